This is an optimization exercise on Yosys and OpenROAD, whose aim is small area, not a production implementation. At most, simulation tests tie the RTL to the original design; equivalence was not proved. Runs are listed by start time; runs that overlapped did not see each other's results, and the first one shown may already differ from the original design. The series may have gaps, and a smaller design here may also do less where the tests do not look. The RTL of runs 2, 3 and 5 to 7 was laid out without a check of its function. The flow treats the clock pin as an ideal source, which a real chip does not have. Power and IR drop assume default switching activity.

==> flow/design.v <==
package state_enc_one_hot_pkg;
    localparam logic [5:0] PRE_FIRST_IDLE = 6'b000001;
    localparam logic [5:0] IDLE           = 6'b000010;
    localparam logic [5:0] START          = 6'b000100;
    localparam logic [5:0] DATA           = 6'b001000;
    localparam logic [5:0] PARITY         = 6'b010000;
    localparam logic [5:0] STOP           = 6'b100000;
endpackage
import state_enc_one_hot_pkg::*;
module Rx # (
    parameter int W_DATA = 'd8,
    parameter int W_DVSR = 'd16
) (
    input logic clk,
    input logic rst_n,
    input logic [W_DVSR - 1 : 0] dvsr,
    input logic Rx_din,
    output logic [W_DATA - 1 : 0] Rx_dout,
    output logic Rx_done,
    output logic parity_error,
    output logic framing_error
);
    localparam int W_DATA_BIT_NO = $clog2(W_DATA);
    localparam int OVRSMPL = 'd16;
    logic [5:0] state;
    logic [5:0] next_state;
    logic [W_DVSR - 1 : 0] tick_no, next_tick_no;
    logic [W_DATA_BIT_NO - 1 : 0] bit_no, next_bit_no;
    integer max_cnt;
    logic [W_DATA - 1 : 0] next_Rx_dout;
    logic next_Rx_done;
    logic next_parity_error;
    logic next_framing_error;
    always_ff @(posedge clk or negedge rst_n) begin
        if (!rst_n) begin
            state <= IDLE;
            tick_no <= 'd0;
            bit_no <= 'd0;
            max_cnt <= 'd0;
        end
        else begin
            state <= next_state;
            tick_no <= next_tick_no;
            bit_no <= next_bit_no;
            max_cnt <= dvsr * OVRSMPL * 'd2;
        end
    end
    always_comb begin
        next_state = state;
        next_tick_no = tick_no;
        next_bit_no = bit_no;
        case (state)
            IDLE: begin
                if (!Rx_din) begin
                    next_state = START;
                end
            end
            START: begin
                if (tick_no >= ((max_cnt / 'd2)) - 'd1) begin
                    next_state = DATA;
                    next_tick_no = 'd0;
                    next_bit_no = 'd0;
                end
                else begin
                    next_tick_no = tick_no + 'd1;
                end
            end
            DATA: begin
                if (tick_no >= (max_cnt - 'd1)) begin
                    next_tick_no = 'd0;
                    if (bit_no >= (W_DATA - 'd1)) begin
                        next_state = PARITY;
                        next_bit_no = 'd0;
                    end
                    else begin
                        next_bit_no = bit_no + 'd1;
                    end
                end
                else begin
                    next_tick_no = tick_no + 'd1;
                end
            end
            PARITY: begin
                if (tick_no >= (max_cnt - 'd1)) begin
                    next_state = STOP;
                    next_tick_no = 'd0;
                end
                else begin
                    next_tick_no = tick_no + 'd1;
                end
            end
            STOP: begin
                if (tick_no >= (max_cnt - 'd1)) begin
                    next_state = IDLE;
                    next_tick_no = 'd0;
                end
                else begin
                    next_tick_no = tick_no + 'd1;
                end
            end
            default: begin
                next_state = IDLE;
                next_tick_no = 'd0;
                next_bit_no = 'd0;
            end
        endcase
    end
    always_ff @(posedge clk or negedge rst_n) begin
        if (!rst_n) begin
            Rx_dout <= 'd0;
            Rx_done <= 'b0;
            parity_error <= 'b0;
            framing_error <= 'b0;
        end
        else begin
            Rx_dout <= next_Rx_dout;
            Rx_done <= next_Rx_done;
            parity_error <= next_parity_error;
            framing_error <= next_framing_error;
        end
    end
    always_comb begin
        next_Rx_dout = Rx_dout;
        next_Rx_done = Rx_done;
        next_parity_error = parity_error;
        next_framing_error = framing_error;
        case (state)
            IDLE: begin
                next_Rx_dout = 'd0;
                next_Rx_done = 'b0;
                next_parity_error = 'b0;
                next_framing_error = 'b0;
            end
            START: begin
                next_Rx_dout = 'd0;
                next_Rx_done = 'b0;
                next_parity_error = 'b0;
                next_framing_error = 'b0;
            end
            DATA: begin
                if (tick_no >= (max_cnt - 'd1)) begin
                    next_Rx_dout = {Rx_din, Rx_dout[W_DATA - 1 : 1]};
                end
            end
            PARITY: begin
                if (tick_no >= (max_cnt - 'd1)) begin
                    if (^Rx_dout != Rx_din) begin
                        next_parity_error = 'b1;
                    end
                    else begin
                        next_parity_error = 'b0;
                    end
                end
            end
            STOP: begin
                if (tick_no >= (max_cnt - 'd1)) begin
                    next_Rx_done = 'b1;
                    if (Rx_din) begin
                        next_framing_error = 'b0;
                    end
                    else begin
                        next_framing_error = 'b1;
                    end
                end
            end
            default: begin
                next_Rx_dout = 'd0;
                next_Rx_done = 'b0;
                next_parity_error = 'b0;
                next_framing_error = 'b0;
            end
        endcase 
    end
endmodule
import state_enc_one_hot_pkg::*;
module Tx # (
    parameter int W_DATA = 'd8,
    parameter int W_DVSR = 'd16
) (
    input logic clk,
    input logic rst_n,
    input logic [W_DVSR - 1 : 0] dvsr,
    input logic Tx_start,
    input logic [W_DATA - 1 : 0] Tx_din,
    output logic Tx_dout,
    output logic Tx_done
);
    localparam int W_DATA_BIT_NO = $clog2(W_DATA);
    localparam int OVRSMPL = 'd16;
    logic [5:0] state;
    logic [5:0] next_state;
    logic [W_DVSR - 1 : 0] tick_no, next_tick_no;
    logic [W_DATA_BIT_NO - 1 : 0] bit_no, next_bit_no;
    integer max_cnt;
    logic next_Tx_dout;
    logic next_Tx_done;
    always_ff @(posedge clk or negedge rst_n) begin
        if (!rst_n) begin
            state <= PRE_FIRST_IDLE;
            tick_no <= 'd0;
            bit_no <= 'd0;
            max_cnt <= 'd0;
        end
        else begin
            state <= next_state;
            tick_no <= next_tick_no;
            bit_no <= next_bit_no;
            max_cnt <= dvsr * OVRSMPL * 'd2;
        end
    end
    always_comb begin
        next_state = state;
        next_tick_no = tick_no;
        next_bit_no = bit_no;
        case (state)
            PRE_FIRST_IDLE: begin
                next_state = IDLE;
            end
            IDLE: begin
                if (Tx_start) begin
                    next_state = START;
                end
            end
            START: begin
                if (tick_no >= (max_cnt - 'd1)) begin
                    next_state = DATA;
                    next_tick_no = 'd0;
                end
                else begin
                    next_tick_no = tick_no + 'd1;
                end
            end
            DATA: begin
                if (tick_no >= (max_cnt - 'd1)) begin
                    next_tick_no = 'd0;
                    if (bit_no >= (W_DATA - 'd1)) begin
                        next_state = PARITY;
                        next_bit_no = 'd0;
                    end
                    else begin
                        next_bit_no = bit_no + 'd1;
                    end
                end
                else begin
                    next_tick_no = tick_no + 'd1;
                end
            end
            PARITY: begin
                if (tick_no >= (max_cnt - 'd1)) begin
                    next_state = STOP;
                    next_tick_no = 'd0;
                end
                else begin
                    next_tick_no = tick_no + 'd1;
                end
            end
            STOP: begin
                if (tick_no >= (max_cnt - 'd1)) begin
                    next_state = IDLE;
                    next_tick_no = 'd0;
                end
                else begin
                    next_tick_no = tick_no + 'd1;
                end
            end
            default: begin
                next_state = IDLE;
                next_tick_no = 'd0;
                next_bit_no = 'd0;
            end
        endcase
    end
    always_ff @(posedge clk or negedge rst_n) begin
        if (!rst_n) begin
            Tx_dout <= 'b1;
            Tx_done <= 'b0;
        end
        else begin
            Tx_dout <= next_Tx_dout;
            Tx_done <= next_Tx_done;
        end
    end
    always_comb begin
        next_Tx_dout = Tx_dout;
        next_Tx_done = Tx_done;
        case (state)
            PRE_FIRST_IDLE: begin
                next_Tx_dout = 'b1;
                next_Tx_done = 'b0;
            end
            IDLE: begin
                next_Tx_dout = 'b1;
                next_Tx_done = 'b0;
            end
            START: begin
                next_Tx_dout = 'b0;
                next_Tx_done = 'b0;
            end
            DATA: begin
                next_Tx_dout = Tx_din[bit_no];
                next_Tx_done = 'b0;
            end
            PARITY: begin
                next_Tx_dout = ^Tx_din;
                next_Tx_done = 'b0;
            end
            STOP: begin
                next_Tx_dout = 'b1;
                if (tick_no >= (max_cnt - 'd1)) begin
                    next_Tx_done = 'b1;
                end
                else begin
                    next_Tx_done = 'b0;
                end
            end
            default: begin
                next_Tx_dout = 'b1;
                next_Tx_done = 'b0;
            end
        endcase 
    end
endmodule
module FIFO # (
    parameter int W_DATA = 'd8,
    parameter int D_FIFO = 'd8,
    parameter bit FWFT = 1'b0
) (
    input logic clk,
    input logic rst_n,
    input logic wr_en,
    input logic rd_en,
    input logic [W_DATA - 1 : 0] wr_data,
    output logic [W_DATA - 1 : 0] rd_data,
    output logic full,
    output logic empty
);
    localparam int W_PTR = $clog2(D_FIFO);
    logic [W_DATA - 1 : 0] mem [0 : D_FIFO - 1];
    logic [W_PTR : 0] wr_ptr;
    logic [W_PTR : 0] rd_ptr;
    always_comb begin
        full = (wr_ptr [W_PTR - 1 : 0] == rd_ptr [W_PTR - 1 : 0]) && (wr_ptr [W_PTR] != rd_ptr [W_PTR]);
        empty = (wr_ptr == rd_ptr);
    end
    always_ff @(posedge clk or negedge rst_n) begin
        if (!rst_n) begin
            wr_ptr <= 'd0;
            rd_ptr <= 'd0;
        end
        else begin
            if (wr_en && !full) begin
                mem[wr_ptr [W_PTR - 1 : 0]] <= wr_data;
                wr_ptr <= wr_ptr + 1;
            end
            if (rd_en && !empty) begin
                rd_ptr <= rd_ptr + 1;
            end
        end
    end
    generate
        if (FWFT) begin: g_fwft
            assign rd_data = mem[rd_ptr [W_PTR - 1 : 0]];
        end
        else begin: g_reg
            always_ff @(posedge clk or negedge rst_n) begin
                if (!rst_n) begin
                    rd_data <= 'd0;
                end
                else if (rd_en && !empty) begin
                    rd_data <= mem[rd_ptr [W_PTR - 1 : 0]];
                end
            end
        end
    endgenerate
endmodule
module top # (
    parameter int W_DATA = 'd8,
    parameter int W_DVSR = 'd16,
    parameter int D_FIFO = 'd8
) (
    input logic clk,
    input logic rst_n,
    input logic [W_DVSR - 1 : 0] dvsr,
    input logic Rx_din,
    input logic rd_uart,
    input logic wr_uart,
    input logic [W_DATA - 1 : 0] wr_data,
    output logic [W_DATA - 1 : 0] rd_data,
    output logic Tx_dout,
    output logic Rx_full,
    output logic Rx_empty,
    output logic Tx_full,
    output logic parity_error,
    output logic framing_error
);
    logic [W_DATA - 1 : 0] Rx_dout;
    logic Rx_done;
    logic Tx_empty;
    logic Tx_start;
    logic Tx_done;
    logic [W_DATA - 1 : 0] Tx_din;
    assign Tx_start = !Tx_empty && !Tx_done;
    Rx # (
        .W_DATA(W_DATA),
        .W_DVSR(W_DVSR)
    ) Rx_inst (
        .clk(clk),
        .rst_n(rst_n),
        .dvsr(dvsr),
        .Rx_din(Rx_din),
        .Rx_dout(Rx_dout),
        .Rx_done(Rx_done),
        .parity_error(parity_error),
        .framing_error(framing_error)
    );
    FIFO # (
        .W_DATA(W_DATA),
        .D_FIFO(D_FIFO)
    ) Rx_fifo_inst (
        .clk(clk),
        .rst_n(rst_n),
        .wr_en(Rx_done),
        .rd_en(rd_uart),
        .wr_data(Rx_dout),
        .rd_data(rd_data),
        .full(Rx_full),
        .empty(Rx_empty)
    );
    Tx # (
        .W_DATA(W_DATA),
        .W_DVSR(W_DVSR)
    ) Tx_inst (
        .clk(clk),
        .rst_n(rst_n),
        .dvsr(dvsr),
        .Tx_start(Tx_start),
        .Tx_din(Tx_din),
        .Tx_dout(Tx_dout),
        .Tx_done(Tx_done)
    );
    FIFO # (
        .W_DATA(W_DATA),
        .D_FIFO(D_FIFO),
        .FWFT(1)
    ) Tx_fifo_inst (
        .clk(clk),
        .rst_n(rst_n),
        .wr_en(wr_uart),
        .rd_en(Tx_done),
        .wr_data(wr_data),
        .rd_data(Tx_din),
        .full(Tx_full),
        .empty(Tx_empty)
    );
endmodule
==> flow/run.sh <==
#!/bin/bash
# synth_recipe.tcl (not shown) runs the flow's synth.tcl, then flattens the netlist and writes it again
# the make line also repeats each setting of config.mk as NAME=value (left out here)
make -C /OpenROAD-flow-scripts/flow DESIGN_CONFIG=/design/flow/config.mk WORK_HOME=/design/flow/orfs CLKGATE_MAP_FILE= SYNTH_SCRIPT=/design/flow/synth_recipe.tcl finish
==> flow/config.mk <==
export PLATFORM = sky130hd
export DESIGN_NAME = top
export DESIGN_NICKNAME = top
export VERILOG_FILES = /design/flow/design.v
export SDC_FILE = /design/flow/constraint.sdc
export NUM_CORES = 4
export LEC_CHECK = 0
export CAP_MARGIN = 20
export CORE_MARGIN = 2
export CORE_UTILIZATION = 40
export SLEW_MARGIN = 20
==> flow/constraint.sdc <==
create_clock -name core_clock -period 10.0 [get_ports {clk}]
set_input_delay 2.0000 -clock core_clock [delete_from_list [all_inputs] [get_ports {clk}]]
set_output_delay 2.0000 -clock core_clock [all_outputs]
set_load 0.01 [all_outputs]
==> results of run 1 <==
## logic make-up after synthesis
group                    Yosys count
flip-flops                       230
AO/OA/AOI/OAI                    241
adder cells (fa/ha/maj)           55
XOR/XNOR                          45
other                              1
multiplexers                      16
buffers and inverters             81
AND/OR/NAND/NOR                  277
## state kept, by name, indices dropped and copies added, names as in the netlist, 4 cells and up
name	cells
Tx_fifo_inst.mem	64
Tx_inst.max_cnt	16
Tx_inst.tick_no	16
Rx_inst.Rx_dout	8
Rx_fifo_inst.wr_ptr	4
Rx_fifo_inst.mem	64
Rx_fifo_inst.rd_data	8
Rx_inst.state	5
Rx_fifo_inst.rd_ptr	4
Tx_inst.state	6
Tx_fifo_inst.wr_ptr	4
Rx_inst.tick_no	16
Tx_fifo_inst.rd_ptr	4
## tightest hold or removal path, stage by stage (launching register included)
cell and delay [ns]:
dfrtp_1 0.34, nand2_1 0.04, o21ai_0 0.06
## cell usage after synthesis (5+ instances only)
master    instances
mux2i_1           5
xor2_1           15
inv_1            33
nor3_1           22
mux2_2            9
nand2b_1          8
xnor2_1          26
a22oi_1          19
clkbuf_1         36
a21o_1           11
o21ai_0          44
a221oi_1         13
nor4_1           11
a22o_1           14
ha_1             53
o22ai_1           5
a221o_1          12
and3_1           21
o31ai_1           7
or2_2            10
and2_1            9
nand4_1           7
a222oi_1         16
nor2_1           56
edfxtp_1        128
a31oi_1          17
o21a_1            5
nand2_1          65
o32ai_1           5
dfrtp_1          99
or3_1            13
nand3_1          31
or4_1             5
a21oi_1          33
## power by group through the flow
| stage | logic [mW] | clock network, mW | registers, mW |
|---|---|---|---|
| finish | 0.295 | 0.968 | 1.09 |
| global route | 0.330 | 1.02 | 1.10 |
| CTS | 0.294 | 0.986 | 1.09 |
| detailed placement | 0.293 | 0 | 1.11 |
| global placement | 0.290 | 0 | 1.11 |
| floorplan | 0.217 | 0 | 1.10 |
## worst min path at each step
stage | end | slack [ns] | depth (start not counted)
floorplan | Tx_inst.Tx_done$_DFF_PN0_ | 0.46 | 1
global placement | Rx_fifo_inst.rd_data[6]$_DFFE_PN0P_ | 0.46 | 2
detailed placement | Rx_fifo_inst.rd_data[1]$_DFFE_PN0P_ | 0.47 | 2
CTS | Rx_fifo_inst.rd_data[1]$_DFFE_PN0P_ | 0.48 | 2
global route | Rx_fifo_inst.rd_data[6]$_DFFE_PN0P_ | 0.50 | 2
finish | Rx_fifo_inst.rd_data[1]$_DFFE_PN0P_ | 0.47 | 2
## stage by stage
| stage | worst slack, ns | utilization, % | power, mW | hold slack (ns) | std cells |
|---|---|---|---|---|---|
| finish | 5.27 | 46.3 | 2.36 | 0.474 | 1368 |
| global route | 5.09 | 46.3 | 2.45 | 0.502 | 1368 |
| CTS | 5.19 | 46.3 | 2.37 | 0.483 | 1368 |
| detailed placement | 5.18 | 43.1 | 1.41 | 0.470 | 1320 |
| global placement | 5.32 | 43.1 | 1.40 | 0.462 | 1320 |
| floorplan | 6.32 | - | 1.31 | 0.456 | 946 |
## cell type report
cell class | count | area [µm²] | share of cell area (%)
Sequential cell | 230 | 6400 | 49.7
Multi-Input combinational cell | 635 | 4570 | 35.5
Clock buffer | 37 | 722 | 5.61
Tap cell | 378 | 473 | 3.67
Timing Repair Buffer | 44 | 433 | 3.36
Clock inverter | 11 | 156 | 1.21
Inverter | 33 | 124 | 0.962
## metal layers
layer	share of wire, %	routed length [µm]
met1	47	11500
met2	47	11600
met3	3.7	912
met4	2.2	543
met5	0	0
==> run summary, run 1 <==
# TYPE chip_impl_metric gauge
chip_impl_info{name="status",value="finished clean"} 1
chip_impl_info{name="crit_end",value="Rx_empty"} 1
chip_impl_metric{name="synthArstFlopShare",unit="%"} 44.3
chip_impl_metric{name="layout-area-overhead-vs-synth",unit="%"} 14.3
chip_impl_metric{name="finalNetCount",unit=""} 1052
chip_impl_info{name="synth.largest_area_cell",value="edfxtp_1"} 1
chip_impl_metric{name="gr_usage_total",unit="%"} 16.7
chip_impl_metric{name="yosys_warnings",unit=""} 6
chip_impl_metric{name="floorplan.initialDensity",unit="%"} 40.5
chip_impl_info{name="mostFrequentLayoutCell",value="edfxtp_1"} 1
chip_impl_metric{name="syn-instance-count",unit=""} 946
chip_impl_metric{name="dr_pass1_iterations",unit=""} 5
chip_impl_metric{name="power_density",unit="nW/µm²"} 183
chip_impl_metric{name="switching_share",unit="%"} 26.1
chip_impl_metric{name="synth_top_area_share",unit="%"} 34.1
chip_impl_metric{name="power.share.clock",unit="%"} 41.1
chip_impl_metric{name="synth.net_count",unit=""} 1028
chip_impl_metric{name="critical_path.max_fanout",unit=""} 21
chip_impl_metric{name="timing.critical_path.depth",unit=""} 4
chip_impl_metric{name="placed_cell_area",unit="µm²"} 12000
chip_impl_metric{name="vdd_ir_drop_max",unit="mV"} 0.137
chip_impl_metric{name="synth_adder_area_share",unit="%"} 6.07
chip_impl_info{name="rsz0062_at_grt",value="no"} 1
chip_impl_metric{name="grt_antenna_before_repair",unit=""} 0
chip_impl_metric{name="period_share",unit="%"} 47.3
chip_impl_metric{name="post_synth_edffs",unit=""} 128
chip_impl_info{name="hold_path.class",value="flop to flop"} 1
chip_impl_metric{name="detailedPlacementHpwl",unit="mm"} 16.5
chip_impl_metric{name="port_buffer_count",unit=""} 42
chip_impl_info{name="worst_r2r_startpoint",value="Tx_inst.max_cnt[5]$_DFF_PN0_"} 1
chip_impl_metric{name="grt_max_degree",unit=""} 66
chip_impl_metric{name="globalRouteMet1Util",unit="%"} 22.9
chip_impl_info{name="worst_setup_path_start_kind",value="flop"} 1
chip_impl_metric{name="top_level_ports",unit=""} 43
chip_impl_metric{name="post-route-drc-count",unit=""} 0
chip_impl_metric{name="critical_path_buf_inv_count",unit=""} 2
chip_impl_info{name="endpoint_kind",value="output port"} 1
chip_impl_metric{name="share_of_final_layout_standard_cells_stronger_than_drive_strength_1",unit="%"} 7.78
chip_impl_metric{name="globalRouteOverflowTotal",unit=""} 0
chip_impl_metric{name="total_routed_wirelength",unit="mm"} 24.6
chip_impl_metric{name="synth.lib_cells_used.distinct",unit=""} 84
chip_impl_metric{name="postCtsSetupRepairBufs",unit=""} 0
chip_impl_metric{name="cts.clk_slew.worst_paths",unit="ns"} 0.06
chip_impl_metric{name="detail_route.wl_per_cell",unit="µm"} 18.0
chip_impl_metric{name="fmax",unit="MHz"} 212
chip_impl_metric{name="place_congestion",unit=""} 0.815
chip_impl_metric{name="clk-insertion-delay-late",unit="ns"} 0.55
chip_impl_info{name="yosys-top-cells-area",value="edfxtp_1 34%, dfrtp_1 22%, ha_1 5.9%"} 1
chip_impl_metric{name="cts_htree_levels",unit=""} 1
chip_impl_metric{name="cap_violations",unit=""} 0
chip_impl_metric{name="p_leak",unit="nW"} 5.09
chip_impl_metric{name="drv_slew",unit=""} 0
chip_impl_metric{name="comb_power_share",unit="%"} 12.5
chip_impl_metric{name="post_synth_xor_area_fraction",unit="%"} 4.00
chip_impl_metric{name="die_w",unit="µm"} 172
chip_impl_metric{name="period_needed",unit="ns"} 4.73
chip_impl_metric{name="postSynthRegisterBits",unit=""} 230
chip_impl_metric{name="die_extent_in_y",unit="µm"} 172
chip_impl_info{name="synth_ff_type",value="edfxtp_1"} 1
chip_impl_metric{name="r2r_slack",unit="ns"} 5.52
chip_impl_info{name="tritoncts",value="done"} 1
chip_impl_metric{name="grt.met2_usage",unit="%"} 28.0
chip_impl_info{name="main_combinational_cell_family_by_area_after_synthesis",value="compound AO/OA/AOI/OAI gates"} 1
chip_impl_metric{name="design.core.area",unit="µm²"} 27800
chip_impl_metric{name="synth_compound_gate_area_share",unit="%"} 15.8
chip_impl_metric{name="mean_post_synth_cell_area",unit="µm²"} 11.9
chip_impl_metric{name="muxShareOfSynthArea",unit="%"} 1.74
chip_impl_metric{name="final_antenna_net_count",unit=""} 0
chip_impl_info{name="cp_cell_sequence",value="xor2_1 > or4_1 > inv_1 > clkdlybuf4s50_1"} 1
chip_impl_metric{name="setup-violations-final",unit=""} 0
chip_impl_metric{name="rr_worst_depth",unit=""} 13
chip_impl_info{name="r2r_end",value="Tx_inst.state[5]$_DFFE_PN0P_"} 1
chip_impl_metric{name="synth-simple-area-share",unit="%"} 12.5
chip_impl_metric{name="clock-sinks",unit=""} 230
chip_impl_metric{name="dr.first_iter.drc_count",unit=""} 373
chip_impl_metric{name="cp.required",unit="ns"} 8.00
chip_impl_metric{name="rows",unit=""} 61
chip_impl_metric{name="timing.final.hold_violations",unit=""} 0
chip_impl_metric{name="netSwitchingPower",unit="mW"} 0.614
chip_impl_metric{name="cp_data_arrival_time",unit="ns"} 2.73
chip_impl_metric{name="clock_skew",unit="ns"} 0.0231
chip_impl_info{name="setup.worst_path.start",value="Rx_fifo_inst.rd_ptr[2]$_DFFE_PN0P_"} 1
chip_impl_metric{name="grt_first_pass_wirelength",unit="mm"} 39.2
chip_impl_info{name="clock-root-buffer",value="clkbuf_16"} 1
chip_impl_metric{name="synth_seq_area_share",unit="%"} 56.8
chip_impl_metric{name="antennaDiodeCount",unit=""} 0
chip_impl_metric{name="use_met3",unit="%"} 2.21
chip_impl_info{name="cp_slowest_cell",value="dfrtp_1"} 1
chip_impl_metric{name="slew-limit-headroom",unit="%"} 39.7
chip_impl_metric{name="filler_cell_count",unit=""} 2541
chip_impl_metric{name="resized_gates_after_cts",unit=""} 0
chip_impl_info{name="cpLargestDelayFamily",value="flip-flops"} 1
chip_impl_metric{name="synth.cell_area",unit="µm²"} 11300
chip_impl_metric{name="viasPerCell",unit=""} 5.53
chip_impl_metric{name="layout.cell_area.non_filler",unit="µm²"} 12900
chip_impl_metric{name="routed-via-count",unit=""} 7570
chip_impl_info{name="grt_most_used_layer",value="met2"} 1
chip_impl_info{name="min_from",value="Rx_fifo_inst.rd_data[1]$_DFFE_PN0P_"} 1
chip_impl_metric{name="worst-slew-pin-transition",unit="ns"} 0.897
chip_impl_metric{name="power_frac_seq",unit="%"} 46.4
chip_impl_metric{name="cts_inserted_buffers",unit=""} 26
chip_impl_metric{name="p_int",unit="mW"} 1.74
chip_impl_info{name="mostFrequentLayoutCells",value="128 x edfxtp_1, 99 x dfrtp_1, 65 x nand2_1"} 1
chip_impl_metric{name="timing.critical_path.slowest_cell_delay",unit="ns"} 0.80
chip_impl_info{name="critical_path_class",value="flop to output port"} 1
chip_impl_metric{name="die_area",unit="µm²"} 29500
chip_impl_metric{name="setup_tns",unit="ns"} 0
chip_impl_metric{name="grt_pass1_vias",unit=""} 7417
chip_impl_metric{name="cts.path.max_buffers",unit=""} 3
chip_impl_metric{name="post_cts_hold_buffer_count",unit=""} 0
==> run 2: changes to the inputs <==
==> flow/design.v (replaced) <==
package state_enc_one_hot_pkg;
    localparam logic [5:0] PRE_FIRST_IDLE = 6'b000001;
    localparam logic [5:0] IDLE           = 6'b000010;
    localparam logic [5:0] START          = 6'b000100;
    localparam logic [5:0] DATA           = 6'b001000;
    localparam logic [5:0] PARITY         = 6'b010000;
    localparam logic [5:0] STOP           = 6'b100000;
endpackage
module Rx (
    input logic clk,
    input logic rst_n,
    input logic [11:0] dvsr,
    input logic Rx_din,
    output logic [7:0] Rx_dout,
    output logic Rx_done,
    output logic parity_error,
    output logic framing_error
);
    logic [3:0] bit_st;
    logic [4:0] sub;
    logic [11:0] cnt;
    logic par;
    logic idle, term, tick, ev;
    assign idle = bit_st[3] & bit_st[1] & !bit_st[0];
    assign term = (cnt == 12'd1);
    assign tick = term & !idle;
    assign ev = tick & (&sub);
    always_ff @(posedge clk) begin
        cnt <= (idle | term) ? dvsr : cnt - 12'd1;
    end
    always_ff @(posedge clk or negedge rst_n) begin
        if (!rst_n) begin
            bit_st <= 4'd10;
        end
        else if (idle) begin
            bit_st <= Rx_din ? 4'd10 : 4'd15;
        end
        else begin
            bit_st <= bit_st + {3'd0, ev};
        end
    end
    always_ff @(posedge clk) begin
        sub <= idle ? 5'd16 : sub + {4'd0, tick};
    end
    always_ff @(posedge clk) begin
        if (ev & !bit_st[3]) begin
            Rx_dout <= {Rx_din, Rx_dout[7:1]};
        end
    end
    always_ff @(posedge clk or negedge rst_n) begin
        if (!rst_n) begin
            par <= 1'b0;
            Rx_done <= 1'b0;
            framing_error <= 1'b0;
        end
        else begin
            par <= !idle & (par ^ (ev & Rx_din & (!bit_st[3] | (!bit_st[1] & !bit_st[0]))));
            Rx_done <= ev & bit_st[3] & !bit_st[1] & bit_st[0];
            framing_error <= ev & bit_st[3] & !bit_st[1] & bit_st[0] & !Rx_din;
        end
    end
    assign parity_error = par & bit_st[3] & !bit_st[2] & (bit_st[1] | bit_st[0]);
endmodule
module Tx (
    input logic clk,
    input logic rst_n,
    input logic [11:0] dvsr,
    input logic Tx_empty,
    input logic Tx_bit,
    output logic [2:0] Tx_bit_no,
    output logic Tx_dout,
    output logic Tx_done
);
    logic [3:0] bit_st;
    logic [4:0] sub;
    logic [11:0] cnt;
    logic par;
    logic idle, term, tick, ev;
    assign idle = bit_st[3] & bit_st[1] & !bit_st[0];
    assign term = (cnt == 12'd1);
    assign tick = term & !idle;
    assign ev = tick & (&sub);
    assign Tx_bit_no = bit_st[2:0];
    always_ff @(posedge clk) begin
        cnt <= (idle | term) ? dvsr : cnt - 12'd1;
    end
    always_ff @(posedge clk or negedge rst_n) begin
        if (!rst_n) begin
            bit_st <= 4'd10;
        end
        else if (idle) begin
            bit_st <= (!Tx_done & !Tx_empty) ? 4'd15 : 4'd10;
        end
        else begin
            bit_st <= bit_st + {3'd0, ev};
        end
    end
    always_ff @(posedge clk) begin
        sub <= idle ? 5'd0 : sub + {4'd0, tick};
    end
    always_ff @(posedge clk or negedge rst_n) begin
        if (!rst_n) begin
            par <= 1'b0;
            Tx_done <= 1'b1;
            Tx_dout <= 1'b1;
        end
        else begin
            par <= !idle & (par ^ (ev & !bit_st[3] & Tx_bit));
            Tx_done <= ev & bit_st[3] & !bit_st[1] & bit_st[0];
            if (idle) begin
                Tx_dout <= 1'b1;
            end
            else if (!bit_st[3]) begin
                Tx_dout <= Tx_bit;
            end
            else begin
                Tx_dout <= bit_st[0] ? !bit_st[1] : par;
            end
        end
    end
endmodule
module FIFO (
    input logic clk,
    input logic rst_n,
    input logic wr_en,
    input logic rd_en,
    input logic [7:0] wr_data,
    input logic [2:0] rd_bit,
    output logic [7:0] head,
    output logic head_bit,
    output logic full,
    output logic empty
);
    logic [7:0] mem [0:7];
    logic [3:0] last;
    logic wr, rd;
    assign empty = last[3];
    assign full = !last[3] & (&last[2:0]);
    assign wr = wr_en & !full;
    assign rd = rd_en & !empty;
    assign head = mem[last[2:0]];
    assign head_bit = head[rd_bit];
    always_ff @(posedge clk or negedge rst_n) begin
        if (!rst_n) begin
            last <= 4'd15;
        end
        else if (wr & !rd) begin
            last <= last + 4'd1;
        end
        else if (rd & !wr) begin
            last <= last - 4'd1;
        end
    end
    always_ff @(posedge clk) begin
        if (wr) begin
            mem[0] <= wr_data;
            for (int i = 1; i < 8; i++) begin
                mem[i] <= mem[i - 1];
            end
        end
    end
endmodule
module top (
    input logic clk,
    input logic rst_n,
    input logic [15:0] dvsr,
    input logic Rx_din,
    input logic rd_uart,
    input logic wr_uart,
    input logic [7:0] wr_data,
    output logic [7:0] rd_data,
    output logic Tx_dout,
    output logic Rx_full,
    output logic Rx_empty,
    output logic Tx_full,
    output logic parity_error,
    output logic framing_error
);
    logic [7:0] Rx_dout;
    logic Rx_done;
    logic [7:0] Rx_head;
    logic Rx_head_bit;
    logic Tx_empty;
    logic Tx_done;
    logic Tx_bit;
    logic [2:0] Tx_bit_no;
    logic [7:0] Tx_head;
    Rx Rx_inst (
        .clk(clk),
        .rst_n(rst_n),
        .dvsr(dvsr[11:0]),
        .Rx_din(Rx_din),
        .Rx_dout(Rx_dout),
        .Rx_done(Rx_done),
        .parity_error(parity_error),
        .framing_error(framing_error)
    );
    FIFO Rx_fifo_inst (
        .clk(clk),
        .rst_n(rst_n),
        .wr_en(Rx_done),
        .rd_en(rd_uart),
        .wr_data(Rx_dout),
        .rd_bit(3'd0),
        .head(Rx_head),
        .head_bit(Rx_head_bit),
        .full(Rx_full),
        .empty(Rx_empty)
    );
    always_ff @(posedge clk or negedge rst_n) begin
        if (!rst_n) begin
            rd_data <= 8'd0;
        end
        else if (rd_uart & !Rx_empty) begin
            rd_data <= Rx_head;
        end
    end
    Tx Tx_inst (
        .clk(clk),
        .rst_n(rst_n),
        .dvsr(dvsr[11:0]),
        .Tx_empty(Tx_empty),
        .Tx_bit(Tx_bit),
        .Tx_bit_no(Tx_bit_no),
        .Tx_dout(Tx_dout),
        .Tx_done(Tx_done)
    );
    FIFO Tx_fifo_inst (
        .clk(clk),
        .rst_n(rst_n),
        .wr_en(wr_uart),
        .rd_en(Tx_done),
        .wr_data(wr_data),
        .rd_bit(Tx_bit_no),
        .head(Tx_head),
        .head_bit(Tx_bit),
        .full(Tx_full),
        .empty(Tx_empty)
    );
endmodule
==> run summary, run 2 <==
# TYPE chip_impl_metric gauge
chip_impl_info{name="hold_path.class",value="flop to flop"} 1
chip_impl_info{name="status",value="finished clean"} 1
chip_impl_metric{name="place_congestion",unit=""} 0.783
chip_impl_metric{name="syn-instance-count",unit=""} 622
chip_impl_metric{name="critical_path_buf_inv_count",unit=""} 2
chip_impl_metric{name="mean_post_synth_cell_area",unit="µm²"} 13.3
chip_impl_metric{name="p_leak",unit="nW"} 3.42
chip_impl_metric{name="postSynthRegisterBits",unit=""} 200
chip_impl_metric{name="critical_path.max_fanout",unit=""} 27
chip_impl_info{name="grt_most_used_layer",value="met2"} 1
chip_impl_metric{name="detail_route.wl_per_cell",unit="µm"} 16.5
chip_impl_metric{name="synth_top_area_share",unit="%"} 49.3
chip_impl_metric{name="synth.lib_cells_used.distinct",unit=""} 63
chip_impl_metric{name="design.core.area",unit="µm²"} 20300
chip_impl_metric{name="gr_usage_total",unit="%"} 14.9
chip_impl_metric{name="cts.path.max_buffers",unit=""} 2
chip_impl_metric{name="globalRouteOverflowTotal",unit=""} 0
chip_impl_metric{name="top_level_ports",unit=""} 43
chip_impl_metric{name="layout.cell_area.non_filler",unit="µm²"} 9500
chip_impl_metric{name="grt_first_pass_wirelength",unit="mm"} 25.9
chip_impl_metric{name="port_buffer_count",unit=""} 38
chip_impl_metric{name="cts.clk_slew.worst_paths",unit="ns"} 0.07
chip_impl_metric{name="viasPerCell",unit=""} 5.28
chip_impl_metric{name="setup-violations-final",unit=""} 0
chip_impl_metric{name="resized_gates_after_cts",unit=""} 0
chip_impl_metric{name="cp.required",unit="ns"} 8.00
chip_impl_metric{name="routed-via-count",unit=""} 4961
chip_impl_metric{name="die_area",unit="µm²"} 21900
chip_impl_info{name="endpoint_kind",value="output port"} 1
chip_impl_metric{name="preCtsSetupSlack",unit="ns"} 5.19
chip_impl_info{name="synth_ff_type",value="edfxtp_1"} 1
chip_impl_metric{name="setup_tns",unit="ns"} 0
chip_impl_metric{name="die_extent_in_y",unit="µm"} 148
chip_impl_metric{name="rows",unit=""} 52
chip_impl_info{name="clock-root-buffer",value="clkbuf_16"} 1
chip_impl_metric{name="placed_cell_area",unit="µm²"} 8930
chip_impl_info{name="rsz0062_at_grt",value="no"} 1
chip_impl_metric{name="cts_inserted_buffers",unit=""} 17
chip_impl_metric{name="grt_pass1_vias",unit=""} 5096
chip_impl_info{name="worst_setup_path_start_kind",value="flop"} 1
chip_impl_metric{name="layout-area-overhead-vs-synth",unit="%"} 14.7
chip_impl_info{name="yosys-top-cells-area",value="edfxtp_1 49%, dfxtp_1 8.2%, dfrtp_1 4.8%"} 1
chip_impl_metric{name="grt_antenna_before_repair",unit=""} 0
chip_impl_metric{name="total_routed_wirelength",unit="mm"} 15.5
chip_impl_metric{name="worst-slew-pin-transition",unit="ns"} 0.834
chip_impl_metric{name="post_synth_edffs",unit=""} 136
chip_impl_metric{name="cts_htree_levels",unit=""} 4
chip_impl_metric{name="synth_seq_area_share",unit="%"} 66.8
chip_impl_metric{name="timing.critical_path.slowest_cell_delay",unit="ns"} 0.87
chip_impl_metric{name="grt_max_degree",unit=""} 66
chip_impl_metric{name="grt.met2_usage",unit="%"} 24.0
chip_impl_info{name="mostFrequentLayoutCells",value="136 x edfxtp_1, 53 x nor2_1, 42 x a21oi_1"} 1
chip_impl_info{name="tritoncts",value="done"} 1
chip_impl_metric{name="clock_skew",unit="ns"} 0.00991
chip_impl_metric{name="layout_setup_ws",unit="ns"} 5.12
chip_impl_metric{name="share_of_final_layout_standard_cells_stronger_than_drive_strength_1",unit="%"} 11.5
chip_impl_metric{name="cap_violations",unit=""} 0
chip_impl_info{name="mostFrequentLayoutCell",value="edfxtp_1"} 1
chip_impl_metric{name="synth.net_count",unit=""} 671
chip_impl_metric{name="clock-sinks",unit=""} 200
chip_impl_metric{name="post-route-drc-count",unit=""} 0
chip_impl_metric{name="detailedPlacementHpwl",unit="mm"} 9.98
chip_impl_metric{name="fmax",unit="MHz"} 205
chip_impl_metric{name="dr.first_iter.drc_count",unit=""} 300
chip_impl_info{name="netlist_top_cells_count",value="136 x edfxtp_1, 53 x nor2_1, 42 x a21oi_1"} 1
chip_impl_info{name="cpLargestDelayFamily",value="buffers and inverters"} 1
chip_impl_metric{name="clk-insertion-delay-late",unit="ns"} 0.43
chip_impl_metric{name="period_needed",unit="ns"} 4.88
chip_impl_metric{name="power_density",unit="nW/µm²"} 259
chip_impl_info{name="critical_path_class",value="flop to output port"} 1
chip_impl_metric{name="vdd_ir_drop_max",unit="mV"} 0.121
chip_impl_metric{name="yosys_warnings",unit=""} 5
chip_impl_info{name="cp_cell_sequence",value="inv_1 > nor4b_1 > clkdlybuf4s50_1"} 1
chip_impl_metric{name="timing.final.hold_violations",unit=""} 0
chip_impl_info{name="cp_slowest_cell",value="dfstp_2"} 1
chip_impl_metric{name="floorplan.initialDensity",unit="%"} 40.8
chip_impl_metric{name="finalNetCount",unit=""} 706
chip_impl_metric{name="slew-limit-headroom",unit="%"} 44.4
chip_impl_metric{name="die_w",unit="µm"} 148
chip_impl_metric{name="postCtsSetupRepairBufs",unit=""} 0
chip_impl_metric{name="cp_data_arrival_time",unit="ns"} 2.88
chip_impl_metric{name="period_share",unit="%"} 48.8
chip_impl_metric{name="drv_slew",unit=""} 0
chip_impl_metric{name="final_antenna_net_count",unit=""} 0
chip_impl_metric{name="use_met3",unit="%"} 3.77
chip_impl_metric{name="dr_pass1_iterations",unit=""} 4
chip_impl_metric{name="post_cts_hold_buffer_count",unit=""} 0
chip_impl_metric{name="synth.cell_area",unit="µm²"} 8280
chip_impl_metric{name="globalRouteMet1Util",unit="%"} 19.5
chip_impl_info{name="synth_most_common_cell",value="edfxtp_1"} 1
chip_impl_metric{name="synthArstFlopShare",unit="%"} 15.0
chip_impl_info{name="synth.largest_area_cell",value="edfxtp_1"} 1
chip_impl_metric{name="antennaDiodeCount",unit=""} 0
run 2: metrics by stage:
step	total power, mW	std cells	hold WS, ns	utilization [%]
2_1_floorplan	1.61	622	0.400	-
3_3_place_gp	1.78	908	0.406	44.0
3_5_place_dp	1.80	908	0.405	44.0
4_1_cts	2.48	940	0.422	46.8
5_1_grt	2.60	940	0.428	46.8
6_report	2.46	940	0.420	46.8
run 2: report_power, final:
| group | internal, mW | total (mW) | leakage [nW] | switching (mW) |
|---|---|---|---|---|
| Clock | 0.369 | 0.676 | 0.279 | 0.307 |
| Combinational | 0.295 | 0.581 | 1.24 | 0.287 |
| Sequential | 1.04 | 1.21 | 1.90 | 0.170 |
| Total | 1.70 | 2.46 | 3.42 | 0.763 |
run 2: path summary, 6_finish.rpt:
kind	startpoint	to	slack [ns]	depth (start not counted)
min reg2reg	Rx_inst.Rx_dout[0]$_DFFE_PP_	Rx_fifo_inst.mem[0][0]$_DFFE_PP_	0.42	0
max	Tx_fifo_inst.last[1]$_DFFE_PN1P_	Tx_full	5.12	3
max in group asynchronous	rst_n	Tx_inst.bit_st[1]$_DFF_PN1_	7.67	2
max reg2reg	Tx_fifo_inst.last[1]$_DFFE_PN1P_	Tx_fifo_inst.last[3]$_DFFE_PN1P_	6.22	12
min in group asynchronous	rst_n	rd_data[3]$_DFFE_PN0P_	1.98	2
min	Rx_inst.Rx_dout[0]$_DFFE_PP_	Rx_fifo_inst.mem[0][0]$_DFFE_PP_	0.42	0
run 2: cell type report:
class	instances	area, µm²
Clock buffer	17	425
Clock inverter	15	148
Fill cell	1809	10800
Inverter	20	75.1
Multi-Input combinational cell	377	2580
Sequential cell	200	5530
Tap cell	270	338
Timing Repair Buffer	41	403
run 2: worst reg2reg max path: stages, from the launching register on:
cell     delay, ns
dfstp_2       0.87
inv_1         0.27
nor4b_1       0.65
nor2b_4       0.06
buf_4         0.37
ha_1          0.39
inv_1         0.13
ha_1          0.25
a21o_1        0.18
a21oi_1       0.16
xnor2_1       0.08
nor2_1        0.13
xor2_1        0.16
run 2: kinds of logic (layout without fill, tap and decap cells):
kind of cell	Yosys count	after routing	share of synthesized area (%)
flops	200	200	66.8
simple gates	171	171	10.3
compound gates	125	125	9.85
mux	27	27	3.97
fa+ha+maj	20	20	3.20
buf+inv	45	93	2.24
xor+xnor	34	34	3.60
run 2: routing by layer:
metal / vias to the layer above / part of all wire [%]
li1: 2376 / -
met1: 2465 / 46
met2: 100 / 48
met3: 20 / 4.1
met4: 0 / 1.6
met5: - / 0
==> run 3: changes to the inputs <==
==> flow/flow/run.sh (new file) <==
#!/bin/bash
# Standard layout, with 1x port buffers and a smaller clock tree without dummy loads.
set -e
export BUFFER_PORTS_ARGS="-buffer_cell sky130_fd_sc_hd__buf_1"
export CTS_ARGS="-sink_clustering_enable -repair_clock_nets -dont_use_dummy_load -buf_list {sky130_fd_sc_hd__clkbuf_4 sky130_fd_sc_hd__clkbuf_8}"
bash standard.sh > standard.log 2>&1
==> flow/standard.sh (new file) <==
#!/bin/bash
# synth_recipe.tcl (not shown) runs the flow's synth.tcl, then flattens the netlist and writes it again
# the make line also repeats each setting of config.mk as NAME=value (left out here)
make -C /OpenROAD-flow-scripts/flow DESIGN_CONFIG=/design/flow/config.mk WORK_HOME=/design/flow/orfs CLKGATE_MAP_FILE= SYNTH_SCRIPT=/design/flow/synth_recipe.tcl "${@:-finish}"
removed: flow/run.sh
==> run summary, run 3 <==
# TYPE chip_impl_metric gauge
chip_impl_info{name="status",value="finished clean"} 1
chip_impl_info{name="holdPathEnd",value="Rx_fifo_inst.mem[0][1]$_DFFE_PP_"} 1
chip_impl_metric{name="cp.required",unit="ns"} 8.00
chip_impl_metric{name="finalNetCount",unit=""} 705
chip_impl_metric{name="layout.cell_area.non_filler",unit="µm²"} 8920
chip_impl_metric{name="r2r_slack",unit="ns"} 6.23
chip_impl_metric{name="fmax",unit="MHz"} 222
chip_impl_metric{name="clock-sinks",unit=""} 200
chip_impl_metric{name="timing.critical_path.slowest_cell_delay",unit="ns"} 0.88
chip_impl_metric{name="synth.lib_cells_used.distinct",unit=""} 63
chip_impl_metric{name="grt_pass1_vias",unit=""} 4861
chip_impl_info{name="endpoint_kind",value="output port"} 1
chip_impl_info{name="min_from",value="Rx_inst.Rx_dout[1]$_DFFE_PP_"} 1
chip_impl_metric{name="layout-area-overhead-vs-synth",unit="%"} 7.68
chip_impl_metric{name="setup-violations-final",unit=""} 0
chip_impl_info{name="cp_slowest_cell",value="dfstp_2"} 1
chip_impl_metric{name="place_congestion",unit=""} 0.777
chip_impl_metric{name="post-route-drc-count",unit=""} 0
chip_impl_metric{name="detail_route.wl_per_cell",unit="µm"} 16.5
chip_impl_metric{name="vdd_ir_drop_max",unit="mV"} 0.0921
chip_impl_metric{name="clk-insertion-delay-late",unit="ns"} 0.46
chip_impl_metric{name="die_area",unit="µm²"} 21900
chip_impl_metric{name="synth_top_area_share",unit="%"} 49.3
chip_impl_metric{name="cts_htree_levels",unit=""} 4
chip_impl_metric{name="drv_slew",unit=""} 0
chip_impl_metric{name="grt_first_pass_wirelength",unit="mm"} 24.7
chip_impl_metric{name="yosys_warnings",unit=""} 5
chip_impl_metric{name="cap_violations",unit=""} 0
chip_impl_metric{name="port_buffer_count",unit=""} 38
chip_impl_metric{name="synth_seq_area_share",unit="%"} 66.8
chip_impl_metric{name="dr_pass1_iterations",unit=""} 5
chip_impl_metric{name="synthArstFlopShare",unit="%"} 15.0
chip_impl_info{name="netlist_top_cells_count",value="136 x edfxtp_1, 53 x nor2_1, 42 x a21oi_1"} 1
chip_impl_metric{name="setup_tns",unit="ns"} 0
chip_impl_info{name="critical_path_class",value="flop to output port"} 1
chip_impl_metric{name="cts.clk_slew.worst_paths",unit="ns"} 0.10
chip_impl_metric{name="syn-instance-count",unit=""} 622
chip_impl_metric{name="top_level_ports",unit=""} 43
chip_impl_metric{name="worst-slew-pin-transition",unit="ns"} 0.846
chip_impl_metric{name="slew-limit-headroom",unit="%"} 43.6
chip_impl_metric{name="globalRouteOverflowTotal",unit=""} 0
chip_impl_metric{name="grt_antenna_before_repair",unit=""} 0
chip_impl_info{name="worst_r2r_startpoint",value="Tx_fifo_inst.last[1]$_DFFE_PN1P_"} 1
chip_impl_metric{name="timing.final.hold_violations",unit=""} 0
chip_impl_metric{name="post_cts_hold_buffer_count",unit=""} 0
chip_impl_metric{name="critical_path.max_fanout",unit=""} 27
chip_impl_metric{name="period_needed",unit="ns"} 4.50
chip_impl_metric{name="whs_path_depth",unit=""} 0
chip_impl_metric{name="dr.first_iter.drc_count",unit=""} 335
chip_impl_info{name="hold_path.class",value="flop to flop"} 1
chip_impl_metric{name="die_w",unit="µm"} 148
chip_impl_metric{name="period_share",unit="%"} 45.0
chip_impl_metric{name="viasPerCell",unit=""} 5.32
chip_impl_info{name="synth_most_common_cell",value="edfxtp_1"} 1
chip_impl_metric{name="clock_skew",unit="ns"} 0.0424
chip_impl_metric{name="p_leak",unit="nW"} 3.16
chip_impl_metric{name="final_antenna_net_count",unit=""} 0
chip_impl_info{name="rsz0062_at_grt",value="no"} 1
chip_impl_metric{name="gr_usage_total",unit="%"} 14.2
chip_impl_info{name="synth_ff_type",value="edfxtp_1"} 1
chip_impl_info{name="clock-root-buffer",value="clkbuf_8"} 1
chip_impl_metric{name="placed_cell_area",unit="µm²"} 8680
chip_impl_metric{name="rr_worst_depth",unit=""} 12
chip_impl_metric{name="die_extent_in_y",unit="µm"} 148
chip_impl_info{name="r2r_end",value="Tx_fifo_inst.last[3]$_DFFE_PN1P_"} 1
chip_impl_metric{name="total_routed_wirelength",unit="mm"} 15.2
chip_impl_metric{name="cp_data_arrival_time",unit="ns"} 2.50
chip_impl_info{name="mostFrequentLayoutCells",value="136 x edfxtp_1, 53 x nor2_1, 42 x a21oi_1"} 1
chip_impl_metric{name="synth.net_count",unit=""} 671
chip_impl_metric{name="postSynthRegisterBits",unit=""} 200
chip_impl_metric{name="power_density",unit="nW/µm²"} 241
chip_impl_metric{name="rows",unit=""} 52
chip_impl_metric{name="synth.cell_area",unit="µm²"} 8280
chip_impl_metric{name="design.core.area",unit="µm²"} 20300
chip_impl_metric{name="cts.path.max_buffers",unit=""} 2
chip_impl_metric{name="antennaDiodeCount",unit=""} 0
chip_impl_info{name="cp_cell_sequence",value="inv_1 > nor4b_1 > buf_1"} 1
chip_impl_metric{name="share_of_final_layout_standard_cells_stronger_than_drive_strength_1",unit="%"} 9.94
chip_impl_info{name="tritoncts",value="done"} 1
chip_impl_metric{name="cts_inserted_buffers",unit=""} 17
chip_impl_metric{name="postCtsSetupRepairBufs",unit=""} 0
chip_impl_info{name="yosys-top-cells-area",value="edfxtp_1 49%, dfxtp_1 8.2%, dfrtp_1 4.8%"} 1
chip_impl_metric{name="filler_cell_count",unit=""} 1869
chip_impl_metric{name="mean_post_synth_cell_area",unit="µm²"} 13.3
chip_impl_metric{name="detailedPlacementHpwl",unit="mm"} 9.89
chip_impl_info{name="worst_setup_path_start_kind",value="flop"} 1
chip_impl_metric{name="floorplan.initialDensity",unit="%"} 40.8
chip_impl_info{name="synth.largest_area_cell",value="edfxtp_1"} 1
chip_impl_metric{name="grt_max_degree",unit=""} 66
chip_impl_info{name="mostFrequentLayoutCell",value="edfxtp_1"} 1
chip_impl_metric{name="routed-via-count",unit=""} 4920
chip_impl_metric{name="post_synth_edffs",unit=""} 136
chip_impl_metric{name="resized_gates_after_cts",unit=""} 0
-- run 3: cell counts after synthesis --
No cell type changed its count.
-- run 3: where the power goes --
part / internal (mW) / switching [mW] / leakage (nW)
combinational: 0.261 / 0.289 / 1.14
clock: 0.151 / 0.238 / 0.122
sequential: 1.04 / 0.171 / 1.90
total: 1.45 / 0.698 / 3.16
-- run 3: critical path, delay by kind of cell, from the launching register on --
kind | cells | cell delay (ns)
flip-flops | 1 | 0.88
buffers and inverters | 2 | 0.50
AND/OR/NAND/NOR | 1 | 0.68
-- run 3: worst max-delay path by stage --
stage	cells past startpoint	slack, ns	startpoint	to
floorplan	9	3.47	wr_uart	Tx_fifo_inst.last[3]$_DFFE_PN1P_
global placement	11	5.70	wr_uart	Tx_fifo_inst.last[3]$_DFFE_PN1P_
detailed placement	11	5.64	wr_uart	Tx_fifo_inst.last[3]$_DFFE_PN1P_
CTS	3	5.47	Tx_fifo_inst.last[1]$_DFFE_PN1P_	Tx_full
global route	3	5.36	Tx_fifo_inst.last[1]$_DFFE_PN1P_	Tx_full
finish	3	5.50	Tx_fifo_inst.last[1]$_DFFE_PN1P_	Tx_full
-- run 3: per-layer routing --
metal | up-vias | global-route usage (%) | routed length, µm
met2 | 119 | 22.0 | 7120
met5 | - | 0 | 0
met3 | 21 | 3.80 | 656
li1 | 2356 | - | -
met4 | 0 | 4.67 | 243
met1 | 2424 | 19.7 | 7230
-- run 3: logic make-up after synthesis --
| family | synth area share, % |
|---|---|
| compound gates | 9.85 |
| xor+xnor | 3.60 |
| fa+ha+maj | 3.20 |
| buf+inv | 2.24 |
| flops | 66.8 |
| mux | 3.97 |
| simple gates | 10.3 |
-- run 3: layout make-up --
class / instances / area [µm²] / area share [%]
multi-input combinational: 377 / 2580 / 28.9
timing repair buffer: 40 / 159 / 1.78
sequential: 200 / 5530 / 62.1
inverter: 20 / 75.1 / 0.842
tap: 270 / 338 / 3.79
clock buffer: 17 / 234 / 2.62
-- run 3: metrics by stage --
| stage | utilization [%] | worst slack (ns) | hold slack, ns | power (mW) | cells |
|---|---|---|---|---|---|
| 2_1_floorplan | - | 3.47 | 0.400 | 1.61 | 622 |
| 3_3_place_gp | 42.8 | 5.70 | 0.405 | 1.75 | 907 |
| 3_5_place_dp | 42.8 | 5.64 | 0.411 | 1.77 | 907 |
| 4_1_cts | 43.9 | 5.47 | 0.430 | 2.16 | 924 |
| 5_1_grt | 43.9 | 5.36 | 0.442 | 2.29 | 924 |
| 6_report | 43.9 | 5.50 | 0.428 | 2.14 | 924 |
==> run 4: changes to the inputs <==
--- a/flow/design.v
+++ b/flow/design.v
@@ -9,112 +9,110 @@
 module Rx (
     input logic clk,
     input logic rst_n,
-    input logic [11:0] dvsr,
+    input logic [10:0] dvsr,
     input logic Rx_din,
     output logic [7:0] Rx_dout,
     output logic Rx_done,
     output logic parity_error,
     output logic framing_error
 );
-    logic [3:0] bit_st;
+    logic [3:0] st;
     logic [4:0] sub;
-    logic [11:0] cnt;
+    logic [10:0] cnt;
     logic par;
-    logic idle, term, tick, ev;
-    assign idle = bit_st[3] & bit_st[1] & !bit_st[0];
-    assign term = (cnt == 12'd1);
-    assign tick = term & !idle;
+    logic wait_start, term, tick, ev;
+    assign wait_start = st[3] & st[1] & !(st[2] & st[0]);
+    assign term = (cnt == 11'd1);
+    assign tick = term & !wait_start;
     assign ev = tick & (&sub);
     always_ff @(posedge clk) begin
-        cnt <= (idle | term) ? dvsr : cnt - 12'd1;
-    end
-    always_ff @(posedge clk or negedge rst_n) begin
-        if (!rst_n) begin
-            bit_st <= 4'd10;
-        end
-        else if (idle) begin
-            bit_st <= Rx_din ? 4'd10 : 4'd15;
-        end
-        else begin
-            bit_st <= bit_st + {3'd0, ev};
-        end
-    end
-    always_ff @(posedge clk) begin
-        sub <= idle ? 5'd16 : sub + {4'd0, tick};
-    end
-    always_ff @(posedge clk) begin
-        if (ev & !bit_st[3]) begin
+        cnt <= (wait_start | term) ? dvsr : cnt - 11'd1;
+    end
+    always_ff @(posedge clk or negedge rst_n) begin
+        if (!rst_n) begin
+            st <= 4'd11;
+        end
+        else if (wait_start) begin
+            st <= {1'b1, !Rx_din, 2'b11};
+        end
+        else begin
+            st <= (st + {3'd0, ev}) | {1'b0, ev & st[3] & !st[2] & st[0] & !Rx_din, 2'b00};
+        end
+    end
+    always_ff @(posedge clk) begin
+        sub <= wait_start ? 5'd16 : sub + {4'd0, tick};
+    end
+    always_ff @(posedge clk) begin
+        if (ev & !st[3]) begin
             Rx_dout <= {Rx_din, Rx_dout[7:1]};
         end
     end
     always_ff @(posedge clk or negedge rst_n) begin
         if (!rst_n) begin
             par <= 1'b0;
-            Rx_done <= 1'b0;
-            framing_error <= 1'b0;
-        end
-        else begin
-            par <= !idle & (par ^ (ev & Rx_din & (!bit_st[3] | (!bit_st[1] & !bit_st[0]))));
-            Rx_done <= ev & bit_st[3] & !bit_st[1] & bit_st[0];
-            framing_error <= ev & bit_st[3] & !bit_st[1] & bit_st[0] & !Rx_din;
-        end
-    end
-    assign parity_error = par & bit_st[3] & !bit_st[2] & (bit_st[1] | bit_st[0]);
+        end
+        else begin
+            par <= !wait_start & (par ^ (ev & Rx_din & !(st[3] & st[0])));
+        end
+    end
+    assign Rx_done = st[3] & st[1] & !st[0];
+    assign framing_error = st[3] & st[2] & !st[0];
+    assign parity_error = par & st[3] & (st[1] ^ st[0]);
 endmodule
 module Tx (
     input logic clk,
     input logic rst_n,
-    input logic [11:0] dvsr,
+    input logic [10:0] dvsr,
     input logic Tx_empty,
     input logic Tx_bit,
     output logic [2:0] Tx_bit_no,
     output logic Tx_dout,
     output logic Tx_done
 );
-    logic [3:0] bit_st;
+    logic [3:0] st;
     logic [4:0] sub;
-    logic [11:0] cnt;
+    logic [10:0] cnt;
     logic par;
-    logic idle, term, tick, ev;
-    assign idle = bit_st[3] & bit_st[1] & !bit_st[0];
-    assign term = (cnt == 12'd1);
-    assign tick = term & !idle;
+    logic idle, not_busy, term, tick, ev;
+    assign not_busy = st[3] & st[1] & !st[2];
+    assign idle = not_busy & st[0];
+    assign Tx_done = not_busy & !st[0];
+    assign term = (cnt == 11'd1);
+    assign tick = term & !not_busy;
     assign ev = tick & (&sub);
-    assign Tx_bit_no = bit_st[2:0];
-    always_ff @(posedge clk) begin
-        cnt <= (idle | term) ? dvsr : cnt - 12'd1;
-    end
-    always_ff @(posedge clk or negedge rst_n) begin
-        if (!rst_n) begin
-            bit_st <= 4'd10;
+    assign Tx_bit_no = st[2:0];
+    always_ff @(posedge clk) begin
+        cnt <= (not_busy | term) ? dvsr : cnt - 11'd1;
+    end
+    always_ff @(posedge clk or negedge rst_n) begin
+        if (!rst_n) begin
+            st <= 4'd10;
         end
         else if (idle) begin
-            bit_st <= (!Tx_done & !Tx_empty) ? 4'd15 : 4'd10;
-        end
-        else begin
-            bit_st <= bit_st + {3'd0, ev};
-        end
-    end
-    always_ff @(posedge clk) begin
-        sub <= idle ? 5'd0 : sub + {4'd0, tick};
+            st[2] <= !Tx_empty;
+        end
+        else begin
+            st <= st + {3'd0, ev | Tx_done};
+        end
+    end
+    always_ff @(posedge clk) begin
+        sub <= not_busy ? 5'd0 : sub + {4'd0, tick};
     end
     always_ff @(posedge clk or negedge rst_n) begin
         if (!rst_n) begin
             par <= 1'b0;
-            Tx_done <= 1'b1;
             Tx_dout <= 1'b1;
         end
         else begin
-            par <= !idle & (par ^ (ev & !bit_st[3] & Tx_bit));
-            Tx_done <= ev & bit_st[3] & !bit_st[1] & bit_st[0];
-            if (idle) begin
-                Tx_dout <= 1'b1;
-            end
-            else if (!bit_st[3]) begin
+            par <= !not_busy & (par ^ (ev & !st[3] & Tx_bit));
+            if (!st[3]) begin
                 Tx_dout <= Tx_bit;
             end
+            else if (st[2]) begin
+                Tx_dout <= 1'b0;
+            end
             else begin
-                Tx_dout <= bit_st[0] ? !bit_st[1] : par;
+                Tx_dout <= st[1] | st[0] | par;
             end
         end
     end
@@ -188,7 +186,7 @@
     Rx Rx_inst (
         .clk(clk),
         .rst_n(rst_n),
-        .dvsr(dvsr[11:0]),
+        .dvsr(dvsr[10:0]),
         .Rx_din(Rx_din),
         .Rx_dout(Rx_dout),
         .Rx_done(Rx_done),
@@ -218,7 +216,7 @@
     Tx Tx_inst (
         .clk(clk),
         .rst_n(rst_n),
-        .dvsr(dvsr[11:0]),
+        .dvsr(dvsr[10:0]),
         .Tx_empty(Tx_empty),
         .Tx_bit(Tx_bit),
         .Tx_bit_no(Tx_bit_no),
==> flow/flow/run.sh (replaced) <==
#!/bin/bash
# Standard layout, with 1x port buffers and a smaller clock tree without dummy loads.
set -e
export BUFFER_PORTS_ARGS="-buffer_cell sky130_fd_sc_hd__buf_1"
export CTS_ARGS="-sink_clustering_enable -repair_clock_nets -dont_use_dummy_load -buf_list sky130_fd_sc_hd__clkbuf_8"
bash standard.sh > standard.log 2>&1
==> run summary, run 4 <==
# TYPE chip_impl_metric gauge
chip_impl_metric{name="timing.critical_path.depth",unit=""} 3
chip_impl_metric{name="post_synth_edffs",unit=""} 136
chip_impl_metric{name="post_synth_xor_area_fraction",unit="%"} 3.64
chip_impl_metric{name="cp_data_arrival_time",unit="ns"} 2.84
chip_impl_info{name="synth.largest_area_cell",value="edfxtp_1"} 1
chip_impl_metric{name="postSynthRegisterBits",unit=""} 195
chip_impl_metric{name="synth_compound_gate_area_share",unit="%"} 8.05
chip_impl_metric{name="preCtsSetupSlack",unit="ns"} 5.66
chip_impl_metric{name="cp.required",unit="ns"} 8.00
chip_impl_metric{name="worst-slew-pin-transition",unit="ns"} 0.791
chip_impl_metric{name="use_met3",unit="%"} 3.45
chip_impl_metric{name="clk-insertion-delay-late",unit="ns"} 0.46
chip_impl_metric{name="synth_top_area_share",unit="%"} 49.9
chip_impl_metric{name="drv_slew",unit=""} 0
chip_impl_info{name="cpLargestDelayFamily",value="flip-flops"} 1
chip_impl_info{name="endpoint_kind",value="output port"} 1
chip_impl_metric{name="p_int",unit="mW"} 1.43
chip_impl_metric{name="power.share.clock",unit="%"} 18.5
chip_impl_metric{name="floorplan.initialDensity",unit="%"} 40.6
chip_impl_metric{name="postCtsSetupRepairBufs",unit=""} 0
chip_impl_info{name="cp_cell_sequence",value="clkinv_1 > nor3_1 > buf_1"} 1
chip_impl_metric{name="resized_gates_after_cts",unit=""} 0
chip_impl_info{name="main_combinational_cell_family_by_area_after_synthesis",value="simple AND/OR/NAND/NOR gates"} 1
chip_impl_metric{name="dr.first_iter.drc_count",unit=""} 261
chip_impl_metric{name="finalNetCount",unit=""} 686
chip_impl_metric{name="layout_setup_ws",unit="ns"} 5.16
chip_impl_info{name="critical_path_class",value="flop to output port"} 1
chip_impl_metric{name="layout-area-overhead-vs-synth",unit="%"} 7.94
chip_impl_metric{name="rr_worst_depth",unit=""} 12
chip_impl_info{name="rsz0062_at_grt",value="no"} 1
chip_impl_metric{name="place_congestion",unit=""} 0.799
chip_impl_metric{name="viasPerCell",unit=""} 5.17
chip_impl_metric{name="grt_first_pass_wirelength",unit="mm"} 23.0
chip_impl_metric{name="post_cts_hold_buffer_count",unit=""} 0
chip_impl_metric{name="switching_share",unit="%"} 31.9
chip_impl_metric{name="detail_route.wl_per_cell",unit="µm"} 15.5
chip_impl_metric{name="globalRouteOverflowTotal",unit=""} 0
chip_impl_metric{name="period_share",unit="%"} 48.4
chip_impl_metric{name="synth.lib_cells_used.distinct",unit=""} 56
chip_impl_metric{name="critical_path_buf_inv_count",unit=""} 2
chip_impl_info{name="tritoncts",value="done"} 1
chip_impl_metric{name="placed_cell_area",unit="µm²"} 8600
chip_impl_metric{name="total_routed_wirelength",unit="mm"} 14.0
chip_impl_metric{name="netSwitchingPower",unit="mW"} 0.667
chip_impl_metric{name="globalRouteMet1Util",unit="%"} 18.2
chip_impl_metric{name="fmax",unit="MHz"} 207
chip_impl_info{name="synth_ff_type",value="edfxtp_1"} 1
chip_impl_info{name="status",value="finished clean"} 1
chip_impl_metric{name="clock-sinks",unit=""} 195
chip_impl_metric{name="grt_antenna_before_repair",unit=""} 0
chip_impl_metric{name="power_density",unit="nW/µm²"} 237
chip_impl_metric{name="whs_path_depth",unit=""} 0
chip_impl_metric{name="grt_pass1_vias",unit=""} 4691
chip_impl_metric{name="power_frac_seq",unit="%"} 57.8
chip_impl_metric{name="setup_tns",unit="ns"} 0
chip_impl_metric{name="synthArstFlopShare",unit="%"} 13.8
chip_impl_metric{name="cts.path.max_buffers",unit=""} 2
chip_impl_metric{name="synth_seq_area_share",unit="%"} 66.2
chip_impl_metric{name="die_area",unit="µm²"} 21600
chip_impl_metric{name="synth.net_count",unit=""} 651
chip_impl_metric{name="layout.cell_area.non_filler",unit="µm²"} 8830
chip_impl_metric{name="final_util",unit="%"} 43.8
chip_impl_info{name="cp_slowest_cell",value="dfstp_2"} 1
chip_impl_info{name="mostFrequentLayoutCell",value="edfxtp_1"} 1
chip_impl_metric{name="vdd_ir_drop_max",unit="mV"} 0.123
chip_impl_metric{name="cts_htree_levels",unit=""} 4
chip_impl_metric{name="dr_pass1_iterations",unit=""} 4
chip_impl_metric{name="gr_usage_total",unit="%"} 13.4
chip_impl_metric{name="setup-violations-final",unit=""} 0
chip_impl_metric{name="top_level_ports",unit=""} 43
chip_impl_metric{name="synth.cell_area",unit="µm²"} 8180
chip_impl_metric{name="synth-simple-area-share",unit="%"} 10.9
chip_impl_info{name="worst_setup_path_start_kind",value="flop"} 1
chip_impl_metric{name="grt_max_degree",unit=""} 66
chip_impl_metric{name="port_buffer_count",unit=""} 37
chip_impl_metric{name="comb_power_share",unit="%"} 23.7
chip_impl_metric{name="share_of_final_layout_standard_cells_stronger_than_drive_strength_1",unit="%"} 10.2
chip_impl_metric{name="period_needed",unit="ns"} 4.84
chip_impl_metric{name="detailedPlacementHpwl",unit="mm"} 9.06
chip_impl_metric{name="syn-instance-count",unit=""} 602
chip_impl_metric{name="cts.clk_slew.worst_paths",unit="ns"} 0.10
chip_impl_info{name="hold_path.class",value="flop to flop"} 1
chip_impl_metric{name="total_power",unit="mW"} 2.09
chip_impl_info{name="yosys-top-cells-area",value="edfxtp_1 50%, dfxtp_1 7.8%, dfstp_2 4.5%"} 1
chip_impl_metric{name="die_extent_in_y",unit="µm"} 147
chip_impl_metric{name="synth_adder_area_share",unit="%"} 3.24
chip_impl_metric{name="muxShareOfSynthArea",unit="%"} 5.93
chip_impl_info{name="mostFrequentLayoutCells",value="136 x edfxtp_1, 46 x nor2_1, 41 x nand2_1"} 1
chip_impl_info{name="grt_most_used_layer",value="met2"} 1
chip_impl_metric{name="yosys_warnings",unit=""} 5
chip_impl_metric{name="post-route-drc-count",unit=""} 0
chip_impl_metric{name="die_w",unit="µm"} 147
chip_impl_metric{name="timing.final.hold_violations",unit=""} 0
chip_impl_info{name="netlist_top_cells_count",value="136 x edfxtp_1, 46 x nor2_1, 41 x nand2_1"} 1
chip_impl_metric{name="antennaDiodeCount",unit=""} 0
chip_impl_info{name="clock-root-buffer",value="clkbuf_8"} 1
chip_impl_metric{name="p_leak",unit="nW"} 3.13
chip_impl_metric{name="routed-via-count",unit=""} 4683
chip_impl_metric{name="timing.critical_path.slowest_cell_delay",unit="ns"} 0.97
chip_impl_metric{name="cts_inserted_buffers",unit=""} 17
chip_impl_metric{name="mean_post_synth_cell_area",unit="µm²"} 13.6
chip_impl_metric{name="clock_skew",unit="ns"} 0.0269
chip_impl_metric{name="slew-limit-headroom",unit="%"} 47.3
chip_impl_metric{name="cap_violations",unit=""} 0
chip_impl_metric{name="grt.met2_usage",unit="%"} 21.2
chip_impl_info{name="synth_most_common_cell",value="edfxtp_1"} 1
chip_impl_metric{name="rows",unit=""} 52
chip_impl_metric{name="critical_path.max_fanout",unit=""} 28
chip_impl_metric{name="design.core.area",unit="µm²"} 20200
chip_impl_metric{name="final_antenna_net_count",unit=""} 0
[run 4: path summary, 6_finish.rpt]
kind / start / to / slack, ns
worst max-delay path: Rx_fifo_inst.last[0]$_DFFE_PN1P_ / Rx_full / 5.16
worst min-delay path: Rx_inst.Rx_dout[7]$_DFFE_PP_ / Rx_inst.Rx_dout[6]$_DFFE_PP_ / 0.43
worst max register to register: Rx_fifo_inst.last[0]$_DFFE_PN1P_ / Rx_fifo_inst.last[3]$_DFFE_PN1P_ / 5.82
worst min register to register: Rx_inst.Rx_dout[7]$_DFFE_PP_ / Rx_inst.Rx_dout[6]$_DFFE_PP_ / 0.43
max in group asynchronous: rst_n / Tx_inst.st[2]$_DFF_PN0_ / 7.93
min in group asynchronous: rst_n / rd_data[6]$_DFFE_PN0P_ / 1.58
[run 4: worst register-to-register path, cell delays in order, from the launching register on]
cell and delay (ns):
dfstp_2 0.97, clkinv_1 0.48, nor3_1 0.71, nor4bb_4 0.09, buf_4 0.40, ha_1 0.37, inv_1 0.12, ha_1 0.25
a21o_1 0.18, a21oi_1 0.17, xnor2_1 0.08, nor2_1 0.13, xor2_1 0.16
[run 4: layout make-up]
cell class                      count  area, µm²
Fill cell                        1830      11300
Inverter                           16       60.1
Tap cell                          270        338
Clock buffer                       17        234
Timing Repair Buffer               40        163
Multi-Input combinational cell    367       2620
Sequential cell                   195       5420
[run 4: logic make-up after synthesis]
kind of cell    Yosys count
flops                   195
simple gates            168
compound gates          107
buf+inv                  40
mux                      38
xor+xnor                 34
fa+ha+maj                20
[run 4: per-stage QoR]
stage	hold slack [ns]	cells
global route	0.452	905
floorplan	0.400	602
global placement	0.410	888
CTS	0.434	905
detailed placement	0.418	888
finish	0.432	905
[run 4: power by group through the flow]
| stage | Clock, mW | Sequential [mW] | Combinational [mW] |
|---|---|---|---|
| final | 0.387 | 1.21 | 0.496 |
| after global routing | 0.432 | 1.24 | 0.560 |
| after CTS | 0.403 | 1.21 | 0.498 |
| after detailed placement | 0 | 1.23 | 0.495 |
| after global placement | 0 | 1.22 | 0.479 |
| after floorplan | 0 | 1.12 | 0.470 |
[run 4: routing by layer]
layer	up-vias	part of all wire, %
li1	2280	-
met1	2320	49
met2	72	47
met3	11	3.3
met4	0	1.2
met5	-	0
==> run 5: changes to the inputs <==
--- a/flow/design.v
+++ b/flow/design.v
@@ -16,7 +16,7 @@
     output logic parity_error,
     output logic framing_error
 );
-    logic [3:0] st;
+    logic [3:0] st, st_q, st_d;
     logic [4:0] sub;
     logic [10:0] cnt;
     logic par;
@@ -28,15 +28,21 @@
     always_ff @(posedge clk) begin
         cnt <= (wait_start | term) ? dvsr : cnt - 11'd1;
     end
-    always_ff @(posedge clk or negedge rst_n) begin
-        if (!rst_n) begin
-            st <= 4'd11;
-        end
-        else if (wait_start) begin
-            st <= {1'b1, !Rx_din, 2'b11};
-        end
-        else begin
-            st <= (st + {3'd0, ev}) | {1'b0, ev & st[3] & !st[2] & st[0] & !Rx_din, 2'b00};
+    assign st = st_q ^ 4'b1011;
+    always_comb begin
+        if (wait_start) begin
+            st_d = {1'b1, !Rx_din, 2'b11};
+        end
+        else begin
+            st_d = (st + {3'd0, ev}) | {1'b0, ev & st[3] & !st[2] & st[0] & !Rx_din, 2'b00};
+        end
+    end
+    always_ff @(posedge clk or negedge rst_n) begin
+        if (!rst_n) begin
+            st_q <= 4'd0;
+        end
+        else begin
+            st_q <= st_d ^ 4'b1011;
         end
     end
     always_ff @(posedge clk) begin
@@ -69,7 +75,7 @@
     output logic Tx_dout,
     output logic Tx_done
 );
-    logic [3:0] st;
+    logic [3:0] st, st_q, st_d;
     logic [4:0] sub;
     logic [10:0] cnt;
     logic par;
@@ -84,15 +90,21 @@
     always_ff @(posedge clk) begin
         cnt <= (not_busy | term) ? dvsr : cnt - 11'd1;
     end
-    always_ff @(posedge clk or negedge rst_n) begin
-        if (!rst_n) begin
-            st <= 4'd10;
-        end
-        else if (idle) begin
-            st[2] <= !Tx_empty;
-        end
-        else begin
-            st <= st + {3'd0, ev | Tx_done};
+    assign st = st_q ^ 4'b1010;
+    always_comb begin
+        if (idle) begin
+            st_d = {st[3], !Tx_empty, st[1:0]};
+        end
+        else begin
+            st_d = st + {3'd0, ev | Tx_done};
+        end
+    end
+    always_ff @(posedge clk or negedge rst_n) begin
+        if (!rst_n) begin
+            st_q <= 4'd0;
+        end
+        else begin
+            st_q <= st_d ^ 4'b1010;
         end
     end
     always_ff @(posedge clk) begin
@@ -130,23 +142,23 @@
     output logic empty
 );
     logic [7:0] mem [0:7];
-    logic [3:0] last;
+    logic [3:0] nlast;
     logic wr, rd;
-    assign empty = last[3];
-    assign full = !last[3] & (&last[2:0]);
+    assign empty = !nlast[3];
+    assign full = nlast[3] & !(|nlast[2:0]);
     assign wr = wr_en & !full;
     assign rd = rd_en & !empty;
-    assign head = mem[last[2:0]];
+    assign head = mem[~nlast[2:0]];
     assign head_bit = head[rd_bit];
     always_ff @(posedge clk or negedge rst_n) begin
         if (!rst_n) begin
-            last <= 4'd15;
+            nlast <= 4'd0;
         end
         else if (wr & !rd) begin
-            last <= last + 4'd1;
+            nlast <= nlast - 4'd1;
         end
         else if (rd & !wr) begin
-            last <= last - 4'd1;
+            nlast <= nlast + 4'd1;
         end
     end
     always_ff @(posedge clk) begin
--- a/flow/config.mk
+++ b/flow/config.mk
@@ -7,5 +7,6 @@
 export LEC_CHECK = 0
 export CAP_MARGIN = 20
 export CORE_MARGIN = 2
-export CORE_UTILIZATION = 40
+export CORE_UTILIZATION = 70
+export PLACE_DENSITY = 0.85
 export SLEW_MARGIN = 20
==> run summary, run 5 <==
# TYPE chip_impl_metric gauge
chip_impl_info{name="status",value="finished clean"} 1
chip_impl_info{name="critical_path_class",value="flop to output port"} 1
chip_impl_metric{name="share_of_final_layout_standard_cells_stronger_than_drive_strength_1",unit="%"} 8.26
chip_impl_metric{name="design.core.area",unit="µm²"} 11400
chip_impl_metric{name="worst-slew-pin-transition",unit="ns"} 1.01
chip_impl_metric{name="drv_slew",unit=""} 0
chip_impl_metric{name="layout.cell_area.non_filler",unit="µm²"} 8580
chip_impl_metric{name="cts.clk_slew.worst_paths",unit="ns"} 0.08
chip_impl_metric{name="post_synth_edffs",unit=""} 136
chip_impl_metric{name="fmax",unit="MHz"} 236
chip_impl_metric{name="dr.first_iter.drc_count",unit=""} 578
chip_impl_metric{name="floorplan.initialDensity",unit="%"} 71.2
chip_impl_metric{name="layout-area-overhead-vs-synth",unit="%"} 5.97
chip_impl_metric{name="grt_antenna_before_repair",unit=""} 0
chip_impl_metric{name="mean_post_synth_cell_area",unit="µm²"} 13.4
chip_impl_metric{name="port_buffer_count",unit=""} 37
chip_impl_metric{name="period_needed",unit="ns"} 4.24
chip_impl_info{name="netlist_top_cells_count",value="136 x edfxtp_1, 51 x nand2_1, 45 x nor2_1"} 1
chip_impl_metric{name="resized_gates_after_cts",unit=""} 0
chip_impl_metric{name="use_met3",unit="%"} 6.26
chip_impl_metric{name="cts_htree_levels",unit=""} 4
chip_impl_metric{name="synth.cell_area",unit="µm²"} 8100
chip_impl_metric{name="postCtsSetupRepairBufs",unit=""} 0
chip_impl_metric{name="clock-sinks",unit=""} 195
chip_impl_metric{name="routed-via-count",unit=""} 4919
chip_impl_metric{name="timing.final.hold_violations",unit=""} 0
chip_impl_metric{name="timing.critical_path.slowest_cell_delay",unit="ns"} 0.80
chip_impl_metric{name="synth.net_count",unit=""} 654
chip_impl_metric{name="globalRouteOverflowTotal",unit=""} 0
chip_impl_metric{name="critical_path.max_fanout",unit=""} 21
chip_impl_metric{name="synth_seq_area_share",unit="%"} 66.7
chip_impl_metric{name="rows",unit=""} 39
chip_impl_metric{name="placed_cell_area",unit="µm²"} 8340
chip_impl_info{name="grt_most_used_layer",value="met2"} 1
chip_impl_metric{name="setup_tns",unit="ns"} 0
chip_impl_metric{name="die_extent_in_y",unit="µm"} 112
chip_impl_metric{name="detail_route.wl_per_cell",unit="µm"} 18.3
chip_impl_metric{name="dr_pass1_iterations",unit=""} 5
chip_impl_metric{name="cts.path.max_buffers",unit=""} 2
chip_impl_metric{name="filler_cell_count",unit=""} 675
chip_impl_metric{name="viasPerCell",unit=""} 6.27
chip_impl_metric{name="synthArstFlopShare",unit="%"} 13.8
chip_impl_metric{name="cp.required",unit="ns"} 8.00
chip_impl_info{name="tritoncts",value="done"} 1
chip_impl_metric{name="top_level_ports",unit=""} 43
chip_impl_metric{name="globalRouteMet1Util",unit="%"} 34.7
chip_impl_metric{name="vdd_ir_drop_max",unit="mV"} 0.157
chip_impl_metric{name="finalNetCount",unit=""} 693
chip_impl_metric{name="gr_usage_total",unit="%"} 24.5
chip_impl_metric{name="grt_max_degree",unit=""} 66
chip_impl_metric{name="grt_pass1_vias",unit=""} 4844
chip_impl_info{name="worst_setup_path_start_kind",value="flop"} 1
chip_impl_metric{name="total_routed_wirelength",unit="mm"} 14.4
chip_impl_info{name="clock-root-buffer",value="clkbuf_8"} 1
chip_impl_metric{name="yosys_warnings",unit=""} 5
chip_impl_info{name="synth_ff_type",value="edfxtp_1"} 1
chip_impl_metric{name="cts_inserted_buffers",unit=""} 17
chip_impl_metric{name="cp_data_arrival_time",unit="ns"} 2.24
chip_impl_metric{name="clock_skew",unit="ns"} 0.0141
chip_impl_info{name="cp_slowest_cell",value="dfrtp_1"} 1
chip_impl_metric{name="post_cts_hold_buffer_count",unit=""} 0
chip_impl_info{name="synth_most_common_cell",value="edfxtp_1"} 1
chip_impl_metric{name="clk-insertion-delay-late",unit="ns"} 0.45
chip_impl_info{name="rsz0062_at_grt",value="no"} 1
chip_impl_metric{name="grt_first_pass_wirelength",unit="mm"} 23.9
chip_impl_metric{name="synth.lib_cells_used.distinct",unit=""} 64
chip_impl_metric{name="postSynthRegisterBits",unit=""} 195
chip_impl_metric{name="grt.met2_usage",unit="%"} 38.5
chip_impl_info{name="endpoint_kind",value="output port"} 1
chip_impl_metric{name="die_w",unit="µm"} 112
chip_impl_metric{name="period_share",unit="%"} 42.4
chip_impl_metric{name="setup-violations-final",unit=""} 0
chip_impl_metric{name="p_leak",unit="nW"} 3.02
chip_impl_metric{name="detailedPlacementHpwl",unit="mm"} 9.70
chip_impl_info{name="yosys-top-cells-area",value="edfxtp_1 50%, dfrtp_1 8.0%, dfxtp_1 7.9%"} 1
chip_impl_info{name="synth.largest_area_cell",value="edfxtp_1"} 1
chip_impl_metric{name="cap_violations",unit=""} 0
chip_impl_metric{name="slew-limit-headroom",unit="%"} 32.4
chip_impl_metric{name="critical_path_buf_inv_count",unit=""} 2
chip_impl_info{name="cpLargestDelayFamily",value="flip-flops"} 1
chip_impl_info{name="hold_path.class",value="flop to flop"} 1
chip_impl_metric{name="die_area",unit="µm²"} 12400
chip_impl_metric{name="power_density",unit="nW/µm²"} 255
chip_impl_metric{name="synth_top_area_share",unit="%"} 50.4
chip_impl_metric{name="place_congestion",unit=""} 0.822
chip_impl_info{name="cp_cell_sequence",value="clkinv_1 > and3_1 > buf_1"} 1
chip_impl_metric{name="final_antenna_net_count",unit=""} 0
chip_impl_metric{name="syn-instance-count",unit=""} 605
chip_impl_metric{name="antennaDiodeCount",unit=""} 0
chip_impl_metric{name="post-route-drc-count",unit=""} 0
chip_impl_info{name="mostFrequentLayoutCells",value="136 x edfxtp_1, 51 x nand2_1, 45 x nor2_1"} 1
chip_impl_info{name="mostFrequentLayoutCell",value="edfxtp_1"} 1
## run 5: cell type report
cell class	instances	area, µm²	share of cell area, %
Clock buffer	17	234	2.73
Inverter	16	60.1	0.700
Multi-Input combinational cell	370	2510	29.3
Sequential cell	195	5400	63.0
Tap cell	143	179	2.09
Timing Repair Buffer	44	191	2.23
## run 5: cells by family after synthesis
family	Yosys count	share of synthesized area, %
buffers and inverters	40	2.41
DFF	195	66.7
adders and majority gates	20	3.28
and+or+nand+nor	168	10.0
AOI/OAI and AO/OA	118	9.55
muxes	29	4.20
xor gates and xnor gates	35	3.79
## run 5: worst paths after layout
| path | startpoint | end | slack (ns) | cells past startpoint |
|---|---|---|---|---|
| setup / recovery | Rx_fifo_inst.nlast[1]$_DFFE_PN0P_ | Rx_full | 5.76 | 3 |
| hold reg to reg | Tx_fifo_inst.mem[1][2]$_DFFE_PP_ | Tx_fifo_inst.mem[2][2]$_DFFE_PP_ | 0.44 | 0 |
| hold / removal | Tx_fifo_inst.mem[1][2]$_DFFE_PP_ | Tx_fifo_inst.mem[2][2]$_DFFE_PP_ | 0.44 | 0 |
| setup reg to reg | Rx_fifo_inst.nlast[1]$_DFFE_PN0P_ | Rx_fifo_inst.nlast[3]$_DFFE_PN0P_ | 6.15 | 11 |
| min in group asynchronous | rst_n | Tx_fifo_inst.nlast[2]$_DFFE_PN0P_ | 1.56 | 2 |
| max in group asynchronous | rst_n | Tx_inst.Tx_dout$_DFF_PN1_ | 8.13 | 2 |
## run 5: worst register-to-register path, delay by kind of cell, from the launching register on
family                     cells  cell delay [ns]
DFF                            1             0.80
adders and majority gates      2             0.61
xor gates and xnor gates       2             0.25
and+or+nand+nor                3             0.54
AOI/OAI and AO/OA              2             0.35
buffers and inverters          2             1.21
## run 5: through the flow
step | setup slack, ns | utilization (%) | hold WS (ns) | power (mW) | instances
finish | 5.76 | 75.4 | 0.441 | 2.19 | 785
global route | 5.63 | 75.4 | 0.449 | 2.32 | 785
CTS | 5.78 | 75.4 | 0.446 | 2.19 | 785
detailed placement | 5.68 | 73.4 | 0.430 | 1.82 | 768
global placement | 5.86 | 73.4 | 0.423 | 1.77 | 768
floorplan | 1.10 | - | 0.400 | 1.66 | 605
## run 5: metal layers
layer	vias to the layer above	routed length, µm
li1	2306	-
met1	2378	6190
met2	213	7020
met3	22	982
met4	0	162
met5	-	0
## run 5: power by group
group / leakage, nW / internal (mW) / switching (mW)
clock network: 0.122 / 0.151 / 0.225
registers: 1.87 / 1.02 / 0.150
logic: 1.03 / 0.268 / 0.374
total: 3.02 / 1.44 / 0.749
==> run 6: changes to the inputs <==
==> flow/flow/run.sh (replaced) <==
#!/bin/bash
# The standard layout with three changes:
#  - synthesis maps the logic with an area-oriented ABC script (flow/abc_map.script);
#    everything else in synthesis, and so every register, is as in the standard synthesis
#  - port buffers are buf_1
#  - the clock tree is built from clkbuf_8 without dummy loads
set -e
rm -rf scripts_area
cp -r "$FLOW_HOME/scripts" scripts_area
cp flow/abc_map.script scripts_area/abc_speed.script
SCRIPTS_DIR=$PWD/scripts_area bash standard.sh synth > synth.log 2>&1
export BUFFER_PORTS_ARGS="-buffer_cell sky130_fd_sc_hd__buf_1"
export CTS_ARGS="-sink_clustering_enable -repair_clock_nets -dont_use_dummy_load -buf_list sky130_fd_sc_hd__clkbuf_8"
bash standard.sh > standard.log 2>&1
==> flow/flow/abc_map.script (new file) <==
&get -n
&st
&dch
&nf -R 1000
&put
==> run summary, run 6 <==
# TYPE chip_impl_metric gauge
chip_impl_info{name="status",value="finished clean"} 1
chip_impl_metric{name="post_synth_edffs",unit=""} 136
chip_impl_info{name="hold_path.class",value="flop to flop"} 1
chip_impl_metric{name="period_needed",unit="ns"} 4.03
chip_impl_metric{name="yosys_warnings",unit=""} 5
chip_impl_metric{name="synth.cell_area",unit="µm²"} 7560
chip_impl_metric{name="post-route-drc-count",unit=""} 0
chip_impl_metric{name="detail_route.wl_per_cell",unit="µm"} 19.0
chip_impl_info{name="mostFrequentLayoutCell",value="edfxtp_1"} 1
chip_impl_metric{name="cts.path.max_buffers",unit=""} 2
chip_impl_metric{name="port_buffer_count",unit=""} 37
chip_impl_metric{name="floorplan.initialDensity",unit="%"} 72.6
chip_impl_info{name="clock-root-buffer",value="clkbuf_8"} 1
chip_impl_metric{name="synth.net_count",unit=""} 589
chip_impl_metric{name="period_share",unit="%"} 40.3
chip_impl_metric{name="synthArstFlopShare",unit="%"} 13.8
chip_impl_metric{name="total_routed_wirelength",unit="mm"} 14.0
chip_impl_metric{name="routed-via-count",unit=""} 4743
chip_impl_info{name="worst_setup_path_start_kind",value="flop"} 1
chip_impl_metric{name="synth_seq_area_share",unit="%"} 71.4
chip_impl_metric{name="synth_top_area_share",unit="%"} 54.0
chip_impl_metric{name="share_of_final_layout_standard_cells_stronger_than_drive_strength_1",unit="%"} 4.98
chip_impl_metric{name="cts_htree_levels",unit=""} 4
chip_impl_metric{name="setup_tns",unit="ns"} 0
chip_impl_metric{name="postCtsSetupRepairBufs",unit=""} 0
chip_impl_metric{name="layout.cell_area.non_filler",unit="µm²"} 8190
chip_impl_info{name="tritoncts",value="done"} 1
chip_impl_info{name="synth_ff_type",value="edfxtp_1"} 1
chip_impl_metric{name="slew-limit-headroom",unit="%"} 27.6
chip_impl_metric{name="timing.final.hold_violations",unit=""} 0
chip_impl_metric{name="grt_first_pass_wirelength",unit="mm"} 22.1
chip_impl_metric{name="rows",unit=""} 37
chip_impl_info{name="synth.largest_area_cell",value="edfxtp_1"} 1
chip_impl_info{name="yosys-top-cells-area",value="edfxtp_1 54%, dfrtp_1 8.6%, dfxtp_1 8.5%"} 1
chip_impl_metric{name="placed_cell_area",unit="µm²"} 7950
chip_impl_metric{name="design.core.area",unit="µm²"} 10400
chip_impl_info{name="rsz0062_at_grt",value="no"} 1
chip_impl_metric{name="globalRouteOverflowTotal",unit=""} 0
chip_impl_metric{name="die_area",unit="µm²"} 11700
chip_impl_info{name="mostFrequentLayoutCells",value="136 x edfxtp_1, 37 x nand2_1, 37 x buf_1"} 1
chip_impl_metric{name="clock_skew",unit="ns"} 0.0200
chip_impl_metric{name="grt_antenna_before_repair",unit=""} 0
chip_impl_metric{name="place_congestion",unit=""} 0.834
chip_impl_metric{name="resized_gates_after_cts",unit=""} 0
chip_impl_metric{name="p_leak",unit="nW"} 2.86
chip_impl_metric{name="grt_pass1_vias",unit=""} 4632
chip_impl_metric{name="dr_pass1_iterations",unit=""} 6
chip_impl_metric{name="cts.clk_slew.worst_paths",unit="ns"} 0.08
chip_impl_metric{name="fmax",unit="MHz"} 248
chip_impl_info{name="netlist_top_cells_count",value="136 x edfxtp_1, 37 x nand2_1, 36 x nor2_1, 36 x o21ai_0, 32 x dfxtp_1"} 1
chip_impl_metric{name="cap_violations",unit=""} 0
chip_impl_metric{name="clock-sinks",unit=""} 195
chip_impl_metric{name="synth.lib_cells_used.distinct",unit=""} 38
chip_impl_metric{name="detailedPlacementHpwl",unit="mm"} 9.60
chip_impl_metric{name="post_cts_hold_buffer_count",unit=""} 0
chip_impl_metric{name="viasPerCell",unit=""} 6.43
chip_impl_info{name="endpoint_kind",value="output port"} 1
chip_impl_metric{name="layout-area-overhead-vs-synth",unit="%"} 8.29
chip_impl_metric{name="postSynthRegisterBits",unit=""} 195
chip_impl_metric{name="grt_max_degree",unit=""} 66
chip_impl_metric{name="worst-slew-pin-transition",unit="ns"} 1.08
chip_impl_metric{name="syn-instance-count",unit=""} 540
chip_impl_metric{name="clk-insertion-delay-late",unit="ns"} 0.45
chip_impl_metric{name="finalNetCount",unit=""} 653
chip_impl_metric{name="gr_usage_total",unit="%"} 25.5
chip_impl_metric{name="cp.required",unit="ns"} 8.00
chip_impl_metric{name="antennaDiodeCount",unit=""} 0
chip_impl_info{name="critical_path_class",value="flop to output port"} 1
chip_impl_metric{name="die_extent_in_y",unit="µm"} 108
chip_impl_metric{name="power_density",unit="nW/µm²"} 211
chip_impl_metric{name="drv_slew",unit=""} 0
chip_impl_metric{name="final_antenna_net_count",unit=""} 0
chip_impl_metric{name="top_level_ports",unit=""} 43
chip_impl_info{name="synth_most_common_cell",value="edfxtp_1"} 1
chip_impl_metric{name="r2r_slack",unit="ns"} 6.72
chip_impl_metric{name="cp_data_arrival_time",unit="ns"} 2.03
chip_impl_metric{name="die_w",unit="µm"} 108
chip_impl_metric{name="mean_post_synth_cell_area",unit="µm²"} 14.0
chip_impl_metric{name="vdd_ir_drop_max",unit="mV"} 0.145
chip_impl_metric{name="dr.first_iter.drc_count",unit=""} 525
chip_impl_metric{name="setup-violations-final",unit=""} 0
chip_impl_metric{name="filler_cell_count",unit=""} 622
chip_impl_metric{name="critical_path.max_fanout",unit=""} 9
chip_impl_metric{name="cts_inserted_buffers",unit=""} 17
[run 6: cell types whose count changed in the layout (fill, tap and decap cells not counted), sizes merged, moves of 7 or more]
| cell | delta |
|---|---|
| nor2 | -10 |
| nand2 | -14 |
| mux2i | -10 |
| a22oi | +17 |
| o22ai | -7 |
| clkinv | +14 |
| mux2 | -16 |
| nand3 | +10 |
| inv | -15 |
| a222oi | +13 |
[run 6: routing by layer]
layer	vias to the layer above	wire length [µm]	track usage [%]
met5	-	0	0
met4	0	232	10.2
met3	21	923	6.57
met2	187	7120	41.3
met1	2325	5750	33.7
li1	2210	-	-
[run 6: power by group]
group / internal, mW / switching (mW)
Combinational: 0.124 / 0.189
Clock: 0.150 / 0.223
Sequential: 0.969 / 0.0729
Total: 1.24 / 0.485
[run 6: layout make-up]
class | instances | area [µm²] | share of cell area (%)
sequential | 195 | 5400 | 65.9
multi-input combinational | 330 | 2130 | 26.0
clock buffer | 17 | 234 | 2.86
timing repair buffer | 45 | 199 | 2.43
tap | 136 | 170 | 2.08
inverter | 15 | 56.3 | 0.687
[run 6: kinds of logic after synthesis]
group	count (synthesis)	share of synthesized area [%]
DFF	195	71.4
AOI/OAI and AO/OA	134	11.7
adders and majority gates	20	3.51
xor gates and xnor gates	29	3.36
and+or+nand+nor	146	9.15
buffers and inverters	15	0.744
muxes	1	0.149
[run 6: through the flow]
step,instances,power [mW],util [%],hold slack (ns),worst slack (ns)
finish,738,1.73,78.6,0.422,5.97
global route,738,1.80,78.6,0.443,5.82
CTS,738,1.73,78.5,0.424,5.58
detailed placement,721,1.37,76.3,0.424,5.75
global placement,721,1.34,76.3,0.406,5.85
floorplan,540,1.26,-,0.400,1.07
[run 6: path summary, 6_finish.rpt]
kind | from | end | cells after the start
min reg2reg | Rx_inst.Rx_dout[0]$_DFFE_PP_ | Rx_fifo_inst.mem[0][0]$_DFFE_PP_ | 0
min in group asynchronous | rst_n | Rx_inst.st_q[1]$_DFF_PN0_ | 2
max reg2reg | Rx_fifo_inst.nlast[1]$_DFFE_PN0P_ | Rx_fifo_inst.nlast[3]$_DFFE_PN0P_ | 11
max in group asynchronous | rst_n | Tx_inst.Tx_dout$_DFF_PN1_ | 2
min | Rx_inst.Rx_dout[0]$_DFFE_PP_ | Rx_fifo_inst.mem[0][0]$_DFFE_PP_ | 0
max | Rx_fifo_inst.nlast[1]$_DFFE_PN0P_ | Rx_full | 3
[run 6: worst max-delay path, cell delays in order, from the launching register on]
cell and delay (ns):
dfrtp_1 0.48, nor3_2 0.64, and2_0 0.30, buf_1 0.18
==> run 7: changes to the inputs <==
==> flow/flow/run.sh (replaced) <==
#!/bin/bash
# The standard layout with three changes:
#  - synthesis maps the logic with an area-oriented ABC script (flow/abc_map.script);
#    everything else in synthesis, and so every register, is as in the standard synthesis
#  - port buffers are buf_1
#  - the clock tree is built from clkbuf_4 without dummy loads, then buffers whose
#    sinks see a slow edge are upsized (flow/clk_fix.tcl)
set -e
rm -rf scripts_area
cp -r "$FLOW_HOME/scripts" scripts_area
cp flow/abc_map.script scripts_area/abc_speed.script
SCRIPTS_DIR=$PWD/scripts_area bash standard.sh synth > synth.log 2>&1
export BUFFER_PORTS_ARGS="-buffer_cell sky130_fd_sc_hd__buf_1"
export CTS_ARGS="-sink_clustering_enable -repair_clock_nets -dont_use_dummy_load -buf_list sky130_fd_sc_hd__clkbuf_4"
export POST_CTS_TCL=$PWD/flow/clk_fix.tcl
bash standard.sh > standard.log 2>&1
==> flow/flow/clk_fix.tcl (new file) <==
set clk_slew_target 0.110
set next_size {sky130_fd_sc_hd__clkbuf_1 sky130_fd_sc_hd__clkbuf_2
               sky130_fd_sc_hd__clkbuf_2 sky130_fd_sc_hd__clkbuf_4
               sky130_fd_sc_hd__clkbuf_4 sky130_fd_sc_hd__clkbuf_8
               sky130_fd_sc_hd__clkbuf_8 sky130_fd_sc_hd__clkbuf_16}
set lib_cells {}
foreach {from to} $next_size { dict set lib_cells $from $to }

proc pin_slew { pin } {
  return [expr max([get_property $pin slew_max_rise], [get_property $pin slew_max_fall])]
}

set_propagated_clock [all_clocks]
for {set iter 0} {$iter < 40} {incr iter} {
  estimate_parasitics -placement
  set worst 0
  set worst_drv ""
  foreach inst [get_cells clkbuf_*] {
    set m [get_property $inst ref_name]
    if {![dict exists $lib_cells $m]} { continue }
    set out [get_pins -of_objects $inst -filter "direction==output"]
    set net [get_nets -of_objects $out]
    foreach p [get_pins -of_objects $net -filter "direction==input"] {
      set s [pin_slew $p]
      if {$s > $worst} { set worst $s; set worst_drv $inst }
    }
  }
  puts "clk_fix: iteration $iter worst sink slew [format %.1f [expr $worst * 1000]] ps at [get_full_name $worst_drv]"
  if {$worst <= $clk_slew_target || $worst_drv eq ""} { break }
  # upsize the driver, or the buffer feeding it when the driver's own input is slow
  set drv $worst_drv
  set in [get_pins -of_objects $drv -filter "direction==input"]
  set innet [get_nets -of_objects $in]
  set up [lindex [get_pins -of_objects $innet -filter "direction==output"] 0]
  if {$up ne "" && [pin_slew $in] > $clk_slew_target} {
    set updrv [get_cells -of_objects $up]
    if {[dict exists $lib_cells [get_property $updrv ref_name]]} { set drv $updrv }
  }
  set m [get_property $drv ref_name]
  puts "clk_fix: [get_full_name $drv] $m -> [dict get $lib_cells $m]"
  replace_cell $drv [dict get $lib_cells $m]
}
detailed_placement
check_placement -verbose
==> run summary, run 7 <==
# TYPE chip_impl_metric gauge
chip_impl_metric{name="mean_post_synth_cell_area",unit="µm²"} 14.0
chip_impl_metric{name="syn-instance-count",unit=""} 540
chip_impl_metric{name="total_power",unit="mW"} 1.71
chip_impl_metric{name="fmax",unit="MHz"} 251
chip_impl_metric{name="p_leak",unit="nW"} 2.85
chip_impl_metric{name="timing.final.hold_violations",unit=""} 0
chip_impl_metric{name="globalRouteMet1Util",unit="%"} 33.2
chip_impl_info{name="status",value="finished clean"} 1
chip_impl_info{name="critical_path_class",value="flop to output port"} 1
chip_impl_info{name="endpoint_kind",value="output port"} 1
chip_impl_metric{name="globalRouteOverflowTotal",unit=""} 0
chip_impl_info{name="holdPathEnd",value="Rx_fifo_inst.mem[1][7]$_DFFE_PP_"} 1
chip_impl_info{name="synth_most_common_cell",value="edfxtp_1"} 1
chip_impl_metric{name="post_synth_edffs",unit=""} 136
chip_impl_metric{name="floorplan.initialDensity",unit="%"} 72.6
chip_impl_metric{name="die_w",unit="µm"} 108
chip_impl_metric{name="period_needed",unit="ns"} 3.99
chip_impl_metric{name="grt_antenna_before_repair",unit=""} 0
chip_impl_metric{name="setup-violations-final",unit=""} 0
chip_impl_metric{name="postSynthRegisterBits",unit=""} 195
chip_impl_info{name="r2r_end",value="Rx_fifo_inst.nlast[3]$_DFFE_PN0P_"} 1
chip_impl_metric{name="die_extent_in_y",unit="µm"} 108
chip_impl_metric{name="post-route-drc-count",unit=""} 0
chip_impl_metric{name="grt_first_pass_wirelength",unit="mm"} 21.9
chip_impl_info{name="main_combinational_cell_family_by_area_after_synthesis",value="compound AO/OA/AOI/OAI gates"} 1
chip_impl_metric{name="setup_tns",unit="ns"} 0
chip_impl_metric{name="dr_pass1_iterations",unit=""} 8
chip_impl_info{name="worst_setup_path_start_kind",value="flop"} 1
chip_impl_metric{name="power_density",unit="nW/µm²"} 209
chip_impl_metric{name="synth_seq_area_share",unit="%"} 71.4
chip_impl_metric{name="whs_path_depth",unit=""} 0
chip_impl_info{name="rsz0062_at_grt",value="no"} 1
chip_impl_metric{name="critical_path.max_fanout",unit=""} 9
chip_impl_info{name="tritoncts",value="done"} 1
chip_impl_metric{name="clk-insertion-delay-late",unit="ns"} 0.39
chip_impl_metric{name="use_met3",unit="%"} 5.97
chip_impl_metric{name="die_area",unit="µm²"} 11700
chip_impl_metric{name="rows",unit=""} 37
chip_impl_info{name="mostFrequentLayoutCell",value="edfxtp_1"} 1
chip_impl_metric{name="synth.lib_cells_used.distinct",unit=""} 38
chip_impl_metric{name="clock-sinks",unit=""} 195
chip_impl_metric{name="final_antenna_net_count",unit=""} 0
chip_impl_metric{name="synth.cell_area",unit="µm²"} 7560
chip_impl_metric{name="yosys_warnings",unit=""} 5
chip_impl_metric{name="synth_compound_gate_area_share",unit="%"} 11.7
chip_impl_metric{name="synth-simple-area-share",unit="%"} 9.15
chip_impl_metric{name="period_share",unit="%"} 39.9
chip_impl_metric{name="total_routed_wirelength",unit="mm"} 13.9
chip_impl_metric{name="grt.met2_usage",unit="%"} 41.2
chip_impl_info{name="synth.largest_area_cell",value="edfxtp_1"} 1
chip_impl_metric{name="cp_data_arrival_time",unit="ns"} 1.99
chip_impl_metric{name="place_congestion",unit=""} 0.834
chip_impl_metric{name="routed-via-count",unit=""} 4746
chip_impl_info{name="setup.worst_path.start",value="Rx_fifo_inst.nlast[1]$_DFFE_PN0P_"} 1
chip_impl_metric{name="cts.clk_slew.worst_paths",unit="ns"} 0.11
chip_impl_metric{name="r2r_slack",unit="ns"} 6.71
chip_impl_metric{name="grt_max_degree",unit=""} 66
chip_impl_metric{name="finalNetCount",unit=""} 653
chip_impl_metric{name="dr.first_iter.drc_count",unit=""} 513
chip_impl_metric{name="detail_route.wl_per_cell",unit="µm"} 18.8
chip_impl_metric{name="design.core.area",unit="µm²"} 10400
chip_impl_metric{name="vdd_ir_drop_max",unit="mV"} 0.133
chip_impl_info{name="min_from",value="Rx_fifo_inst.mem[0][7]$_DFFE_PP_"} 1
chip_impl_info{name="worst_r2r_startpoint",value="Rx_fifo_inst.nlast[1]$_DFFE_PN0P_"} 1
chip_impl_info{name="grt_most_used_layer",value="met2"} 1
chip_impl_info{name="yosys-top-cells-area",value="edfxtp_1 54%, dfrtp_1 8.6%, dfxtp_1 8.5%"} 1
chip_impl_metric{name="synth.net_count",unit=""} 589
chip_impl_info{name="synth_ff_type",value="edfxtp_1"} 1
chip_impl_metric{name="muxShareOfSynthArea",unit="%"} 0.149
chip_impl_metric{name="top_level_ports",unit=""} 43
chip_impl_metric{name="layout-area-overhead-vs-synth",unit="%"} 7.86
chip_impl_metric{name="share_of_final_layout_standard_cells_stronger_than_drive_strength_1",unit="%"} 4.98
chip_impl_metric{name="port_buffer_count",unit=""} 37
chip_impl_metric{name="synth_top_area_share",unit="%"} 54.0
chip_impl_metric{name="gr_usage_total",unit="%"} 25.1
chip_impl_info{name="mostFrequentLayoutCells",value="136 x edfxtp_1, 37 x nand2_1, 37 x buf_1"} 1
chip_impl_metric{name="worst-slew-pin-transition",unit="ns"} 1.11
chip_impl_metric{name="synth_adder_area_share",unit="%"} 3.51
chip_impl_metric{name="slew-limit-headroom",unit="%"} 25.5
chip_impl_metric{name="grt_pass1_vias",unit=""} 4608
chip_impl_metric{name="cp.required",unit="ns"} 8.00
chip_impl_metric{name="clock_skew",unit="ns"} 0.0369
chip_impl_metric{name="viasPerCell",unit=""} 6.43
chip_impl_metric{name="rr_worst_depth",unit=""} 11
chip_impl_metric{name="detailedPlacementHpwl",unit="mm"} 9.60
chip_impl_info{name="hold_path.class",value="flop to flop"} 1
chip_impl_metric{name="synthArstFlopShare",unit="%"} 13.8
chip_impl_metric{name="drv_slew",unit=""} 0
chip_impl_metric{name="cap_violations",unit=""} 0
chip_impl_metric{name="post_synth_xor_area_fraction",unit="%"} 3.36
chip_impl_info{name="netlist_top_cells_count",value="136 x edfxtp_1, 37 x nand2_1, 36 x nor2_1, 36 x o21ai_0, 32 x dfxtp_1"} 1
chip_impl_metric{name="antennaDiodeCount",unit=""} 0
run 7: cell counts after synthesis:
Identical to the previous run, type by type.
run 7: final cells by class:
| type | count | area (µm²) |
|---|---|---|
| clock buffer | 17 | 201 |
| fill | 630 | 2260 |
| inverter | 15 | 56.3 |
| multi-input combinational | 330 | 2130 |
| sequential | 195 | 5400 |
| tap | 136 | 170 |
| timing repair buffer | 45 | 199 |
run 7: cell families after synthesis:
| kind of cell | Yosys count |
|---|---|
| and+or+nand+nor | 146 |
| muxes | 1 |
| DFF | 195 |
| xor gates and xnor gates | 29 |
| buffers and inverters | 15 |
| AOI/OAI and AO/OA | 134 |
| adders and majority gates | 20 |
run 7: worst max-delay path by stage:
stage	endpoint	slack, ns	cells past startpoint
final	Rx_full	6.01	3
after global routing	Rx_full	5.88	3
after detailed placement	Tx_fifo_inst.nlast[3]$_DFFE_PN0P_	5.75	10
after global placement	Tx_fifo_inst.nlast[3]$_DFFE_PN0P_	5.85	10
after floorplan	Rx_fifo_inst.nlast[3]$_DFFE_PN0P_	1.07	10
run 7: critical path, stage by stage, from the launching register on:
cell and delay, ns:
dfrtp_1 0.48, nor3_2 0.64, and2_0 0.29, buf_1 0.18
run 7: through the flow:
step	utilization (%)	setup slack [ns]	hold slack, ns	instance area, µm²	instances
after floorplan	-	1.07	0.400	7560	540
after global placement	76.3	5.85	0.406	7950	721
after detailed placement	76.3	5.75	0.424	7950	721
after global routing	78.3	5.88	0.436	8160	738
final	78.3	6.01	0.420	8160	738
run 7: report_power, final:
| group | leakage, nW | switching [mW] | total, mW | internal [mW] |
|---|---|---|---|---|
| registers | 1.89 | 0.0730 | 1.04 | 0.969 |
| clock network | 0.109 | 0.221 | 0.353 | 0.132 |
| logic | 0.851 | 0.188 | 0.313 | 0.124 |
run 7: per-layer routing:
metal | share of wire (%) | vias to the layer above | wire (µm)
li1 | - | 2209 | -
met1 | 41 | 2320 | 5680
met2 | 51 | 197 | 7030
met3 | 6.9 | 20 | 960
met4 | 1.5 | 0 | 208
met5 | 0 | - | 0
==> run 8: changes to the inputs <==
--- a/flow/design.v
+++ b/flow/design.v
@@ -17,6 +17,22 @@
     output logic framing_error
 );
     logic [3:0] st, st_q, st_d;
+    function automatic logic [3:0] inc4(input logic [3:0] x, input logic en);
+        logic c;
+        c = en;
+        for (int i = 0; i < 4; i++) begin
+            inc4[i] = x[i] ^ c;
+            c = c & x[i];
+        end
+    endfunction
+    function automatic logic [4:0] inc5(input logic [4:0] x, input logic en);
+        logic c;
+        c = en;
+        for (int i = 0; i < 5; i++) begin
+            inc5[i] = x[i] ^ c;
+            c = c & x[i];
+        end
+    endfunction
     logic [4:0] sub;
     logic [10:0] cnt;
     logic par;
@@ -34,7 +50,7 @@
             st_d = {1'b1, !Rx_din, 2'b11};
         end
         else begin
-            st_d = (st + {3'd0, ev}) | {1'b0, ev & st[3] & !st[2] & st[0] & !Rx_din, 2'b00};
+            st_d = inc4(st, ev) | {1'b0, ev & st[3] & !st[2] & st[0] & !Rx_din, 2'b00};
         end
     end
     always_ff @(posedge clk or negedge rst_n) begin
@@ -46,7 +62,7 @@
         end
     end
     always_ff @(posedge clk) begin
-        sub <= wait_start ? 5'd16 : sub + {4'd0, tick};
+        sub <= wait_start ? 5'd16 : inc5(sub, tick);
     end
     always_ff @(posedge clk) begin
         if (ev & !st[3]) begin
@@ -75,7 +91,23 @@
     output logic Tx_dout,
     output logic Tx_done
 );
-    logic [3:0] st, st_q, st_d;
+    logic [3:0] st;
+    function automatic logic [3:0] inc4(input logic [3:0] x, input logic en);
+        logic c;
+        c = en;
+        for (int i = 0; i < 4; i++) begin
+            inc4[i] = x[i] ^ c;
+            c = c & x[i];
+        end
+    endfunction
+    function automatic logic [4:0] inc5(input logic [4:0] x, input logic en);
+        logic c;
+        c = en;
+        for (int i = 0; i < 5; i++) begin
+            inc5[i] = x[i] ^ c;
+            c = c & x[i];
+        end
+    endfunction
     logic [4:0] sub;
     logic [10:0] cnt;
     logic par;
@@ -90,25 +122,19 @@
     always_ff @(posedge clk) begin
         cnt <= (not_busy | term) ? dvsr : cnt - 11'd1;
     end
-    assign st = st_q ^ 4'b1010;
-    always_comb begin
-        if (idle) begin
-            st_d = {st[3], !Tx_empty, st[1:0]};
-        end
-        else begin
-            st_d = st + {3'd0, ev | Tx_done};
-        end
-    end
-    always_ff @(posedge clk or negedge rst_n) begin
-        if (!rst_n) begin
-            st_q <= 4'd0;
-        end
-        else begin
-            st_q <= st_d ^ 4'b1010;
-        end
-    end
-    always_ff @(posedge clk) begin
-        sub <= not_busy ? 5'd0 : sub + {4'd0, tick};
+    always_ff @(posedge clk or negedge rst_n) begin
+        if (!rst_n) begin
+            st <= 4'd10;
+        end
+        else if (idle) begin
+            st[2] <= !Tx_empty;
+        end
+        else begin
+            st <= inc4(st, ev | Tx_done);
+        end
+    end
+    always_ff @(posedge clk) begin
+        sub <= not_busy ? 5'd0 : inc5(sub, tick);
     end
     always_ff @(posedge clk or negedge rst_n) begin
         if (!rst_n) begin
==> flow/flow/run.sh (replaced) <==
#!/bin/bash
# The standard layout with these changes:
#  - synthesis maps all logic, adders included, with an area-oriented ABC script
#    (flow/abc_map.script) instead of ORFS's adder cells and speed script; everything
#    else in synthesis, and so every register, is as in the standard synthesis
#  - port buffers are buf_1
#  - the clock tree is built from clkbuf_4 without dummy loads, then buffers whose
#    sinks see a slow edge are upsized (flow/clk_fix.tcl)
set -e
rm -rf scripts_area
cp -r "$FLOW_HOME/scripts" scripts_area
cp flow/abc_map.script scripts_area/abc_speed.script
SCRIPTS_DIR=$PWD/scripts_area bash standard.sh ADDER_MAP_FILE= synth > synth.log 2>&1
export BUFFER_PORTS_ARGS="-buffer_cell sky130_fd_sc_hd__buf_1"
export CTS_ARGS="-sink_clustering_enable -repair_clock_nets -dont_use_dummy_load -buf_list sky130_fd_sc_hd__clkbuf_4"
export POST_CTS_TCL=$PWD/flow/clk_fix.tcl
bash standard.sh > standard.log 2>&1
==> flow/flow/abc_map.script (replaced) <==
&get -n
&st
&dc2
&dch -f
&nf -R 1000 -p -F 8 -A 4 -C 32
&put
==> flow/config.mk (replaced) <==
export PLATFORM = sky130hd
export DESIGN_NAME = top
export DESIGN_NICKNAME = top
export VERILOG_FILES = /design/flow/design.v
export SDC_FILE = /design/flow/constraint.sdc
export NUM_CORES = 4
export LEC_CHECK = 0
export CAP_MARGIN = 0
export CORE_MARGIN = 2
export CORE_UTILIZATION = 85
export PLACE_DENSITY = 0.95
export SLEW_MARGIN = 0
==> run summary, run 8 <==
# TYPE chip_impl_metric gauge
chip_impl_info{name="status",value="stopped before the end"} 1
chip_impl_info{name="lastStage",value="4_1_cts"} 1
chip_impl_info{name="toolErrorMsg",value="[ERROR DPL-0033] detailed placement checks failed during check placement."} 1
chip_impl_metric{name="placed_cell_area",unit="µm²"} 7700
chip_impl_metric{name="clock-sinks",unit=""} 195
chip_impl_metric{name="preCtsSetupSlack",unit="ns"} 6.33
chip_impl_metric{name="synth_compound_gate_area_share",unit="%"} 13.0
chip_impl_metric{name="synth.lib_cells_used.distinct",unit=""} 42
chip_impl_info{name="synth_most_common_cell",value="edfxtp_1"} 1
chip_impl_metric{name="post_synth_xor_area_fraction",unit="%"} 2.86
chip_impl_info{name="main_combinational_cell_family_by_area_after_synthesis",value="compound AO/OA/AOI/OAI gates"} 1
chip_impl_metric{name="die_w",unit="µm"} 97.0
chip_impl_metric{name="mean_post_synth_cell_area",unit="µm²"} 14.2
chip_impl_metric{name="place_congestion",unit=""} 0.845
chip_impl_info{name="synth.largest_area_cell",value="edfxtp_1"} 1
chip_impl_info{name="netlist_top_cells_count",value="136 x edfxtp_1, 37 x a21oi_1, 33 x nor2_1, 33 x o21ai_0, 32 x dfxtp_1"} 1
chip_impl_metric{name="floorplan.initialDensity",unit="%"} 88.5
chip_impl_metric{name="synthArstFlopShare",unit="%"} 13.8
chip_impl_metric{name="synth_adder_area_share",unit="%"} 0.273
chip_impl_metric{name="place_inst",unit=""} 668
chip_impl_metric{name="muxShareOfSynthArea",unit="%"} 0.307
chip_impl_metric{name="synth.net_count",unit=""} 545
chip_impl_metric{name="synth_top_area_share",unit="%"} 55.6
chip_impl_metric{name="detailedPlacementHpwl",unit="mm"} 12.7
chip_impl_metric{name="post_synth_edffs",unit=""} 136
chip_impl_metric{name="syn-instance-count",unit=""} 516
chip_impl_metric{name="synth-simple-area-share",unit="%"} 9.64
chip_impl_metric{name="postSynthRegisterBits",unit=""} 195
chip_impl_metric{name="yosys_warnings",unit=""} 5
chip_impl_metric{name="top_level_ports",unit=""} 43
chip_impl_metric{name="die_extent_in_y",unit="µm"} 97.0
chip_impl_metric{name="rows",unit=""} 33
chip_impl_info{name="yosys-top-cells-area",value="edfxtp_1 56%, dfxtp_1 8.7%, dfrtp_1 8.2%"} 1
chip_impl_metric{name="port_buffer_count",unit=""} 37
chip_impl_metric{name="synth_seq_area_share",unit="%"} 73.6
chip_impl_metric{name="synth.cell_area",unit="µm²"} 7340
chip_impl_info{name="synth_ff_type",value="edfxtp_1"} 1
==> run 8: cell count changes after synthesis, sizes merged, moves of 4 or more <==
cell    previous run  this run
a31oi              5         9
a21oi             31        37
xnor2             19        13
or3                0         4
nand3             23        14
a22oi             24        29
a22o               6         2
ha                18         0
nand2             37        30
clkinv            15         6
nor3b              0         6
==> run 8: worst max path at each step <==
stage / from / to / slack, ns / cells after the start
after floorplan: Rx_fifo_inst.nlast[0]$_DFFE_PN0P_ / Rx_fifo_inst.nlast[1]$_DFFE_PN0P_ / 5.44 / 7
after detailed placement: wr_uart / Tx_fifo_inst.nlast[3]$_DFFE_PN0P_ / 6.33 / 7
after global placement: wr_uart / Tx_fifo_inst.nlast[3]$_DFFE_PN0P_ / 6.47 / 7
==> run 8: kinds of logic after synthesis <==
| group | count (synthesis) |
|---|---|
| flops | 195 |
| compound gates | 146 |
| simple gates | 141 |
| xor+xnor | 24 |
| buf+inv | 6 |
| mux | 2 |
| fa+ha+maj | 2 |
==> run 8: power groups by stage <==
stage | Clock [mW] | Sequential (mW) | Combinational, mW
after floorplan | 0 | 1.06 | 0.278
after global placement | 0 | 1.07 | 0.402
after detailed placement | 0 | 1.09 | 0.465
==> run 9: changes to the inputs <==
--- a/flow/config.mk
+++ b/flow/config.mk
@@ -7,6 +7,6 @@
 export LEC_CHECK = 0
 export CAP_MARGIN = 0
 export CORE_MARGIN = 2
-export CORE_UTILIZATION = 85
-export PLACE_DENSITY = 0.95
+export CORE_UTILIZATION = 70
+export PLACE_DENSITY = 0.85
 export SLEW_MARGIN = 0
==> run summary, run 9 <==
# TYPE chip_impl_metric gauge
chip_impl_metric{name="setup_tns",unit="ns"} 0
chip_impl_info{name="holdPathEnd",value="Tx_fifo_inst.mem[6][4]$_DFFE_PP_"} 1
chip_impl_metric{name="post-route-drc-count",unit=""} 0
chip_impl_info{name="yosys-top-cells-area",value="edfxtp_1 56%, dfxtp_1 8.7%, dfrtp_1 8.2%"} 1
chip_impl_info{name="synth.largest_area_cell",value="edfxtp_1"} 1
chip_impl_metric{name="grt_first_pass_wirelength",unit="mm"} 22.4
chip_impl_metric{name="synth.lib_cells_used.distinct",unit=""} 42
chip_impl_metric{name="share_of_final_layout_standard_cells_stronger_than_drive_strength_1",unit="%"} 5.52
chip_impl_metric{name="synthArstFlopShare",unit="%"} 13.8
chip_impl_metric{name="yosys_warnings",unit=""} 5
chip_impl_metric{name="power_density",unit="nW/µm²"} 233
chip_impl_metric{name="syn-instance-count",unit=""} 516
chip_impl_metric{name="synth_seq_area_share",unit="%"} 73.6
chip_impl_metric{name="rows",unit=""} 37
chip_impl_metric{name="synth.net_count",unit=""} 545
chip_impl_info{name="worst_setup_path_start_kind",value="flop"} 1
chip_impl_info{name="tritoncts",value="done"} 1
chip_impl_metric{name="grt_antenna_before_repair",unit=""} 0
chip_impl_metric{name="preCtsSetupSlack",unit="ns"} 6.46
chip_impl_metric{name="setup-violations-final",unit=""} 0
chip_impl_info{name="synth_ff_type",value="edfxtp_1"} 1
chip_impl_metric{name="synth_top_area_share",unit="%"} 55.6
chip_impl_metric{name="cp.required",unit="ns"} 8.00
chip_impl_metric{name="grt_max_degree",unit=""} 67
chip_impl_metric{name="layout_setup_ws",unit="ns"} 6.39
chip_impl_metric{name="fmax",unit="MHz"} 277
chip_impl_metric{name="detail_route.wl_per_cell",unit="µm"} 19.6
chip_impl_metric{name="die_w",unit="µm"} 106
chip_impl_info{name="worst_r2r_startpoint",value="Rx_inst.st_q[0]$_DFF_PN0_"} 1
chip_impl_metric{name="rr_worst_depth",unit=""} 10
chip_impl_metric{name="placed_cell_area",unit="µm²"} 7740
chip_impl_metric{name="finalNetCount",unit=""} 611
chip_impl_metric{name="clock-sinks",unit=""} 195
chip_impl_metric{name="layout-area-overhead-vs-synth",unit="%"} 8.07
chip_impl_metric{name="viasPerCell",unit=""} 6.51
chip_impl_info{name="hold_path.class",value="flop to flop"} 1
chip_impl_metric{name="design.core.area",unit="µm²"} 10300
chip_impl_metric{name="postSynthRegisterBits",unit=""} 195
chip_impl_metric{name="clk-insertion-delay-late",unit="ns"} 0.39
chip_impl_metric{name="cap_violations",unit=""} 0
chip_impl_metric{name="slew-limit-headroom",unit="%"} 35.9
chip_impl_metric{name="r2r_slack",unit="ns"} 7.21
chip_impl_metric{name="die_area",unit="µm²"} 11300
chip_impl_metric{name="die_extent_in_y",unit="µm"} 106
chip_impl_metric{name="total_routed_wirelength",unit="mm"} 14.0
chip_impl_info{name="endpoint_kind",value="output port"} 1
chip_impl_info{name="r2r_end",value="Rx_inst.st_q[2]$_DFF_PN0_"} 1
chip_impl_metric{name="post_synth_edffs",unit=""} 136
chip_impl_metric{name="critical_path.max_fanout",unit=""} 13
chip_impl_metric{name="filler_cell_count",unit=""} 634
chip_impl_metric{name="period_needed",unit="ns"} 3.61
chip_impl_info{name="mostFrequentLayoutCell",value="edfxtp_1"} 1
chip_impl_metric{name="place_inst",unit=""} 699
chip_impl_metric{name="cp_data_arrival_time",unit="ns"} 1.61
chip_impl_metric{name="floorplan.initialDensity",unit="%"} 71.5
chip_impl_metric{name="gr_usage_total",unit="%"} 26.5
chip_impl_metric{name="cts.clk_slew.worst_paths",unit="ns"} 0.11
chip_impl_metric{name="drv_slew",unit=""} 0
chip_impl_metric{name="routed-via-count",unit=""} 4658
chip_impl_metric{name="vdd_ir_drop_max",unit="mV"} 0.173
chip_impl_metric{name="worst-slew-pin-transition",unit="ns"} 0.954
chip_impl_metric{name="timing.final.hold_violations",unit=""} 0
chip_impl_metric{name="top_level_ports",unit=""} 43
chip_impl_info{name="synth_most_common_cell",value="edfxtp_1"} 1
chip_impl_metric{name="final_util",unit="%"} 77.2
chip_impl_metric{name="place_congestion",unit=""} 0.816
chip_impl_info{name="netlist_top_cells_count",value="136 x edfxtp_1, 37 x a21oi_1, 33 x nor2_1, 33 x o21ai_0, 32 x dfxtp_1"} 1
chip_impl_info{name="rsz0062_at_grt",value="no"} 1
chip_impl_metric{name="synth.cell_area",unit="µm²"} 7340
chip_impl_info{name="critical_path_class",value="flop to output port"} 1
chip_impl_metric{name="whs_path_depth",unit=""} 0
chip_impl_metric{name="holdWs",unit="ns"} 0.434
chip_impl_metric{name="detailedPlacementHpwl",unit="mm"} 9.09
chip_impl_metric{name="dr_pass1_iterations",unit=""} 7
chip_impl_info{name="min_from",value="Tx_fifo_inst.mem[5][4]$_DFFE_PP_"} 1
chip_impl_metric{name="dr.first_iter.drc_count",unit=""} 495
chip_impl_metric{name="p_leak",unit="nW"} 2.70
chip_impl_metric{name="clock_skew",unit="ns"} 0.0304
chip_impl_metric{name="antennaDiodeCount",unit=""} 0
chip_impl_metric{name="layout.cell_area.non_filler",unit="µm²"} 7940
chip_impl_metric{name="port_buffer_count",unit=""} 37
chip_impl_metric{name="period_share",unit="%"} 36.1
chip_impl_metric{name="grt_pass1_vias",unit=""} 4571
chip_impl_metric{name="finalNonFillerCells",unit=""} 716
chip_impl_metric{name="mean_post_synth_cell_area",unit="µm²"} 14.2
chip_impl_info{name="status",value="finished clean"} 1
chip_impl_metric{name="globalRouteOverflowTotal",unit=""} 0
chip_impl_info{name="mostFrequentLayoutCells",value="136 x edfxtp_1, 37 x a21oi_1, 37 x buf_1"} 1
chip_impl_metric{name="total_power",unit="mW"} 1.85
chip_impl_metric{name="final_antenna_net_count",unit=""} 0
run 9: cell counts after synthesis:
No cell type changed its count.
run 9: report_power, final:
part,internal [mW],switching (mW),total [mW]
registers,0.973,0.0931,1.07
logic,0.172,0.261,0.433
clock network,0.132,0.221,0.353
run 9: final cells by class:
class | instances | area [µm²] | share of cell area (%)
Tap cell | 136 | 170 | 2.14
Clock buffer | 17 | 201 | 2.54
Sequential cell | 195 | 5400 | 68.1
Timing Repair Buffer | 47 | 214 | 2.70
Multi-Input combinational cell | 315 | 1930 | 24.3
Inverter | 6 | 22.5 | 0.284
run 9: critical path: stages (launching register included):
cell and delay (ns):
dfrtp_1 0.53, nor3_1 0.34, and2_0 0.21, buf_1 0.16
run 9: kinds of logic (layout without fill, tap and decap cells):
family / count (synthesis) / in the layout / share of synthesized area (%)
flip-flops: 195 / 195 / 73.6
AO/OA/AOI/OAI: 146 / 146 / 13.0
AND/OR/NAND/NOR: 141 / 141 / 9.64
XOR/XNOR: 24 / 24 / 2.86
buffers and inverters: 6 / 70 / 0.307
adder cells (fa/ha/maj): 2 / 2 / 0.273
multiplexers: 2 / 2 / 0.307
run 9: how the worst max path moves through the flow:
stage	from	to	slack, ns
after floorplan	Rx_fifo_inst.nlast[0]$_DFFE_PN0P_	Rx_fifo_inst.nlast[1]$_DFFE_PN0P_	5.44
after global placement	wr_uart	Tx_fifo_inst.nlast[3]$_DFFE_PN0P_	6.48
after detailed placement	wr_uart	Tx_fifo_inst.nlast[3]$_DFFE_PN0P_	6.46
after global routing	Tx_fifo_inst.nlast[0]$_DFFE_PN0P_	Tx_full	6.32
final	Tx_fifo_inst.nlast[0]$_DFFE_PN0P_	Tx_full	6.39
run 9: metal layers:
layer	vias to the layer above	share of wire (%)	track usage, %	wire length, µm
met2	236	48	40.0	6750
met5	-	0	0	0
li1	2154	-	-	-
met3	35	8.2	6.44	1150
met4	0	2.4	14.3	332
met1	2233	41	36.2	5770
==> run 10: changes to the inputs <==
--- a/flow/config.mk
+++ b/flow/config.mk
@@ -7,6 +7,6 @@
 export LEC_CHECK = 0
 export CAP_MARGIN = 0
 export CORE_MARGIN = 2
-export CORE_UTILIZATION = 70
-export PLACE_DENSITY = 0.85
+export CORE_UTILIZATION = 78
+export PLACE_DENSITY = 0.92
 export SLEW_MARGIN = 0
==> run summary, run 10 <==
# TYPE chip_impl_metric gauge
chip_impl_metric{name="cp_data_arrival_time",unit="ns"} 1.62
chip_impl_metric{name="slew-limit-headroom",unit="%"} 10.1
chip_impl_info{name="r2r_end",value="Tx_inst.par$_DFF_PN0_"} 1
chip_impl_metric{name="layout-area-overhead-vs-synth",unit="%"} 7.34
chip_impl_metric{name="finalNetCount",unit=""} 608
chip_impl_info{name="worst_r2r_startpoint",value="Tx_fifo_inst.nlast[1]$_DFFE_PN0P_"} 1
chip_impl_metric{name="grt_first_pass_wirelength",unit="mm"} 23.2
chip_impl_info{name="worst_setup_path_start_kind",value="flop"} 1
chip_impl_metric{name="synth_compound_gate_area_share",unit="%"} 13.0
chip_impl_metric{name="synthArstFlopShare",unit="%"} 13.8
chip_impl_metric{name="top_level_ports",unit=""} 43
chip_impl_metric{name="critical_path_buf_inv_count",unit=""} 1
chip_impl_metric{name="final_antenna_net_count",unit=""} 0
chip_impl_metric{name="period_share",unit="%"} 36.2
chip_impl_info{name="synth_ff_type",value="edfxtp_1"} 1
chip_impl_metric{name="grt_antenna_before_repair",unit=""} 0
chip_impl_metric{name="rows",unit=""} 35
chip_impl_metric{name="synth.cell_area",unit="µm²"} 7340
chip_impl_metric{name="synth_top_area_share",unit="%"} 55.6
chip_impl_metric{name="clock-sinks",unit=""} 195
chip_impl_metric{name="clock_skew",unit="ns"} 0.0355
chip_impl_metric{name="vdd_ir_drop_max",unit="mV"} 0.125
chip_impl_metric{name="mean_post_synth_cell_area",unit="µm²"} 14.2
chip_impl_metric{name="cp.required",unit="ns"} 8.00
chip_impl_metric{name="critical_path.max_fanout",unit=""} 10
chip_impl_metric{name="rr_worst_depth",unit=""} 11
chip_impl_metric{name="timing.critical_path.slowest_cell_delay",unit="ns"} 0.51
chip_impl_metric{name="floorplan.initialDensity",unit="%"} 79.9
chip_impl_info{name="tritoncts",value="done"} 1
chip_impl_metric{name="synth_seq_area_share",unit="%"} 73.6
chip_impl_metric{name="post_synth_xor_area_fraction",unit="%"} 2.86
chip_impl_metric{name="r2r_slack",unit="ns"} 6.68
chip_impl_metric{name="timing.final.hold_violations",unit=""} 0
chip_impl_info{name="cpLargestDelayFamily",value="simple AND/OR/NAND/NOR gates"} 1
chip_impl_info{name="crit_end",value="Rx_full"} 1
chip_impl_metric{name="grt_pass1_vias",unit=""} 4659
chip_impl_metric{name="die_area",unit="µm²"} 10200
chip_impl_metric{name="antennaDiodeCount",unit=""} 0
chip_impl_info{name="main_combinational_cell_family_by_area_after_synthesis",value="compound AO/OA/AOI/OAI gates"} 1
chip_impl_info{name="cp_slowest_cell",value="dfrtp_1"} 1
chip_impl_metric{name="die_extent_in_y",unit="µm"} 101
chip_impl_metric{name="layout.cell_area.non_filler",unit="µm²"} 7880
chip_impl_metric{name="worst-slew-pin-transition",unit="ns"} 1.35
chip_impl_metric{name="dr.first_iter.drc_count",unit=""} 502
chip_impl_metric{name="yosys_warnings",unit=""} 5
chip_impl_info{name="mostFrequentLayoutCell",value="edfxtp_1"} 1
chip_impl_metric{name="p_leak",unit="nW"} 2.68
chip_impl_metric{name="grt_max_degree",unit=""} 67
chip_impl_info{name="rsz0062_at_grt",value="no"} 1
chip_impl_metric{name="detail_route.wl_per_cell",unit="µm"} 21.2
chip_impl_metric{name="cap_violations",unit=""} 0
chip_impl_metric{name="share_of_final_layout_standard_cells_stronger_than_drive_strength_1",unit="%"} 5.03
chip_impl_metric{name="post_synth_edffs",unit=""} 136
chip_impl_info{name="hold_path.class",value="flop to flop"} 1
chip_impl_info{name="synth_most_common_cell",value="edfxtp_1"} 1
chip_impl_metric{name="synth_adder_area_share",unit="%"} 0.273
chip_impl_metric{name="syn-instance-count",unit=""} 516
chip_impl_metric{name="gr_usage_total",unit="%"} 30.7
chip_impl_metric{name="post-route-drc-count",unit=""} 0
chip_impl_metric{name="synth.lib_cells_used.distinct",unit=""} 42
chip_impl_metric{name="cts.clk_slew.worst_paths",unit="ns"} 0.11
chip_impl_metric{name="detailedPlacementHpwl",unit="mm"} 9.47
chip_impl_metric{name="die_w",unit="µm"} 101
chip_impl_info{name="cp_cell_sequence",value="nor3_1 > and2_0 > buf_1"} 1
chip_impl_info{name="critical_path_class",value="flop to output port"} 1
chip_impl_metric{name="period_needed",unit="ns"} 3.62
chip_impl_info{name="setup.worst_path.start",value="Rx_fifo_inst.nlast[0]$_DFFE_PN0P_"} 1
chip_impl_metric{name="placed_cell_area",unit="µm²"} 7680
chip_impl_metric{name="routed-via-count",unit=""} 4745
chip_impl_info{name="synth.largest_area_cell",value="edfxtp_1"} 1
chip_impl_metric{name="muxShareOfSynthArea",unit="%"} 0.307
chip_impl_metric{name="synth-simple-area-share",unit="%"} 9.64
chip_impl_metric{name="globalRouteOverflowTotal",unit=""} 0
chip_impl_metric{name="viasPerCell",unit=""} 6.90
chip_impl_metric{name="clk-insertion-delay-late",unit="ns"} 0.38
chip_impl_metric{name="setup-violations-final",unit=""} 0
chip_impl_metric{name="dr_pass1_iterations",unit=""} 5
chip_impl_metric{name="place_congestion",unit=""} 0.844
chip_impl_metric{name="synth.net_count",unit=""} 545
chip_impl_info{name="endpoint_kind",value="output port"} 1
chip_impl_metric{name="power_density",unit="nW/µm²"} 235
chip_impl_info{name="yosys-top-cells-area",value="edfxtp_1 56%, dfxtp_1 8.7%, dfrtp_1 8.2%"} 1
chip_impl_metric{name="total_power",unit="mW"} 1.85
chip_impl_metric{name="fmax",unit="MHz"} 276
chip_impl_metric{name="design.core.area",unit="µm²"} 9200
chip_impl_metric{name="timing.critical_path.depth",unit=""} 3
chip_impl_info{name="mostFrequentLayoutCells",value="136 x edfxtp_1, 37 x a21oi_1, 37 x buf_1"} 1
chip_impl_metric{name="postSynthRegisterBits",unit=""} 195
chip_impl_metric{name="setup_tns",unit="ns"} 0
chip_impl_info{name="netlist_top_cells_count",value="136 x edfxtp_1, 37 x a21oi_1, 33 x nor2_1, 33 x o21ai_0, 32 x dfxtp_1"} 1
chip_impl_metric{name="total_routed_wirelength",unit="mm"} 14.6
chip_impl_info{name="status",value="finished clean"} 1
chip_impl_metric{name="drv_slew",unit=""} 0
chip_impl_metric{name="port_buffer_count",unit=""} 37
## run 10: cell counts after synthesis
Identical to the previous run, type by type.
## run 10: through the flow
step                hold slack, ns  worst slack [ns]  utilization [%]  std cells
floorplan                    0.400              5.44                -        516
global placement             0.403              6.51             83.5        671
detailed placement           0.411              6.45             83.5        671
global route                 0.437              6.28             85.7        688
finish                       0.419              6.38             85.7        688
## run 10: how the worst min path moves through the flow
stage                                           startpoint                               end  slack (ns)  cells past startpoint
final                     Tx_fifo_inst.mem[6][5]$_DFFE_PP_  Tx_fifo_inst.mem[7][5]$_DFFE_PP_        0.42                      0
after global routing          Rx_inst.Rx_dout[0]$_DFFE_PP_  Rx_fifo_inst.mem[0][0]$_DFFE_PP_        0.44                      0
after detailed placement      Rx_inst.Rx_dout[0]$_DFFE_PP_  Rx_fifo_inst.mem[0][0]$_DFFE_PP_        0.41                      0
after global placement        Rx_inst.Rx_dout[0]$_DFFE_PP_  Rx_fifo_inst.mem[0][0]$_DFFE_PP_        0.40                      0
after floorplan               Rx_inst.Rx_dout[0]$_DFFE_PP_  Rx_fifo_inst.mem[0][0]$_DFFE_PP_        0.40                      0
## run 10: power by group
| group | internal, mW | leakage, nW | switching, mW |
|---|---|---|---|
| logic | 0.166 | 0.709 | 0.262 |
| registers | 0.972 | 1.87 | 0.0969 |
| clock network | 0.132 | 0.109 | 0.223 |
| total | 1.27 | 2.68 | 0.582 |
## run 10: cell families (layout without fill, tap and decap cells)
family	Yosys count	in the layout
compound gates	146	146
mux	2	2
fa+ha+maj	2	2
flops	195	195
simple gates	141	141
xor+xnor	24	24
buf+inv	6	67
## run 10: area by class of cell
class,count,area [µm²]
Clock buffer,17,201
Fill cell,449,1310
Inverter,6,22.5
Multi-Input combinational cell,315,1930
Sequential cell,195,5400
Tap cell,111,139
Timing Repair Buffer,44,191
## run 10: layer usage
layer	vias to the layer above	global-route usage (%)	wire, µm
met3	26	9.29	1380
met1	2297	40.5	5740
met4	0	10.9	236
met5	-	0	0
met2	275	49.3	7220
li1	2147	-	-
==> run 11: changes to the inputs <==
--- a/flow/config.mk
+++ b/flow/config.mk
@@ -7,6 +7,6 @@
 export LEC_CHECK = 0
 export CAP_MARGIN = 0
 export CORE_MARGIN = 2
-export CORE_UTILIZATION = 78
-export PLACE_DENSITY = 0.92
+export CORE_UTILIZATION = 80
+export PLACE_DENSITY = 0.95
 export SLEW_MARGIN = 0
==> run summary, run 11 <==
# TYPE chip_impl_metric gauge
chip_impl_info{name="crit_end",value="Tx_full"} 1
chip_impl_metric{name="die_extent_in_y",unit="µm"} 99.8
chip_impl_metric{name="netSwitchingPower",unit="mW"} 0.635
chip_impl_metric{name="post-route-drc-count",unit=""} 0
chip_impl_metric{name="synth_top_area_share",unit="%"} 55.6
chip_impl_metric{name="die_area",unit="µm²"} 9960
chip_impl_metric{name="detail_route.wl_per_cell",unit="µm"} 24.8
chip_impl_metric{name="final_antenna_net_count",unit=""} 0
chip_impl_metric{name="layout-area-overhead-vs-synth",unit="%"} 7.80
chip_impl_metric{name="grt_first_pass_wirelength",unit="mm"} 26.4
chip_impl_metric{name="vdd_ir_drop_max",unit="mV"} 0.151
chip_impl_metric{name="viasPerCell",unit=""} 7.39
chip_impl_metric{name="total_routed_wirelength",unit="mm"} 17.1
chip_impl_metric{name="port_buffer_count",unit=""} 37
chip_impl_info{name="r2r_end",value="Tx_inst.par$_DFF_PN0_"} 1
chip_impl_metric{name="period_needed",unit="ns"} 3.69
chip_impl_metric{name="dr_pass1_iterations",unit=""} 8
chip_impl_metric{name="die_w",unit="µm"} 99.8
chip_impl_metric{name="grt_antenna_before_repair",unit=""} 1
chip_impl_info{name="worst_setup_path_start_kind",value="flop"} 1
chip_impl_info{name="setup.worst_path.start",value="Tx_fifo_inst.nlast[0]$_DFFE_PN0P_"} 1
chip_impl_metric{name="post_synth_edffs",unit=""} 136
chip_impl_info{name="rsz0062_at_grt",value="no"} 1
chip_impl_metric{name="share_of_final_layout_standard_cells_stronger_than_drive_strength_1",unit="%"} 5.52
chip_impl_metric{name="mean_post_synth_cell_area",unit="µm²"} 14.2
chip_impl_metric{name="cts.clk_slew.worst_paths",unit="ns"} 0.12
chip_impl_metric{name="grt_pass1_vias",unit=""} 4875
chip_impl_metric{name="clk-insertion-delay-late",unit="ns"} 0.40
chip_impl_metric{name="syn-instance-count",unit=""} 516
chip_impl_metric{name="worst-slew-pin-transition",unit="ns"} 1.09
chip_impl_metric{name="synthArstFlopShare",unit="%"} 13.8
chip_impl_metric{name="power_density",unit="nW/µm²"} 242
chip_impl_metric{name="synth_seq_area_share",unit="%"} 73.6
chip_impl_metric{name="period_share",unit="%"} 36.9
chip_impl_info{name="critical_path_class",value="flop to output port"} 1
chip_impl_metric{name="clock-sinks",unit=""} 195
chip_impl_info{name="mostFrequentLayoutCells",value="136 x edfxtp_1, 37 x a21oi_1, 37 x buf_1"} 1
chip_impl_info{name="status",value="finished clean"} 1
chip_impl_metric{name="p_leak",unit="nW"} 2.71
chip_impl_metric{name="routed-via-count",unit=""} 5091
chip_impl_info{name="netlist_top_cells_count",value="136 x edfxtp_1, 37 x a21oi_1, 33 x nor2_1, 33 x o21ai_0, 32 x dfxtp_1"} 1
chip_impl_metric{name="top_level_ports",unit=""} 43
chip_impl_metric{name="yosys_warnings",unit=""} 5
chip_impl_metric{name="critical_path.max_fanout",unit=""} 13
chip_impl_metric{name="rr_worst_depth",unit=""} 12
chip_impl_metric{name="globalRouteOverflowTotal",unit=""} 0
chip_impl_metric{name="multi_input_area",unit="µm²"} 1930
chip_impl_metric{name="synth.lib_cells_used.distinct",unit=""} 42
chip_impl_info{name="mostFrequentLayoutCell",value="edfxtp_1"} 1
chip_impl_metric{name="grt_max_degree",unit=""} 67
chip_impl_metric{name="fmax",unit="MHz"} 271
chip_impl_metric{name="r2r_slack",unit="ns"} 7.00
chip_impl_info{name="hold_path.class",value="flop to flop"} 1
chip_impl_metric{name="finalNetCount",unit=""} 611
chip_impl_metric{name="setup_tns",unit="ns"} 0
chip_impl_metric{name="detailedPlacementHpwl",unit="mm"} 10.1
chip_impl_metric{name="dr.first_iter.drc_count",unit=""} 895
chip_impl_info{name="worst_r2r_startpoint",value="Tx_fifo_inst.nlast[1]$_DFFE_PN0P_"} 1
chip_impl_metric{name="place_congestion",unit=""} 0.828
chip_impl_metric{name="comb_power_share",unit="%"} 24.0
chip_impl_metric{name="synth.net_count",unit=""} 545
chip_impl_metric{name="floorplan.initialDensity",unit="%"} 83.4
chip_impl_metric{name="final_util",unit="%"} 89.9
chip_impl_metric{name="slew-limit-headroom",unit="%"} 27.4
chip_impl_metric{name="power_frac_seq",unit="%"} 56.1
chip_impl_metric{name="timing.final.hold_violations",unit=""} 0
chip_impl_metric{name="gr_usage_total",unit="%"} 36.1
chip_impl_metric{name="cp.required",unit="ns"} 8.00
chip_impl_info{name="synth_ff_type",value="edfxtp_1"} 1
chip_impl_metric{name="p_int",unit="mW"} 1.28
chip_impl_metric{name="drv_slew",unit=""} 0
chip_impl_metric{name="sequential_area",unit="µm²"} 5400
chip_impl_metric{name="cp_data_arrival_time",unit="ns"} 1.69
chip_impl_metric{name="postSynthRegisterBits",unit=""} 195
chip_impl_metric{name="rows",unit=""} 34
chip_impl_metric{name="cap_violations",unit=""} 0
chip_impl_metric{name="switching_share",unit="%"} 33.1
chip_impl_metric{name="setup-violations-final",unit=""} 0
chip_impl_metric{name="clock_skew",unit="ns"} 0.0404
chip_impl_info{name="tritoncts",value="done"} 1
chip_impl_metric{name="power.share.clock",unit="%"} 19.9
chip_impl_info{name="synth_most_common_cell",value="edfxtp_1"} 1
chip_impl_metric{name="filler_cell_count",unit=""} 333
chip_impl_metric{name="design.core.area",unit="µm²"} 8810
chip_impl_metric{name="synth.cell_area",unit="µm²"} 7340
chip_impl_info{name="synth.largest_area_cell",value="edfxtp_1"} 1
chip_impl_info{name="yosys-top-cells-area",value="edfxtp_1 56%, dfxtp_1 8.7%, dfrtp_1 8.2%"} 1
chip_impl_info{name="endpoint_kind",value="output port"} 1
-- run 11: cell counts after synthesis --
No cell type changed its count.
-- run 11: area by class of cell --
class | instances | share of cell area (%)
Tap cell | 108 | 1.71
Clock buffer | 17 | 2.70
Antenna cell | 1 | 0.0316
Timing Repair Buffer | 47 | 2.70
Sequential cell | 195 | 68.3
Multi-Input combinational cell | 315 | 24.3
Inverter | 6 | 0.284
-- run 11: metal layers --
layer  global-route usage, %  wire (µm)
met5                       0          0
met4                    14.2        635
met3                    8.50       1880
met2                    60.0       8680
met1                    47.0       5890
-- run 11: critical path, stage by stage (launching register included) --
cell     delay [ns]
dfrtp_1        0.56
nor3_1         0.33
and2_0         0.25
buf_1          0.18
-- run 11: worst min path at each step --
stage	from	slack (ns)	cells after the start	endpoint
after global routing	Tx_fifo_inst.mem[1][3]$_DFFE_PP_	0.45	0	Tx_fifo_inst.mem[2][3]$_DFFE_PP_
after global placement	Rx_inst.Rx_dout[0]$_DFFE_PP_	0.40	0	Rx_fifo_inst.mem[0][0]$_DFFE_PP_
final	Tx_fifo_inst.mem[2][1]$_DFFE_PP_	0.44	0	Tx_fifo_inst.mem[3][1]$_DFFE_PP_
after floorplan	Rx_inst.Rx_dout[0]$_DFFE_PP_	0.40	0	Rx_fifo_inst.mem[0][0]$_DFFE_PP_
after detailed placement	Tx_fifo_inst.mem[6][5]$_DFFE_PP_	0.44	0	Tx_fifo_inst.mem[7][5]$_DFFE_PP_
-- run 11: kinds of logic after synthesis --
family          after synthesis  share of synthesized area [%]
compound gates              146                           13.0
xor+xnor                     24                           2.86
fa+ha+maj                     2                          0.273
buf+inv                       6                          0.307
flops                       195                           73.6
mux                           2                          0.307
simple gates                141                           9.64
-- run 11: power groups by stage --
| stage | Sequential [mW] | Clock, mW | Combinational (mW) |
|---|---|---|---|
| floorplan | 1.06 | 0 | 0.278 |
| detailed placement | 1.09 | 0 | 0.422 |
| finish | 1.08 | 0.381 | 0.461 |
| global placement | 1.07 | 0 | 0.395 |
| global route | 1.09 | 0.400 | 0.488 |
-- run 11: through the flow --
stage / cell area [µm²] / power (mW) / setup slack [ns] / hold slack, ns / instances
final: 7920 / 1.92 / 6.31 / 0.435 / 689
after global routing: 7920 / 1.98 / 6.20 / 0.453 / 689
after detailed placement: 7700 / 1.51 / 6.39 / 0.437 / 671
after global placement: 7700 / 1.46 / 6.48 / 0.402 / 671
after floorplan: 7340 / 1.34 / 5.44 / 0.400 / 516
==> run 12: changes to the inputs <==
--- a/flow/flow/clk_fix.tcl
+++ b/flow/flow/clk_fix.tcl
@@ -1,4 +1,4 @@
-set clk_slew_target 0.110
+set clk_slew_target 0.105
 set next_size {sky130_fd_sc_hd__clkbuf_1 sky130_fd_sc_hd__clkbuf_2
                sky130_fd_sc_hd__clkbuf_2 sky130_fd_sc_hd__clkbuf_4
                sky130_fd_sc_hd__clkbuf_4 sky130_fd_sc_hd__clkbuf_8
==> flow/config.mk (replaced) <==
export PLATFORM = sky130hd
export DESIGN_NAME = top
export DESIGN_NICKNAME = top
export VERILOG_FILES = /design/flow/design.v
export SDC_FILE = /design/flow/constraint.sdc
export NUM_CORES = 4
export LEC_CHECK = 0
export CAP_MARGIN = 20
export CORE_MARGIN = 2
export CORE_UTILIZATION = 78
export PLACE_DENSITY = 0.92
export SLEW_MARGIN = 20
==> run summary, run 12 <==
# TYPE chip_impl_metric gauge
chip_impl_metric{name="share_of_final_layout_standard_cells_stronger_than_drive_strength_1",unit="%"} 5.55
chip_impl_metric{name="power_density",unit="nW/µm²"} 236
chip_impl_metric{name="cap_violations",unit=""} 0
chip_impl_metric{name="routed-via-count",unit=""} 4750
chip_impl_metric{name="synth-simple-area-share",unit="%"} 9.64
chip_impl_metric{name="clock-sinks",unit=""} 195
chip_impl_info{name="min_from",value="Rx_fifo_inst.mem[6][2]$_DFFE_PP_"} 1
chip_impl_metric{name="grt_first_pass_wirelength",unit="mm"} 23.2
chip_impl_metric{name="fmax",unit="MHz"} 276
chip_impl_metric{name="period_share",unit="%"} 36.3
chip_impl_metric{name="rr_worst_depth",unit=""} 11
chip_impl_metric{name="post_synth_edffs",unit=""} 136
chip_impl_metric{name="floorplan.initialDensity",unit="%"} 79.9
chip_impl_metric{name="timing.final.hold_violations",unit=""} 0
chip_impl_metric{name="clock_skew",unit="ns"} 0.0329
chip_impl_metric{name="synth_top_area_share",unit="%"} 55.6
chip_impl_info{name="mostFrequentLayoutCell",value="edfxtp_1"} 1
chip_impl_metric{name="total_routed_wirelength",unit="mm"} 14.6
chip_impl_metric{name="cp_data_arrival_time",unit="ns"} 1.63
chip_impl_metric{name="top_level_ports",unit=""} 43
chip_impl_metric{name="port_buffer_count",unit=""} 37
chip_impl_metric{name="antennaDiodeCount",unit=""} 0
chip_impl_metric{name="rows",unit=""} 35
chip_impl_info{name="status",value="finished clean"} 1
chip_impl_metric{name="synth.net_count",unit=""} 545
chip_impl_metric{name="syn-instance-count",unit=""} 516
chip_impl_metric{name="post_synth_xor_area_fraction",unit="%"} 2.86
chip_impl_metric{name="grt_antenna_before_repair",unit=""} 0
chip_impl_metric{name="final_antenna_net_count",unit=""} 0
chip_impl_info{name="synth.largest_area_cell",value="edfxtp_1"} 1
chip_impl_metric{name="detailedPlacementHpwl",unit="mm"} 9.47
chip_impl_metric{name="filler_cell_count",unit=""} 442
chip_impl_metric{name="setup-violations-final",unit=""} 0
chip_impl_metric{name="critical_path_buf_inv_count",unit=""} 1
chip_impl_metric{name="timing.critical_path.depth",unit=""} 3
chip_impl_metric{name="yosys_warnings",unit=""} 5
chip_impl_info{name="synth_most_common_cell",value="edfxtp_1"} 1
chip_impl_metric{name="detail_route.wl_per_cell",unit="µm"} 21.3
chip_impl_metric{name="gr_usage_total",unit="%"} 30.8
chip_impl_info{name="worst_setup_path_start_kind",value="flop"} 1
chip_impl_metric{name="dr_pass1_iterations",unit=""} 5
chip_impl_info{name="endpoint_kind",value="output port"} 1
chip_impl_metric{name="die_w",unit="µm"} 101
chip_impl_metric{name="dr.first_iter.drc_count",unit=""} 465
chip_impl_metric{name="whs_path_depth",unit=""} 0
chip_impl_info{name="cp_cell_sequence",value="nor3_1 > and2_0 > buf_1"} 1
chip_impl_metric{name="cp.required",unit="ns"} 8.00
chip_impl_metric{name="vdd_ir_drop_max",unit="mV"} 0.174
chip_impl_metric{name="finalNetCount",unit=""} 608
chip_impl_metric{name="synth_compound_gate_area_share",unit="%"} 13.0
chip_impl_metric{name="worst-slew-pin-transition",unit="ns"} 0.918
chip_impl_info{name="tritoncts",value="done"} 1
chip_impl_metric{name="die_area",unit="µm²"} 10200
chip_impl_metric{name="drv_slew",unit=""} 0
chip_impl_metric{name="grt_pass1_vias",unit=""} 4660
chip_impl_info{name="main_combinational_cell_family_by_area_after_synthesis",value="compound AO/OA/AOI/OAI gates"} 1
chip_impl_metric{name="synth.cell_area",unit="µm²"} 7340
chip_impl_metric{name="setup_tns",unit="ns"} 0
chip_impl_metric{name="slew-limit-headroom",unit="%"} 38.3
chip_impl_info{name="worst_r2r_startpoint",value="Tx_fifo_inst.nlast[1]$_DFFE_PN0P_"} 1
chip_impl_metric{name="synth_seq_area_share",unit="%"} 73.6
chip_impl_info{name="mostFrequentLayoutCells",value="136 x edfxtp_1, 37 x a21oi_1, 37 x buf_1"} 1
chip_impl_info{name="cpLargestDelayFamily",value="simple AND/OR/NAND/NOR gates"} 1
chip_impl_metric{name="die_extent_in_y",unit="µm"} 101
chip_impl_info{name="rsz0062_at_grt",value="no"} 1
chip_impl_metric{name="postSynthRegisterBits",unit=""} 195
chip_impl_metric{name="synth_adder_area_share",unit="%"} 0.273
chip_impl_info{name="critical_path_class",value="flop to output port"} 1
chip_impl_info{name="cp_slowest_cell",value="dfrtp_1"} 1
chip_impl_info{name="synth_ff_type",value="edfxtp_1"} 1
chip_impl_metric{name="post-route-drc-count",unit=""} 0
chip_impl_metric{name="period_needed",unit="ns"} 3.63
chip_impl_info{name="setup.worst_path.start",value="Rx_fifo_inst.nlast[0]$_DFFE_PN0P_"} 1
chip_impl_metric{name="mean_post_synth_cell_area",unit="µm²"} 14.2
chip_impl_metric{name="globalRouteOverflowTotal",unit=""} 0
chip_impl_metric{name="design.core.area",unit="µm²"} 9200
chip_impl_metric{name="synthArstFlopShare",unit="%"} 13.8
chip_impl_info{name="hold_path.class",value="flop to flop"} 1
chip_impl_metric{name="layout-area-overhead-vs-synth",unit="%"} 7.72
chip_impl_metric{name="cts.clk_slew.worst_paths",unit="ns"} 0.11
chip_impl_metric{name="timing.critical_path.slowest_cell_delay",unit="ns"} 0.51
chip_impl_metric{name="grt_max_degree",unit=""} 67
chip_impl_info{name="yosys-top-cells-area",value="edfxtp_1 56%, dfxtp_1 8.7%, dfrtp_1 8.2%"} 1
chip_impl_metric{name="p_leak",unit="nW"} 2.69
chip_impl_metric{name="clk-insertion-delay-late",unit="ns"} 0.39
chip_impl_metric{name="place_congestion",unit=""} 0.844
chip_impl_metric{name="muxShareOfSynthArea",unit="%"} 0.307
chip_impl_metric{name="holdWs",unit="ns"} 0.425
chip_impl_metric{name="viasPerCell",unit=""} 6.90
chip_impl_metric{name="synth.lib_cells_used.distinct",unit=""} 42
chip_impl_metric{name="critical_path.max_fanout",unit=""} 10
chip_impl_info{name="netlist_top_cells_count",value="136 x edfxtp_1, 37 x a21oi_1, 33 x nor2_1, 33 x o21ai_0, 32 x dfxtp_1"} 1
## run 12: cell types whose count changed in the layout (fill, tap and decap cells not counted)
cell	change
buf_4	-3
diode_2	-1
nor3b_1	-3
nor3b_2	+3
## run 12: path summary, 6_finish.rpt
| path | slack, ns | to |
|---|---|---|
| max | 6.37 | Rx_full |
| min | 0.42 | Rx_fifo_inst.mem[7][2]$_DFFE_PP_ |
| max reg2reg | 7.12 | Tx_inst.par$_DFF_PN0_ |
| min reg2reg | 0.42 | Rx_fifo_inst.mem[7][2]$_DFFE_PP_ |
| max in group asynchronous | 8.04 | Tx_inst.st[3]$_DFFE_PN1N_ |
| min in group asynchronous | 1.61 | rd_data[3]$_DFFE_PN0P_ |
## run 12: area by class of cell
| class | instances | area [µm²] | area share (%) |
|---|---|---|---|
| Clock buffer | 17 | 214 | 2.70 |
| Inverter | 6 | 22.5 | 0.285 |
| Multi-Input combinational cell | 315 | 1940 | 24.5 |
| Sequential cell | 195 | 5400 | 68.3 |
| Tap cell | 111 | 139 | 1.76 |
| Timing Repair Buffer | 44 | 191 | 2.42 |
## run 12: where the power goes
part / total, mW / switching, mW / internal, mW
clock network: 0.363 / 0.223 / 0.140
logic: 0.432 / 0.264 / 0.168
registers: 1.07 / 0.0992 / 0.972
## run 12: layer usage
metal,up-vias,track usage [%],share of wire [%]
li1,2148,-,-
met2,254,49.4,50
met5,-,0,0
met4,0,11.3,2.0
met1,2313,40.5,39
met3,35,9.36,9.7
## run 12: stage by stage
stage                     std cells  area [µm²]  util [%]  power, mW  setup slack, ns
final                           688        7910      86.0       1.87             6.37
after global routing            688        7910      86.0       1.94             6.27
after detailed placement        671        7680      83.5       1.49             6.45
after global placement          671        7680      83.5       1.46             6.51
after floorplan                 516        7340         -       1.34             5.44
## run 12: cell families (layout without fill, tap and decap cells)
| group | after synthesis | in the layout |
|---|---|---|
| fa+ha+maj | 2 | 2 |
| compound gates | 146 | 146 |
| mux | 2 | 2 |
| buf+inv | 6 | 67 |
| flops | 195 | 195 |
| simple gates | 141 | 141 |
| xor+xnor | 24 | 24 |
==> run 13: changes to the inputs <==
--- a/flow/config.mk
+++ b/flow/config.mk
@@ -8,5 +8,6 @@
 export CAP_MARGIN = 20
 export CORE_MARGIN = 2
 export CORE_UTILIZATION = 78
+export GPL_TIMING_DRIVEN = 0
 export PLACE_DENSITY = 0.92
 export SLEW_MARGIN = 20
==> run summary, run 13 <==
# TYPE chip_impl_metric gauge
chip_impl_metric{name="synth_compound_gate_area_share",unit="%"} 13.0
chip_impl_info{name="worst_setup_path_start_kind",value="flop"} 1
chip_impl_metric{name="syn-instance-count",unit=""} 516
chip_impl_metric{name="post_synth_xor_area_fraction",unit="%"} 2.86
chip_impl_metric{name="gr_usage_total",unit="%"} 31.5
chip_impl_metric{name="port_buffer_count",unit=""} 37
chip_impl_metric{name="grt_pass1_vias",unit=""} 4592
chip_impl_metric{name="final_antenna_net_count",unit=""} 0
chip_impl_metric{name="period_needed",unit="ns"} 4.22
chip_impl_metric{name="dr.first_iter.drc_count",unit=""} 676
chip_impl_metric{name="synth_adder_area_share",unit="%"} 0.273
chip_impl_metric{name="preCtsSetupSlack",unit="ns"} 6.29
chip_impl_metric{name="detail_route.wl_per_cell",unit="µm"} 22.1
chip_impl_metric{name="vdd_ir_drop_max",unit="mV"} 0.142
chip_impl_metric{name="muxShareOfSynthArea",unit="%"} 0.307
chip_impl_metric{name="die_area",unit="µm²"} 10200
chip_impl_metric{name="layout-area-overhead-vs-synth",unit="%"} 8.36
chip_impl_metric{name="critical_path.max_fanout",unit=""} 13
chip_impl_metric{name="postSynthRegisterBits",unit=""} 195
chip_impl_info{name="synth_most_common_cell",value="edfxtp_1"} 1
chip_impl_info{name="cp_slowest_cell",value="nor3_2"} 1
chip_impl_metric{name="total_routed_wirelength",unit="mm"} 15.1
chip_impl_metric{name="grt_max_degree",unit=""} 37
chip_impl_metric{name="grt_antenna_before_repair",unit=""} 0
chip_impl_metric{name="cts.clk_slew.worst_paths",unit="ns"} 0.10
chip_impl_metric{name="synth.cell_area",unit="µm²"} 7340
chip_impl_info{name="critical_path_class",value="flop to output port"} 1
chip_impl_info{name="netlist_top_cells_count",value="136 x edfxtp_1, 37 x a21oi_1, 33 x nor2_1, 33 x o21ai_0, 32 x dfxtp_1"} 1
chip_impl_metric{name="die_w",unit="µm"} 101
chip_impl_metric{name="synth_seq_area_share",unit="%"} 73.6
chip_impl_metric{name="cp.required",unit="ns"} 8.00
chip_impl_info{name="mostFrequentLayoutCells",value="136 x edfxtp_1, 37 x a21oi_1, 36 x buf_1"} 1
chip_impl_metric{name="drv_slew",unit=""} 0
chip_impl_metric{name="synth.net_count",unit=""} 545
chip_impl_metric{name="post-route-drc-count",unit=""} 0
chip_impl_metric{name="design.core.area",unit="µm²"} 9200
chip_impl_metric{name="synth_top_area_share",unit="%"} 55.6
chip_impl_info{name="cp_cell_sequence",value="nor3_2 > and2_0 > buf_1"} 1
chip_impl_info{name="status",value="finished clean"} 1
chip_impl_metric{name="floorplan.initialDensity",unit="%"} 79.9
chip_impl_metric{name="place_congestion",unit=""} 0.813
chip_impl_metric{name="layout_setup_ws",unit="ns"} 5.78
chip_impl_metric{name="timing.critical_path.slowest_cell_delay",unit="ns"} 0.78
chip_impl_metric{name="worst-slew-pin-transition",unit="ns"} 0.938
chip_impl_metric{name="setup-violations-final",unit=""} 0
chip_impl_metric{name="synth-simple-area-share",unit="%"} 9.64
chip_impl_metric{name="power_density",unit="nW/µm²"} 238
chip_impl_metric{name="antennaDiodeCount",unit=""} 0
chip_impl_metric{name="grt_first_pass_wirelength",unit="mm"} 23.6
chip_impl_metric{name="p_leak",unit="nW"} 2.71
chip_impl_info{name="endpoint_kind",value="output port"} 1
chip_impl_metric{name="timing.final.hold_violations",unit=""} 0
chip_impl_metric{name="detailedPlacementHpwl",unit="mm"} 9.83
chip_impl_info{name="yosys-top-cells-area",value="edfxtp_1 56%, dfxtp_1 8.7%, dfrtp_1 8.2%"} 1
chip_impl_info{name="synth_ff_type",value="edfxtp_1"} 1
chip_impl_metric{name="clock-sinks",unit=""} 195
chip_impl_metric{name="slew-limit-headroom",unit="%"} 37.0
chip_impl_metric{name="total_power",unit="mW"} 1.89
chip_impl_metric{name="top_level_ports",unit=""} 43
chip_impl_metric{name="clock_skew",unit="ns"} 0.0266
chip_impl_info{name="mostFrequentLayoutCell",value="edfxtp_1"} 1
chip_impl_metric{name="period_share",unit="%"} 42.2
chip_impl_metric{name="die_extent_in_y",unit="µm"} 101
chip_impl_metric{name="rows",unit=""} 35
chip_impl_metric{name="viasPerCell",unit=""} 7.06
chip_impl_metric{name="clk-insertion-delay-late",unit="ns"} 0.39
chip_impl_info{name="tritoncts",value="done"} 1
chip_impl_info{name="synth.largest_area_cell",value="edfxtp_1"} 1
chip_impl_info{name="main_combinational_cell_family_by_area_after_synthesis",value="compound AO/OA/AOI/OAI gates"} 1
chip_impl_metric{name="routed-via-count",unit=""} 4836
chip_impl_metric{name="setup_tns",unit="ns"} 0
chip_impl_metric{name="synth.lib_cells_used.distinct",unit=""} 42
chip_impl_metric{name="post_synth_edffs",unit=""} 136
chip_impl_info{name="hold_path.class",value="flop to flop"} 1
chip_impl_metric{name="finalNetCount",unit=""} 605
chip_impl_metric{name="dr_pass1_iterations",unit=""} 5
chip_impl_metric{name="globalRouteOverflowTotal",unit=""} 0
chip_impl_metric{name="mean_post_synth_cell_area",unit="µm²"} 14.2
chip_impl_metric{name="yosys_warnings",unit=""} 5
chip_impl_metric{name="cp_data_arrival_time",unit="ns"} 2.22
chip_impl_metric{name="filler_cell_count",unit=""} 404
chip_impl_metric{name="synthArstFlopShare",unit="%"} 13.8
chip_impl_metric{name="fmax",unit="MHz"} 237
chip_impl_metric{name="share_of_final_layout_standard_cells_stronger_than_drive_strength_1",unit="%"} 5.75
chip_impl_metric{name="cap_violations",unit=""} 0
chip_impl_info{name="rsz0062_at_grt",value="no"} 1
[run 13: path summary, 6_finish.rpt]
kind | end | depth (start not counted) | startpoint | slack [ns]
setup / recovery | Tx_full | 3 | Tx_fifo_inst.nlast[0]$_DFFE_PN0P_ | 5.78
hold / removal | Tx_fifo_inst.mem[3][7]$_DFFE_PP_ | 0 | Tx_fifo_inst.mem[2][7]$_DFFE_PP_ | 0.44
setup reg to reg | Tx_fifo_inst.nlast[3]$_DFFE_PN0P_ | 8 | Tx_fifo_inst.nlast[0]$_DFFE_PN0P_ | 6.78
hold reg to reg | Tx_fifo_inst.mem[3][7]$_DFFE_PP_ | 0 | Tx_fifo_inst.mem[2][7]$_DFFE_PP_ | 0.44
max in group asynchronous | Tx_inst.st[0]$_DFFE_PN0N_ | 1 | rst_n | 7.91
min in group asynchronous | Rx_inst.st_q[3]$_DFF_PN0_ | 1 | rst_n | 1.64
[run 13: area by class of cell]
class	instances	area (µm²)	share of cell area [%]
tap	111	139	1.75
multi-input combinational	315	1950	24.5
sequential	195	5400	67.9
inverter	6	23.8	0.299
clock buffer	17	226	2.85
timing repair buffer	41	213	2.67
[run 13: through the flow]
stage	utilization (%)	std cells	instance area, µm²	hold slack (ns)
final	86.5	685	7960	0.436
after detailed placement	84.0	668	7720	0.434
after global routing	86.5	685	7960	0.437
after global placement	82.9	664	7620	0.425
after floorplan	-	516	7340	0.400
[run 13: cells by family after synthesis]
family | Yosys count
and+or+nand+nor | 141
AOI/OAI and AO/OA | 146
muxes | 2
buffers and inverters | 6
xor gates and xnor gates | 24
DFF | 195
adders and majority gates | 2
[run 13: worst max-delay path: cells and delay by family (launching register included)]
kind,cells,cell delay (ns)
buf+inv,1,0.19
flops,1,0.57
simple gates,2,1.09
[run 13: power by group]
group / switching [mW] / leakage, nW / internal, mW
logic: 0.273 / 0.720 / 0.166
registers: 0.104 / 1.87 / 0.972
clock network: 0.228 / 0.120 / 0.149
[run 13: routing by layer]
metal	global-route usage, %	wire length [µm]
met1	41.7	5670
met2	49.5	7340
met3	8.88	1600
met4	14.4	525
met5	0	0
==> run 14: changes to the inputs <==
--- a/flow/design.v
+++ b/flow/design.v
@@ -196,6 +196,53 @@
         end
     end
 endmodule
+module FIFO_drain (
+    input logic clk,
+    input logic rst_n,
+    input logic wr_en,
+    input logic rd_en,
+    input logic [7:0] wr_data,
+    input logic [2:0] rd_bit,
+    output logic head_bit,
+    output logic full,
+    output logic empty
+);
+    logic [7:0] mem [0:7];
+    logic [7:0] valid;
+    logic [7:0] moves;
+    logic wr;
+    assign full = &valid;
+    assign empty = !(|valid);
+    assign wr = wr_en & !full;
+    assign head_bit = mem[0][rd_bit];
+    always_comb begin
+        moves[0] = rd_en & valid[0];
+        for (int i = 1; i < 8; i++) begin
+            moves[i] = valid[i] & (!valid[i - 1] | moves[i - 1]);
+        end
+    end
+    always_ff @(posedge clk or negedge rst_n) begin
+        if (!rst_n) begin
+            valid <= 8'd0;
+        end
+        else begin
+            for (int i = 0; i < 7; i++) begin
+                valid[i] <= (valid[i] & !moves[i]) | moves[i + 1];
+            end
+            valid[7] <= (valid[7] & !moves[7]) | wr;
+        end
+    end
+    always_ff @(posedge clk) begin
+        for (int i = 0; i < 7; i++) begin
+            if (moves[i + 1]) begin
+                mem[i] <= mem[i + 1];
+            end
+        end
+        if (wr) begin
+            mem[7] <= wr_data;
+        end
+    end
+endmodule
 module top (
     input logic clk,
     input logic rst_n,
@@ -220,7 +267,6 @@
     logic Tx_done;
     logic Tx_bit;
     logic [2:0] Tx_bit_no;
-    logic [7:0] Tx_head;
     Rx Rx_inst (
         .clk(clk),
         .rst_n(rst_n),
@@ -261,14 +307,13 @@
         .Tx_dout(Tx_dout),
         .Tx_done(Tx_done)
     );
-    FIFO Tx_fifo_inst (
+    FIFO_drain Tx_fifo_inst (
         .clk(clk),
         .rst_n(rst_n),
         .wr_en(wr_uart),
         .rd_en(Tx_done),
         .wr_data(wr_data),
         .rd_bit(Tx_bit_no),
-        .head(Tx_head),
         .head_bit(Tx_bit),
         .full(Tx_full),
         .empty(Tx_empty)
--- a/flow/flow/run.sh
+++ b/flow/flow/run.sh
@@ -6,6 +6,8 @@
 #  - port buffers are buf_1
 #  - the clock tree is built from clkbuf_4 without dummy loads, then buffers whose
 #    sinks see a slow edge are upsized (flow/clk_fix.tcl)
+# Each tool's output goes to synth.log / standard.log here and to ORFS's own logs
+# under orfs/logs.
 set -e
 rm -rf scripts_area
 cp -r "$FLOW_HOME/scripts" scripts_area
--- a/flow/config.mk
+++ b/flow/config.mk
@@ -8,6 +8,5 @@
 export CAP_MARGIN = 20
 export CORE_MARGIN = 2
 export CORE_UTILIZATION = 78
-export GPL_TIMING_DRIVEN = 0
 export PLACE_DENSITY = 0.92
 export SLEW_MARGIN = 20
==> run summary, run 14 <==
# TYPE chip_impl_metric gauge
chip_impl_metric{name="detail_route.wl_per_cell",unit="µm"} 20.7
chip_impl_metric{name="muxShareOfSynthArea",unit="%"} 1.24
chip_impl_metric{name="synth_top_area_share",unit="%"} 57.2
chip_impl_metric{name="post_synth_edffs",unit=""} 136
chip_impl_metric{name="period_needed",unit="ns"} 3.77
chip_impl_metric{name="drv_slew",unit=""} 0
chip_impl_info{name="mostFrequentLayoutCells",value="136 x edfxtp_1, 42 x nor2_1, 36 x buf_1"} 1
chip_impl_metric{name="detailedPlacementHpwl",unit="mm"} 8.59
chip_impl_metric{name="finalNetCount",unit=""} 563
chip_impl_metric{name="synth.cell_area",unit="µm²"} 7140
chip_impl_metric{name="port_buffer_count",unit=""} 37
chip_impl_info{name="netlist_top_cells_count",value="136 x edfxtp_1, 43 x nor2_1, 32 x dfxtp_1"} 1
chip_impl_metric{name="grt_max_degree",unit=""} 69
chip_impl_info{name="endpoint_kind",value="output port"} 1
chip_impl_metric{name="setup-violations-final",unit=""} 0
chip_impl_metric{name="layout-area-overhead-vs-synth",unit="%"} 7.66
chip_impl_info{name="synth_ff_type",value="edfxtp_1"} 1
chip_impl_metric{name="floorplan.initialDensity",unit="%"} 81.0
chip_impl_metric{name="yosys_warnings",unit=""} 7
chip_impl_info{name="synth_most_common_cell",value="edfxtp_1"} 1
chip_impl_metric{name="die_area",unit="µm²"} 9930
chip_impl_metric{name="die_w",unit="µm"} 99.6
chip_impl_metric{name="design.core.area",unit="µm²"} 8810
chip_impl_metric{name="die_extent_in_y",unit="µm"} 99.6
chip_impl_metric{name="worst-slew-pin-transition",unit="ns"} 0.886
chip_impl_metric{name="clock_skew",unit="ns"} 0.0328
chip_impl_info{name="main_combinational_cell_family_by_area_after_synthesis",value="simple AND/OR/NAND/NOR gates"} 1
chip_impl_metric{name="post_synth_xor_area_fraction",unit="%"} 1.96
chip_impl_info{name="status",value="finished clean"} 1
chip_impl_metric{name="top_level_ports",unit=""} 43
chip_impl_metric{name="power_density",unit="nW/µm²"} 221
chip_impl_metric{name="slew-limit-headroom",unit="%"} 41.0
chip_impl_info{name="min_from",value="Tx_fifo_inst.mem[1][6]$_DFFE_PP_"} 1
chip_impl_metric{name="total_routed_wirelength",unit="mm"} 13.2
chip_impl_info{name="worst_r2r_startpoint",value="Rx_inst.cnt[8]$_DFF_P_"} 1
chip_impl_metric{name="postSynthRegisterBits",unit=""} 199
chip_impl_info{name="mostFrequentLayoutCell",value="edfxtp_1"} 1
chip_impl_info{name="setup.worst_path.start",value="Rx_fifo_inst.nlast[2]$_DFFE_PN0P_"} 1
chip_impl_metric{name="syn-instance-count",unit=""} 474
chip_impl_metric{name="globalRouteMet1Util",unit="%"} 37.2
chip_impl_metric{name="clock-sinks",unit=""} 199
chip_impl_metric{name="critical_path.max_fanout",unit=""} 10
chip_impl_metric{name="dr.first_iter.drc_count",unit=""} 414
chip_impl_metric{name="mean_post_synth_cell_area",unit="µm²"} 15.1
chip_impl_info{name="synth.largest_area_cell",value="edfxtp_1"} 1
chip_impl_metric{name="synth_adder_area_share",unit="%"} 0
chip_impl_metric{name="final_antenna_net_count",unit=""} 0
chip_impl_metric{name="cap_violations",unit=""} 0
chip_impl_metric{name="layout_setup_ws",unit="ns"} 6.23
chip_impl_metric{name="synth-simple-area-share",unit="%"} 11.0
chip_impl_metric{name="grt_first_pass_wirelength",unit="mm"} 20.9
chip_impl_metric{name="synthArstFlopShare",unit="%"} 15.6
chip_impl_metric{name="setup_tns",unit="ns"} 0
chip_impl_info{name="tritoncts",value="done"} 1
chip_impl_info{name="grt_most_used_layer",value="met2"} 1
chip_impl_metric{name="synth_seq_area_share",unit="%"} 77.1
chip_impl_info{name="critical_path_class",value="flop to output port"} 1
chip_impl_info{name="yosys-top-cells-area",value="edfxtp_1 57%, dfrtp_1 9.8%, dfxtp_1 9.0%"} 1
chip_impl_info{name="rsz0062_at_grt",value="no"} 1
chip_impl_metric{name="rows",unit=""} 34
chip_impl_metric{name="gr_usage_total",unit="%"} 28.5
chip_impl_metric{name="clk-insertion-delay-late",unit="ns"} 0.39
chip_impl_metric{name="share_of_final_layout_standard_cells_stronger_than_drive_strength_1",unit="%"} 5.83
chip_impl_metric{name="use_met3",unit="%"} 6.61
chip_impl_info{name="worst_setup_path_start_kind",value="flop"} 1
chip_impl_metric{name="cts.clk_slew.worst_paths",unit="ns"} 0.11
chip_impl_metric{name="place_congestion",unit=""} 0.811
chip_impl_metric{name="synth.net_count",unit=""} 503
chip_impl_metric{name="timing.final.hold_violations",unit=""} 0
chip_impl_metric{name="cp.required",unit="ns"} 8.00
chip_impl_metric{name="grt_pass1_vias",unit=""} 4220
chip_impl_metric{name="synth_compound_gate_area_share",unit="%"} 8.45
chip_impl_metric{name="viasPerCell",unit=""} 6.72
chip_impl_info{name="hold_path.class",value="flop to flop"} 1
chip_impl_metric{name="antennaDiodeCount",unit=""} 0
chip_impl_metric{name="routed-via-count",unit=""} 4302
chip_impl_metric{name="p_leak",unit="nW"} 2.63
chip_impl_metric{name="grt.met2_usage",unit="%"} 46.5
chip_impl_metric{name="vdd_ir_drop_max",unit="mV"} 0.153
chip_impl_metric{name="post-route-drc-count",unit=""} 0
chip_impl_metric{name="fmax",unit="MHz"} 265
chip_impl_metric{name="cp_data_arrival_time",unit="ns"} 1.77
chip_impl_metric{name="globalRouteOverflowTotal",unit=""} 0
chip_impl_metric{name="synth.lib_cells_used.distinct",unit=""} 42
chip_impl_metric{name="grt_antenna_before_repair",unit=""} 0
chip_impl_metric{name="dr_pass1_iterations",unit=""} 5
chip_impl_metric{name="period_share",unit="%"} 37.7
chip_impl_metric{name="preCtsSetupSlack",unit="ns"} 6.16
run 14: per-layer routing:
layer | routed length [µm] | vias up
met2 | 6850 | 263
met5 | 0 | -
li1 | - | 1922
met4 | 287 | 0
met3 | 1050 | 28
met1 | 5050 | 2089
run 14: path summary, 6_finish.rpt:
kind                                                    endpoint  slack, ns  depth (start not counted)
worst max register to register         Rx_inst.st_q[2]$_DFF_PN0_       6.58                         11
worst min-delay path            Tx_fifo_inst.mem[0][6]$_DFFE_PP_       0.40                          0
worst min register to register  Tx_fifo_inst.mem[0][6]$_DFFE_PP_       0.40                          0
worst max-delay path                                     Rx_full       6.23                          3
max in group asynchronous                 rd_data[0]$_DFFE_PN0P_       7.70                          1
min in group asynchronous              Tx_inst.st[0]$_DFFE_PN0N_       1.72                          1
run 14: kinds of logic after synthesis:
logic type	count (synthesis)
xor+xnor	16
compound gates	95
simple gates	154
mux	6
buf+inv	4
flops	199
run 14: area by class of cell:
cell class / instances / area, µm²
Tap cell: 108 / 135
Sequential cell: 199 / 5500
Timing Repair Buffer: 41 / 170
Inverter: 4 / 15.0
Multi-Input combinational cell: 271 / 1640
Fill cell: 375 / 1120
Clock buffer: 17 / 219
run 14: power breakdown:
part | switching [mW] | internal [mW]
Sequential | 0.0791 | 0.949
Combinational | 0.179 | 0.125
Clock | 0.223 | 0.145
Total | 0.481 | 1.22
run 14: per-stage QoR:
step	cells	hold slack [ns]	power, mW	util (%)	cell area [µm²]
5_1_grt	640	0.417	1.76	87.2	7680
3_5_place_dp	623	0.405	1.33	84.6	7450
2_1_floorplan	474	0.400	1.22	-	7140
6_report	640	0.404	1.70	87.2	7680
3_3_place_gp	623	0.400	1.30	84.6	7450
run 14: worst max-delay path: stages (launching register included):
cell     delay [ns]
dfrtp_1        0.54
nor3_1         0.37
and2_0         0.29
buf_1          0.19
==> run 15: changes to the inputs <==
--- a/flow/config.mk
+++ b/flow/config.mk
@@ -7,6 +7,6 @@
 export LEC_CHECK = 0
 export CAP_MARGIN = 20
 export CORE_MARGIN = 2
-export CORE_UTILIZATION = 78
-export PLACE_DENSITY = 0.92
+export CORE_UTILIZATION = 70
+export PLACE_DENSITY = 0.85
 export SLEW_MARGIN = 20
==> run summary, run 15 <==
# TYPE chip_impl_metric gauge
chip_impl_metric{name="clock_skew",unit="ns"} 0.0176
chip_impl_metric{name="die_w",unit="µm"} 105
chip_impl_metric{name="setup_tns",unit="ns"} 0
chip_impl_metric{name="comb_power_share",unit="%"} 17.4
chip_impl_info{name="yosys-top-cells-area",value="edfxtp_1 57%, dfrtp_1 9.8%, dfxtp_1 9.0%"} 1
chip_impl_metric{name="yosys_warnings",unit=""} 7
chip_impl_info{name="hold_path.class",value="flop to flop"} 1
chip_impl_info{name="rsz0062_at_grt",value="no"} 1
chip_impl_info{name="worst_r2r_startpoint",value="Tx_inst.st[1]$_DFFE_PN1N_"} 1
chip_impl_info{name="worst_setup_path_start_kind",value="flop"} 1
chip_impl_metric{name="globalRouteOverflowTotal",unit=""} 0
chip_impl_metric{name="mean_post_synth_cell_area",unit="µm²"} 15.1
chip_impl_metric{name="synthArstFlopShare",unit="%"} 15.6
chip_impl_metric{name="whs_path_depth",unit=""} 0
chip_impl_info{name="mostFrequentLayoutCells",value="136 x edfxtp_1, 42 x nor2_1, 36 x buf_1"} 1
chip_impl_metric{name="synth_top_area_share",unit="%"} 57.2
chip_impl_metric{name="syn-instance-count",unit=""} 474
chip_impl_info{name="synth_ff_type",value="edfxtp_1"} 1
chip_impl_metric{name="floorplan.initialDensity",unit="%"} 72.7
chip_impl_metric{name="synth_compound_gate_area_share",unit="%"} 8.45
chip_impl_metric{name="p_int",unit="mW"} 1.23
chip_impl_metric{name="grt_max_degree",unit=""} 69
chip_impl_metric{name="timing.final.hold_violations",unit=""} 0
chip_impl_metric{name="grt_antenna_before_repair",unit=""} 0
chip_impl_metric{name="setup-violations-final",unit=""} 0
chip_impl_metric{name="clock-sinks",unit=""} 199
chip_impl_metric{name="dr.first_iter.drc_count",unit=""} 242
chip_impl_info{name="synth_most_common_cell",value="edfxtp_1"} 1
chip_impl_info{name="synth.largest_area_cell",value="edfxtp_1"} 1
chip_impl_info{name="tritoncts",value="done"} 1
chip_impl_metric{name="synth-simple-area-share",unit="%"} 11.0
chip_impl_metric{name="design.core.area",unit="µm²"} 9820
chip_impl_metric{name="antennaDiodeCount",unit=""} 0
chip_impl_metric{name="synth.cell_area",unit="µm²"} 7140
chip_impl_metric{name="p_leak",unit="nW"} 2.64
chip_impl_metric{name="power.share.clock",unit="%"} 22.3
chip_impl_metric{name="synth.net_count",unit=""} 503
chip_impl_metric{name="synth_seq_area_share",unit="%"} 77.1
chip_impl_metric{name="power_density",unit="nW/µm²"} 219
chip_impl_metric{name="port_buffer_count",unit=""} 37
chip_impl_metric{name="synth_adder_area_share",unit="%"} 0
chip_impl_metric{name="die_area",unit="µm²"} 11000
chip_impl_info{name="cp_cell_sequence",value="nor3_1 > and2_0 > buf_1"} 1
chip_impl_metric{name="slew-limit-headroom",unit="%"} 45.7
chip_impl_info{name="r2r_end",value="Tx_fifo_inst.mem[6][5]$_DFFE_PP_"} 1
chip_impl_metric{name="total_routed_wirelength",unit="mm"} 11.6
chip_impl_metric{name="switching_share",unit="%"} 27.4
chip_impl_metric{name="r2r_slack",unit="ns"} 6.88
chip_impl_metric{name="fmax",unit="MHz"} 279
chip_impl_metric{name="cp.required",unit="ns"} 8.00
chip_impl_metric{name="grt_first_pass_wirelength",unit="mm"} 19.1
chip_impl_metric{name="synth.lib_cells_used.distinct",unit=""} 42
chip_impl_metric{name="final_antenna_net_count",unit=""} 0
chip_impl_metric{name="place_congestion",unit=""} 0.766
chip_impl_info{name="status",value="finished clean"} 1
chip_impl_info{name="min_from",value="Tx_fifo_inst.mem[4][4]$_DFFE_PP_"} 1
chip_impl_metric{name="period_needed",unit="ns"} 3.59
chip_impl_info{name="holdPathEnd",value="Tx_fifo_inst.mem[3][4]$_DFFE_PP_"} 1
chip_impl_metric{name="top_level_ports",unit=""} 43
chip_impl_metric{name="share_of_final_layout_standard_cells_stronger_than_drive_strength_1",unit="%"} 5.82
chip_impl_metric{name="detail_route.wl_per_cell",unit="µm"} 17.4
chip_impl_metric{name="timing.critical_path.slowest_cell_delay",unit="ns"} 0.51
chip_impl_metric{name="post_synth_xor_area_fraction",unit="%"} 1.96
chip_impl_info{name="critical_path_class",value="flop to output port"} 1
chip_impl_metric{name="rows",unit=""} 36
chip_impl_info{name="netlist_top_cells_count",value="136 x edfxtp_1, 43 x nor2_1, 32 x dfxtp_1"} 1
chip_impl_metric{name="routed-via-count",unit=""} 4010
chip_impl_metric{name="finalNetCount",unit=""} 564
chip_impl_metric{name="die_extent_in_y",unit="µm"} 105
chip_impl_metric{name="post_synth_edffs",unit=""} 136
chip_impl_metric{name="cap_violations",unit=""} 0
chip_impl_metric{name="worst-slew-pin-transition",unit="ns"} 0.814
chip_impl_metric{name="power_frac_seq",unit="%"} 60.3
chip_impl_metric{name="critical_path.max_fanout",unit=""} 10
chip_impl_metric{name="vdd_ir_drop_max",unit="mV"} 0.179
chip_impl_metric{name="clk-insertion-delay-late",unit="ns"} 0.38
chip_impl_metric{name="drv_slew",unit=""} 0
chip_impl_metric{name="cp_data_arrival_time",unit="ns"} 1.59
chip_impl_metric{name="rr_worst_depth",unit=""} 9
chip_impl_metric{name="period_share",unit="%"} 35.9
chip_impl_metric{name="grt_pass1_vias",unit=""} 3976
chip_impl_metric{name="dr_pass1_iterations",unit=""} 5
chip_impl_metric{name="muxShareOfSynthArea",unit="%"} 1.24
chip_impl_metric{name="netSwitchingPower",unit="mW"} 0.465
chip_impl_info{name="main_combinational_cell_family_by_area_after_synthesis",value="simple AND/OR/NAND/NOR gates"} 1
chip_impl_info{name="mostFrequentLayoutCell",value="edfxtp_1"} 1
chip_impl_metric{name="viasPerCell",unit=""} 6.02
chip_impl_metric{name="gr_usage_total",unit="%"} 23.0
chip_impl_info{name="endpoint_kind",value="output port"} 1
chip_impl_metric{name="cts.clk_slew.worst_paths",unit="ns"} 0.09
chip_impl_metric{name="layout-area-overhead-vs-synth",unit="%"} 8.42
chip_impl_metric{name="detailedPlacementHpwl",unit="mm"} 7.86
chip_impl_metric{name="postSynthRegisterBits",unit=""} 199
chip_impl_metric{name="total_power",unit="mW"} 1.70
chip_impl_metric{name="post-route-drc-count",unit=""} 0
chip_impl_info{name="cp_slowest_cell",value="dfrtp_1"} 1
## run 15: critical path: cells and delay by family, from the launching register on
family / cells / cell delay (ns)
and+or+nand+nor: 2 / 0.53
buffers and inverters: 1 / 0.17
DFF: 1 / 0.51
## run 15: worst max path at each step
| stage | startpoint | endpoint | slack, ns |
|---|---|---|---|
| 2_1_floorplan | Rx_fifo_inst.nlast[0]$_DFFE_PN0P_ | Rx_fifo_inst.nlast[2]$_DFFE_PN0P_ | 4.98 |
| 3_3_place_gp | rd_uart | Rx_fifo_inst.nlast[2]$_DFFE_PN0P_ | 6.51 |
| 3_5_place_dp | rd_uart | Rx_fifo_inst.nlast[2]$_DFFE_PN0P_ | 6.44 |
| 5_1_grt | Rx_fifo_inst.nlast[0]$_DFFE_PN0P_ | Rx_full | 6.27 |
| 6_report | Rx_fifo_inst.nlast[2]$_DFFE_PN0P_ | Rx_full | 6.41 |
## run 15: metal layers
metal	up-vias	global-route usage (%)	wire, µm
li1	1926	-	-
met2	123	35.9	5670
met3	29	6.43	711
met5	-	0	0
met4	0	10.3	275
met1	1932	30.6	4920
## run 15: power groups by stage
stage               logic (mW)  registers [mW]  clock network [mW]
floorplan                0.196            1.03                   0
global placement         0.276            1.03                   0
detailed placement       0.293            1.04                   0
global route             0.329            1.03               0.419
finish                   0.295            1.02               0.379
## run 15: cell families (layout without fill, tap and decap cells)
group	Yosys count	after routing
flip-flops	199	199
AND/OR/NAND/NOR	154	154
AO/OA/AOI/OAI	95	95
XOR/XNOR	16	16
multiplexers	6	6
buffers and inverters	4	63
## run 15: per-stage QoR
step                      cell area [µm²]  util, %  worst slack, ns  std cells  hold WS [ns]
after floorplan                      7140        -             4.98        474         0.400
after global placement               7490     76.2             6.51        649         0.400
after detailed placement             7500     76.4             6.44        649         0.405
after global routing                 7740     78.8             6.27        666         0.428
final                                7740     78.8             6.41        666         0.424
## run 15: cell type report
class                      instances  area [µm²]
clock buffer                      17         239
inverter                           4        15.0
fill                             588        2080
timing repair buffer              42         178
tap                              133         166
sequential                       199        5500
multi-input combinational        271        1630
==> run 16: changes to the inputs <==
--- a/flow/design.v
+++ b/flow/design.v
@@ -155,68 +155,75 @@
         end
     end
 endmodule
-module FIFO (
+module FIFO_drain (
     input logic clk,
     input logic rst_n,
     input logic wr_en,
     input logic rd_en,
     input logic [7:0] wr_data,
     input logic [2:0] rd_bit,
-    output logic [7:0] head,
     output logic head_bit,
     output logic full,
     output logic empty
 );
     logic [7:0] mem [0:7];
-    logic [3:0] nlast;
-    logic wr, rd;
-    assign empty = !nlast[3];
-    assign full = nlast[3] & !(|nlast[2:0]);
+    logic [7:0] valid;
+    logic [7:0] moves;
+    logic wr;
+    assign full = &valid;
+    assign empty = !(|valid);
     assign wr = wr_en & !full;
-    assign rd = rd_en & !empty;
-    assign head = mem[~nlast[2:0]];
-    assign head_bit = head[rd_bit];
+    assign head_bit = mem[0][rd_bit];
+    always_comb begin
+        moves[0] = rd_en & valid[0];
+        for (int i = 1; i < 8; i++) begin
+            moves[i] = valid[i] & (!valid[i - 1] | moves[i - 1]);
+        end
+    end
     always_ff @(posedge clk or negedge rst_n) begin
         if (!rst_n) begin
-            nlast <= 4'd0;
-        end
-        else if (wr & !rd) begin
-            nlast <= nlast - 4'd1;
+            valid <= 8'd0;
         end
-        else if (rd & !wr) begin
-            nlast <= nlast + 4'd1;
+        else begin
+            for (int i = 0; i < 7; i++) begin
+                valid[i] <= (valid[i] & !moves[i]) | moves[i + 1];
+            end
+            valid[7] <= (valid[7] & !moves[7]) | wr;
         end
     end
     always_ff @(posedge clk) begin
-        if (wr) begin
-            mem[0] <= wr_data;
-            for (int i = 1; i < 8; i++) begin
-                mem[i] <= mem[i - 1];
+        for (int i = 0; i < 7; i++) begin
+            if (moves[i + 1]) begin
+                mem[i] <= mem[i + 1];
             end
         end
+        if (wr) begin
+            mem[7] <= wr_data;
+        end
     end
 endmodule
-module FIFO_drain (
+module FIFO_rx (
     input logic clk,
     input logic rst_n,
     input logic wr_en,
     input logic rd_en,
     input logic [7:0] wr_data,
-    input logic [2:0] rd_bit,
-    output logic head_bit,
+    output logic [7:0] head,
     output logic full,
     output logic empty
 );
     logic [7:0] mem [0:7];
     logic [7:0] valid;
     logic [7:0] moves;
-    logic wr;
+    logic wr, rd, flush;
     assign full = &valid;
     assign empty = !(|valid);
     assign wr = wr_en & !full;
-    assign head_bit = mem[0][rd_bit];
+    assign rd = rd_en & !empty;
+    assign flush = rd & !valid[0];
+    assign head = valid[0] ? mem[0] : wr_data;
     always_comb begin
-        moves[0] = rd_en & valid[0];
+        moves[0] = rd & valid[0];
         for (int i = 1; i < 8; i++) begin
             moves[i] = valid[i] & (!valid[i - 1] | moves[i - 1]);
         end
@@ -225,6 +232,9 @@
         if (!rst_n) begin
             valid <= 8'd0;
         end
+        else if (flush) begin
+            valid <= 8'd0;
+        end
         else begin
             for (int i = 0; i < 7; i++) begin
                 valid[i] <= (valid[i] & !moves[i]) | moves[i + 1];
@@ -262,7 +272,6 @@
     logic [7:0] Rx_dout;
     logic Rx_done;
     logic [7:0] Rx_head;
-    logic Rx_head_bit;
     logic Tx_empty;
     logic Tx_done;
     logic Tx_bit;
@@ -277,15 +286,13 @@
         .parity_error(parity_error),
         .framing_error(framing_error)
     );
-    FIFO Rx_fifo_inst (
+    FIFO_rx Rx_fifo_inst (
         .clk(clk),
         .rst_n(rst_n),
         .wr_en(Rx_done),
         .rd_en(rd_uart),
         .wr_data(Rx_dout),
-        .rd_bit(3'd0),
         .head(Rx_head),
-        .head_bit(Rx_head_bit),
         .full(Rx_full),
         .empty(Rx_empty)
     );
==> run summary, run 16 <==
# TYPE chip_impl_metric gauge
chip_impl_metric{name="synth_top_area_share",unit="%"} 57.5
chip_impl_metric{name="mean_post_synth_cell_area",unit="µm²"} 15.2
chip_impl_metric{name="yosys_warnings",unit=""} 7
chip_impl_metric{name="comb_power_share",unit="%"} 6.8
chip_impl_metric{name="r2r_slack",unit="ns"} 6.94
chip_impl_info{name="rsz0062_at_grt",value="no"} 1
chip_impl_metric{name="final_util",unit="%"} 80.0
chip_impl_metric{name="setup-violations-final",unit=""} 0
chip_impl_metric{name="grt_antenna_before_repair",unit=""} 0
chip_impl_metric{name="dr.first_iter.drc_count",unit=""} 354
chip_impl_metric{name="p_leak",unit="nW"} 2.71
chip_impl_info{name="min_from",value="Tx_fifo_inst.mem[5][5]$_DFFE_PP_"} 1
chip_impl_metric{name="switching_share",unit="%"} 22.8
chip_impl_metric{name="p_int",unit="mW"} 1.25
chip_impl_metric{name="slew-limit-headroom",unit="%"} 28.2
chip_impl_info{name="critical_path_class",value="flop to output port"} 1
chip_impl_info{name="status",value="finished clean"} 1
chip_impl_info{name="main_combinational_cell_family_by_area_after_synthesis",value="simple AND/OR/NAND/NOR gates"} 1
chip_impl_metric{name="timing.final.hold_violations",unit=""} 0
chip_impl_metric{name="synth-simple-area-share",unit="%"} 11.0
chip_impl_metric{name="detailedPlacementHpwl",unit="mm"} 8.04
chip_impl_metric{name="power_density",unit="nW/µm²"} 207
chip_impl_metric{name="rows",unit=""} 36
chip_impl_metric{name="rr_worst_depth",unit=""} 9
chip_impl_metric{name="grt_pass1_vias",unit=""} 4100
chip_impl_metric{name="vdd_ir_drop_max",unit="mV"} 0.108
chip_impl_metric{name="clock_skew",unit="ns"} 0.0346
chip_impl_info{name="yosys-top-cells-area",value="edfxtp_1 57%, dfrtp_1 11%, dfxtp_1 9.0%"} 1
chip_impl_metric{name="synth_compound_gate_area_share",unit="%"} 6.08
chip_impl_metric{name="final_antenna_net_count",unit=""} 0
chip_impl_info{name="synth.largest_area_cell",value="edfxtp_1"} 1
chip_impl_metric{name="synth_adder_area_share",unit="%"} 0
chip_impl_metric{name="total_power",unit="mW"} 1.62
chip_impl_info{name="worst_setup_path_start_kind",value="flop"} 1
chip_impl_metric{name="synth.cell_area",unit="µm²"} 7100
chip_impl_metric{name="cts.clk_slew.worst_paths",unit="ns"} 0.06
chip_impl_metric{name="floorplan.initialDensity",unit="%"} 72.3
chip_impl_info{name="synth_most_common_cell",value="edfxtp_1"} 1
chip_impl_metric{name="viasPerCell",unit=""} 5.89
chip_impl_metric{name="place_congestion",unit=""} 0.805
chip_impl_info{name="mostFrequentLayoutCell",value="edfxtp_1"} 1
chip_impl_metric{name="whs_path_depth",unit=""} 0
chip_impl_metric{name="clock-sinks",unit=""} 203
chip_impl_metric{name="top_level_ports",unit=""} 43
chip_impl_metric{name="gr_usage_total",unit="%"} 22.5
chip_impl_metric{name="cap_violations",unit=""} 0
chip_impl_metric{name="die_area",unit="µm²"} 11000
chip_impl_metric{name="port_buffer_count",unit=""} 37
chip_impl_metric{name="syn-instance-count",unit=""} 467
chip_impl_info{name="netlist_top_cells_count",value="136 x edfxtp_1, 39 x nor2_1, 32 x dfrtp_1, 32 x dfxtp_1"} 1
chip_impl_info{name="tritoncts",value="done"} 1
chip_impl_metric{name="routed-wl-met2",unit="mm"} 5.84
chip_impl_metric{name="filler_cell_count",unit=""} 553
chip_impl_metric{name="die_extent_in_y",unit="µm"} 105
chip_impl_metric{name="postSynthRegisterBits",unit=""} 203
chip_impl_metric{name="grt_first_pass_wirelength",unit="mm"} 19.1
chip_impl_metric{name="setup_tns",unit="ns"} 0
chip_impl_metric{name="worst-slew-pin-transition",unit="ns"} 1.07
chip_impl_metric{name="period_needed",unit="ns"} 4.08
chip_impl_metric{name="layout.cell_area.non_filler",unit="µm²"} 7850
chip_impl_metric{name="layout-area-overhead-vs-synth",unit="%"} 10.5
chip_impl_metric{name="synth.lib_cells_used.distinct",unit=""} 35
chip_impl_metric{name="post-route-drc-count",unit=""} 0
chip_impl_metric{name="detail_route.wl_per_cell",unit="µm"} 17.3
chip_impl_metric{name="cp.required",unit="ns"} 8.00
chip_impl_metric{name="antennaDiodeCount",unit=""} 0
chip_impl_metric{name="netSwitchingPower",unit="mW"} 0.369
chip_impl_metric{name="finalNetCount",unit=""} 585
chip_impl_info{name="holdPathEnd",value="Tx_fifo_inst.mem[4][5]$_DFFE_PP_"} 1
chip_impl_metric{name="globalRouteOverflowTotal",unit=""} 0
chip_impl_metric{name="fmax",unit="MHz"} 245
chip_impl_metric{name="post_synth_xor_area_fraction",unit="%"} 1.97
chip_impl_metric{name="grt_max_degree",unit=""} 36
chip_impl_metric{name="detailroute.wirelength.met3",unit="µm"} 786
chip_impl_metric{name="cp_data_arrival_time",unit="ns"} 2.08
chip_impl_metric{name="synthArstFlopShare",unit="%"} 17.2
chip_impl_metric{name="m1_wl",unit="mm"} 4.97
chip_impl_info{name="route.top_layer_used",value="met4"} 1
chip_impl_metric{name="critical_path.max_fanout",unit=""} 16
chip_impl_metric{name="clk-insertion-delay-late",unit="ns"} 0.50
chip_impl_info{name="mostFrequentLayoutCells",value="136 x edfxtp_1, 43 x clkbuf_4, 39 x nor2_1"} 1
chip_impl_info{name="r2r_end",value="Tx_fifo_inst.mem[6][7]$_DFFE_PP_"} 1
chip_impl_metric{name="synth_seq_area_share",unit="%"} 78.9
chip_impl_info{name="worst_r2r_startpoint",value="Tx_inst.st[3]$_DFFE_PN1N_"} 1
chip_impl_info{name="endpoint_kind",value="output port"} 1
chip_impl_metric{name="drv_slew",unit=""} 0
chip_impl_metric{name="total_routed_wirelength",unit="mm"} 11.9
chip_impl_metric{name="period_share",unit="%"} 40.8
chip_impl_metric{name="routed-via-count",unit=""} 4047
chip_impl_metric{name="power.share.clock",unit="%"} 32.9
chip_impl_metric{name="design.core.area",unit="µm²"} 9820
chip_impl_metric{name="post_synth_edffs",unit=""} 136
chip_impl_metric{name="muxShareOfSynthArea",unit="%"} 1.90
chip_impl_info{name="synth_ff_type",value="edfxtp_1"} 1
chip_impl_metric{name="die_w",unit="µm"} 105
chip_impl_metric{name="placed_cell_area",unit="µm²"} 7430
chip_impl_metric{name="share_of_final_layout_standard_cells_stronger_than_drive_strength_1",unit="%"} 10.1
chip_impl_info{name="hold_path.class",value="flop to flop"} 1
chip_impl_metric{name="power_frac_seq",unit="%"} 60.3
chip_impl_metric{name="synth.net_count",unit=""} 496
chip_impl_metric{name="dr_pass1_iterations",unit=""} 5
-- run 16: cell count changes after synthesis, sizes merged, moves of 4 or more --
cell    change
nand2       +5
a31oi       -4
o21ai      +10
nand4       +4
dfrtp       +4
mux2i       +8
a222oi      -8
a22oi      -16
nor2        -4
nor2b       +5
-- run 16: power groups by stage --
| stage | Combinational [mW] | Sequential (mW) | Clock [mW] |
|---|---|---|---|
| after floorplan | 0.0646 | 0.993 | 0 |
| after global placement | 0.101 | 0.990 | 0 |
| after detailed placement | 0.108 | 0.995 | 0 |
| after global routing | 0.123 | 0.984 | 0.579 |
| final | 0.110 | 0.978 | 0.534 |
-- run 16: layer usage --
layer / vias to the layer above / global-route usage, %
met1: 1924 / 29.3
met5: - / 0
li1: 1926 / -
met4: 0 / 11.6
met3: 29 / 5.12
met2: 168 / 36.1
-- run 16: final cells by class --
cell class,instances,area [µm²],area share (%)
Clock buffer,48,425,5.42
Inverter,4,15.0,0.191
Multi-Input combinational cell,260,1490,18.9
Sequential cell,203,5600,71.4
Tap cell,133,166,2.12
Timing Repair Buffer,39,155,1.98
-- run 16: per-stage QoR --
stage	hold slack, ns	setup WS, ns	std cells
3_5_place_dp	0.405	5.93	639
6_report	0.388	5.92	687
5_1_grt	0.391	5.80	687
3_3_place_gp	0.400	6.09	639
2_1_floorplan	0.400	6.59	467
-- run 16: how the worst max path moves through the flow --
stage,startpoint,endpoint,cells after the start
2_1_floorplan,rd_uart,Rx_fifo_inst.mem[0][0]$_DFFE_PP_,2
3_3_place_gp,rd_uart,Rx_fifo_inst.mem[0][1]$_DFFE_PP_,3
3_5_place_dp,rd_uart,Rx_fifo_inst.mem[0][0]$_DFFE_PP_,3
5_1_grt,Rx_fifo_inst.valid[0]$_DFF_PN0_,Rx_empty,4
6_report,Rx_fifo_inst.valid[0]$_DFF_PN0_,Rx_empty,4
-- run 16: cells by family (layout without fill, tap and decap cells) --
kind of cell | after synthesis | count (layout)
buf+inv | 4 | 91
simple gates | 155 | 155
compound gates | 78 | 78
xor+xnor | 16 | 16
flops | 203 | 203
mux | 11 | 11
-- run 16: worst max-delay path: stages, from the launching register on --
cell and delay (ns):
dfrtp_1 0.64, nor4_1 0.52, nand2_1 0.19, clkinv_1 0.08, buf_1 0.16
==> run 17: changes to the inputs <==
--- a/flow/config.mk
+++ b/flow/config.mk
@@ -7,6 +7,6 @@
 export LEC_CHECK = 0
 export CAP_MARGIN = 20
 export CORE_MARGIN = 2
-export CORE_UTILIZATION = 70
-export PLACE_DENSITY = 0.85
+export CORE_UTILIZATION = 78
+export PLACE_DENSITY = 0.92
 export SLEW_MARGIN = 20
==> run summary, run 17 <==
# TYPE chip_impl_metric gauge
chip_impl_metric{name="die_w",unit="µm"} 99.4
chip_impl_metric{name="floorplan.initialDensity",unit="%"} 81.1
chip_impl_metric{name="preCtsSetupSlack",unit="ns"} 5.91
chip_impl_metric{name="postSynthRegisterBits",unit=""} 203
chip_impl_metric{name="clock-sinks",unit=""} 203
chip_impl_metric{name="total_power",unit="mW"} 1.62
chip_impl_metric{name="finalNetCount",unit=""} 585
chip_impl_metric{name="place_congestion",unit=""} 0.869
chip_impl_metric{name="detail_route.wl_per_cell",unit="µm"} 19.1
chip_impl_metric{name="synth.net_count",unit=""} 496
chip_impl_info{name="endpoint_kind",value="output port"} 1
chip_impl_metric{name="synth.lib_cells_used.distinct",unit=""} 35
chip_impl_metric{name="layout-area-overhead-vs-synth",unit="%"} 9.92
chip_impl_metric{name="slew-limit-headroom",unit="%"} 26.1
chip_impl_metric{name="final_util",unit="%"} 89.1
chip_impl_metric{name="setup_tns",unit="ns"} 0
chip_impl_metric{name="cp_data_arrival_time",unit="ns"} 2.12
chip_impl_metric{name="place_inst",unit=""} 614
chip_impl_metric{name="layout_setup_ws",unit="ns"} 5.88
chip_impl_metric{name="die_extent_in_y",unit="µm"} 99.4
chip_impl_metric{name="power_density",unit="nW/µm²"} 208
chip_impl_info{name="critical_path_class",value="flop to output port"} 1
chip_impl_metric{name="antennaDiodeCount",unit=""} 0
chip_impl_metric{name="syn-instance-count",unit=""} 467
chip_impl_metric{name="globalRouteOverflowTotal",unit=""} 0
chip_impl_metric{name="p_leak",unit="nW"} 2.70
chip_impl_info{name="synth_most_common_cell",value="edfxtp_1"} 1
chip_impl_info{name="synth_ff_type",value="edfxtp_1"} 1
chip_impl_metric{name="placed_cell_area",unit="µm²"} 7390
chip_impl_metric{name="r2r_slack",unit="ns"} 6.94
chip_impl_metric{name="cap_violations",unit=""} 0
chip_impl_metric{name="design.core.area",unit="µm²"} 8760
chip_impl_metric{name="worst-slew-pin-transition",unit="ns"} 1.10
chip_impl_info{name="mostFrequentLayoutCells",value="136 x edfxtp_1, 43 x clkbuf_4, 39 x nor2_1"} 1
chip_impl_metric{name="total_routed_wirelength",unit="mm"} 12.7
chip_impl_metric{name="synth_top_area_share",unit="%"} 57.5
chip_impl_metric{name="dr_pass1_iterations",unit=""} 5
chip_impl_metric{name="grt_max_degree",unit=""} 36
chip_impl_info{name="synth.largest_area_cell",value="edfxtp_1"} 1
chip_impl_metric{name="synthArstFlopShare",unit="%"} 17.2
chip_impl_metric{name="cts.clk_slew.worst_paths",unit="ns"} 0.07
chip_impl_metric{name="viasPerCell",unit=""} 6.24
chip_impl_metric{name="clk-insertion-delay-late",unit="ns"} 0.47
chip_impl_info{name="worst_setup_path_start_kind",value="flop"} 1
chip_impl_metric{name="share_of_final_layout_standard_cells_stronger_than_drive_strength_1",unit="%"} 10.1
chip_impl_metric{name="synth.cell_area",unit="µm²"} 7100
chip_impl_metric{name="final_antenna_net_count",unit=""} 0
chip_impl_info{name="hold_path.class",value="flop to flop"} 1
chip_impl_metric{name="routed-via-count",unit=""} 4131
chip_impl_metric{name="detailedPlacementHpwl",unit="mm"} 8.36
chip_impl_metric{name="rows",unit=""} 34
chip_impl_info{name="yosys-top-cells-area",value="edfxtp_1 57%, dfrtp_1 11%, dfxtp_1 9.0%"} 1
chip_impl_metric{name="port_buffer_count",unit=""} 37
chip_impl_metric{name="die_area",unit="µm²"} 9890
chip_impl_metric{name="synth_seq_area_share",unit="%"} 78.9
chip_impl_metric{name="grt_first_pass_wirelength",unit="mm"} 20.0
chip_impl_metric{name="grt_pass1_vias",unit=""} 4152
chip_impl_metric{name="period_share",unit="%"} 41.2
chip_impl_metric{name="clock_skew",unit="ns"} 0.0388
chip_impl_metric{name="finalNonFillerCells",unit=""} 662
chip_impl_metric{name="setup-violations-final",unit=""} 0
chip_impl_metric{name="cp.required",unit="ns"} 8.00
chip_impl_metric{name="post_synth_edffs",unit=""} 136
chip_impl_metric{name="post-route-drc-count",unit=""} 0
chip_impl_metric{name="dr.first_iter.drc_count",unit=""} 307
chip_impl_metric{name="vdd_ir_drop_max",unit="mV"} 0.122
chip_impl_metric{name="grt_antenna_before_repair",unit=""} 0
chip_impl_metric{name="yosys_warnings",unit=""} 7
chip_impl_info{name="netlist_top_cells_count",value="136 x edfxtp_1, 39 x nor2_1, 32 x dfrtp_1, 32 x dfxtp_1"} 1
chip_impl_info{name="status",value="finished clean"} 1
chip_impl_metric{name="layout.cell_area.non_filler",unit="µm²"} 7810
chip_impl_info{name="mostFrequentLayoutCell",value="edfxtp_1"} 1
chip_impl_metric{name="mean_post_synth_cell_area",unit="µm²"} 15.2
chip_impl_metric{name="holdWs",unit="ns"} 0.391
chip_impl_metric{name="gr_usage_total",unit="%"} 26.7
chip_impl_metric{name="critical_path.max_fanout",unit=""} 16
chip_impl_metric{name="drv_slew",unit=""} 0
chip_impl_info{name="tritoncts",value="done"} 1
chip_impl_metric{name="fmax",unit="MHz"} 243
chip_impl_info{name="rsz0062_at_grt",value="no"} 1
chip_impl_metric{name="period_needed",unit="ns"} 4.12
chip_impl_metric{name="top_level_ports",unit=""} 43
chip_impl_metric{name="timing.final.hold_violations",unit=""} 0
chip_impl_metric{name="filler_cell_count",unit=""} 341
## run 17: cell counts after synthesis
No cell type changed its count.
## run 17: critical path, stage by stage (launching register included)
cell      delay, ns
dfrtp_1        0.65
nor4_1         0.55
nand2_1        0.21
clkinv_1       0.07
buf_1          0.15
## run 17: power breakdown
group / internal, mW / switching, mW
sequential: 0.937 / 0.0445
combinational: 0.0467 / 0.0687
clock: 0.260 / 0.266
## run 17: cell families (layout without fill, tap and decap cells)
group	count (synthesis)	in the layout	share of synthesized area [%]
compound gates	78	78	6.08
xor+xnor	16	16	1.97
buf+inv	4	91	0.211
flops	203	203	78.9
mux	11	11	1.90
simple gates	155	155	11.0
## run 17: per-layer routing
metal | GRT usage [%] | vias to the layer above | wire length [µm]
met1 | 35.9 | 1990 | 5250
met2 | 43.7 | 200 | 6380
met5 | 0 | - | 0
met3 | 5.13 | 26 | 756
li1 | - | 1915 | -
met4 | 11.7 | 0 | 270
## run 17: worst paths after layout
check	cells past startpoint	startpoint	endpoint
max	4	Rx_fifo_inst.valid[0]$_DFF_PN0_	Rx_empty
min in group asynchronous	1	rst_n	Tx_fifo_inst.valid[4]$_DFF_PN0_
min	0	Rx_fifo_inst.mem[2][4]$_DFFE_PP_	Rx_fifo_inst.mem[1][4]$_DFFE_PP_
min reg2reg	0	Rx_fifo_inst.mem[2][4]$_DFFE_PP_	Rx_fifo_inst.mem[1][4]$_DFFE_PP_
max reg2reg	6	Rx_fifo_inst.valid[0]$_DFF_PN0_	Rx_fifo_inst.mem[2][5]$_DFFE_PP_
max in group asynchronous	1	rst_n	Rx_inst.st_q[2]$_DFF_PN0_
## run 17: layout make-up
class | instances | area (µm²) | share of cell area, %
clock buffers | 48 | 414 | 5.30
flip-flops and latches | 203 | 5600 | 71.8
inverters | 4 | 15.0 | 0.192
multi-input cells | 260 | 1490 | 19.0
repair buffers | 39 | 155 | 1.99
well taps | 108 | 135 | 1.73
==> run 18: changes to the inputs <==
==> flow/flow/run.sh (replaced) <==
#!/bin/bash
# The standard layout with these changes:
#  - synthesis maps all logic, adders included, with an area-oriented ABC script
#    (flow/abc_map.script) instead of ORFS's adder cells and speed script; everything
#    else in synthesis, and so every register, is as in the standard synthesis
#  - port buffers are buf_1
#  - the clock tree is CTS's H-tree of clkbuf_4 without sink clustering or dummy
#    loads, then buffers whose sinks see a slow edge are upsized (flow/clk_fix.tcl)
# Each tool's output goes to synth.log / standard.log here and to ORFS's own logs
# under orfs/logs.
set -e
rm -rf scripts_area
cp -r "$FLOW_HOME/scripts" scripts_area
cp flow/abc_map.script scripts_area/abc_speed.script
SCRIPTS_DIR=$PWD/scripts_area bash standard.sh ADDER_MAP_FILE= synth > synth.log 2>&1
export BUFFER_PORTS_ARGS="-buffer_cell sky130_fd_sc_hd__buf_1"
export CTS_ARGS="-repair_clock_nets -dont_use_dummy_load -buf_list sky130_fd_sc_hd__clkbuf_4"
export POST_CTS_TCL=$PWD/flow/clk_fix.tcl
bash standard.sh > standard.log 2>&1
==> flow/flow/clk_fix.tcl (replaced) <==
if {![info exists clk_slew_target]} { set clk_slew_target 0.105 }
set clk_next_size [dict create \
  sky130_fd_sc_hd__clkbuf_1 sky130_fd_sc_hd__clkbuf_2 \
  sky130_fd_sc_hd__clkbuf_2 sky130_fd_sc_hd__clkbuf_4 \
  sky130_fd_sc_hd__clkbuf_4 sky130_fd_sc_hd__clkbuf_8 \
  sky130_fd_sc_hd__clkbuf_8 sky130_fd_sc_hd__clkbuf_16]

proc clk_pin_slew { pin } {
  return [expr {max([get_property $pin slew_max_rise], [get_property $pin slew_max_fall])}]
}

# the flip-flop clock pin with the slowest edge: {slew pin}
proc clk_worst_sink {} {
  set worst 0
  set worst_pin ""
  foreach p [get_pins -hierarchical */CLK] {
    set s [clk_pin_slew $p]
    if {$s > $worst} { set worst $s; set worst_pin $p }
  }
  return [list $worst $worst_pin]
}

# the clock buffer to upsize for a slow pin: its driver, or the buffer feeding
# that driver when the driver's own input edge is already too slow
proc clk_buffer_to_upsize { pin target next_size } {
  set drv_pin [lindex [get_pins -of_objects [get_nets -of_objects $pin] -filter "direction==output"] 0]
  if {$drv_pin eq ""} { return "" }
  set drv [get_cells -of_objects $drv_pin]
  while {1} {
    set in [get_pins -of_objects $drv -filter "direction==input"]
    set up_pin [lindex [get_pins -of_objects [get_nets -of_objects $in] -filter "direction==output"] 0]
    if {$up_pin eq "" || [clk_pin_slew $in] <= $target} { break }
    set up [get_cells -of_objects $up_pin]
    if {![dict exists $next_size [get_property $up ref_name]]} { break }
    set drv $up
  }
  if {![dict exists $next_size [get_property $drv ref_name]]} { return "" }
  return $drv
}

set_propagated_clock [all_clocks]
for {set round 0} {$round < 6} {incr round} {
  set changed 0
  for {set iter 0} {$iter < 40} {incr iter} {
    estimate_parasitics -placement
    lassign [clk_worst_sink] worst pin
    puts "clk_fix: round $round step $iter worst clock-pin slew [format %.1f [expr {$worst * 1000}]] ps"
    if {$worst <= $clk_slew_target} { break }
    set buf [clk_buffer_to_upsize $pin $clk_slew_target $clk_next_size]
    if {$buf eq ""} { break }
    set m [get_property $buf ref_name]
    puts "clk_fix: [get_full_name $buf] $m -> [dict get $clk_next_size $m]"
    replace_cell $buf [dict get $clk_next_size $m]
    set changed 1
  }
  detailed_placement
  if {!$changed} { break }
}
estimate_parasitics -placement
lassign [clk_worst_sink] worst pin
puts "clk_fix: final worst clock-pin slew [format %.1f [expr {$worst * 1000}]] ps"
check_placement -verbose
==> run summary, run 18 <==
# TYPE chip_impl_metric gauge
chip_impl_metric{name="detailedPlacementHpwl",unit="mm"} 8.36
chip_impl_metric{name="post_synth_edffs",unit=""} 136
chip_impl_info{name="status",value="finished clean"} 1
chip_impl_metric{name="rr_worst_depth",unit=""} 6
chip_impl_metric{name="mean_post_synth_cell_area",unit="µm²"} 15.2
chip_impl_info{name="critical_path_class",value="flop to output port"} 1
chip_impl_metric{name="final_util",unit="%"} 87.1
chip_impl_metric{name="cp.required",unit="ns"} 8.00
chip_impl_info{name="synth_ff_type",value="edfxtp_1"} 1
chip_impl_info{name="cp_cell_sequence",value="nor4_1 > nand2_1 > clkinv_1 > buf_1"} 1
chip_impl_metric{name="top_level_ports",unit=""} 43
chip_impl_metric{name="floorplan.initialDensity",unit="%"} 81.1
chip_impl_metric{name="drv_slew",unit=""} 0
chip_impl_info{name="yosys-top-cells-area",value="edfxtp_1 57%, dfrtp_1 11%, dfxtp_1 9.0%"} 1
chip_impl_metric{name="cp_data_arrival_time",unit="ns"} 2.09
chip_impl_metric{name="yosys_warnings",unit=""} 7
chip_impl_metric{name="postSynthRegisterBits",unit=""} 203
chip_impl_metric{name="synth.cell_area",unit="µm²"} 7100
chip_impl_info{name="tritoncts",value="done"} 1
chip_impl_metric{name="finalNonFillerCells",unit=""} 631
chip_impl_metric{name="synth_seq_area_share",unit="%"} 78.9
chip_impl_metric{name="clock-sinks",unit=""} 203
chip_impl_metric{name="share_of_final_layout_standard_cells_stronger_than_drive_strength_1",unit="%"} 4.78
chip_impl_metric{name="period_needed",unit="ns"} 4.09
chip_impl_metric{name="filler_cell_count",unit=""} 377
chip_impl_info{name="netlist_top_cells_count",value="136 x edfxtp_1, 39 x nor2_1, 32 x dfrtp_1, 32 x dfxtp_1"} 1
chip_impl_metric{name="port_buffer_count",unit=""} 37
chip_impl_metric{name="fmax",unit="MHz"} 244
chip_impl_metric{name="routed-via-count",unit=""} 4007
chip_impl_metric{name="synth_top_area_share",unit="%"} 57.5
chip_impl_metric{name="syn-instance-count",unit=""} 467
chip_impl_metric{name="vdd_ir_drop_max",unit="mV"} 0.137
chip_impl_metric{name="design.core.area",unit="µm²"} 8760
chip_impl_metric{name="grt_antenna_before_repair",unit=""} 0
chip_impl_info{name="synth_most_common_cell",value="edfxtp_1"} 1
chip_impl_metric{name="grt_max_degree",unit=""} 36
chip_impl_info{name="mostFrequentLayoutCells",value="136 x edfxtp_1, 39 x nor2_1, 36 x buf_1"} 1
chip_impl_info{name="endpoint_kind",value="output port"} 1
chip_impl_metric{name="die_w",unit="µm"} 99.4
chip_impl_metric{name="synthArstFlopShare",unit="%"} 17.2
chip_impl_metric{name="layout-area-overhead-vs-synth",unit="%"} 7.43
chip_impl_metric{name="place_inst",unit=""} 614
chip_impl_metric{name="clock_skew",unit="ns"} 0.0223
chip_impl_info{name="synth.largest_area_cell",value="edfxtp_1"} 1
chip_impl_metric{name="setup-violations-final",unit=""} 0
chip_impl_metric{name="period_share",unit="%"} 40.9
chip_impl_metric{name="antennaDiodeCount",unit=""} 0
chip_impl_metric{name="viasPerCell",unit=""} 6.35
chip_impl_metric{name="timing.critical_path.slowest_cell_delay",unit="ns"} 0.67
chip_impl_info{name="r2r_end",value="Rx_fifo_inst.mem[2][2]$_DFFE_PP_"} 1
chip_impl_metric{name="post-route-drc-count",unit=""} 0
chip_impl_metric{name="synth.net_count",unit=""} 496
chip_impl_info{name="mostFrequentLayoutCell",value="edfxtp_1"} 1
chip_impl_info{name="cp_slowest_cell",value="dfrtp_1"} 1
chip_impl_metric{name="worst-slew-pin-transition",unit="ns"} 1.09
chip_impl_metric{name="detail_route.wl_per_cell",unit="µm"} 19.8
chip_impl_info{name="worst_setup_path_start_kind",value="flop"} 1
chip_impl_metric{name="rows",unit=""} 34
chip_impl_info{name="hold_path.class",value="flop to flop"} 1
chip_impl_metric{name="globalRouteOverflowTotal",unit=""} 0
chip_impl_metric{name="cts.clk_slew.worst_paths",unit="ns"} 0.10
chip_impl_info{name="rsz0062_at_grt",value="no"} 1
chip_impl_metric{name="dr_pass1_iterations",unit=""} 5
chip_impl_metric{name="slew-limit-headroom",unit="%"} 26.6
chip_impl_metric{name="synth.lib_cells_used.distinct",unit=""} 35
chip_impl_metric{name="multi_input_area",unit="µm²"} 1490
chip_impl_metric{name="gr_usage_total",unit="%"} 26.8
chip_impl_metric{name="clk-insertion-delay-late",unit="ns"} 0.37
chip_impl_metric{name="place_congestion",unit=""} 0.869
chip_impl_metric{name="die_area",unit="µm²"} 9890
chip_impl_metric{name="setup_tns",unit="ns"} 0
chip_impl_metric{name="grt_first_pass_wirelength",unit="mm"} 19.5
chip_impl_metric{name="timing.final.hold_violations",unit=""} 0
chip_impl_metric{name="critical_path.max_fanout",unit=""} 16
chip_impl_metric{name="r2r_slack",unit="ns"} 6.88
chip_impl_metric{name="total_routed_wirelength",unit="mm"} 12.5
chip_impl_info{name="worst_r2r_startpoint",value="Rx_fifo_inst.valid[0]$_DFF_PN0_"} 1
chip_impl_metric{name="cap_violations",unit=""} 0
chip_impl_metric{name="finalNetCount",unit=""} 554
chip_impl_metric{name="sequential_area",unit="µm²"} 5600
chip_impl_metric{name="final_antenna_net_count",unit=""} 0
chip_impl_info{name="setup.worst_path.start",value="Rx_fifo_inst.valid[0]$_DFF_PN0_"} 1
chip_impl_metric{name="p_leak",unit="nW"} 2.58
chip_impl_metric{name="die_extent_in_y",unit="µm"} 99.4
chip_impl_info{name="crit_end",value="Rx_empty"} 1
chip_impl_metric{name="power_density",unit="nW/µm²"} 194
chip_impl_metric{name="dr.first_iter.drc_count",unit=""} 267
chip_impl_metric{name="grt_pass1_vias",unit=""} 3934
run 18: cell counts after synthesis:
Identical to the previous run, type by type.
run 18: per-stage QoR:
stage | cell area, µm² | hold WS [ns] | power (mW) | worst slack (ns)
finish | 7630 | 0.398 | 1.48 | 5.91
global route | 7630 | 0.404 | 1.53 | 5.90
detailed placement | 7390 | 0.405 | 1.11 | 5.91
global placement | 7390 | 0.400 | 1.09 | 6.12
floorplan | 7100 | 0.400 | 1.06 | 6.59
run 18: logic make-up (layout without fill, tap and decap cells):
kind of cell	count (synthesis)	count (layout)	share of synthesized area, %
AO/OA/AOI/OAI	78	78	6.08
XOR/XNOR	16	16	1.97
buffers and inverters	4	60	0.211
flip-flops	203	203	78.9
multiplexers	11	11	1.90
AND/OR/NAND/NOR	155	155	11.0
run 18: area by class of cell:
| type | count | share of cell area [%] |
|---|---|---|
| clock buffers | 17 | 3.11 |
| repair buffers | 39 | 2.03 |
| inverters | 4 | 0.197 |
| multi-input cells | 260 | 19.5 |
| flip-flops and latches | 203 | 73.4 |
| well taps | 108 | 1.77 |
run 18: worst min-delay path by stage:
| stage | from | endpoint | cells after the start |
|---|---|---|---|
| 2_1_floorplan | Rx_fifo_inst.mem[1][0]$_DFFE_PP_ | Rx_fifo_inst.mem[0][0]$_DFFE_PP_ | 0 |
| 5_1_grt | Rx_fifo_inst.mem[4][0]$_DFFE_PP_ | Rx_fifo_inst.mem[3][0]$_DFFE_PP_ | 0 |
| 3_5_place_dp | Rx_fifo_inst.mem[3][4]$_DFFE_PP_ | Rx_fifo_inst.mem[2][4]$_DFFE_PP_ | 0 |
| 3_3_place_gp | Rx_fifo_inst.mem[4][4]$_DFFE_PP_ | Rx_fifo_inst.mem[3][4]$_DFFE_PP_ | 0 |
| 6_report | Rx_fifo_inst.mem[2][4]$_DFFE_PP_ | Rx_fifo_inst.mem[1][4]$_DFFE_PP_ | 0 |
run 18: power by group:
group	total [mW]	internal [mW]	switching, mW
combinational	0.114	0.0467	0.0671
clock	0.386	0.158	0.228
sequential	0.979	0.935	0.0436
run 18: layer usage:
layer	share of wire, %	up-vias	global-route usage (%)
met4	2.0	0	10.4
met3	5.5	25	4.99
met2	51	168	45.2
met1	41	1977	35.3
met5	0	-	0
li1	-	1837	-
run 18: critical path, delay by kind of cell, from the launching register on:
family        cells  cell delay, ns
simple gates      2            0.83
flops             1            0.67
buf+inv           2            0.22
==> run 19: changes to the inputs <==
==> flow/design.v: back to that of run 14 <==
==> run summary, run 19 <==
# TYPE chip_impl_metric gauge
chip_impl_info{name="status",value="finished clean"} 1
chip_impl_metric{name="filler_cell_count",unit=""} 375
chip_impl_metric{name="period_needed",unit="ns"} 3.77
chip_impl_info{name="synth.largest_area_cell",value="edfxtp_1"} 1
chip_impl_metric{name="p_int",unit="mW"} 1.22
chip_impl_metric{name="top_level_ports",unit=""} 43
chip_impl_metric{name="cp.required",unit="ns"} 8.00
chip_impl_metric{name="vdd_ir_drop_max",unit="mV"} 0.153
chip_impl_info{name="r2r_end",value="Rx_inst.st_q[2]$_DFF_PN0_"} 1
chip_impl_metric{name="globalRouteMet1Util",unit="%"} 37.2
chip_impl_metric{name="grt_pass1_vias",unit=""} 4220
chip_impl_metric{name="power.share.clock",unit="%"} 21.6
chip_impl_info{name="rsz0062_at_grt",value="no"} 1
chip_impl_metric{name="grt_antenna_before_repair",unit=""} 0
chip_impl_info{name="synth_ff_type",value="edfxtp_1"} 1
chip_impl_metric{name="rows",unit=""} 34
chip_impl_metric{name="share_of_final_layout_standard_cells_stronger_than_drive_strength_1",unit="%"} 5.83
chip_impl_metric{name="worst-slew-pin-transition",unit="ns"} 0.886
chip_impl_metric{name="multi_input_area",unit="µm²"} 1640
chip_impl_metric{name="synth.cell_area",unit="µm²"} 7140
chip_impl_info{name="yosys-top-cells-area",value="edfxtp_1 57%, dfrtp_1 9.8%, dfxtp_1 9.0%"} 1
chip_impl_metric{name="use_met3",unit="%"} 6.61
chip_impl_info{name="synth_most_common_cell",value="edfxtp_1"} 1
chip_impl_metric{name="power_frac_seq",unit="%"} 60.5
chip_impl_metric{name="timing.critical_path.slowest_cell_delay",unit="ns"} 0.54
chip_impl_metric{name="place_congestion",unit=""} 0.811
chip_impl_metric{name="viasPerCell",unit=""} 6.72
chip_impl_metric{name="port_buffer_count",unit=""} 37
chip_impl_info{name="cp_cell_sequence",value="nor3_1 > and2_0 > buf_1"} 1
chip_impl_metric{name="synth.net_count",unit=""} 503
chip_impl_metric{name="netSwitchingPower",unit="mW"} 0.481
chip_impl_info{name="setup.worst_path.start",value="Rx_fifo_inst.nlast[2]$_DFFE_PN0P_"} 1
chip_impl_metric{name="die_extent_in_y",unit="µm"} 99.6
chip_impl_info{name="tritoncts",value="done"} 1
chip_impl_metric{name="clock-sinks",unit=""} 199
chip_impl_metric{name="slew-limit-headroom",unit="%"} 41.0
chip_impl_info{name="worst_r2r_startpoint",value="Rx_inst.cnt[8]$_DFF_P_"} 1
chip_impl_metric{name="sequential_area",unit="µm²"} 5500
chip_impl_metric{name="grt_max_degree",unit=""} 69
chip_impl_info{name="endpoint_kind",value="output port"} 1
chip_impl_metric{name="synth.lib_cells_used.distinct",unit=""} 42
chip_impl_metric{name="cp_data_arrival_time",unit="ns"} 1.77
chip_impl_metric{name="timing.final.hold_violations",unit=""} 0
chip_impl_metric{name="total_routed_wirelength",unit="mm"} 13.2
chip_impl_metric{name="synthArstFlopShare",unit="%"} 15.6
chip_impl_info{name="critical_path_class",value="flop to output port"} 1
chip_impl_metric{name="synth_top_area_share",unit="%"} 57.2
chip_impl_metric{name="postSynthRegisterBits",unit=""} 199
chip_impl_metric{name="rr_worst_depth",unit=""} 11
chip_impl_metric{name="drv_slew",unit=""} 0
chip_impl_metric{name="globalRouteOverflowTotal",unit=""} 0
chip_impl_metric{name="floorplan.initialDensity",unit="%"} 81.0
chip_impl_metric{name="power_density",unit="nW/µm²"} 221
chip_impl_metric{name="dr_pass1_iterations",unit=""} 5
chip_impl_metric{name="mean_post_synth_cell_area",unit="µm²"} 15.1
chip_impl_metric{name="die_w",unit="µm"} 99.6
chip_impl_metric{name="detailedPlacementHpwl",unit="mm"} 8.59
chip_impl_metric{name="post_synth_edffs",unit=""} 136
chip_impl_info{name="crit_end",value="Rx_full"} 1
chip_impl_info{name="grt_most_used_layer",value="met2"} 1
chip_impl_metric{name="clk-insertion-delay-late",unit="ns"} 0.39
chip_impl_metric{name="final_antenna_net_count",unit=""} 0
chip_impl_metric{name="design.core.area",unit="µm²"} 8810
chip_impl_metric{name="critical_path.max_fanout",unit=""} 10
chip_impl_metric{name="switching_share",unit="%"} 28.3
chip_impl_info{name="netlist_top_cells_count",value="136 x edfxtp_1, 43 x nor2_1, 32 x dfxtp_1"} 1
chip_impl_metric{name="setup_tns",unit="ns"} 0
chip_impl_metric{name="r2r_slack",unit="ns"} 6.58
chip_impl_metric{name="cts.clk_slew.worst_paths",unit="ns"} 0.11
chip_impl_metric{name="yosys_warnings",unit=""} 7
chip_impl_metric{name="cap_violations",unit=""} 0
chip_impl_metric{name="die_area",unit="µm²"} 9930
chip_impl_info{name="mostFrequentLayoutCells",value="136 x edfxtp_1, 42 x nor2_1, 36 x buf_1"} 1
chip_impl_info{name="mostFrequentLayoutCell",value="edfxtp_1"} 1
chip_impl_metric{name="gr_usage_total",unit="%"} 28.5
chip_impl_metric{name="syn-instance-count",unit=""} 474
chip_impl_metric{name="p_leak",unit="nW"} 2.63
chip_impl_metric{name="dr.first_iter.drc_count",unit=""} 414
chip_impl_metric{name="total_power",unit="mW"} 1.70
chip_impl_metric{name="setup-violations-final",unit=""} 0
chip_impl_metric{name="fmax",unit="MHz"} 265
chip_impl_metric{name="routed-via-count",unit=""} 4302
chip_impl_metric{name="synth_seq_area_share",unit="%"} 77.1
chip_impl_metric{name="detail_route.wl_per_cell",unit="µm"} 20.7
chip_impl_metric{name="grt_first_pass_wirelength",unit="mm"} 20.9
chip_impl_info{name="worst_setup_path_start_kind",value="flop"} 1
chip_impl_metric{name="comb_power_share",unit="%"} 17.9
chip_impl_metric{name="finalNetCount",unit=""} 563
chip_impl_info{name="cp_slowest_cell",value="dfrtp_1"} 1
chip_impl_metric{name="antennaDiodeCount",unit=""} 0
chip_impl_metric{name="post-route-drc-count",unit=""} 0
chip_impl_info{name="hold_path.class",value="flop to flop"} 1
chip_impl_metric{name="grt.met2_usage",unit="%"} 46.5
chip_impl_metric{name="period_share",unit="%"} 37.7
chip_impl_metric{name="clock_skew",unit="ns"} 0.0328
chip_impl_metric{name="layout-area-overhead-vs-synth",unit="%"} 7.66
==> run 19: cell count changes in the layout (fill, tap and decap cells not counted), sizes merged, moves of 5 or more <==
cell and delta:
nor2b -5, mux2i -8, o21ai -10, a22oi +16, nand2 -5, a222oi +8
==> run 19: worst min-delay path by stage <==
stage,startpoint,to,depth (start not counted)
finish,Tx_fifo_inst.mem[1][6]$_DFFE_PP_,Tx_fifo_inst.mem[0][6]$_DFFE_PP_,0
global route,Tx_fifo_inst.mem[5][7]$_DFFE_PP_,Tx_fifo_inst.mem[4][7]$_DFFE_PP_,0
detailed placement,Tx_fifo_inst.mem[1][3]$_DFFE_PP_,Tx_fifo_inst.mem[0][3]$_DFFE_PP_,0
global placement,Tx_fifo_inst.mem[2][5]$_DFFE_PP_,Tx_fifo_inst.mem[1][5]$_DFFE_PP_,0
floorplan,Rx_inst.Rx_dout[0]$_DFFE_PP_,Rx_fifo_inst.mem[0][0]$_DFFE_PP_,0
==> run 19: final cells by class <==
type | instances | area share [%]
Clock buffer | 17 | 2.85
Inverter | 4 | 0.195
Multi-Input combinational cell | 271 | 21.3
Sequential cell | 199 | 71.6
Tap cell | 108 | 1.76
Timing Repair Buffer | 41 | 2.21
==> run 19: kinds of logic (layout without fill, tap and decap cells) <==
family | Yosys count | after routing | synth area share, %
buffers and inverters | 4 | 62 | 0.210
multiplexers | 6 | 6 | 1.24
flip-flops | 199 | 199 | 77.1
AO/OA/AOI/OAI | 95 | 95 | 8.45
AND/OR/NAND/NOR | 154 | 154 | 11.0
XOR/XNOR | 16 | 16 | 1.96
==> run 19: routing by layer <==
metal	vias to the layer above	routed length (µm)
met3	28	1050
met4	0	287
li1	1922	-
met2	263	6850
met1	2089	5050
met5	-	0
==> run 19: stage by stage <==
step | hold WS [ns] | worst slack [ns] | instances | area (µm²) | util, %
detailed placement | 0.405 | 6.16 | 623 | 7450 | 84.6
floorplan | 0.400 | 4.98 | 474 | 7140 | -
global placement | 0.400 | 6.41 | 623 | 7450 | 84.6
global route | 0.417 | 6.19 | 640 | 7680 | 87.2
finish | 0.404 | 6.23 | 640 | 7680 | 87.2
==> run 19: power by group through the flow <==
stage	Sequential (mW)	Clock (mW)	Combinational, mW
after global routing	1.04	0.394	0.329
final	1.03	0.368	0.304
after detailed placement	1.04	0	0.291
after floorplan	1.03	0	0.196
after global placement	1.03	0	0.268
==> run 19: critical path: cells and delay by family (launching register included) <==
kind	cells	cell delay (ns)
buffers and inverters	1	0.19
AND/OR/NAND/NOR	2	0.66
flip-flops	1	0.54
==> run 20: changes to the inputs <==
==> flow/design.v: back to that of run 16 <==
--- a/flow/config.mk
+++ b/flow/config.mk
@@ -7,6 +7,6 @@
 export LEC_CHECK = 0
 export CAP_MARGIN = 20
 export CORE_MARGIN = 2
-export CORE_UTILIZATION = 78
-export PLACE_DENSITY = 0.92
+export CORE_UTILIZATION = 82
+export PLACE_DENSITY = 0.95
 export SLEW_MARGIN = 20
==> run summary, run 20 <==
# TYPE chip_impl_metric gauge
chip_impl_metric{name="holdWs",unit="ns"} 0.399
chip_impl_metric{name="grt_max_degree",unit=""} 36
chip_impl_metric{name="vdd_ir_drop_max",unit="mV"} 0.152
chip_impl_metric{name="post_synth_edffs",unit=""} 136
chip_impl_metric{name="syn-instance-count",unit=""} 467
chip_impl_metric{name="total_routed_wirelength",unit="mm"} 13.8
chip_impl_metric{name="die_w",unit="µm"} 97.1
chip_impl_metric{name="period_needed",unit="ns"} 4.06
chip_impl_metric{name="switching_share",unit="%"} 23.2
chip_impl_metric{name="grt_first_pass_wirelength",unit="mm"} 21.5
chip_impl_metric{name="p_int",unit="mW"} 1.13
chip_impl_info{name="cp_cell_sequence",value="nand4_1 > nor2_1 > buf_1"} 1
chip_impl_metric{name="clk-insertion-delay-late",unit="ns"} 0.39
chip_impl_info{name="netlist_top_cells_count",value="136 x edfxtp_1, 39 x nor2_1, 32 x dfrtp_1, 32 x dfxtp_1"} 1
chip_impl_info{name="synth.largest_area_cell",value="edfxtp_1"} 1
chip_impl_metric{name="clock_skew",unit="ns"} 0.0344
chip_impl_metric{name="top_level_ports",unit=""} 43
chip_impl_metric{name="final_antenna_net_count",unit=""} 0
chip_impl_info{name="rsz0062_at_grt",value="no"} 1
chip_impl_metric{name="synth_top_area_share",unit="%"} 57.5
chip_impl_metric{name="detailedPlacementHpwl",unit="mm"} 9.48
chip_impl_metric{name="die_area",unit="µm²"} 9420
chip_impl_metric{name="power.share.clock",unit="%"} 25.5
chip_impl_info{name="status",value="finished clean"} 1
chip_impl_metric{name="share_of_final_layout_standard_cells_stronger_than_drive_strength_1",unit="%"} 4.96
chip_impl_metric{name="synth.lib_cells_used.distinct",unit=""} 35
chip_impl_metric{name="slew-limit-headroom",unit="%"} 37.3
chip_impl_info{name="endpoint_kind",value="output port"} 1
chip_impl_metric{name="viasPerCell",unit=""} 6.59
chip_impl_info{name="synth_ff_type",value="edfxtp_1"} 1
chip_impl_metric{name="gr_usage_total",unit="%"} 30.6
chip_impl_metric{name="clock-sinks",unit=""} 203
chip_impl_metric{name="timing.final.hold_violations",unit=""} 0
chip_impl_metric{name="cp_data_arrival_time",unit="ns"} 2.06
chip_impl_metric{name="setup-violations-final",unit=""} 0
chip_impl_metric{name="cap_violations",unit=""} 0
chip_impl_metric{name="total_power",unit="mW"} 1.47
chip_impl_metric{name="die_extent_in_y",unit="µm"} 97.1
chip_impl_info{name="tritoncts",value="done"} 1
chip_impl_metric{name="power_frac_seq",unit="%"} 66.7
chip_impl_metric{name="finalNetCount",unit=""} 555
chip_impl_metric{name="synth_seq_area_share",unit="%"} 78.9
chip_impl_metric{name="antennaDiodeCount",unit=""} 0
chip_impl_metric{name="timing.critical_path.slowest_cell_delay",unit="ns"} 0.81
chip_impl_metric{name="layout_setup_ws",unit="ns"} 5.94
chip_impl_metric{name="detail_route.wl_per_cell",unit="µm"} 21.9
chip_impl_info{name="synth_most_common_cell",value="edfxtp_1"} 1
chip_impl_metric{name="routed-via-count",unit=""} 4146
chip_impl_metric{name="synth.net_count",unit=""} 496
chip_impl_metric{name="comb_power_share",unit="%"} 7.8
chip_impl_metric{name="floorplan.initialDensity",unit="%"} 85.6
chip_impl_metric{name="globalRouteOverflowTotal",unit=""} 0
chip_impl_metric{name="postSynthRegisterBits",unit=""} 203
chip_impl_metric{name="period_share",unit="%"} 40.6
chip_impl_info{name="yosys-top-cells-area",value="edfxtp_1 57%, dfrtp_1 11%, dfxtp_1 9.0%"} 1
chip_impl_metric{name="yosys_warnings",unit=""} 7
chip_impl_info{name="worst_setup_path_start_kind",value="flop"} 1
chip_impl_metric{name="grt_antenna_before_repair",unit=""} 0
chip_impl_metric{name="grt_pass1_vias",unit=""} 4110
chip_impl_metric{name="dr_pass1_iterations",unit=""} 5
chip_impl_metric{name="worst-slew-pin-transition",unit="ns"} 0.936
chip_impl_metric{name="synthArstFlopShare",unit="%"} 17.2
chip_impl_metric{name="layout-area-overhead-vs-synth",unit="%"} 7.40
chip_impl_metric{name="design.core.area",unit="µm²"} 8300
chip_impl_metric{name="place_inst",unit=""} 611
chip_impl_info{name="critical_path_class",value="flop to output port"} 1
chip_impl_metric{name="port_buffer_count",unit=""} 37
chip_impl_metric{name="synth.cell_area",unit="µm²"} 7100
chip_impl_info{name="mostFrequentLayoutCell",value="edfxtp_1"} 1
chip_impl_metric{name="power_density",unit="nW/µm²"} 193
chip_impl_metric{name="drv_slew",unit=""} 0
chip_impl_metric{name="critical_path.max_fanout",unit=""} 16
chip_impl_metric{name="dr.first_iter.drc_count",unit=""} 403
chip_impl_metric{name="netSwitchingPower",unit="mW"} 0.341
chip_impl_info{name="mostFrequentLayoutCells",value="136 x edfxtp_1, 39 x nor2_1, 36 x buf_1"} 1
chip_impl_metric{name="cp.required",unit="ns"} 8.00
chip_impl_info{name="cp_slowest_cell",value="dfrtp_1"} 1
chip_impl_metric{name="preCtsSetupSlack",unit="ns"} 5.90
chip_impl_metric{name="place_congestion",unit=""} 0.864
chip_impl_metric{name="setup_tns",unit="ns"} 0
chip_impl_info{name="hold_path.class",value="flop to flop"} 1
chip_impl_metric{name="cts.clk_slew.worst_paths",unit="ns"} 0.11
chip_impl_metric{name="rows",unit=""} 33
chip_impl_metric{name="p_leak",unit="nW"} 2.58
chip_impl_metric{name="mean_post_synth_cell_area",unit="µm²"} 15.2
chip_impl_metric{name="post-route-drc-count",unit=""} 0
chip_impl_metric{name="finalNonFillerCells",unit=""} 629
chip_impl_metric{name="fmax",unit="MHz"} 246
-- run 20: cell types whose count changed after synthesis, moves of 5 or more --
cell	before	now
mux2i_1	1	9
a222oi_1	8	0
o21ai_0	21	31
nand2_1	26	31
a22oi_1	16	0
nor2b_1	7	12
-- run 20: worst paths after layout --
kind / slack [ns] / cells past startpoint / startpoint / endpoint
setup / recovery: 5.94 / 3 / Rx_fifo_inst.valid[0]$_DFF_PN0_ / Rx_full
hold / removal: 0.40 / 0 / Tx_fifo_inst.mem[3][2]$_DFFE_PP_ / Tx_fifo_inst.mem[2][2]$_DFFE_PP_
setup reg to reg: 6.73 / 9 / Tx_inst.st[3]$_DFFE_PN1N_ / Tx_fifo_inst.mem[6][3]$_DFFE_PP_
hold reg to reg: 0.40 / 0 / Tx_fifo_inst.mem[3][2]$_DFFE_PP_ / Tx_fifo_inst.mem[2][2]$_DFFE_PP_
max in group asynchronous: 8.00 / 2 / rst_n / Rx_fifo_inst.valid[6]$_DFF_PN0_
min in group asynchronous: 1.52 / 1 / rst_n / Tx_fifo_inst.valid[5]$_DFF_PN0_
-- run 20: worst max-delay path, delay by kind of cell (launching register included) --
family,cells,cell delay [ns]
buf+inv,1,0.20
flops,1,0.81
simple gates,2,0.65
-- run 20: metrics by stage --
stage,util (%),instance area [µm²]
6_report,91.9,7630
5_1_grt,91.9,7630
3_5_place_dp,89.1,7390
3_3_place_gp,89.1,7390
2_1_floorplan,-,7100
-- run 20: cell families after synthesis --
| family | share of synthesized area (%) |
|---|---|
| xor+xnor | 1.97 |
| simple gates | 11.0 |
| buf+inv | 0.211 |
| flops | 78.9 |
| compound gates | 6.08 |
| mux | 1.90 |
-- run 20: final cells by class --
class / instances / area, µm²
Sequential cell: 203 / 5600
Clock buffer: 17 / 219
Timing Repair Buffer: 40 / 175
Tap cell: 105 / 131
Fill cell: 249 / 669
Multi-Input combinational cell: 260 / 1490
Inverter: 4 / 15.0
-- run 20: per-layer routing --
layer	part of all wire, %	track usage (%)	vias to the layer above
met5	0	0	-
met4	3.0	9.21	0
met3	7.9	7.91	47
met2	53	53.1	257
met1	36	38.5	2001
li1	-	-	1841
-- run 20: power groups by stage --
stage | registers [mW] | clock network, mW | logic (mW)
final | 0.980 | 0.375 | 0.115
after floorplan | 0.993 | 0 | 0.0646
after detailed placement | 0.997 | 0 | 0.112
after global routing | 0.985 | 0.405 | 0.125
after global placement | 0.989 | 0 | 0.100
==> run 21: changes to the inputs <==
--- a/flow/config.mk
+++ b/flow/config.mk
@@ -7,6 +7,6 @@
 export LEC_CHECK = 0
 export CAP_MARGIN = 20
 export CORE_MARGIN = 2
-export CORE_UTILIZATION = 82
-export PLACE_DENSITY = 0.95
+export CORE_UTILIZATION = 74
+export PLACE_DENSITY = 0.9
 export SLEW_MARGIN = 20
==> run summary, run 21 <==
# TYPE chip_impl_metric gauge
chip_impl_info{name="status",value="finished clean"} 1
chip_impl_metric{name="mean_post_synth_cell_area",unit="µm²"} 15.2
chip_impl_metric{name="critical_path.max_fanout",unit=""} 16
chip_impl_metric{name="rows",unit=""} 35
chip_impl_metric{name="detailroute.wirelength.met3",unit="µm"} 772
chip_impl_metric{name="yosys_warnings",unit=""} 7
chip_impl_metric{name="synthArstFlopShare",unit="%"} 17.2
chip_impl_metric{name="r2r_slack",unit="ns"} 6.76
chip_impl_info{name="synth.largest_area_cell",value="edfxtp_1"} 1
chip_impl_info{name="mostFrequentLayoutCells",value="136 x edfxtp_1, 39 x nor2_1, 36 x buf_1"} 1
chip_impl_metric{name="detailedPlacementHpwl",unit="mm"} 8.88
chip_impl_metric{name="die_w",unit="µm"} 102
chip_impl_metric{name="finalNonFillerCells",unit=""} 652
chip_impl_info{name="yosys-top-cells-area",value="edfxtp_1 57%, dfrtp_1 11%, dfxtp_1 9.0%"} 1
chip_impl_info{name="endpoint_kind",value="output port"} 1
chip_impl_metric{name="switching_share",unit="%"} 23.0
chip_impl_metric{name="routed-via-count",unit=""} 4082
chip_impl_info{name="synth_most_common_cell",value="edfxtp_1"} 1
chip_impl_info{name="r2r_end",value="Tx_fifo_inst.mem[6][5]$_DFFE_PP_"} 1
chip_impl_info{name="setup.worst_path.start",value="Rx_fifo_inst.valid[0]$_DFF_PN0_"} 1
chip_impl_metric{name="floorplan.initialDensity",unit="%"} 76.5
chip_impl_metric{name="cp_data_arrival_time",unit="ns"} 1.94
chip_impl_metric{name="timing.critical_path.depth",unit=""} 3
chip_impl_metric{name="netSwitchingPower",unit="mW"} 0.335
chip_impl_metric{name="grt_antenna_before_repair",unit=""} 0
chip_impl_metric{name="cp.required",unit="ns"} 8.00
chip_impl_info{name="min_from",value="Tx_fifo_inst.mem[6][5]$_DFFE_PP_"} 1
chip_impl_info{name="rsz0062_at_grt",value="no"} 1
chip_impl_metric{name="timing.final.hold_violations",unit=""} 0
chip_impl_metric{name="slew-limit-headroom",unit="%"} 38.1
chip_impl_metric{name="total_power",unit="mW"} 1.46
chip_impl_metric{name="die_extent_in_y",unit="µm"} 102
chip_impl_metric{name="dr_pass1_iterations",unit=""} 8
chip_impl_metric{name="final_antenna_net_count",unit=""} 0
chip_impl_metric{name="period_needed",unit="ns"} 3.94
chip_impl_info{name="holdPathEnd",value="Tx_fifo_inst.mem[5][5]$_DFFE_PP_"} 1
chip_impl_info{name="tritoncts",value="done"} 1
chip_impl_metric{name="antennaDiodeCount",unit=""} 0
chip_impl_metric{name="share_of_final_layout_standard_cells_stronger_than_drive_strength_1",unit="%"} 4.78
chip_impl_metric{name="whs_path_depth",unit=""} 0
chip_impl_metric{name="setup_tns",unit="ns"} 0
chip_impl_metric{name="synth.cell_area",unit="µm²"} 7100
chip_impl_info{name="mostFrequentLayoutCell",value="edfxtp_1"} 1
chip_impl_metric{name="place_congestion",unit=""} 0.884
chip_impl_metric{name="top_level_ports",unit=""} 43
chip_impl_info{name="critical_path_class",value="flop to output port"} 1
chip_impl_metric{name="grt_first_pass_wirelength",unit="mm"} 20.0
chip_impl_metric{name="filler_cell_count",unit=""} 461
chip_impl_metric{name="post_synth_edffs",unit=""} 136
chip_impl_metric{name="critical_path_buf_inv_count",unit=""} 1
chip_impl_info{name="worst_r2r_startpoint",value="Tx_inst.st[3]$_DFFE_PN1N_"} 1
chip_impl_metric{name="place_inst",unit=""} 635
chip_impl_metric{name="die_area",unit="µm²"} 10400
chip_impl_metric{name="port_buffer_count",unit=""} 37
chip_impl_metric{name="rr_worst_depth",unit=""} 9
chip_impl_metric{name="syn-instance-count",unit=""} 467
chip_impl_metric{name="drv_slew",unit=""} 0
chip_impl_info{name="cpLargestDelayFamily",value="flip-flops"} 1
chip_impl_info{name="cp_cell_sequence",value="nand4_1 > nor2_1 > buf_1"} 1
chip_impl_metric{name="post-route-drc-count",unit=""} 0
chip_impl_metric{name="synth_top_area_share",unit="%"} 57.5
chip_impl_metric{name="clock-sinks",unit=""} 203
chip_impl_metric{name="grt_max_degree",unit=""} 36
chip_impl_metric{name="finalNetCount",unit=""} 554
chip_impl_metric{name="globalRouteOverflowTotal",unit=""} 0
chip_impl_metric{name="p_leak",unit="nW"} 2.57
chip_impl_metric{name="grt_pass1_vias",unit=""} 4037
chip_impl_metric{name="preCtsSetupSlack",unit="ns"} 5.95
chip_impl_metric{name="viasPerCell",unit=""} 6.26
chip_impl_metric{name="comb_power_share",unit="%"} 7.8
chip_impl_metric{name="worst-slew-pin-transition",unit="ns"} 0.929
chip_impl_metric{name="synth.net_count",unit=""} 496
chip_impl_metric{name="cap_violations",unit=""} 0
chip_impl_metric{name="timing.critical_path.slowest_cell_delay",unit="ns"} 0.82
chip_impl_metric{name="layout_setup_ws",unit="ns"} 6.06
chip_impl_info{name="route.top_layer_used",value="met4"} 1
chip_impl_metric{name="clk-insertion-delay-late",unit="ns"} 0.38
chip_impl_info{name="synth_ff_type",value="edfxtp_1"} 1
chip_impl_metric{name="period_share",unit="%"} 39.4
chip_impl_metric{name="postSynthRegisterBits",unit=""} 203
chip_impl_metric{name="layout-area-overhead-vs-synth",unit="%"} 7.47
chip_impl_metric{name="gr_usage_total",unit="%"} 26.7
chip_impl_metric{name="power_frac_seq",unit="%"} 67.4
chip_impl_info{name="netlist_top_cells_count",value="136 x edfxtp_1, 39 x nor2_1, 32 x dfrtp_1, 32 x dfxtp_1"} 1
chip_impl_metric{name="routed-wl-met2",unit="mm"} 6.32
chip_impl_metric{name="m1_wl",unit="mm"} 5.06
chip_impl_metric{name="clock_skew",unit="ns"} 0.0326
chip_impl_metric{name="design.core.area",unit="µm²"} 9280
chip_impl_metric{name="cts.clk_slew.worst_paths",unit="ns"} 0.11
chip_impl_metric{name="fmax",unit="MHz"} 254
chip_impl_info{name="worst_setup_path_start_kind",value="flop"} 1
chip_impl_metric{name="power_density",unit="nW/µm²"} 191
chip_impl_metric{name="vdd_ir_drop_max",unit="mV"} 0.101
chip_impl_info{name="hold_path.class",value="flop to flop"} 1
chip_impl_metric{name="p_int",unit="mW"} 1.12
chip_impl_metric{name="power.share.clock",unit="%"} 24.8
chip_impl_metric{name="synth.lib_cells_used.distinct",unit=""} 35
chip_impl_metric{name="setup-violations-final",unit=""} 0
chip_impl_info{name="cp_slowest_cell",value="dfrtp_1"} 1
chip_impl_metric{name="total_routed_wirelength",unit="mm"} 12.7
chip_impl_metric{name="synth_seq_area_share",unit="%"} 78.9
chip_impl_metric{name="dr.first_iter.drc_count",unit=""} 289
chip_impl_metric{name="detail_route.wl_per_cell",unit="µm"} 19.5
[run 21: final cells by class]
type                    count  area [µm²]  share of cell area (%)
multi-input cells         260        1490                    19.5
well taps                 129         161                    2.11
flip-flops and latches    203        5600                    73.4
inverters                   4        15.0                   0.197
clock buffers              17         214                    2.80
repair buffers             39         155                    2.03
[run 21: how the worst max path moves through the flow]
stage | to
after global placement | Rx_fifo_inst.mem[0][0]$_DFFE_PP_
final | Rx_full
after floorplan | Rx_fifo_inst.mem[0][0]$_DFFE_PP_
after detailed placement | Rx_fifo_inst.mem[0][2]$_DFFE_PP_
after global routing | Rx_full
[run 21: metal layers]
layer,track usage [%],up-vias
met5,0,-
met4,16.3,0
met3,5.54,48
met2,43.3,216
met1,33.4,1970
li1,-,1848
[run 21: kinds of logic (layout without fill, tap and decap cells)]
logic type	Yosys count	in the layout	share of synthesized area (%)
DFF	203	203	78.9
and+or+nand+nor	155	155	11.0
AOI/OAI and AO/OA	78	78	6.08
xor gates and xnor gates	16	16	1.97
muxes	11	11	1.90
buffers and inverters	4	60	0.211
[run 21: power by group through the flow]
stage	Clock, mW	Combinational, mW	Sequential (mW)
after detailed placement	0	0.111	0.997
after floorplan	0	0.0646	0.993
after global routing	0.392	0.128	0.988
after global placement	0	0.101	0.989
final	0.362	0.114	0.982
[run 21: through the flow]
| stage | hold WS, ns | cell area, µm² | util, % |
|---|---|---|---|
| finish | 0.396 | 7630 | 82.2 |
| global route | 0.396 | 7630 | 82.2 |
| detailed placement | 0.405 | 7420 | 79.9 |
| global placement | 0.400 | 7420 | 79.9 |
| floorplan | 0.400 | 7100 | - |

[what the ideal ports hide]
No port has a modelled driver above. Below, the same layouts with a new extraction and two added sets of constraints.
Step 1 sets driving cells, clkbuf_16 on the clock port and buf_2 on the other inputs (assumed; they add their load-dependent delay and slew).
Step 2 times the ports against the registers' clock, not the clock port: input delays grow and output delays shrink by t, the midpoint of the rising clock arrivals with the driver on.
Slacks: ideal ports / drivers / drivers and shift; pairs: ideal ports / drivers.
run	t (ns)	setup WS [ns]	clock arrival spread, ns
run 1	0.589	5.273 / 5.221 / 5.523	0.025 / 0.025
run 2	0.470	5.119 / 5.076 / 5.193	0.013 / 0.013
run 3	0.478	5.504 / 5.467 / 5.648	0.046 / 0.045
run 4	0.481	5.162 / 5.124 / 5.605	0.030 / 0.030
run 5	0.477	5.760 / 5.723 / 5.673	0.016 / 0.016
run 6	0.479	5.967 / 5.931 / 5.642	0.022 / 0.021
run 7	0.414	6.012 / 5.971 / 5.714	0.037 / 0.037
run 9	0.412	6.391 / 6.351 / 6.435	0.036 / 0.036
run 10	0.408	6.381 / 6.341 / 6.453	0.037 / 0.038
run 11	0.422	6.312 / 6.272 / 6.338	0.042 / 0.041
run 12	0.410	6.373 / 6.332 / 6.418	0.037 / 0.036
run 13	0.414	5.779 / 5.736 / 6.150	0.027 / 0.027
run 14	0.413	6.233 / 6.192 / 6.010	0.034 / 0.034
run 15	0.410	6.412 / 6.370 / 6.393	0.019 / 0.019
run 16	0.511	5.918 / 5.887 / 5.994	0.034 / 0.034
run 17	0.489	5.881 / 5.848 / 6.018	0.040 / 0.041
run 18	0.396	5.907 / 5.871 / 6.004	0.024 / 0.024
run 19	0.413	6.233 / 6.192 / 6.010	0.034 / 0.034
run 20	0.407	5.942 / 5.904 / 5.977	0.034 / 0.034
run 21	0.397	6.058 / 6.024 / 6.086	0.033 / 0.033
After both steps setup and hold are still met in every run listed. For run 6, which loses most, drivers alone change the setup slack by -0.036 ns; drivers and shift together by -0.325 ns.
